This design comes from an exercise in tuning for a short achievable clock period and few clock cycles on the open sky130 flow, not from production work. Where RTL was checked, it was by simulation tests only, not by an equivalence proof against the original. The runs stand in the order in which they began. Some may have run side by side, so a run need not build on the results above it, and the first need not be the original design. Not every run is shown, and edits may drop behaviour that the tests do not exercise. The RTL of runs 2 and 3 was laid out without a check of its function.

`design/flow/design.v`:
```
module ALU(
    input [31:0] A, B,
    input [5:0] ALUFun,
    output reg [31:0] S
);
always @(*) begin
    case (ALUFun)
        6'b000000: S <= A+B;
        6'b000001: S <= A+~B+1;
        6'b011000: S <= A&B;
        6'b011110: S <= A|B;
        6'b010110: S <= A^B;
        6'b010001: S <= ~(A|B);
        6'b011010: S <= A;
        6'b100000: S <= B<<A[4:0];
        6'b100001: S <= B>>A[4:0];
        6'b100011: S <= {{31{B[31]}}, B}>>A[4:0];
        6'b110011: S <= A==B;
        6'b110001: S <= A!=B;
        6'b110101: S <= A<B;
        6'b111101: S <= A<=B;
        6'b111011: S <= A<B;
        6'b111111: S <= A>B;
      default: S <= 0;
    endcase
end
endmodule
module Control(
    input [5:0] opcode, funct,
    input IRQ,
    output [2:0] PCSrc,
    output [1:0] RegDst,
    output RegWr,
    output ALUSrc1, ALUSrc2,
    output [5:0] ALUFun,
    output MemWr, MemRd,
    output [1:0] MemToReg,
    output EXTOp,
    output LUOp
);
wire Undefined;
assign Undefined = !((opcode==0&&(funct==6'h20||funct==6'h21||funct==6'h22||funct==6'h23||funct==6'h24||funct==6'h25||funct==6'h26||funct==6'h27||funct==6'h00||funct==6'h02||funct==6'h03||funct==6'h2A||funct==6'h2B||funct==6'h08||funct==6'h09))
                    ||opcode==6'h23||opcode==6'h2B||opcode==6'h0F||opcode==6'h08||opcode==6'h09||opcode==6'h0C||opcode==6'h0D||opcode==6'h0A||opcode==6'h0B||opcode==6'h04||opcode==6'h05||opcode==6'h06||opcode==6'h07||opcode==6'h01
                    ||opcode==6'h02||opcode==6'h03);
assign PCSrc = IRQ ? 4 :
               Undefined ? 5 :
               (opcode==0&&(funct==6'h08||funct==6'h09)) ? 3 :
               (opcode==6'h04||opcode==6'h05||opcode==6'h06||opcode==6'h07||opcode==6'h01) ? 1 :
               (opcode==6'h02||opcode==6'h03) ? 2 : 0;
assign RegDst = IRQ||Undefined ? 3 :
                opcode==0 ? 0 :
                opcode==6'h03 ? 2 : 1;
assign RegWr = IRQ||Undefined ? 1 :
               (opcode==0&&funct==6'h08)||opcode==6'h2B||opcode==6'h04||opcode==6'h05||opcode==6'h06||opcode==6'h07||opcode==6'h01||opcode==6'h02 ? 0 : 1;
assign ALUSrc1 = opcode==0&&(funct==6'h00||funct==6'h02||funct==6'h03);
assign ALUSrc2 = opcode==6'h23||opcode==6'h2B||opcode==6'h0F||opcode==6'h08||opcode==6'h09||opcode==6'h0C||opcode==6'h0D||opcode==6'h0A||opcode==6'h0B;
assign ALUFun = (opcode==0&&(funct==6'h20||funct==6'h21))||opcode==6'h23||opcode==6'h2B||opcode==6'h0F||opcode==6'h08||opcode==6'h09 ? 6'b000_000 :
                opcode==0&&(funct==6'h22||funct==6'h23) ? 6'b000_001 :
                (opcode==0&&funct==6'h24)||opcode==6'h0C ? 6'b011_000 :
                (opcode==0&&funct==6'h25)||opcode==6'h0D ? 6'b011_110 :
                opcode==0&&funct==6'h26 ? 6'b010_110 :
                opcode==0&&funct==6'h27 ? 6'b010_001 :
                opcode==0&&funct==6'h00 ? 6'b100_000 :
                opcode==0&&funct==6'h02 ? 6'b100_001 :
                opcode==0&&funct==6'h03 ? 6'b100_011 :
                (opcode==0&&(funct==6'h2A||funct==6'h2B))||opcode==6'h0A||opcode==6'h0B ? 6'b110_101 :
                opcode==6'h04 ? 6'b110_011 :
                opcode==6'h05 ? 6'b110_001 :
                opcode==6'h06 ? 6'b111_101 :
                opcode==6'h07 ? 6'b111_111 :
                opcode==6'h01 ? 6'b111_011 : 6'b000_000;
assign MemWr = !IRQ && opcode==6'h2B;
assign MemRd = opcode==6'h23;
assign MemToReg = IRQ||Undefined||(opcode==0&&funct==6'h09)||opcode==6'h03 ? 2 :
                  opcode==6'h23 ? 1 : 0;
assign EXTOp = opcode!=6'h0C;
assign LUOp = opcode==6'h0F;
endmodule
module RegFile(
    input reset, clk, wr,
    input [4:0] addr1, addr2, addr3,
    input [31:0] data3,
    output [31:0] data1, data2
);
reg [31:0] RF_DATA[31:1];
integer i;
assign data1 = (addr1==5'b0) ? 32'b0 :
               (wr&&addr1==addr3) ? data3 : RF_DATA[addr1];
assign data2 = (addr2==5'b0) ? 32'b0 :
               (wr&&addr2==addr3) ? data3 : RF_DATA[addr2];
always @(negedge reset or posedge clk) begin
    if (~reset) begin
        for(i=1; i<32; i=i+1) RF_DATA[i] <= 32'b0;
    end
    else begin
        if(wr && addr3) RF_DATA[addr3] <= data3;
    end
end
endmodule
module AheadBranch(
    input [31:0] ID_DataBusA, ID_DataBusB,
    input [5:0] ID_ALUFun,
    output reg Branch
);
always @(*) begin
    case (ID_ALUFun)
        6'b110011: Branch <= ID_DataBusA==ID_DataBusB;
        6'b110001: Branch <= ID_DataBusA!=ID_DataBusB;
        6'b110101: Branch <= ID_DataBusA<ID_DataBusB;
        6'b111101: Branch <= ID_DataBusA<=ID_DataBusB;
        6'b111011: Branch <= ID_DataBusA<ID_DataBusB;
        6'b111111: Branch <= ID_DataBusA>ID_DataBusB;
      default: Branch <= 0;
    endcase
end
endmodule
module ALUIn_Forwarding(
    input [31:0] MEM_PC_4,
    input [4:0] MEM_Rd, MEM_Rt,
    input [31:0] MEM_ALUOut,
    input [1:0] MEM_RegDst,
    input MEM_RegWr,
    input [1:0] MEM_MemToReg,
    input [31:0] WB_PC_4,
    input [4:0] WB_Rd, WB_Rt,
    input [1:0] WB_RegDst,
    input [1:0] WB_MemToReg,
    input WB_RegWr,
    input [31:0] WB_ALUOut, WB_MemOut,
    input [4:0] ALUIn_reg,  
    input [31:0] ALUIn_prev,  
    output reg [31:0] ALUIn_forw  
);
always @(*) begin
    if (MEM_RegWr && MEM_MemToReg==0 && ALUIn_reg!=0
        && ( (MEM_RegDst==0 && ALUIn_reg==MEM_Rd)
           ||(MEM_RegDst==1 && ALUIn_reg==MEM_Rt)
           ||(MEM_RegDst==2 && ALUIn_reg==5'd31)
           ||(MEM_RegDst==3 && ALUIn_reg==5'd26)))
        ALUIn_forw <= MEM_ALUOut;  
    else  
    if (MEM_RegWr && MEM_MemToReg==2 && ALUIn_reg!=0
        && ( (MEM_RegDst==0 && ALUIn_reg==MEM_Rd)
           ||(MEM_RegDst==1 && ALUIn_reg==MEM_Rt)
           ||(MEM_RegDst==2 && ALUIn_reg==5'd31)
           ||(MEM_RegDst==3 && ALUIn_reg==5'd26)))
        ALUIn_forw <= MEM_PC_4;  
    else
    if (WB_RegWr && WB_MemToReg==0 && ALUIn_reg!=0
        && ( (WB_RegDst==0 && ALUIn_reg==WB_Rd)
           ||(WB_RegDst==1 && ALUIn_reg==WB_Rt)
           ||(WB_RegDst==2 && ALUIn_reg==5'd31)
           ||(WB_RegDst==3 && ALUIn_reg==5'd26)))
        ALUIn_forw <= WB_ALUOut;  
    else
    if (WB_RegWr && WB_MemToReg==1 && ALUIn_reg!=0
        && ( (WB_RegDst==0 && ALUIn_reg==WB_Rd)
           ||(WB_RegDst==1 && ALUIn_reg==WB_Rt)
           ||(WB_RegDst==2 && ALUIn_reg==5'd31)
           ||(WB_RegDst==3 && ALUIn_reg==5'd26)))
        ALUIn_forw <= WB_MemOut;  
    else
    if (WB_RegWr && WB_MemToReg==2 && ALUIn_reg!=0
    && ( (WB_RegDst==0 && ALUIn_reg==WB_Rd)
       ||(WB_RegDst==1 && ALUIn_reg==WB_Rt)
       ||(WB_RegDst==2 && ALUIn_reg==5'd31)
       ||(WB_RegDst==3 && ALUIn_reg==5'd26)))
        ALUIn_forw <= WB_PC_4;  
    else
        ALUIn_forw <= ALUIn_prev;
end
endmodule
module MEM_DataBusB_Forwarding(
    input [31:0] WB_PC_4,
    input [4:0] WB_Rd, WB_Rt,
    input [1:0] WB_RegDst,
    input [1:0] WB_MemToReg,
    input WB_RegWr,
    input [31:0] WB_ALUOut, WB_MemOut,
    input [4:0] MEM_DataBusB_reg,  
    input [31:0] MEM_DataBusB_prev,  
    output reg [31:0] MEM_DataBusB_forw  
);
always @(*) begin
    if (WB_RegWr && WB_MemToReg==0 && MEM_DataBusB_reg!=0
        && ( (WB_RegDst==0 && MEM_DataBusB_reg==WB_Rd)
           ||(WB_RegDst==1 && MEM_DataBusB_reg==WB_Rt)
           ||(WB_RegDst==2 && MEM_DataBusB_reg==5'd31)
           ||(WB_RegDst==3 && MEM_DataBusB_reg==5'd26)))
        MEM_DataBusB_forw <= WB_ALUOut;  
    else
    if (WB_RegWr && WB_MemToReg==1 && MEM_DataBusB_reg!=0
        && ( (WB_RegDst==0 && MEM_DataBusB_reg==WB_Rd)
           ||(WB_RegDst==1 && MEM_DataBusB_reg==WB_Rt)
           ||(WB_RegDst==2 && MEM_DataBusB_reg==5'd31)
           ||(WB_RegDst==3 && MEM_DataBusB_reg==5'd26)))
        MEM_DataBusB_forw <= WB_MemOut;  
    else
    if (WB_RegWr && WB_MemToReg==2 && MEM_DataBusB_reg!=0
        && ( (WB_RegDst==0 && MEM_DataBusB_reg==WB_Rd)
           ||(WB_RegDst==1 && MEM_DataBusB_reg==WB_Rt)
           ||(WB_RegDst==2 && MEM_DataBusB_reg==5'd31)
           ||(WB_RegDst==3 && MEM_DataBusB_reg==5'd26)))
        MEM_DataBusB_forw <= WB_PC_4;  
    else
        MEM_DataBusB_forw <= MEM_DataBusB_prev;
end
endmodule
module AheadBranch_Forwarding(
    input [31:0] MEM_PC_4,
    input [4:0] MEM_Rd, MEM_Rt,
    input [31:0] MEM_ALUOut,
    input [1:0] MEM_RegDst,
    input MEM_RegWr,
    input [1:0] MEM_MemToReg,
    input [31:0] EX_PC_4,
    input [4:0] EX_Rd, EX_Rt,
    input [1:0] EX_RegDst,
    input EX_RegWr,
    input [1:0] EX_MemToReg,
    input [4:0] In_reg,  
    input [31:0] In_prev,  
    output reg [31:0] In_forw  
);
always @(*) begin
    if (MEM_RegWr && MEM_MemToReg==0 && In_reg!=0
        && ( (MEM_RegDst==0 && In_reg==MEM_Rd)
           ||(MEM_RegDst==1 && In_reg==MEM_Rt)
           ||(MEM_RegDst==2 && In_reg==5'd31)
           ||(MEM_RegDst==3 && In_reg==5'd26)))
        In_forw <= MEM_ALUOut;  
    else  
    if (MEM_RegWr && MEM_MemToReg==2 && In_reg!=0
        && ( (MEM_RegDst==0 && In_reg==MEM_Rd)
           ||(MEM_RegDst==1 && In_reg==MEM_Rt)
           ||(MEM_RegDst==2 && In_reg==5'd31)
           ||(MEM_RegDst==3 && In_reg==5'd26)))
        In_forw <= MEM_PC_4;  
    else
    if (EX_RegWr && EX_MemToReg==2 && In_reg!=0
        && ( (EX_RegDst==0 && In_reg==EX_Rd)
           ||(EX_RegDst==1 && In_reg==EX_Rt)
           ||(EX_RegDst==2 && In_reg==5'd31)
           ||(EX_RegDst==3 && In_reg==5'd26)))
        In_forw <= EX_PC_4;  
    else
        In_forw <= In_prev;
end
endmodule
module Harzard(
    input [31:0] PC,
    input [5:0] opcode, funct,
    input [2:0] PCSrc,
    input [4:0] ID_Rt, ID_Rs,
    input ID_ALUSrc1, ID_ALUSrc2,
    input Branch,
    input [4:0] EX_Rt,
    input EX_MemRd,
    input IRQ, ID_NoIRQ,
    output reg [1:0] IF_ID_Src,
    output reg IF_NoIRQ,
               ID_EX_Stall,
               PCHold,
    output IRQ_h
);
assign IRQ_h = IRQ && !PC[31] &&
               !(ID_NoIRQ
               ||(opcode==0&&(funct==6'h08||funct==6'h09))  
               ||(opcode==6'h04||opcode==6'h05||opcode==6'h06||opcode==6'h07||opcode==6'h01)  
               ||(opcode==6'h02||opcode==6'h03));  
always @(*) begin
    if (PCSrc==4 || PCSrc==5) begin
        IF_ID_Src <= 1;  
        IF_NoIRQ <= 0;
        ID_EX_Stall <= 0;  
        PCHold <= 0;
    end else
    if (EX_MemRd &&
       ((ID_ALUSrc1==0 && ID_Rs==EX_Rt)
      ||(ID_ALUSrc2==0 && ID_Rt==EX_Rt))) begin
        IF_ID_Src <= 2;  
        IF_NoIRQ <= 0;
        ID_EX_Stall <= 1;
        PCHold <= 1;
    end else
    if (PCSrc==2 || PCSrc==3) begin
        IF_ID_Src <= 1;  
        IF_NoIRQ <= 1;
        ID_EX_Stall <= 0;
        PCHold <= 0;
    end else
    if (PCSrc==1 && Branch) begin
        IF_ID_Src <= 1;  
        IF_NoIRQ <= 1;
        ID_EX_Stall <= 0;
        PCHold <= 0;
    end else begin
        IF_ID_Src <= 0;
        IF_NoIRQ <= 0;
        ID_EX_Stall <= 0;
        PCHold <= 0;
    end
end
endmodule
module IF_ID(
    input reset, clk,
    input [1:0] Src,
    input [31:0] IF_PC_4,
    input [31:0] IF_Instruct,
    input IF_NoIRQ,
    output reg [31:0] ID_PC_4,
    output reg [31:0] ID_Instruct,
    output reg ID_NoIRQ
);
always @(negedge reset or posedge clk) begin
    if (~reset) begin
        ID_PC_4 <= 32'b0;
        ID_Instruct <= 32'b0;
        ID_NoIRQ <= 0;
    end else
    case (Src)
        0:begin
            ID_PC_4 <= IF_PC_4;
            ID_Instruct <= IF_Instruct;
            ID_NoIRQ <= IF_NoIRQ;
        end
        1:begin  
            ID_PC_4 <= IF_PC_4;  
            ID_Instruct <= 32'b0;
            ID_NoIRQ <= IF_NoIRQ;
        end
        2:begin  
            ID_PC_4 <= ID_PC_4;
            ID_Instruct <= ID_Instruct;
            ID_NoIRQ <= ID_NoIRQ;
        end
        default:begin
            ID_PC_4 <= IF_PC_4;
            ID_Instruct <= IF_Instruct;
            ID_NoIRQ <= IF_NoIRQ;
        end
    endcase
end
endmodule
module ID_EX(
    input reset, clk, Stall,
    input [31:0] ID_PC_4,
    input [4:0] ID_Shamt,
    input [4:0] ID_Rd, ID_Rt, ID_Rs,
    input [31:0] ID_DataBusA, ID_DataBusB,
    input ID_ALUSrc1, ID_ALUSrc2,
    input [1:0] ID_RegDst,
    input ID_RegWr,
    input [5:0] ID_ALUFun,
    input ID_MemWr, ID_MemRd,
    input [1:0] ID_MemToReg,
    input [31:0] ID_LUOut,
    output reg [31:0] EX_PC_4,
    output reg [4:0] EX_Shamt,
    output reg [4:0] EX_Rd, EX_Rt, EX_Rs,
    output reg [31:0] EX_DataBusA, EX_DataBusB,
    output reg EX_ALUSrc1, EX_ALUSrc2,
    output reg [1:0] EX_RegDst,
    output reg EX_RegWr,
    output reg [5:0] EX_ALUFun,
    output reg EX_MemWr, EX_MemRd,
    output reg [1:0] EX_MemToReg,
    output reg [31:0] EX_LUOut
);
always @(negedge reset or posedge clk) begin
    if (~reset) begin
        EX_PC_4 <= 32'b0;
        EX_Shamt <= 5'b0;
        EX_Rd <= 5'b0;
        EX_Rt <= 5'b0;
        EX_Rs <= 5'b0;
        EX_DataBusA <= 32'b0;
        EX_DataBusB <= 32'b0;
        EX_ALUSrc1 <= 1'b0;
        EX_ALUSrc2 <= 1'b0;
        EX_RegDst <= 2'b0;
        EX_RegWr <= 1'b0;
        EX_ALUFun <= 6'b0;
        EX_MemWr <= 1'b0;
        EX_MemRd <= 1'b0;
        EX_MemToReg <= 2'b0;
        EX_LUOut <= 32'b0;
    end else
    if (Stall) begin
        EX_PC_4 <= ID_PC_4;  
        EX_Shamt <= 5'b0;
        EX_Rd <= 5'b0;
        EX_Rt <= 5'b0;
        EX_Rs <= 5'b0;
        EX_DataBusA <= 32'b0;
        EX_DataBusB <= 32'b0;
        EX_ALUSrc1 <= 1'b0;
        EX_ALUSrc2 <= 1'b0;
        EX_RegDst <= 2'b0;
        EX_RegWr <= 1'b0;
        EX_ALUFun <= 6'b0;
        EX_MemWr <= 1'b0;
        EX_MemRd <= 1'b0;
        EX_MemToReg <= 2'b0;
        EX_LUOut <= 32'b0;
    end else begin
        EX_PC_4 <= reset ? ID_PC_4 : 32'b0;
        EX_Shamt <= ID_Shamt;
        EX_Rd <= ID_Rd;
        EX_Rt <= ID_Rt;
        EX_Rs <= ID_Rs;
        EX_DataBusA <= ID_DataBusA;
        EX_DataBusB <= ID_DataBusB;
        EX_ALUSrc1 <= ID_ALUSrc1;
        EX_ALUSrc2 <= ID_ALUSrc2;
        EX_RegDst <= ID_RegDst;
        EX_RegWr <= ID_RegWr;
        EX_ALUFun <= ID_ALUFun;
        EX_MemWr <= ID_MemWr;
        EX_MemRd <= ID_MemRd;
        EX_MemToReg <= ID_MemToReg;
        EX_LUOut <= ID_LUOut;
    end
end
endmodule
module EX_MEM(
    input reset, clk,
    input [31:0] EX_PC_4,
    input [4:0] EX_Rd, EX_Rt,
    input [31:0] EX_ALUOut,
    input [31:0] EX_DataBusB,
    input [1:0] EX_RegDst,
    input EX_RegWr,
    input EX_MemWr, EX_MemRd,
    input [1:0] EX_MemToReg,
    output reg [31:0] MEM_PC_4,
    output reg [4:0] MEM_Rd, MEM_Rt,
    output reg [31:0] MEM_ALUOut,
    output reg [31:0] MEM_DataBusB,
    output reg [1:0] MEM_RegDst,
    output reg MEM_RegWr,
    output reg MEM_MemWr, MEM_MemRd,
    output reg [1:0] MEM_MemToReg
);
always @(negedge reset or posedge clk) begin
    if (~reset) begin
        MEM_PC_4 <= 32'b0;
        MEM_Rd <= 5'b0;
        MEM_Rt <= 5'b0;
        MEM_ALUOut <= 32'b0;
        MEM_DataBusB <= 32'b0;
        MEM_RegDst <= 2'b0;
        MEM_RegWr <= 1'b0;
        MEM_MemWr <= 1'b0;
        MEM_MemRd <= 1'b0;
        MEM_MemToReg <= 2'b0;
    end else begin
        MEM_PC_4 <= EX_PC_4;
        MEM_Rd <= EX_Rd;
        MEM_Rt <= EX_Rt;
        MEM_ALUOut <= EX_ALUOut;
        MEM_DataBusB <= EX_DataBusB;
        MEM_RegDst <= EX_RegDst;
        MEM_RegWr <= EX_RegWr;
        MEM_MemWr <= EX_MemWr;
        MEM_MemRd <= EX_MemRd;
        MEM_MemToReg <= EX_MemToReg;
    end
end
endmodule
module MEM_WB(
    input reset, clk,
    input [31:0] MEM_PC_4,
    input [4:0] MEM_Rd, MEM_Rt,
    input [1:0] MEM_RegDst,
    input MEM_RegWr,
    input [1:0] MEM_MemToReg,
    input [31:0] MEM_ALUOut, MEM_MemOut,
    output reg [31:0] WB_PC_4,
    output reg [4:0] WB_Rd, WB_Rt,
    output reg [1:0] WB_RegDst,
    output reg WB_RegWr,
    output reg [1:0] WB_MemToReg,
    output reg [31:0] WB_ALUOut, WB_MemOut
);
always @(negedge reset or posedge clk) begin
    if (~reset) begin
        WB_PC_4 <= 32'b0;
        WB_Rd <= 2'b0;
        WB_Rt <= 2'b0;
        WB_RegDst <= 2'b0;
        WB_RegWr <= 1'b0;
        WB_MemToReg <= 2'b0;
        WB_ALUOut <= 2'b0;
        WB_MemOut <= 2'b0;
    end else begin
        WB_PC_4 <= MEM_PC_4;
        WB_Rd <= MEM_Rd;
        WB_Rt <= MEM_Rt;
        WB_RegDst <= MEM_RegDst;
        WB_RegWr <= MEM_RegWr;
        WB_MemToReg <= MEM_MemToReg;
        WB_ALUOut <= MEM_ALUOut;
        WB_MemOut <= MEM_MemOut;
    end
end
endmodule
module CPU(
    input reset, clk,
    output [31:0] imem_addr,
    input [31:0] imem_data,
    output [31:0] dmem_addr,
    output [31:0] dmem_wdata,
    output dmem_we, dmem_re,
    input [31:0] dmem_rdata
);
reg [31:0] PC;
wire [31:0] IF_PC_4;
wire [31:0] ConBA;
wire [25:0] JT;
wire [31:0] ILLOP;
wire [31:0] XADR;
wire [2:0] PCSrc;
reg [31:0] PC_next;
wire [31:0] IF_Instruct;
wire [1:0] IF_ID_Src;
wire PCHold;
wire IF_NoIRQ;  
wire [31:0] ID_PC_4, ID_Instruct;
wire [15:0] Imm16;
wire [4:0] ID_Shamt;
wire [4:0] ID_Rd, ID_Rt, ID_Rs;
wire [5:0] opcode, funct;
wire IRQ, IRQ_h;
wire EXTOp, LUOp;
wire ID_ALUSrc1, ID_ALUSrc2;
wire [1:0] ID_RegDst;
wire ID_RegWr;
wire [5:0] ID_ALUFun;
wire ID_MemWr, ID_MemRd;
wire [1:0] ID_MemToReg;
wire [31:0] ID_DataBusA, ID_DataBusB;
wire [31:0] ID_DataBusA_forw, ID_DataBusB_forw;
wire [31:0] ID_LUOut, EXTOut;
wire Branch;
wire ID_NoIRQ;  
wire [31:0] EX_PC_4;
wire [4:0] EX_Shamt;
wire [4:0] EX_Rd, EX_Rt, EX_Rs;
wire [31:0] EX_DataBusA, EX_DataBusB;
wire [31:0] EX_DataBusA_forw, EX_DataBusB_forw;
wire EX_ALUSrc1, EX_ALUSrc2;
wire [1:0] EX_RegDst;
wire EX_RegWr;
wire [5:0] EX_ALUFun;
wire EX_MemWr, EX_MemRd;
wire [1:0] EX_MemToReg;
wire [31:0] EX_LUOut;
wire [31:0] ALUIn1, ALUIn2, EX_ALUOut;
wire [31:0] MEM_PC_4;
wire [4:0] MEM_Rd, MEM_Rt;
wire [31:0] MEM_ALUOut;
wire [31:0] MEM_DataBusB, MEM_DataBusB_forw;
wire [1:0] MEM_RegDst;
wire MEM_RegWr;
wire MEM_MemWr, MEM_MemRd;
wire [1:0] MEM_MemToReg;
wire [31:0] MemOut1, MemOut2, MEM_MemOut;  
wire [31:0] WB_PC_4;
wire [4:0] WB_Rd, WB_Rt;
wire [1:0] WB_RegDst;
wire WB_RegWr;
wire [1:0] WB_MemToReg;
wire [31:0] WB_ALUOut, WB_MemOut;
reg [31:0] WB_DataBusC;
reg [4:0] WB_AddrC;
assign IF_PC_4 = {PC[31], PC[30:0]+31'd4};  
assign ILLOP = 32'h80000004;
assign XADR = 32'h80000008;
always @(*) begin
    case (PCSrc)
        0: PC_next <= IF_PC_4;
        1: PC_next <= Branch ? ConBA : IF_PC_4;  
        2: PC_next <= {IF_PC_4[31:28] ,JT, 2'b0};
        3: PC_next <= ID_DataBusA_forw;  
        4: PC_next <= ILLOP;  
        5: PC_next <= XADR;  
        default: PC_next <= 0;
    endcase
end
always @(negedge reset or posedge clk)
    if (~reset) PC <= 32'h80000000;
    else PC <= PCHold ? PC : PC_next;
assign imem_addr = PC;
assign IF_Instruct = imem_data;
IF_ID IF_ID_reg(reset, clk, IF_ID_Src,
                IF_PC_4, IF_Instruct, IF_NoIRQ,
                ID_PC_4, ID_Instruct, ID_NoIRQ);
assign JT = ID_Instruct[25:0],
       Imm16 = ID_Instruct[15:0],
       ID_Shamt = ID_Instruct[10:6],
       ID_Rd = ID_Instruct[15:11],
       ID_Rt = ID_Instruct[20:16],
       ID_Rs = ID_Instruct[25:21],
       opcode = ID_Instruct[31:26],
       funct = ID_Instruct[5:0];
Control control(opcode, funct, IRQ_h, PCSrc, ID_RegDst, ID_RegWr, ID_ALUSrc1, ID_ALUSrc2, ID_ALUFun, ID_MemWr, ID_MemRd, ID_MemToReg, EXTOp, LUOp);
RegFile regfile(reset, clk, WB_RegWr, ID_Rs, ID_Rt, WB_AddrC, WB_DataBusC, ID_DataBusA, ID_DataBusB);
assign EXTOut = EXTOp ? {{16{Imm16[15]}}, Imm16} : {16'b0, Imm16},
       ID_LUOut = LUOp ?  {Imm16, 16'b0} : EXTOut,
       ConBA = ID_PC_4+(EXTOut<<2);  
AheadBranch ab(ID_DataBusA_forw, ID_DataBusB_forw, ID_ALUFun, Branch);
AheadBranch_Forwarding ab_F1(MEM_PC_4, MEM_Rd, MEM_Rt, MEM_ALUOut, MEM_RegDst, MEM_RegWr, MEM_MemToReg,
                             EX_PC_4,  EX_Rd,  EX_Rt,  EX_RegDst, EX_RegWr, EX_MemToReg,
                             ID_Rs, ID_DataBusA, ID_DataBusA_forw);
AheadBranch_Forwarding ab_F2(MEM_PC_4, MEM_Rd, MEM_Rt, MEM_ALUOut, MEM_RegDst, MEM_RegWr, MEM_MemToReg,
                             EX_PC_4,  EX_Rd,  EX_Rt,  EX_RegDst, EX_RegWr, EX_MemToReg,
                             ID_Rt, ID_DataBusB, ID_DataBusB_forw);
Harzard harzard(PC,
                opcode, funct,
                PCSrc, ID_Rt, ID_Rs, ID_ALUSrc1, ID_ALUSrc2, Branch,
                EX_Rt, EX_MemRd,
                IRQ, ID_NoIRQ,
                IF_ID_Src, IF_NoIRQ,
                ID_EX_Stall, PCHold,
                IRQ_h);
ID_EX ID_EX_Reg(reset, clk, ID_EX_Stall,
                ID_PC_4, ID_Shamt, ID_Rd, ID_Rt, ID_Rs, ID_DataBusA, ID_DataBusB, ID_ALUSrc1, ID_ALUSrc2, ID_RegDst, ID_RegWr, ID_ALUFun, ID_MemWr, ID_MemRd, ID_MemToReg, ID_LUOut,
                EX_PC_4, EX_Shamt, EX_Rd, EX_Rt, EX_Rs, EX_DataBusA, EX_DataBusB, EX_ALUSrc1, EX_ALUSrc2, EX_RegDst, EX_RegWr, EX_ALUFun, EX_MemWr, EX_MemRd, EX_MemToReg, EX_LUOut);
assign ALUIn1 = EX_ALUSrc1 ? EX_Shamt : EX_DataBusA_forw,
       ALUIn2 = EX_ALUSrc2 ? EX_LUOut : EX_DataBusB_forw;
ALU alu(ALUIn1, ALUIn2, EX_ALUFun, EX_ALUOut);
ALUIn_Forwarding ALUIn_F1(MEM_PC_4, MEM_Rd, MEM_Rt, MEM_ALUOut, MEM_RegDst,  MEM_RegWr, MEM_MemToReg,
                          WB_PC_4,  WB_Rd,  WB_Rt,  WB_RegDst,  WB_MemToReg, WB_RegWr,  WB_ALUOut, WB_MemOut,
                          EX_Rs, EX_DataBusA, EX_DataBusA_forw);
ALUIn_Forwarding ALUIn_F2(MEM_PC_4, MEM_Rd, MEM_Rt, MEM_ALUOut, MEM_RegDst,  MEM_RegWr, MEM_MemToReg,
                          WB_PC_4,  WB_Rd,  WB_Rt,  WB_RegDst,  WB_MemToReg, WB_RegWr,  WB_ALUOut, WB_MemOut,
                          EX_Rt, EX_DataBusB, EX_DataBusB_forw);
EX_MEM EX_MEM_reg(reset, clk, EX_PC_4,  EX_Rd,  EX_Rt,  EX_ALUOut,  EX_DataBusB_forw,  EX_RegDst,  EX_RegWr,  EX_MemWr,  EX_MemRd,  EX_MemToReg,
                              MEM_PC_4, MEM_Rd, MEM_Rt, MEM_ALUOut, MEM_DataBusB,      MEM_RegDst, MEM_RegWr, MEM_MemWr, MEM_MemRd, MEM_MemToReg);
assign dmem_addr = MEM_ALUOut,
       dmem_wdata = MEM_DataBusB_forw,
       dmem_we = MEM_MemWr,
       dmem_re = MEM_MemRd;
assign IRQ = 1'b0;
assign MEM_MemOut = dmem_rdata;
MEM_DataBusB_Forwarding MEM_DataBusB_F (WB_PC_4, WB_Rd, WB_Rt, WB_RegDst, WB_MemToReg, WB_RegWr, WB_ALUOut, WB_MemOut,
                                        MEM_Rt, MEM_DataBusB, MEM_DataBusB_forw);
MEM_WB MEM_WB_reg(reset, clk, MEM_PC_4, MEM_Rd, MEM_Rt, MEM_RegDst, MEM_RegWr, MEM_MemToReg, MEM_ALUOut, MEM_MemOut,
                              WB_PC_4,  WB_Rd,  WB_Rt,  WB_RegDst,  WB_RegWr,  WB_MemToReg,  WB_ALUOut,  WB_MemOut);
always @(*) begin
    case (WB_MemToReg)
        0: WB_DataBusC <= WB_ALUOut;
        1: WB_DataBusC <= WB_MemOut;
        2: WB_DataBusC <= WB_PC_4;
        default: WB_DataBusC <= 32'b0;
    endcase
end
always @(*) begin
    case (WB_RegDst)
        0: WB_AddrC <= WB_Rd;
        1: WB_AddrC <= WB_Rt;
        2: WB_AddrC <= 5'd31;  
        3: WB_AddrC <= 5'd26;  
    endcase
end
endmodule
```
`design/flow/run.sh`:
```
#!/bin/bash
# synth_recipe.tcl (not shown) runs the flow's synth.tcl, then flattens the netlist and writes it again
# the make line also repeats each setting of config.mk as NAME=value (left out here)
make -C /OpenROAD-flow-scripts/flow DESIGN_CONFIG=/design/flow/config.mk WORK_HOME=/design/flow/orfs CLKGATE_MAP_FILE= SYNTH_SCRIPT=/design/flow/synth_recipe.tcl finish
```
`design/flow/config.mk`:
```
export PLATFORM = sky130hd
export DESIGN_NAME = CPU
export DESIGN_NICKNAME = CPU
export VERILOG_FILES = /design/flow/design.v
export SDC_FILE = /design/flow/constraint.sdc
export NUM_CORES = 4
export LEC_CHECK = 0
export CAP_MARGIN = 40
export CORE_MARGIN = 2
export CORE_UTILIZATION = 25
export GPL_ROUTABILITY_DRIVEN = 1
export PLACE_DENSITY = 0.45
export SLEW_MARGIN = 40
```
`design/flow/constraint.sdc`:
```
create_clock -name core_clock -period 11.0 [get_ports {clk}]
set_input_delay 2.2000 -clock core_clock [delete_from_list [all_inputs] [get_ports {clk}]]
set_output_delay 2.2000 -clock core_clock [all_outputs]
set_load 0.01 [all_outputs]
```
==> out/metrics.yaml, run 1 <==
status:
  outcome: "timing/DRC/antenna clean"
grt:
  grt_max_degree: 137
  grt_pass1_vias: 82000
  grt_pass1_wl_um: 714000
  gr-total-overflow: 0
  grt_use_total_pct: 29.9
  antenna_found_initial: 37
sta:
  final_hold_viol_count: 0
  setup_tns_ns: 0
  drv_slew: 0
  period_needed_ns: 8.97
  fin_crit_sh_pct: 81.5
  tightest_slew_ns: 1.03
  max_slew_margin_pct: 31.3
  finClkSkew_ns: 0.124
  finalSetupViolCount: 0
  grt_setup_unrepaired: "false"
  fmax_mhz: 112
detailed_routing:
  avgRoutedWirePerCell_um: 37.0
  drtIter0Drc: 15100
  drc_errors: 0
  vias: 87700
  avgViaCountPerCell: 6.16
  ant_nets: 0
  routed_wl_um: 527000
  drt_pre_antenna_iters: 9
clocking:
  h-tree-depth: 4
  cts_max_path_buffers: 4
  cts_setup_buffers: 0
  postCtsResizedCells: 0
  clock_latency_ns: 0.95
  cts_buffers: 183
  cts_root_buf: "clkbuf_16"
  cts.sinks: 1475
  clk_pin_slew_ns: 0.07
  postCtsHoldBufs: 0
  cts_tree: "done"
yosys:
  yosysWarningCount: 14
  synth_top_area_share_pct: 43.9
  syn_avg_cell_area_um2: 8.54
  netlist_instances: 9843
  synth.area.top_cells: "dfrtp_1, a21oi_1, a22oi_1"
  async_flop_share_pct: 100
  ys_seq_area_share_pct: 43.9
  netlist-cell-type-count: 101
  synth_top_area_cell: "dfrtp_1"
  ys_seq_elements: 1475
  synth-edff-count: 0
  synth_ff_type: "dfrtp_1"
  syn-cell-area_um2: 84100
place:
  gp_congestion: 0.994
  hpwl_um: 362000
  port_buffers: 163
layout:
  drive_above_1_share_pct: 10.4
  fin_nets: 9913
  fillers: 35100
  regMostFlops: "regfile.RF_DATA"
  largest_reg_flops: 992
  mostFrequentLayoutCells: "dfrtp_1, nor2_1, a21oi_1"
  area_growth_pct: 17.6
  mostFrequentLayoutCell: "dfrtp_1"
worst_setup_path:
  crit_required_ns: 11.76
  end_kind: "register"
  worst_r2r_path_depth: 26
  path_common_cell: "buf_4"
  critPathBufInv: 3
  critical-path-top-delay-family: "simple AND/OR/NAND/NOR gates"
  endpoint: "PC[22]$_DFFE_PN0N_"
  start_kind: "register"
  crit_cells: 26
  critical_path_class: "register to register"
  cp_slowest_stage_delay_ns: 0.80
  cp.arrival_ns: 9.73
  r2r-end: "PC[22]$_DFFE_PN0N_"
  crit_path_start: "IF_ID_reg.ID_Instruct[22]$_DFFE_PN0P_"
  r2r_slack_ns: 2.03
  crit_path_top_delay_cell: "and2_2"
  r2r_start: "IF_ID_reg.ID_Instruct[22]$_DFFE_PN0P_"
  crit_fanout: 29
floorplan:
  start_util_pct: 25.2
  coreArea_um2: 334000
  die_h_um: 584
  dieArea_um2: 341000
  die_x_um: 584
  ios: 164
  row_count: 212
worst_hold_path:
  min_path_cells: 0
  hold_class: "register to register"
run:
  maxCapViolations: 0
[routing by layer]
layer	global-route usage [%]	vias up	wire length [um]
li1	-	35700	-
met1	39.8	43800	214000
met2	42.9	6624	216000
met3	9.58	1604	62800
met4	15.6	18	33800
met5	0.0283	-	112
[worst min path at each step]
stage                                    startpoint  slack [ns]                                end
CTS                 ID_EX_Reg.EX_PC_4[14]$_DFF_PN0_        0.32  EX_MEM_reg.MEM_PC_4[14]$_DFF_PN0_
floorplan              ID_EX_Reg.EX_MemWr$_DFF_PN0_        0.33     EX_MEM_reg.MEM_MemWr$_DFF_PN0_
global route        ID_EX_Reg.EX_PC_4[14]$_DFF_PN0_        0.33  EX_MEM_reg.MEM_PC_4[14]$_DFF_PN0_
global placement       ID_EX_Reg.EX_MemWr$_DFF_PN0_        0.34     EX_MEM_reg.MEM_MemWr$_DFF_PN0_
finish              ID_EX_Reg.EX_PC_4[14]$_DFF_PN0_        0.31  EX_MEM_reg.MEM_PC_4[14]$_DFF_PN0_
detailed placement     ID_EX_Reg.EX_MemWr$_DFF_PN0_        0.35     EX_MEM_reg.MEM_MemWr$_DFF_PN0_
[cell families (layout without fill, tap and decap cells)]
family	after synthesis	after routing	synth area share, %
flip-flops	1475	1475	43.9
AO/OA/AOI/OAI	3424	3424	26.1
AND/OR/NAND/NOR	3323	3323	18.0
buffers and inverters	1051	1042	4.85
adder cells (fa/ha/maj)	161	161	2.42
multiplexers	252	252	3.05
XOR/XNOR	157	157	1.64
other	0	24	0
[layout make-up]
class | count | area (um^2) | share of cell area (%)
multi-input cells | 7317 | 44400 | 44.9
flip-flops and latches | 1475 | 36900 | 37.3
well taps | 4387 | 5490 | 5.55
clock buffers | 252 | 5190 | 5.25
repair buffers | 548 | 5190 | 5.25
clock inverters | 81 | 985 | 0.996
inverters | 161 | 606 | 0.613
diodes | 24 | 60.1 | 0.0608
[per-stage QoR]
stage	hold WS (ns)	setup WS (ns)	cell area (um^2)	std cells	utilization, %
final	0.314	2.03	98900	14200	29.6
after global routing	0.335	2.06	98800	14200	29.6
after CTS	0.317	2.29	98600	14200	29.5
after detailed placement	0.351	2.42	92400	13900	27.7
after global placement	0.340	2.31	91600	13900	27.4
after floorplan	0.331	5.04	84100	9843	-
[Yosys cell counts (42+ instances only)]
cell type,number
o211ai_1,55
nand4_1,174
dfrtp_1,1474
a222oi_1,61
nor2b_1,89
xnor2_1,87
xor2_1,70
inv_1,156
buf_2,62
a31oi_1,52
a221oi_1,81
o21ai_0,631
a22oi_1,737
buf_1,76
nor2_1,1266
a211oi_1,112
nand2_1,826
nand3_1,349
nand2b_1,74
o21a_1,43
a21oi_1,1121
nor4_1,42
and3_1,96
clkbuf_1,741
or3_1,49
ha_1,158
nor3_1,166
o22ai_1,98
mux2i_1,222
Testbench counts, summed over its fixed seeds: cycles 25,002.
Power of run 1 is not shown: the default activity estimate is doubtful for this run.
==> run 2: changes to the inputs <==
==> design/flow/design.v (replaced) <==
module CPU(
    input reset, clk,
    output [31:0] imem_addr,
    input [31:0] imem_data,
    output [31:0] dmem_addr,
    output [31:0] dmem_wdata,
    output dmem_we, dmem_re,
    input [31:0] dmem_rdata
);
reg [31:0] PC;
reg [31:0] ras;                  
reg [31:0] D_inst, D_pc4, D_ras;
reg        D_pred;
reg [31:0] E_a, E_b, E_sd;
reg [4:0]  E_sh, E_rd;
reg        E_load, E_store;
reg        E_fAM, E_fAW, E_fBM, E_fBW, E_fSM, E_fSW, E_sdL;
reg        E_sub, E_add, E_and, E_or, E_xor, E_nor, E_slt, E_sll, E_srl, E_sra;
reg [31:0] M_res, M_sd;
reg [4:0]  M_rd, M_frd;
reg        M_load, M_store, M_sdW;
reg [31:0] W_val;
reg [4:0]  W_rd;
reg [31:0] rf [1:31];
wire [31:0] pc4 = {PC[31], PC[30:0] + 31'd4};
wire [31:0] inst = imem_data;
wire [5:0]  f_op = inst[31:26];
wire f_j   = (f_op == 6'h02) | (f_op == 6'h03);
wire f_br  = (f_op[5:2] == 4'b0001);
wire f_bt  = f_br & (f_op[0] | inst[15]);
wire f_jr  = (f_op == 6'h00) & (inst[5:0] == 6'h08) & (inst[25:21] == 5'd31);
wire f_pred = f_j | f_bt | f_jr;
wire [31:0] f_brtgt = pc4 + {{14{inst[15]}}, inst[15:0], 2'b00};
wire [31:0] f_ptgt = f_j  ? {pc4[31:28], inst[25:0], 2'b00} :
                     f_bt ? f_brtgt : ras;
assign imem_addr = PC;
wire [5:0] op = D_inst[31:26];
wire [5:0] fn = D_inst[5:0];
wire [4:0] rs = D_inst[25:21];
wire [4:0] rt = D_inst[20:16];
wire [4:0] rd = D_inst[15:11];
wire [15:0] imm = D_inst[15:0];
wire rtype  = (op == 6'h00);
wire i_jr   = rtype & (fn == 6'h08);
wire i_jalr = rtype & (fn == 6'h09);
wire i_sll  = rtype & (fn == 6'h00);
wire i_srl  = rtype & (fn == 6'h02);
wire i_sra  = rtype & (fn == 6'h03);
wire i_shift = i_sll | i_srl | i_sra;
wire i_j    = (op == 6'h02);
wire i_jal  = (op == 6'h03);
wire i_beq  = (op == 6'h04);
wire i_bne  = (op == 6'h05);
wire i_blez = (op == 6'h06);
wire i_bgtz = (op == 6'h07);
wire i_br   = (op[5:2] == 4'b0001);
wire i_lw   = (op == 6'h23);
wire i_sw   = (op == 6'h2B);
wire i_lui  = (op == 6'h0F);
wire i_andi = (op == 6'h0C);
wire i_imm  = (op == 6'h08) | (op == 6'h09) | (op == 6'h0A) | (op == 6'h0B) |
              i_andi | (op == 6'h0D) | i_lui | i_lw | i_sw;
wire i_link = i_jal | i_jalr;
wire d_add = (rtype & ((fn == 6'h20) | (fn == 6'h21))) | (op == 6'h08) | (op == 6'h09) |
             i_lui | i_lw | i_sw | i_link;
wire d_sub = rtype & ((fn == 6'h22) | (fn == 6'h23));
wire d_and = (rtype & (fn == 6'h24)) | i_andi;
wire d_or  = (rtype & (fn == 6'h25)) | (op == 6'h0D);
wire d_xor = rtype & (fn == 6'h26);
wire d_nor = rtype & (fn == 6'h27);
wire d_slt = (rtype & ((fn == 6'h2A) | (fn == 6'h2B))) | (op == 6'h0A) | (op == 6'h0B);
wire [4:0] d_rd = i_jal ? 5'd31 :
                  (rtype & ~i_jr) ? rd :
                  (i_imm & ~i_sw) ? rt : 5'd0;
wire [31:0] immv = i_lui  ? {imm, 16'b0} :
                   i_andi ? {16'b0, imm} : {{16{imm[15]}}, imm};
wire [31:0] rf_a = (rs == 5'd0) ? 32'b0 : rf[rs];
wire [31:0] rf_b = (rt == 5'd0) ? 32'b0 : rf[rt];
wire [31:0] rs_rf = (W_rd == rs && W_rd != 5'd0) ? W_val : rf_a;
wire [31:0] rt_rf = (W_rd == rt && W_rd != 5'd0) ? W_val : rf_b;
wire [31:0] rs_v = (M_frd == rs && M_frd != 5'd0) ? M_res : rs_rf;
wire [31:0] rt_v = (M_frd == rt && M_frd != 5'd0) ? M_res : rt_rf;
wire eq = (rs_v == rt_v);
wire le = (rs_v <= rt_v);
wire taken = (i_beq & eq) | (i_bne & ~eq) | (i_blez & le) | (i_bgtz & ~le);
wire [31:0] d_brtgt = D_pc4 + {{14{imm[15]}}, imm, 2'b00};
wire [31:0] d_jtgt = {D_pc4[31:28], D_inst[25:0], 2'b00};
wire use_rs = ~(i_j | i_jal | i_shift);
wire use_rt = rtype | i_beq | i_bne | i_blez | i_bgtz;
wire stall = E_load & (E_rd != 5'd0) &
             ((use_rs & (rs == E_rd)) | (use_rt & (rt == E_rd)));
wire mis_br = i_br & (taken ^ D_pred) & (imm != 16'd0);
wire mis_jr = (i_jr | i_jalr) & ~(D_pred & (rs_v == D_ras));
wire mis_j  = (i_j | i_jal) & ~D_pred;
wire redirect = ~stall & (mis_br | mis_jr | mis_j);
wire [31:0] rtgt = (i_jr | i_jalr) ? rs_v :
                   (i_j | i_jal) ? d_jtgt :
                   taken ? d_brtgt : D_pc4;
wire a_used = use_rs & ~i_link;
wire b_reg  = ~i_imm & ~i_link;
wire fAM = a_used & (rs != 5'd0) & (E_rd == rs);
wire fAW = a_used & (rs != 5'd0) & (M_rd == rs) & ~fAM;
wire fBM = b_reg & (rt != 5'd0) & (E_rd == rt);
wire fBW = b_reg & (rt != 5'd0) & (M_rd == rt) & ~fBM;
wire fSE = i_sw & (rt != 5'd0) & (E_rd == rt);
wire fSM = fSE & ~E_load;
wire fSL = fSE & E_load;
wire fSW = i_sw & (rt != 5'd0) & (M_rd == rt) & ~fSE;
always @(negedge reset or posedge clk) begin
    if (~reset) begin
        PC <= 32'h80000000;
        ras <= 32'b0;
        D_inst <= 32'b0;
        D_pc4 <= 32'b0;
        D_ras <= 32'b0;
        D_pred <= 1'b0;
    end else begin
        if (redirect) begin
            PC <= rtgt;
            D_inst <= 32'b0;
            D_pred <= 1'b0;
        end else if (~stall) begin
            PC <= f_pred ? f_ptgt : pc4;
            D_inst <= inst;
            D_pc4 <= pc4;
            D_ras <= ras;
            D_pred <= f_pred;
        end
        if (~stall & i_link)
            ras <= D_pc4;
    end
end
always @(negedge reset or posedge clk) begin
    if (~reset) begin
        E_a <= 32'b0; E_b <= 32'b0; E_sd <= 32'b0;
        E_sh <= 5'b0; E_rd <= 5'b0;
        E_load <= 1'b0; E_store <= 1'b0;
        E_fAM <= 1'b0; E_fAW <= 1'b0; E_fBM <= 1'b0; E_fBW <= 1'b0;
        E_fSM <= 1'b0; E_fSW <= 1'b0; E_sdL <= 1'b0;
        E_sub <= 1'b0; E_add <= 1'b0; E_and <= 1'b0; E_or <= 1'b0; E_xor <= 1'b0;
        E_nor <= 1'b0; E_slt <= 1'b0; E_sll <= 1'b0; E_srl <= 1'b0; E_sra <= 1'b0;
    end else if (stall) begin
        E_rd <= 5'b0;
        E_load <= 1'b0; E_store <= 1'b0;
        E_fSM <= 1'b0; E_fSW <= 1'b0; E_sdL <= 1'b0;
    end else begin
        E_a <= a_used ? rs_rf : 32'b0;
        E_b <= i_link ? D_pc4 : i_imm ? immv : rt_rf;
        E_sd <= rt_rf;
        E_sh <= D_inst[10:6];
        E_rd <= d_rd;
        E_load <= i_lw;
        E_store <= i_sw;
        E_fAM <= fAM; E_fAW <= fAW; E_fBM <= fBM; E_fBW <= fBW;
        E_fSM <= fSM; E_fSW <= fSW; E_sdL <= fSL;
        E_sub <= d_sub | d_slt;
        E_add <= d_add | d_sub;
        E_and <= d_and; E_or <= d_or; E_xor <= d_xor; E_nor <= d_nor;
        E_slt <= d_slt;
        E_sll <= i_sll; E_srl <= i_srl; E_sra <= i_sra;
    end
end
wire [31:0] A  = E_fAM ? M_res : E_fAW ? W_val : E_a;
wire [31:0] B  = E_fBM ? M_res : E_fBW ? W_val : E_b;
wire [31:0] SD = E_fSM ? M_res : E_fSW ? W_val : E_sd;
wire [31:0] Bx = B ^ {32{E_sub}};
wire [32:0] sum = {1'b0, A} + {1'b0, Bx} + {32'b0, E_sub};
wire lt = ~sum[32];
wire signed [31:0] Bs = B;
wire [31:0] sra_r = Bs >>> E_sh;
wire [31:0] res = ({32{E_add}} & sum[31:0]) |
                  ({32{E_and}} & (A & B)) |
                  ({32{E_or}}  & (A | B)) |
                  ({32{E_xor}} & (A ^ B)) |
                  ({32{E_nor}} & ~(A | B)) |
                  ({32{E_slt}} & {31'b0, lt}) |
                  ({32{E_sll}} & (B << E_sh)) |
                  ({32{E_srl}} & (B >> E_sh)) |
                  ({32{E_sra}} & sra_r);
always @(negedge reset or posedge clk) begin
    if (~reset) begin
        M_res <= 32'b0; M_sd <= 32'b0;
        M_rd <= 5'b0; M_frd <= 5'b0;
        M_load <= 1'b0; M_store <= 1'b0; M_sdW <= 1'b0;
    end else begin
        M_res <= res;
        M_sd <= SD;
        M_rd <= E_rd;
        M_frd <= E_load ? 5'b0 : E_rd;
        M_load <= E_load;
        M_store <= E_store;
        M_sdW <= E_sdL;
    end
end
assign dmem_addr = M_res;
assign dmem_wdata = M_sdW ? W_val : M_sd;
assign dmem_we = M_store;
assign dmem_re = M_load;
always @(negedge reset or posedge clk) begin
    if (~reset) begin
        W_val <= 32'b0;
        W_rd <= 5'b0;
    end else begin
        W_val <= M_load ? dmem_rdata : M_res;
        W_rd <= M_rd;
    end
end
integer i;
always @(negedge reset or posedge clk) begin
    if (~reset) begin
        for (i = 1; i < 32; i = i + 1) rf[i] <= 32'b0;
    end else if (W_rd != 5'd0) begin
        rf[W_rd] <= W_val;
    end
end
endmodule
==> out/metrics.yaml, run 2 <==
status:
  outcome: "timing/DRC/antenna clean"
layout:
  fillers: 34800  # -0.78%
  area_growth_pct: 17.0
  fin_nets: 8784  # -11%
  drive_above_1_share_pct: 22.3  # +12 points
  largest_reg_flops: 992  # unchanged
  finish.utilization_pct: 29.4  # -0.21 points
  regArea_um2: 34900  # -5.5%
  regMostFlops: "rf"
  mostFrequentLayoutCells: "dfrtp_1, mux2_2, nand3_1"
  mostFrequentLayoutCell: "dfrtp_1"
  multi_input_area_um2: 46300  # +4.2%
yosys:
  async_flop_share_pct: 100  # unchanged
  netlist_instances: 8636  # -12%
  synth_top_area_share_pct: 41.5  # -2.4 points
  synth_top_area_cell: "dfrtp_1"
  ys_seq_area_share_pct: 41.6  # -2.4 points
  syn_avg_cell_area_um2: 9.70  # +14%
  synth_compound_area_share_pct: 17.3  # -8.8 points
  synthSimpleGateAreaFrac_pct: 14.6  # -3.4 points
  synth-xor-area-share_pct: 1.85  # +0.21 points
  yosysWarningCount: 2  # -12
  syn-cell-area_um2: 83800  # -0.29%
  ys_seq_elements: 1392  # -5.6%
  synth.area.top_cells: "dfrtp_1, mux2_2, nand3_1"
  synth_ff_type: "dfrtp_1"
  netlist-cell-type-count: 97  # -4.0%
  synth_common_cells: "dfrtp_1, mux2_2, nand3_1"
  synth-edff-count: 0  # unchanged
  synth_most_common_cell: "dfrtp_1"
  synthMuxAreaShare_pct: 17.2  # +14 points
  synth_adder_area_share_pct: 2.85  # +0.42 points
  synth_top_family_by_area: "compound AO/OA/AOI/OAI gates"
place:
  hpwl_um: 335000  # -7.3%
  port_buffers: 163  # unchanged
  gp_congestion: 0.988  # -0.68%
worst_setup_path:
  critical_path_class: "register to register"
  end_kind: "register"
  cp.arrival_ns: 9.35  # -0.38 ns
  r2r-end: "PC[5]$_DFFE_PN0P_"
  r2r_slack_ns: 2.40  # +0.37 ns
  worst_r2r_path_depth: 26  # unchanged
  start_kind: "register"
  crit_required_ns: 11.75  # about the same
  r2r_start: "D_inst[16]$_DFFE_PN0P_"
  crit_fanout: 20  # -31%
floorplan:
  die_x_um: 583  # -0.14%
  coreArea_um2: 334000  # about the same
  dieArea_um2: 340000  # -0.28%
  row_count: 212  # unchanged
  ios: 164  # unchanged
  start_util_pct: 25.1  # -0.052 points
  die_h_um: 583  # -0.14%
clocking:
  clock_latency_ns: 0.92  # -0.03 ns
  postCtsResizedCells: 0  # unchanged
  cts_root_buf: "clkbuf_16"
  cts.sinks: 1392  # -5.6%
  clk_pin_slew_ns: 0.06  # about the same
  cts_tree: "done"
  h-tree-depth: 4  # unchanged
  cts_max_path_buffers: 4  # unchanged
  postCtsHoldBufs: 0  # unchanged
  cts_setup_buffers: 0  # unchanged
  cts_buffers: 168  # -8.2%
grt:
  met1_usage_pct: 36.3  # -3.5 points
  grt_use_total_pct: 28.2  # -1.8 points
  antenna_found_initial: 40  # +8.1%
  grt_pass1_vias: 77700  # -5.3%
  grtUsageMet2_pct: 41.5  # -1.4 points
  grt_pass1_wl_um: 673000  # -5.7%
  grt_max_degree: 136  # -0.73%
  gr-total-overflow: 0  # unchanged
  busiest_layer: "met2"
  met3_usage_pct: 8.80  # -0.78 points
run:
  maxCapViolations: 0  # unchanged
sta:
  grt_setup_unrepaired: "false"
  final_hold_viol_count: 0  # unchanged
  period_needed_ns: 8.60  # -0.368 ns
  fin_crit_sh_pct: 78.2  # -3.3 points
  finalSetupViolCount: 0  # unchanged
  setup_tns_ns: 0  # unchanged
  max_slew_margin_pct: 31.9  # +0.64 points
  drv_slew: 0  # unchanged
  finClkSkew_ns: 0.104  # -0.0202 ns
  tightest_slew_ns: 1.02  # -0.0121 ns
  fmax_mhz: 116  # +4.3%
detailed_routing:
  ant_nets: 0  # unchanged
  drt_pre_antenna_iters: 22  # +13
  routed_wl_um: 496000  # -6.0%
  drtIter0Drc: 13600  # -9.6%
  vias: 81200  # -7.4%
  avgViaCountPerCell: 6.23  # +1.1%
  drc_errors: 0  # unchanged
  avgRoutedWirePerCell_um: 38.0  # +2.6%
worst_hold_path:
  hp-start: "E_sdL$_DFF_PN0_"
  min_path_cells: 0  # unchanged
  hold_end: "M_sdW$_DFF_PN0_"
  hold_class: "register to register"
run 2: changes by cell type after synthesis, sizes merged, moves of 81 or more:
| cell | previous run | this run |
|---|---|---|
| mux2 | 30 | 1051 |
| nor2 | 1269 | 386 |
| a21oi | 1122 | 408 |
| a22oi | 737 | 290 |
| nand3 | 351 | 798 |
| nand2 | 826 | 580 |
| o21ai | 657 | 471 |
| a22o | 21 | 166 |
| clkbuf | 741 | 598 |
| nand4 | 174 | 263 |
| a221oi | 83 | 167 |
| dfrtp | 1474 | 1391 |
| nor3 | 166 | 85 |
run 2: kinds of logic after synthesis:
| kind of cell | after synthesis |
|---|---|
| fa+ha+maj | 189 |
| mux | 1298 |
| xor+xnor | 177 |
| flops | 1392 |
| simple gates | 2487 |
| compound gates | 2117 |
| buf+inv | 976 |
run 2: per-layer routing:
layer	part of all wire, %	wire length (um)
met1	39	195000
met2	42	208000
met3	12	58800
met4	6.7	33400
met5	0.080	396
run 2: how the worst max path moves through the flow:
stage,from,end,slack (ns),depth (start not counted)
6_report,D_inst[16]$_DFFE_PN0P_,PC[5]$_DFFE_PN0P_,2.40,26
5_1_grt,D_inst[16]$_DFFE_PN0P_,D_ras[24]$_DFFE_PN0P_,2.20,25
4_1_cts,D_inst[25]$_DFFE_PN0P_,PC[5]$_DFFE_PN0P_,2.67,24
3_5_place_dp,D_inst[25]$_DFFE_PN0P_,PC[5]$_DFFE_PN0P_,2.69,24
3_3_place_gp,D_inst[23]$_DFFE_PN0P_,PC[19]$_DFFE_PN0P_,2.04,23
2_1_floorplan,D_inst[24]$_DFFE_PN0P_,PC[5]$_DFFE_PN0P_,4.98,28
run 2: stage by stage:
stage	instance area (um^2)	worst slack [ns]	hold WS, ns	instances
2_1_floorplan	83800	4.98	0.331	8636
3_3_place_gp	91300	2.04	0.333	12700
3_5_place_dp	92200	2.69	0.335	12700
4_1_cts	97800	2.67	0.344	13000
5_1_grt	98000	2.20	0.356	13000
6_report	98100	2.40	0.342	13100
run 2: layout make-up:
cell class	instances	area share, %
inverters	154	0.589
well taps	4387	5.60
diodes	15	0.0383
repair buffers	545	5.30
clock inverters	54	0.731
multi-input cells	6268	47.2
flip-flops and latches	1392	35.6
clock buffers	236	5.00
run 2: critical path, stage by stage, from the launching register on:
cell and delay, ns:
dfrtp_1 0.66, nand2b_1 0.78, nor2_4 0.22, buf_4 0.40, buf_4 0.31, a22o_1 0.25, a221oi_1 0.23, nand3_1 0.12
nor4_1 0.52, nor2_1 0.13, a21oi_1 0.59, nand2_1 0.10, o21ai_0 0.11, ha_1 0.18, nand4_1 0.13, nor2_1 0.20
nand4_1 0.19, or3_1 0.48, or3_1 0.52, and3_1 0.23, mux2_2 0.30, or2_1 0.51, buf_4 0.34, mux2_2 0.26
o22ai_1 0.06, or3b_2 0.49, a31oi_1 0.18
Power of run 2 is not shown: the default activity estimate is doubtful for this run.
==> run 3: changes to the inputs <==
==> design/flow/design.v (replaced) <==
module CPU(
    input reset, clk,
    output [31:0] imem_addr,
    input [31:0] imem_data,
    output [31:0] dmem_addr,
    output [31:0] dmem_wdata,
    output dmem_we, dmem_re,
    input [31:0] dmem_rdata
);
reg [31:0] PC;
reg [31:0] ras;                  
reg        D_valid, D_pred;
reg [31:0] D_inst, D_pc4, D_ras;
reg [31:0] D_rsoh, D_rtoh;       
reg        D_rsW, D_rtW;         
reg [4:0]  E_rd;
reg        E_load, E_store, E_br, E_brv, E_jr, E_slow;
reg [31:0] E_a, E_b, E_sd, E_pc4, E_brtgt, E_alt, E_ras;
reg [4:0]  E_sh;
reg        E_pred, E_neg, E_nz, E_x, E_jp;
reg        E_fAM, E_fAW, E_fBM, E_fBW, E_fSM, E_fSW, E_sdL;
reg        E_sub, E_add, E_and, E_or, E_xor, E_nor, E_slt, E_sll, E_srl, E_sra, E_lnk;
reg [4:0]  M_rd;
reg        M_load, M_store, M_slow;
reg [31:0] M_res, M_sd, M_pc4, M_brtgt;
reg        M_sdW, M_le, M_neg, M_pred, M_nz;
reg [4:0]  W_rd;
reg [31:0] W_val;
reg [31:0] rf [1:31];
wire stall, e_red, m_red;
wire [31:0] e_tgt, m_tgt;
wire [31:0] pc4 = {PC[31], PC[30:0] + 31'd4};
wire [31:0] inst = imem_data;
wire [5:0]  f_op = inst[31:26];
wire f_rtype = (f_op == 6'h00);
wire f_j   = (f_op == 6'h02) | (f_op == 6'h03);
wire f_br  = (f_op[5:2] == 4'b0001);
wire f_bt  = f_br & (f_op[0] | inst[15]);
wire f_jr  = f_rtype & (inst[5:0] == 6'h08) & (inst[25:21] == 5'd31);
wire f_call = (f_op == 6'h03) | (f_rtype & (inst[5:0] == 6'h09));
wire f_pred = f_j | f_bt | f_jr;
wire [16:0] f_lo   = {1'b0, PC[17:2]} + {1'b0, inst[15:0]} + 17'd1;
wire [13:0] f_hi   = PC[31:18];
wire [13:0] f_hip1 = PC[31:18] + 14'd1;
wire [13:0] f_him1 = PC[31:18] - 14'd1;
wire        f_wrap = &PC[30:2];
wire [13:0] f_hisel = (f_lo[16] == inst[15]) ? f_hi : f_lo[16] ? f_hip1 : f_him1;
wire [31:0] f_brtgt = {f_hisel[13] ^ f_wrap, f_hisel[12:0], f_lo[15:0], 2'b00};
wire [31:0] f_ptgt = f_j  ? {pc4[31:28], inst[25:0], 2'b00} :
                     f_bt ? f_brtgt : ras;
assign imem_addr = PC;
always @(negedge reset or posedge clk) begin
    if (~reset) begin
        PC <= 32'h80000000;
        ras <= 32'b0;
        D_valid <= 1'b0;
    end else begin
        if (e_red) PC <= e_tgt;
        else if (m_red) PC <= m_tgt;
        else if (~stall) PC <= f_pred ? f_ptgt : pc4;
        if (~stall & f_call) ras <= pc4;
        if (e_red | m_red) D_valid <= 1'b0;
        else if (~stall) D_valid <= 1'b1;
    end
end
wire [4:0] n_rs = stall ? D_inst[25:21] : inst[25:21];
wire [4:0] n_rt = stall ? D_inst[20:16] : inst[20:16];
wire [31:0] f_rsoh = 32'b1 << inst[25:21];
wire [31:0] f_rtoh = 32'b1 << inst[20:16];
always @(posedge clk) begin
    if (~stall) begin
        D_inst <= inst;
        D_pc4 <= pc4;
        D_ras <= ras;
        D_pred <= f_pred;
        D_rsoh <= {f_rsoh[31:1], 1'b0};
        D_rtoh <= {f_rtoh[31:1], 1'b0};
    end
    D_rsW <= (M_rd != 5'd0) & (M_rd == n_rs);
    D_rtW <= (M_rd != 5'd0) & (M_rd == n_rt);
end
wire [5:0] op = D_inst[31:26];
wire [5:0] fn = D_inst[5:0];
wire [4:0] rs = D_inst[25:21];
wire [4:0] rt = D_inst[20:16];
wire [4:0] rd = D_inst[15:11];
wire [15:0] imm = D_inst[15:0];
wire rtype  = (op == 6'h00);
wire i_jr   = rtype & (fn == 6'h08);
wire i_jalr = rtype & (fn == 6'h09);
wire i_sll  = rtype & (fn == 6'h00);
wire i_srl  = rtype & (fn == 6'h02);
wire i_sra  = rtype & (fn == 6'h03);
wire i_shift = i_sll | i_srl | i_sra;
wire i_j    = (op == 6'h02);
wire i_jal  = (op == 6'h03);
wire i_beq  = (op == 6'h04);
wire i_bne  = (op == 6'h05);
wire i_blez = (op == 6'h06);
wire i_bgtz = (op == 6'h07);
wire i_br   = (op[5:2] == 4'b0001);
wire i_lw   = (op == 6'h23);
wire i_sw   = (op == 6'h2B);
wire i_lui  = (op == 6'h0F);
wire i_andi = (op == 6'h0C);
wire i_imm  = (op == 6'h08) | (op == 6'h09) | (op == 6'h0A) | (op == 6'h0B) |
              i_andi | (op == 6'h0D) | i_lui | i_lw | i_sw;
wire i_link = i_jal | i_jalr;
wire d_add = (rtype & ((fn == 6'h20) | (fn == 6'h21))) | (op == 6'h08) | (op == 6'h09) |
             i_lui | i_lw | i_sw;
wire d_sub = rtype & ((fn == 6'h22) | (fn == 6'h23));
wire d_and = (rtype & (fn == 6'h24)) | i_andi;
wire d_or  = (rtype & (fn == 6'h25)) | (op == 6'h0D);
wire d_xor = rtype & (fn == 6'h26);
wire d_nor = rtype & (fn == 6'h27);
wire d_slt = (rtype & ((fn == 6'h2A) | (fn == 6'h2B))) | (op == 6'h0A) | (op == 6'h0B);
wire [4:0] d_rd = i_jal ? 5'd31 :
                  (rtype & ~i_jr) ? rd :
                  (i_imm & ~i_sw) ? rt : 5'd0;
wire [31:0] immv = i_lui  ? {imm, 16'b0} :
                   i_andi ? {16'b0, imm} : {{16{imm[15]}}, imm};
reg [31:0] rf_a, rf_b;
integer k;
always @(*) begin
    rf_a = 32'b0;
    rf_b = 32'b0;
    for (k = 1; k < 32; k = k + 1) begin
        rf_a = rf_a | ({32{D_rsoh[k]}} & rf[k]);
        rf_b = rf_b | ({32{D_rtoh[k]}} & rf[k]);
    end
end
wire [31:0] rs_rf = D_rsW ? W_val : rf_a;
wire [31:0] rt_rf = D_rtW ? W_val : rf_b;
wire [31:0] d_brtgt = D_pc4 + {{14{imm[15]}}, imm, 2'b00};
wire use_rs = ~(i_j | i_jal | i_shift);
wire use_rt = rtype | i_br;
assign stall = D_valid & ((E_load & (E_rd != 5'd0) &
                           ((use_rs & (rs == E_rd)) | (use_rt & (rt == E_rd)))) | E_slow);
wire b_reg = ~i_imm & ~i_link;
wire fAM = use_rs & (rs != 5'd0) & (E_rd == rs);
wire fAW = use_rs & (rs != 5'd0) & (M_rd == rs) & ~fAM;
wire fBM = b_reg & (rt != 5'd0) & (E_rd == rt);
wire fBW = b_reg & (rt != 5'd0) & (M_rd == rt) & ~fBM;
wire fSE = i_sw & (rt != 5'd0) & (E_rd == rt);
wire fSM = fSE & ~E_load;
wire fSL = fSE & E_load;
wire fSW = i_sw & (rt != 5'd0) & (M_rd == rt) & ~fSE;
wire e_bubble = stall | e_red | m_red;
always @(negedge reset or posedge clk) begin
    if (~reset) begin
        E_rd <= 5'b0;
        E_load <= 1'b0; E_store <= 1'b0;
        E_br <= 1'b0; E_brv <= 1'b0; E_jr <= 1'b0; E_slow <= 1'b0;
    end else if (e_bubble | ~D_valid) begin
        E_rd <= 5'b0;
        E_load <= 1'b0; E_store <= 1'b0;
        E_br <= 1'b0; E_brv <= 1'b0; E_jr <= 1'b0; E_slow <= 1'b0;
    end else begin
        E_rd <= d_rd;
        E_load <= i_lw; E_store <= i_sw;
        E_br <= i_br & ~((i_blez | i_bgtz) & (rt != 5'd0));
        E_brv <= i_br & ~((i_blez | i_bgtz) & (rt != 5'd0)) & (imm != 16'd0);
        E_jr <= i_jr | i_jalr;
        E_slow <= (i_blez | i_bgtz) & (rt != 5'd0);
    end
end
always @(posedge clk) begin
    E_a <= use_rs ? rs_rf : 32'b0;
    E_b <= i_link ? D_pc4 : i_imm ? immv : rt_rf;
    E_sd <= rt_rf;
    E_sh <= D_inst[10:6];
    E_pc4 <= D_pc4;
    E_brtgt <= d_brtgt;
    E_alt <= D_pred ? D_pc4 : d_brtgt;
    E_x <= D_pred ^ (i_bne | i_bgtz);
    E_jp <= D_pred;
    E_ras <= D_ras;
    E_pred <= D_pred;
    E_neg <= i_bne | i_bgtz;
    E_nz <= (imm != 16'd0);
    E_fAM <= fAM; E_fAW <= fAW; E_fBM <= fBM; E_fBW <= fBW;
    E_fSM <= fSM; E_fSW <= fSW; E_sdL <= fSL;
    E_sub <= d_sub | d_slt | i_br;
    E_add <= d_add | d_sub;
    E_and <= d_and; E_or <= d_or; E_xor <= d_xor; E_nor <= d_nor;
    E_slt <= d_slt;
    E_sll <= i_sll; E_srl <= i_srl; E_sra <= i_sra;
    E_lnk <= i_link;
end
wire [31:0] A  = E_fAM ? M_res : E_fAW ? W_val : E_a;
wire [31:0] B  = E_fBM ? M_res : E_fBW ? W_val : E_b;
wire [31:0] SD = E_fSM ? M_res : E_fSW ? W_val : E_sd;
wire [31:0] Bx = B ^ {32{E_sub}};
wire [32:0] sum = {1'b0, A} + {1'b0, Bx} + {32'b0, E_sub};
wire lt = ~sum[32];
wire signed [31:0] Bs = B;
wire [31:0] sra_r = Bs >>> E_sh;
wire [31:0] res = ({32{E_add}} & sum[31:0]) |
                  ({32{E_and}} & (A & B)) |
                  ({32{E_or}}  & (A | B)) |
                  ({32{E_xor}} & (A ^ B)) |
                  ({32{E_nor}} & ~(A | B)) |
                  ({32{E_slt}} & {31'b0, lt}) |
                  ({32{E_sll}} & (B << E_sh)) |
                  ({32{E_srl}} & (B >> E_sh)) |
                  ({32{E_sra}} & sra_r) |
                  ({32{E_lnk}} & E_b);
wire E_fAE = ~E_fAM & ~E_fAW;
wire E_fBE = ~E_fBM & ~E_fBW;
wire eq_mw = (M_res == W_val);
wire eq_me = (M_res == E_b);
wire eq_em = (E_a == M_res);
wire eq_we = (W_val == E_b);
wire eq_ew = (E_a == W_val);
wire eq_ee = (E_a == E_b);
wire eq = (E_fAM & E_fBM) | (E_fAW & E_fBW) |
          (E_fAM & E_fBW & eq_mw) | (E_fAW & E_fBM & eq_mw) |
          (E_fAM & E_fBE & eq_me) | (E_fAE & E_fBM & eq_em) |
          (E_fAW & E_fBE & eq_we) | (E_fAE & E_fBW & eq_ew) |
          (E_fAE & E_fBE & eq_ee);
wire eqr = (E_fAM & (M_res == E_ras)) | (E_fAW & (W_val == E_ras)) | (E_fAE & (E_a == E_ras));
wire taken = eq ^ E_neg;
assign e_red = (E_brv & (eq ^ E_x)) | (E_jr & ~(E_jp & eqr));
assign e_tgt = E_jr ? A : E_alt;
always @(negedge reset or posedge clk) begin
    if (~reset) begin
        M_rd <= 5'b0;
        M_load <= 1'b0; M_store <= 1'b0; M_slow <= 1'b0;
    end else begin
        M_rd <= E_rd;
        M_load <= E_load;
        M_store <= E_store;
        M_slow <= E_slow;
    end
end
always @(posedge clk) begin
    M_res <= res;
    M_sd <= SD;
    M_sdW <= E_sdL;
    M_le <= eq | lt;
    M_neg <= E_neg;
    M_pred <= E_pred;
    M_nz <= E_nz;
    M_pc4 <= E_pc4;
    M_brtgt <= E_brtgt;
end
assign dmem_addr = M_res;
assign dmem_wdata = M_sdW ? W_val : M_sd;
assign dmem_we = M_store;
assign dmem_re = M_load;
wire m_taken = M_le ^ M_neg;
assign m_red = M_slow & (m_taken ^ M_pred) & M_nz;
assign m_tgt = m_taken ? M_brtgt : M_pc4;
always @(negedge reset or posedge clk) begin
    if (~reset) W_rd <= 5'b0;
    else W_rd <= M_rd;
end
always @(posedge clk) begin
    W_val <= M_load ? dmem_rdata : M_res;
end
integer i;
always @(negedge reset or posedge clk) begin
    if (~reset) begin
        for (i = 1; i < 32; i = i + 1) rf[i] <= 32'b0;
    end else if (W_rd != 5'd0) begin
        rf[W_rd] <= W_val;
    end
end
endmodule
==> design/flow/flow/run.sh (new file) <==
#!/bin/bash
set -euo pipefail
cd "$(dirname "$0")/.."
bash standard.sh SETUP_SLACK_MARGIN=${FLOW_MARGIN:-7} finish > flow_standard.log 2>&1
==> design/flow/standard.sh (new file) <==
#!/bin/bash
# synth_recipe.tcl (not shown) runs the flow's synth.tcl, then flattens the netlist and writes it again
# the make line also repeats each setting of config.mk as NAME=value (left out here)
make -C /OpenROAD-flow-scripts/flow DESIGN_CONFIG=/design/flow/config.mk WORK_HOME=/design/flow/orfs CLKGATE_MAP_FILE= SYNTH_SCRIPT=/design/flow/synth_recipe.tcl "${@:-finish}"
==> design/flow/config.mk (replaced) <==
export PLATFORM = sky130hd
export DESIGN_NAME = CPU
export DESIGN_NICKNAME = CPU
export VERILOG_FILES = /design/flow/design.v
export SDC_FILE = /design/flow/constraint.sdc
export NUM_CORES = 4
export LEC_CHECK = 0
export CAP_MARGIN = 20
export CORE_MARGIN = 2
export CORE_UTILIZATION = 40
export GPL_ROUTABILITY_DRIVEN = 1
export GPL_TIMING_DRIVEN = 1
export PLACE_DENSITY = 0.6
export SLEW_MARGIN = 20
removed: design/flow/run.sh
==> out/metrics.yaml, run 3 <==
clocking:
  cts_root_buf: "clkbuf_16"
  cts_tree: "done"
  clk_pin_slew_ns: 0.07  # about the same
  cts.sinks: 1651  # +19%
  clock_latency_ns: 0.87  # -0.05 ns
  cts_max_path_buffers: 3  # -1
  cts_buffers: 172  # +2.4%
  h-tree-depth: 4  # unchanged
yosys:
  yosysWarningCount: 2  # unchanged
  synth_top_area_share_pct: 31.8  # -9.7 points
  syn_avg_cell_area_um2: 10.1  # +4.2%
  synth_common_cells: "dfrtp_1, nand2_1, o21ai_0"
  ys_seq_elements: 1651  # +19%
  synth_most_common_cell: "dfrtp_1"
  ys_seq_area_share_pct: 47.2  # +5.6 points
  syn-cell-area_um2: 84900  # +1.3%
  synth_top_area_cell: "dfrtp_1"
  synth.area.top_cells: "dfrtp_1, dfxtp_1, mux2_2"
  synth-edff-count: 159  # +159
  netlist-cell-type-count: 91  # -6.2%
  netlist_instances: 8401  # -2.7%
  async_flop_share_pct: 65.4  # -35 points
  synth_ff_type: "dfrtp_1"
status:
  so.violations: "capacitance limit, slew limit"
  outcome: "finished with violations"
worst_setup_path:
  crit_path_top_delay_cell: "fa_2"
  start_kind: "primary input"
  crit_fanout: 5  # -75%
  cp.arrival_ns: 6.08  # -3.27 ns
  cp_slowest_stage_delay_ns: 0.36  # -0.42 ns
  critical_path_class: "primary input to register"
  critPathBufInv: 4  # +1
  end_kind: "register"
  critical-path-top-delay-family: "compound AO/OA/AOI/OAI gates"
  crit_chain: "clkdlybuf4s15_2, ha_4, o21a_1, o21a_1, nand4_1, a31oi_4, o41ai_4, buf_6, buf_12, buf_16, fa_2, a211oi_2, o21bai_2, a31o_2, a41o_1, o41a_1, xor2_1, a21oi_1, mux2i_1, mux2_4"
  crit_required_ns: 11.75  # about the same
  path_common_cell: "o21a_1"
sta:
  setup_tns_ns: 0  # unchanged
  tightest_slew_ns: 1.56  # +0.545 ns
  max_slew_margin_pct: -4.84  # -37 points
  period_needed_ns: 5.33  # -3.26 ns
  final_hold_viol_count: 0  # unchanged
  finalSetupViolCount: 0  # unchanged
  fmax_mhz: 187  # +61%
  grt_setup_unrepaired: "true"
  finClkSkew_ns: 0.0514  # -0.0528 ns
  drv_slew: 4  # +4
  fin_crit_sh_pct: 48.5  # -30 points
run:
  maxCapViolations: 1  # +1
floorplan:
  dieArea_um2: 216000  # -36%
  ios: 164  # unchanged
  row_count: 169  # -20%
  coreArea_um2: 212000  # -37%
  start_util_pct: 40.1  # +15 points
  die_x_um: 465  # -20%
  die_h_um: 465  # -20%
detailed_routing:
  ant_nets: 0  # unchanged
  avgViaCountPerCell: 6.97  # +12%
  vias: 79700  # -1.9%
  routed_wl_um: 432000  # -13%
  drc_errors: 0  # unchanged
  avgRoutedWirePerCell_um: 37.8  # -0.55%
  drtIter0Drc: 14900  # +9.7%
  drt_pre_antenna_iters: 15  # -32%
layout:
  fin_nets: 8670  # -1.3%
  largest_reg_flops: 992  # unchanged
  area_growth_pct: 16.5
  fillers: 19700  # -44%
  mostFrequentLayoutCell: "dfrtp_1"
  mostFrequentLayoutCells: "dfrtp_1, nand2_1, o21ai_0"
  drive_above_1_share_pct: 19.1  # -3.2 points
  regMostFlops: "rf"
grt:
  antenna_found_initial: 40  # unchanged
  grt_use_total_pct: 38.6  # +10 points
  grt_pass1_vias: 75200  # -3.2%
  grt_max_degree: 162  # +19%
  grt_pass1_wl_um: 593000  # -12%
  gr-total-overflow: 0  # unchanged
place:
  gp_congestion: 1.00  # +1.2%
  hpwl_um: 251000  # -25%
  port_buffers: 163  # unchanged
worst_hold_path:
  hold_class: "register to register"
run 3: changes by cell type in the layout (fill, tap and decap cells not counted), moves of 101 or more:
cell | before | now
edfxtp_1 | 0 | 159
xor2_1 | 55 | 235
a22oi_1 | 290 | 529
nand3_1 | 792 | 201
dfrtp_1 | 1369 | 1049
dfxtp_1 | 0 | 372
nand2_1 | 571 | 919
a21oi_1 | 402 | 212
clkdlybuf4s50_1 | 162 | 61
o21ai_0 | 439 | 777
mux2_2 | 1036 | 499
run 3: per-stage QoR:
stage / instances / instance area [um^2] / util, % / setup slack [ns] / hold WS, ns
after floorplan: 8401 / 85100 / - / 4.92 / 0.310
after global placement: 10900 / 89700 / 42.4 / 3.71 / 0.310
after detailed placement: 10900 / 89700 / 42.4 / 3.73 / 0.312
after CTS: 11400 / 97800 / 46.2 / 5.58 / 0.320
after global routing: 11400 / 98900 / 46.7 / 5.49 / 0.322
final: 11400 / 98900 / 46.7 / 5.67 / 0.321
run 3: kinds of logic (layout without fill, tap and decap cells):
logic type | after synthesis | after routing | share of synthesized area (%)
AO/OA/AOI/OAI | 2435 | 2435 | 19.5
XOR/XNOR | 444 | 444 | 4.58
adder cells (fa/ha/maj) | 157 | 157 | 2.35
buffers and inverters | 927 | 1114 | 4.36
flip-flops | 1651 | 1651 | 47.2
multiplexers | 854 | 854 | 11.7
other | 0 | 23 | 0
AND/OR/NAND/NOR | 1933 | 1933 | 10.4
run 3: routing by layer:
layer  GRT usage [%]  up-vias  share of wire (%)
li1                -    31200                  -
met1            46.7    38800                 35
met2            53.1     7299                 40
met3            18.5     2374                 16
met4            27.3       50                9.1
met5            2.61        -               0.18
run 3: path summary, 6_finish.rpt:
path / slack, ns / to / startpoint / cells after the start
max in group asynchronous: 7.28 / rf[19][15]$_DFFE_PN0P_ / reset / 3
min: 0.32 / M_brtgt[14]$_DFF_P_ / E_brtgt[14]$_DFF_P_ / 0
max: 5.67 / PC[30]$_DFFE_PN0P_ / imem_data[5] / 20
min reg2reg: 0.32 / M_brtgt[14]$_DFF_P_ / E_brtgt[14]$_DFF_P_ / 0
max reg2reg: 6.56 / PC[30]$_DFFE_PN0P_ / PC[2]$_DFFE_PN0P_ / 21
min in group asynchronous: 1.39 / rf[5][18]$_DFFE_PN0P_ / reset / 1
run 3: cell type report:
type                            count  area, um^2  share of cell area, %
Clock buffer                      246        5010                   5.06
Multi-Input combinational cell   5823       42400                   42.8
Tap cell                         2821        3530                   3.57
Sequential cell                  1651       40200                   40.6
Antenna cell                       23        57.6                 0.0582
Inverter                          157         619                  0.626
Clock inverter                     69         846                  0.855
Timing Repair Buffer              642        6270                   6.34
run 3: timing repair:
item                       in CTS  in global routing
hold buffers                    0                  0
gates cloned                   10                  3
resized for setup             510                111
setup endpoints to repair     238                247
setup buffers                 130                 48
pin swaps                      53                 41
Power of run 3 is not shown: the default activity estimate is doubtful for this run.
==> run 4: changes to the inputs <==
--- a/design/flow/design.v
+++ b/design/flow/design.v
@@ -18,7 +18,7 @@
 reg [31:0] E_a, E_b, E_sd, E_pc4, E_brtgt, E_alt, E_ras;
 reg [4:0]  E_sh;
 reg        E_pred, E_neg, E_nz, E_x, E_jp;
-reg        E_fAM, E_fAW, E_fBM, E_fBW, E_fSM, E_fSW, E_sdL;
+reg        E_fAM, E_fAW, E_fAE, E_fBM, E_fBW, E_fBE, E_fSM, E_fSW, E_fSE, E_sdL;
 reg        E_sub, E_add, E_and, E_or, E_xor, E_nor, E_slt, E_sll, E_srl, E_sra, E_lnk;
 reg [4:0]  M_rd;
 reg        M_load, M_store, M_slow;
@@ -35,19 +35,30 @@
 wire f_rtype = (f_op == 6'h00);
 wire f_j   = (f_op == 6'h02) | (f_op == 6'h03);
 wire f_br  = (f_op[5:2] == 4'b0001);
-wire f_bt  = f_br & (f_op[0] | inst[15]);
+wire f_small = (inst[15:6] == 10'h000) | (inst[15:6] == 10'h3FF);
+wire f_bt  = f_br & (f_op[0] | inst[15]) & f_small;
 wire f_jr  = f_rtype & (inst[5:0] == 6'h08) & (inst[25:21] == 5'd31);
 wire f_call = (f_op == 6'h03) | (f_rtype & (inst[5:0] == 6'h09));
 wire f_pred = f_j | f_bt | f_jr;
-wire [16:0] f_lo   = {1'b0, PC[17:2]} + {1'b0, inst[15:0]} + 17'd1;
-wire [13:0] f_hi   = PC[31:18];
-wire [13:0] f_hip1 = PC[31:18] + 14'd1;
-wire [13:0] f_him1 = PC[31:18] - 14'd1;
+wire [6:0] f_lo;
+wire       f_c;
+KSAdd #(.N(7), .L(3)) if_add(.a(PC[8:2]), .b(inst[6:0]), .ci(1'b1), .s(f_lo), .co(f_c));
+wire [22:0] f_hi   = PC[31:9];
+wire [22:0] f_hip1 = PC[31:9] + 23'd1;
+wire [22:0] f_him1 = PC[31:9] - 23'd1;
 wire        f_wrap = &PC[30:2];
-wire [13:0] f_hisel = (f_lo[16] == inst[15]) ? f_hi : f_lo[16] ? f_hip1 : f_him1;
-wire [31:0] f_brtgt = {f_hisel[13] ^ f_wrap, f_hisel[12:0], f_lo[15:0], 2'b00};
-wire [31:0] f_ptgt = f_j  ? {pc4[31:28], inst[25:0], 2'b00} :
-                     f_bt ? f_brtgt : ras;
+wire [22:0] f_hisel;
+HiSel if_hisel(.c(f_c), .sg(inst[15]),
+               .h0({f_hi[22] ^ f_wrap, f_hi[21:0]}),
+               .hp({f_hip1[22] ^ f_wrap, f_hip1[21:0]}),
+               .hm({f_him1[22] ^ f_wrap, f_him1[21:0]}),
+               .h(f_hisel));
+wire [31:0] f_brtgt = {f_hisel, f_lo, 2'b00};
+wire [31:0] pc_next;
+PcNext pc_mux(.e_red(e_red), .e_tgt(e_tgt), .m_red(m_red), .m_tgt(m_tgt),
+              .stall(stall), .pc(PC), .f_j(f_j), .f_bt(f_bt), .f_jr(f_jr),
+              .jtgt({pc4[31:28], inst[25:0], 2'b00}), .brtgt(f_brtgt), .ras(ras),
+              .pc4(pc4), .next(pc_next));
 assign imem_addr = PC;
 always @(negedge reset or posedge clk) begin
     if (~reset) begin
@@ -55,9 +66,7 @@
         ras <= 32'b0;
         D_valid <= 1'b0;
     end else begin
-        if (e_red) PC <= e_tgt;
-        else if (m_red) PC <= m_tgt;
-        else if (~stall) PC <= f_pred ? f_ptgt : pc4;
+        PC <= pc_next;
         if (~stall & f_call) ras <= pc4;
         if (e_red | m_red) D_valid <= 1'b0;
         else if (~stall) D_valid <= 1'b1;
@@ -180,6 +189,7 @@
     E_nz <= (imm != 16'd0);
     E_fAM <= fAM; E_fAW <= fAW; E_fBM <= fBM; E_fBW <= fBW;
     E_fSM <= fSM; E_fSW <= fSW; E_sdL <= fSL;
+    E_fAE <= ~fAM & ~fAW; E_fBE <= ~fBM & ~fBW; E_fSE <= ~fSM & ~fSW;
     E_sub <= d_sub | d_slt | i_br;
     E_add <= d_add | d_sub;
     E_and <= d_and; E_or <= d_or; E_xor <= d_xor; E_nor <= d_nor;
@@ -187,26 +197,14 @@
     E_sll <= i_sll; E_srl <= i_srl; E_sra <= i_sra;
     E_lnk <= i_link;
 end
-wire [31:0] A  = E_fAM ? M_res : E_fAW ? W_val : E_a;
-wire [31:0] B  = E_fBM ? M_res : E_fBW ? W_val : E_b;
-wire [31:0] SD = E_fSM ? M_res : E_fSW ? W_val : E_sd;
-wire [31:0] Bx = B ^ {32{E_sub}};
-wire [32:0] sum = {1'b0, A} + {1'b0, Bx} + {32'b0, E_sub};
-wire lt = ~sum[32];
-wire signed [31:0] Bs = B;
-wire [31:0] sra_r = Bs >>> E_sh;
-wire [31:0] res = ({32{E_add}} & sum[31:0]) |
-                  ({32{E_and}} & (A & B)) |
-                  ({32{E_or}}  & (A | B)) |
-                  ({32{E_xor}} & (A ^ B)) |
-                  ({32{E_nor}} & ~(A | B)) |
-                  ({32{E_slt}} & {31'b0, lt}) |
-                  ({32{E_sll}} & (B << E_sh)) |
-                  ({32{E_srl}} & (B >> E_sh)) |
-                  ({32{E_sra}} & sra_r) |
-                  ({32{E_lnk}} & E_b);
-wire E_fAE = ~E_fAM & ~E_fAW;
-wire E_fBE = ~E_fBM & ~E_fBW;
+wire [31:0] A  = ({32{E_fAM}} & M_res) | ({32{E_fAW}} & W_val) | ({32{E_fAE}} & E_a);
+wire [31:0] B  = ({32{E_fBM}} & M_res) | ({32{E_fBW}} & W_val) | ({32{E_fBE}} & E_b);
+wire [31:0] SD = ({32{E_fSM}} & M_res) | ({32{E_fSW}} & W_val) | ({32{E_fSE}} & E_sd);
+wire [31:0] res;
+wire lt;
+ExAlu alu(.a(A), .b(B), .sh(E_sh), .sub(E_sub), .add(E_add), .land(E_and), .lor(E_or),
+          .lxor(E_xor), .lnor(E_nor), .slt(E_slt), .sll(E_sll), .srl(E_srl), .sra(E_sra),
+          .lnk(E_lnk), .link(E_b), .res(res), .lt(lt));
 wire eq_mw = (M_res == W_val);
 wire eq_me = (M_res == E_b);
 wire eq_em = (E_a == M_res);
@@ -267,3 +265,96 @@
     end
 end
 endmodule
+module KSAdd #(parameter N = 32, parameter L = 5) (
+    input [N-1:0] a, b,
+    input ci,
+    output [N-1:0] s,
+    output co
+);
+wire [N-1:0] p = a ^ b;
+wire [N-1:0] t = a | b;
+wire [N-1:0] g1 = (a & b) | (t & {a[N-2:0] & b[N-2:0], 1'b0});
+wire [N-1:0] t1 = t & {t[N-2:0], 1'b1};
+genvar l, i;
+generate
+    for (l = 1; l <= L; l = l + 1) begin : lvl
+        wire [N-1:0] g, tt;
+        if (l == 1) begin : first
+            assign g = g1;
+            assign tt = t1;
+        end else begin : next
+            for (i = 0; i < N; i = i + 1) begin : pos
+                if (i >= (1 << (l - 1))) begin : comb
+                    assign g[i] = lvl[l-1].g[i] | (lvl[l-1].tt[i] & lvl[l-1].g[i - (1 << (l - 1))]);
+                    assign tt[i] = lvl[l-1].tt[i] & lvl[l-1].tt[i - (1 << (l - 1))];
+                end else begin : pass
+                    assign g[i] = lvl[l-1].g[i];
+                    assign tt[i] = lvl[l-1].tt[i];
+                end
+            end
+        end
+    end
+endgenerate
+wire [N-1:0] G = lvl[L].g;
+wire [N-1:0] T = lvl[L].tt;
+wire [N-1:0] c = G | (T & {N{ci}});
+assign s = p ^ {c[N-2:0], ci};
+assign co = c[N-1];
+endmodule
+module ExAlu(
+    input [31:0] a, b,
+    input [4:0] sh,
+    input sub, add, land, lor, lxor, lnor, slt, sll, srl, sra, lnk,
+    input [31:0] link,
+    output [31:0] res,
+    output lt
+);
+wire [31:0] sum;
+wire co;
+KSAdd #(.N(32), .L(5)) add32(.a(a), .b(b ^ {32{sub}}), .ci(sub), .s(sum), .co(co));
+assign lt = ~co;
+wire signed [31:0] bs = b;
+wire [31:0] sra_r = bs >>> sh;
+wire [31:0] other = ({32{land}} & (a & b)) |
+                    ({32{lor}}  & (a | b)) |
+                    ({32{lxor}} & (a ^ b)) |
+                    ({32{lnor}} & ~(a | b)) |
+                    ({32{sll}}  & (b << sh)) |
+                    ({32{srl}}  & (b >> sh)) |
+                    ({32{sra}}  & sra_r) |
+                    ({32{lnk}}  & link);
+Mux2 #(.N(31)) res_mux(.s(add), .a(other[31:1]), .b(sum[31:1]), .y(res[31:1]));
+Sel3 res0_sel(.sa(add), .a(sum[0]), .sb(slt), .b(lt), .sc(~add & ~slt), .c(other[0]), .y(res[0]));
+endmodule
+module HiSel(
+    input c, sg,
+    input [22:0] h0, hp, hm,
+    output [22:0] h
+);
+assign h = (c == sg) ? h0 : c ? hp : hm;
+endmodule
+module PcNext(
+    input e_red, m_red, stall, f_j, f_bt, f_jr,
+    input [31:0] e_tgt, m_tgt, pc, jtgt, brtgt, ras, pc4,
+    output [31:0] next
+);
+assign next = e_red ? e_tgt :
+              m_red ? m_tgt :
+              stall ? pc :
+              f_j ? jtgt :
+              f_bt ? brtgt :
+              f_jr ? ras : pc4;
+endmodule
+module Mux2 #(parameter N = 32) (
+    input s,
+    input [N-1:0] a, b,
+    output [N-1:0] y
+);
+assign y = s ? b : a;
+endmodule
+module Sel3(
+    input sa, a, sb, b, sc, c,
+    output y
+);
+assign y = (sa & a) | (sb & b) | (sc & c);
+endmodule
==> design/flow/run.sh (new file) <==
#!/bin/bash
# synth_recipe.tcl (not shown) runs the flow's synth.tcl, then flattens the netlist and writes it again
# the make line also repeats each setting of config.mk as NAME=value (left out here)
make -C /OpenROAD-flow-scripts/flow DESIGN_CONFIG=/design/flow/config.mk WORK_HOME=/design/flow/orfs CLKGATE_MAP_FILE= SYNTH_SCRIPT=/design/flow/synth_recipe.tcl finish
==> design/flow/config.mk (replaced) <==
export PLATFORM = sky130hd
export DESIGN_NAME = CPU
export DESIGN_NICKNAME = CPU
export VERILOG_FILES = /design/flow/design.v
export SDC_FILE = /design/flow/constraint.sdc
export NUM_CORES = 4
export LEC_CHECK = 0
export CAP_MARGIN = 40
export CORE_MARGIN = 2
export CORE_UTILIZATION = 25
export GPL_ROUTABILITY_DRIVEN = 1
export GPL_TIMING_DRIVEN = 1
export PLACE_DENSITY = 0.45
export SETUP_SLACK_MARGIN = 5
export SLEW_MARGIN = 40
export SYNTH_HIERARCHICAL = 1
removed: design/flow/flow/run.sh
removed: design/flow/standard.sh
==> out/metrics.yaml, run 4 <==
layout:
  mostFrequentLayoutCell: "dfrtp_1"
  fillers: 36000  # +83%
  largest_reg_flops: 992  # unchanged
  drive_above_1_share_pct: 16.5  # -2.6 points
  multi_input_area_um2: 42800  # +1.1%
  layoutNonFillerInstCount: 13300  # +16%
  fin_nets: 8775  # +1.2%
  area_growth_pct: 15.8
  regMostFlops: "rf"
  mostFrequentLayoutCells: "dfrtp_1, nand2_1, o21ai_0"
  regArea_um2: 40200  # -0.15%
worst_hold_path:
  min_path_cells: 0  # unchanged
  hold_class: "register to register"
floorplan:
  row_count: 216  # +28%
  ios: 164  # unchanged
  dieArea_um2: 353000  # +63%
  start_util_pct: 25.1  # -15 points
  die_x_um: 594  # +28%
  coreArea_um2: 346000  # +64%
  die_h_um: 594  # +28%
clocking:
  clock_latency_ns: 0.92  # +0.05 ns
  cts_tree: "done"
  cts_root_buf: "clkbuf_16"
  postCtsResizedCells: 0  # -100%
  cts_max_path_buffers: 4  # +1
  cts.sinks: 1654  # +0.18%
  postCtsHoldBufs: 0  # unchanged
  clk_pin_slew_ns: 0.06  # about the same
  cts_setup_buffers: 0  # -100%
  h-tree-depth: 4  # unchanged
  cts_buffers: 194  # +13%
worst_setup_path:
  cp.arrival_ns: 3.06  # -3.02 ns
  critical_path_class: "register to primary output"
  crit_required_ns: 8.80  # -2.95 ns
  end_kind: "primary output"
  crit_cells: 3  # -85%
  crit_fanout: 14  # +9
  start_kind: "register"
  critical-path-top-delay-family: "buffers and inverters"
  cp_slowest_stage_delay_ns: 0.87  # +0.51 ns
  crit_chain: "buf_4, mux2_2, clkdlybuf4s50_1"
  critPathBufInv: 2  # -2
  crit_path_top_delay_cell: "dfxtp_1"
  worst_r2r_path_depth: 13  # -38%
yosys:
  synth-edff-count: 159  # unchanged
  ys_seq_elements: 1654  # +0.18%
  netlist-cell-type-count: 116  # +27%
  yosysWarningCount: 8  # +6
  netlist_instances: 8678  # +3.3%
  synth_most_common_cell: "dfrtp_1"
  synth_common_cells: "dfrtp_1, nand2_1, clkbuf_1"
  synth_top_area_cell: "dfrtp_1"
  syn_avg_cell_area_um2: 10.0  # -0.81%
  synth.area.top_cells: "dfrtp_1, dfxtp_1, mux2_2"
  ys_seq_area_share_pct: 46.1  # -1.1 points
  syn-cell-area_um2: 87000  # +2.5%
  synth_top_area_share_pct: 31.0  # -0.76 points
  synth_ff_type: "dfrtp_1"
  async_flop_share_pct: 65.3  # -0.12 points
place:
  gp_congestion: 0.975  # -2.5%
  dp_cells: 12900  # +18%
  dp_slack_ns: 5.24  # +1.51 ns
  hpwl_um: 315000  # +25%
  port_buffers: 163  # unchanged
detailed_routing:
  vias: 80100  # +0.50%
  avgViaCountPerCell: 6.03  # -14%
  drc_errors: 0  # unchanged
  ant_nets: 0  # unchanged
  routed_wl_um: 495000  # +15%
  drt_pre_antenna_iters: 16  # +1
  drtIter0Drc: 14700  # -1.3%
  avgRoutedWirePerCell_um: 37.2  # -1.5%
sta:
  final_hold_viol_count: 0  # unchanged
  setup_tns_ns: 0  # unchanged
  drv_slew: 0  # -4
  worst_slack_ns: 5.74  # +0.0786 ns
  fmax_mhz: 190  # +1.5%
  finClkSkew_ns: 0.0944  # +0.0430 ns
  tightest_slew_ns: 1.04  # -0.521 ns
  period_needed_ns: 5.26  # -0.0786 ns
  finalSetupViolCount: 0  # unchanged
  fin_crit_sh_pct: 47.8  # -0.71 points
  max_slew_margin_pct: 30.5  # +35 points
  grt_setup_unrepaired: "false"
grt:
  grt_use_total_pct: 27.0  # -12 points
  grt_max_degree: 156  # -3.7%
  gr-total-overflow: 0  # unchanged
  grt_pass1_wl_um: 668000  # +13%
  antenna_found_initial: 51  # +28%
  grt_pass1_vias: 75700  # +0.70%
run:
  maxCapViolations: 0  # -1
status:
  outcome: "timing/DRC/antenna clean"
[run 4: kinds of logic after synthesis]
| kind of cell | after synthesis | share of synthesized area [%] |
|---|---|---|
| AO/OA/AOI/OAI | 2376 | 19.2 |
| AND/OR/NAND/NOR | 2021 | 10.9 |
| flip-flops | 1654 | 46.1 |
| buffers and inverters | 1167 | 5.38 |
| multiplexers | 805 | 11.0 |
| XOR/XNOR | 472 | 4.77 |
| adder cells (fa/ha/maj) | 181 | 2.63 |
| other | 2 | 0.00863 |
[run 4: Yosys stat by module, one instance, submodules excluded, a selection]
module  flops+latches  cells inside  copies in the design
CPU              1654          7046                     1
HiSel               0            77                     1
ExAlu               0           807                     1
PcNext              0           263                     1
Sel3                0             2                     1
[run 4: per-layer routing]
metal | vias up | part of all wire, % | wire length [um] | global-route usage, %
met2 | 6459 | 39 | 192000 | 36.3
li1 | 31700 | - | - | -
met3 | 1547 | 13 | 64800 | 9.50
met4 | 30 | 5.9 | 29100 | 13.5
met1 | 40400 | 42 | 209000 | 37.5
met5 | - | 0.054 | 268 | 0
[run 4: cell type report]
class                   count  share of cell area, %
clock buffers             264                   5.53
diodes                     38                 0.0943
inverters                 339                   1.26
multi-input cells        5861                   42.5
flip-flops and latches   1654                   39.8
well taps                4578                   5.68
clock inverters            82                  0.806
repair buffers            478                   4.29
[run 4: worst paths after layout]
| kind | startpoint | to | slack (ns) |
|---|---|---|---|
| max | W_val[3]$_DFF_P_ | dmem_wdata[3] | 5.74 |
| min | E_pc4[24]$_DFF_P_ | M_pc4[24]$_DFF_P_ | 0.28 |
| max reg2reg | M_res[16]$_DFF_P_ | M_res[19]$_DFF_P_ | 6.06 |
| min reg2reg | E_pc4[24]$_DFF_P_ | M_pc4[24]$_DFF_P_ | 0.28 |
| max in group asynchronous | reset | rf[10][17]$_DFFE_PN0P_ | 7.66 |
| min in group asynchronous | reset | ras[24]$_DFFE_PN0P_ | 1.18 |
[run 4: through the flow]
| step | util [%] | hold slack (ns) | cell area, um^2 |
|---|---|---|---|
| after global routing | 29.1 | 0.265 | 101000 |
| final | 29.1 | 0.275 | 101000 |
| after global placement | 27.0 | 0.310 | 93600 |
| after CTS | 29.0 | 0.266 | 100000 |
| after floorplan | - | 0.310 | 87000 |
| after detailed placement | 27.2 | 0.312 | 94100 |
Testbench counts for the RTL of run 4, summed over its fixed seeds: cycles 23,949.
Power of run 4 is not shown: the default activity estimate is doubtful for this run.
==> run 5: changes to the inputs <==
==> design/flow/flow/run.sh (new file) <==
#!/bin/bash
set -euo pipefail
cd "$(dirname "$0")/.."
bash standard.sh SETUP_SLACK_MARGIN=${FLOW_MARGIN:-7} finish > flow_standard.log 2>&1
==> design/flow/standard.sh (new file) <==
#!/bin/bash
# synth_recipe.tcl (not shown) runs the flow's synth.tcl, then flattens the netlist and writes it again
# the make line also repeats each setting of config.mk as NAME=value (left out here)
make -C /OpenROAD-flow-scripts/flow DESIGN_CONFIG=/design/flow/config.mk WORK_HOME=/design/flow/orfs CLKGATE_MAP_FILE= SYNTH_SCRIPT=/design/flow/synth_recipe.tcl "${@:-finish}"
--- a/design/flow/config.mk
+++ b/design/flow/config.mk
@@ -11,6 +11,5 @@
 export GPL_ROUTABILITY_DRIVEN = 1
 export GPL_TIMING_DRIVEN = 1
 export PLACE_DENSITY = 0.45
-export SETUP_SLACK_MARGIN = 5
 export SLEW_MARGIN = 40
 export SYNTH_HIERARCHICAL = 1
removed: design/flow/run.sh
==> out/metrics.yaml, run 5 <==
grt:
  grt_pass1_vias: 76800  # +1.4%
  grt_use_total_pct: 26.9  # -0.096 points
  gr-total-overflow: 0  # unchanged
  antenna_found_initial: 47  # -7.8%
  grt_max_degree: 152  # -2.6%
  grt_pass1_wl_um: 666000  # -0.29%
detailed_routing:
  drt_pre_antenna_iters: 14  # -2
  drc_errors: 0  # unchanged
  ant_nets: 0  # unchanged
  avgRoutedWirePerCell_um: 36.8  # -1.1%
  drtIter0Drc: 14300  # -3.0%
  routed_wl_um: 493000  # -0.30%
  vias: 80800  # +0.84%
  avgViaCountPerCell: 6.03  # about the same
yosys:
  ys_seq_elements: 1654  # unchanged
  async_flop_share_pct: 65.3  # unchanged
  yosysWarningCount: 8  # unchanged
  synth.area.top_cells: "dfrtp_1, dfxtp_1, mux2_2"
  synth_ff_type: "dfrtp_1"
  ys_seq_area_share_pct: 46.1  # unchanged
  synth_top_area_cell: "dfrtp_1"
  netlist_instances: 8678  # unchanged
  synth-edff-count: 159  # unchanged
  syn-cell-area_um2: 87000  # unchanged
  synth_most_common_cell: "dfrtp_1"
  synth_top_area_share_pct: 31.0  # unchanged
  netlist-cell-type-count: 116  # unchanged
  synth_common_cells: "dfrtp_1, nand2_1, clkbuf_1"
  syn_avg_cell_area_um2: 10.0  # unchanged
worst_setup_path:
  end_kind: "primary output"
  crit_path_top_delay_cell: "dfxtp_4"
  crit_chain: "buf_6, buf_12, buf_16, mux2_4, buf_6"
  cp_slowest_stage_delay_ns: 0.44  # -0.43 ns
  r2r_slack_ns: 6.97  # +0.91 ns
  critical_path_class: "register to primary output"
  path_common_cell: "buf_6"
  r2r_start: "W_val[3]$_DFF_P_"
  cp.arrival_ns: 2.28  # -0.78 ns
  worst_r2r_path_depth: 15  # +2
  crit_required_ns: 8.80  # about the same
  crit_fanout: 8  # -6
  start_kind: "register"
  critPathBufInv: 4  # +2
  r2r-end: "M_res[19]$_DFF_P_"
  critical-path-top-delay-family: "buffers and inverters"
floorplan:
  die_x_um: 594  # unchanged
  coreArea_um2: 346000  # unchanged
  row_count: 216  # unchanged
  die_h_um: 594  # unchanged
  start_util_pct: 25.1  # unchanged
  dieArea_um2: 353000  # unchanged
  ios: 164  # unchanged
sta:
  tightest_slew_ns: 1.03  # -0.0116 ns
  period_needed_ns: 4.48  # -0.778 ns
  finClkSkew_ns: 0.120  # +0.0254 ns
  drv_slew: 0  # unchanged
  fin_crit_sh_pct: 40.7  # -7.1 points
  final_hold_viol_count: 0  # unchanged
  grt_setup_unrepaired: "true"
  setup_tns_ns: 0  # unchanged
  fmax_mhz: 223  # +17%
  max_slew_margin_pct: 31.3  # +0.77 points
  finalSetupViolCount: 0  # unchanged
clocking:
  cts_root_buf: "clkbuf_16"
  cts_max_path_buffers: 4  # unchanged
  cts_tree: "done"
  cts_buffers: 190  # -2.1%
  cts.sinks: 1654  # unchanged
  postCtsHoldBufs: 0  # unchanged
  h-tree-depth: 4  # unchanged
  clock_latency_ns: 0.94  # +0.02 ns
  clk_pin_slew_ns: 0.07  # about the same
layout:
  largest_reg_flops: 992  # unchanged
  fin_nets: 8899  # +1.4%
  regMostFlops: "rf"
  area_growth_pct: 18.0
  mostFrequentLayoutCell: "dfrtp_1"
  drive_above_1_share_pct: 19.1  # +2.5 points
  fillers: 35700  # -0.67%
  mostFrequentLayoutCells: "dfrtp_1, nand2_1, o21ai_0"
place:
  hpwl_um: 308000  # -2.2%
  port_buffers: 163  # unchanged
  gp_congestion: 0.968  # -0.75%
worst_hold_path:
  hp-start: "E_brtgt[7]$_DFF_P_"
  hold_class: "register to register"
  hold_end: "M_brtgt[7]$_DFF_P_"
  min_path_cells: 0  # unchanged
status:
  outcome: "timing/DRC/antenna clean"
run:
  maxCapViolations: 0  # unchanged
-- run 5: cells by family after synthesis --
kind of cell | after synthesis | share of synthesized area [%]
AO/OA/AOI/OAI | 2376 | 19.2
XOR/XNOR | 472 | 4.77
adder cells (fa/ha/maj) | 181 | 2.63
buffers and inverters | 1167 | 5.38
flip-flops | 1654 | 46.1
multiplexers | 805 | 11.0
other | 2 | 0.00863
AND/OR/NAND/NOR | 2021 | 10.9
-- run 5: per-stage QoR --
stage	area, um^2	setup slack (ns)	utilization (%)	hold slack (ns)	cells
after floorplan	87100	5.70	-	0.310	8682
after detailed placement	94200	5.15	27.2	0.312	12900
after CTS	102000	6.54	29.5	0.316	13300
after global routing	103000	6.53	29.6	0.329	13400
after global placement	93700	5.21	27.1	0.310	12900
final	103000	6.52	29.7	0.320	13400
-- run 5: layout make-up --
class	instances	area (um^2)	area share, %
diodes	23	57.6	0.0560
clock inverters	54	529	0.515
well taps	4578	5730	5.58
inverters	339	1280	1.25
repair buffers	605	5910	5.75
multi-input cells	5862	43300	42.2
flip-flops and latches	1654	40300	39.2
clock buffers	288	5630	5.48
-- run 5: worst reg2reg max path: stages, from the launching register on --
cell,delay (ns)
dfxtp_1,0.30
buf_6,0.20
a222oi_1,0.53
buf_4,0.28
inv_1,0.13
inv_1,0.09
ha_2,0.24
nor3b_2,0.08
nor3_4,0.32
a2111oi_4,0.16
buf_4,0.19
o31ai_2,0.52
a31oi_1,0.27
a21oi_1,0.23
xnor2_1,0.10
mux2_2,0.26
-- run 5: worst max path at each step --
stage | start | endpoint | slack (ns) | cells after the start
2_1_floorplan | D_inst[2]$_DFFE_PN_ | ras[10]$_DFFE_PN0P_ | 5.70 | 8
3_3_place_gp | imem_data[23] | PC[30]$_DFF_PN0_ | 5.21 | 7
3_5_place_dp | imem_data[23] | PC[30]$_DFF_PN0_ | 5.15 | 7
4_1_cts | M_sdW$_DFF_P_ | dmem_wdata[25] | 6.54 | 5
5_1_grt | M_sdW$_DFF_P_ | dmem_wdata[25] | 6.53 | 5
6_report | M_sdW$_DFF_P_ | dmem_wdata[25] | 6.52 | 5
-- run 5: timing repair --
| item | in CTS | in global routing |
|---|---|---|
| cloned | 12 | 1 |
| endpoints found under the setup margin | 182 | 106 |
| pin swaps | 11 | 26 |
| gates resized for setup | 474 | 90 |
| buffers inserted | 68 | 26 |
-- run 5: metal layers --
metal	GRT usage [%]	vias to the layer above	share of wire, %
met5	0	-	0.043
li1	-	31900	-
met1	36.0	41000	40
met2	37.7	6254	40
met4	13.7	24	5.9
met3	9.59	1577	13
-- run 5: modules after synthesis (local to each module, per instance), excerpt --
| module | cells inside | flip-flops and latches | cell area (um^2) |
|---|---|---|---|
| CPU | 7046 | 1654 | 74400 |
| HiSel | 77 | 0 | 800 |
| PcNext | 263 | 0 | 1860 |
| ExAlu | 807 | 0 | 6390 |
| Sel3 | 2 | 0 | 13.8 |
Power of run 5 is not shown: the default activity estimate is doubtful for this run.
==> run 6: changes to the inputs <==
--- a/design/flow/design.v
+++ b/design/flow/design.v
@@ -23,7 +23,7 @@
 reg [4:0]  M_rd;
 reg        M_load, M_store, M_slow;
 reg [31:0] M_res, M_sd, M_pc4, M_brtgt;
-reg        M_sdW, M_le, M_neg, M_pred, M_nz;
+reg        M_le, M_neg, M_pred, M_nz;
 reg [4:0]  W_rd;
 reg [31:0] W_val;
 reg [31:0] rf [1:31];
@@ -199,10 +199,12 @@
 end
 wire [31:0] A  = ({32{E_fAM}} & M_res) | ({32{E_fAW}} & W_val) | ({32{E_fAE}} & E_a);
 wire [31:0] B  = ({32{E_fBM}} & M_res) | ({32{E_fBW}} & W_val) | ({32{E_fBE}} & E_b);
+wire [31:0] Bx = ({32{E_fBM}} & (M_res ^ {32{E_sub}})) | ({32{E_fBW}} & (W_val ^ {32{E_sub}})) |
+                 ({32{E_fBE}} & (E_b ^ {32{E_sub}}));
 wire [31:0] SD = ({32{E_fSM}} & M_res) | ({32{E_fSW}} & W_val) | ({32{E_fSE}} & E_sd);
 wire [31:0] res;
 wire lt;
-ExAlu alu(.a(A), .b(B), .sh(E_sh), .sub(E_sub), .add(E_add), .land(E_and), .lor(E_or),
+ExAlu alu(.a(A), .b(B), .bx(Bx), .sh(E_sh), .sub(E_sub), .add(E_add), .land(E_and), .lor(E_or),
           .lxor(E_xor), .lnor(E_nor), .slt(E_slt), .sll(E_sll), .srl(E_srl), .sra(E_sra),
           .lnk(E_lnk), .link(E_b), .res(res), .lt(lt));
 wire eq_mw = (M_res == W_val);
@@ -233,8 +235,7 @@
 end
 always @(posedge clk) begin
     M_res <= res;
-    M_sd <= SD;
-    M_sdW <= E_sdL;
+    M_sd <= E_sdL ? dmem_rdata : SD;
     M_le <= eq | lt;
     M_neg <= E_neg;
     M_pred <= E_pred;
@@ -243,7 +244,7 @@
     M_brtgt <= E_brtgt;
 end
 assign dmem_addr = M_res;
-assign dmem_wdata = M_sdW ? W_val : M_sd;
+assign dmem_wdata = M_sd;
 assign dmem_we = M_store;
 assign dmem_re = M_load;
 wire m_taken = M_le ^ M_neg;
@@ -302,7 +303,7 @@
 assign co = c[N-1];
 endmodule
 module ExAlu(
-    input [31:0] a, b,
+    input [31:0] a, b, bx,
     input [4:0] sh,
     input sub, add, land, lor, lxor, lnor, slt, sll, srl, sra, lnk,
     input [31:0] link,
@@ -311,7 +312,7 @@
 );
 wire [31:0] sum;
 wire co;
-KSAdd #(.N(32), .L(5)) add32(.a(a), .b(b ^ {32{sub}}), .ci(sub), .s(sum), .co(co));
+KSAdd #(.N(32), .L(5)) add32(.a(a), .b(bx), .ci(sub), .s(sum), .co(co));
 assign lt = ~co;
 wire signed [31:0] bs = b;
 wire [31:0] sra_r = bs >>> sh;
==> out/metrics.yaml, run 6 <==
place:
  port_buffers: 163  # unchanged
  gp_congestion: 0.984  # +1.7%
  hpwl_um: 327000  # +6.3%
floorplan:
  start_util_pct: 25.1  # about the same
  ios: 164  # unchanged
  row_count: 217  # +0.46%
  coreArea_um2: 349000  # +0.93%
  die_h_um: 597  # +0.46%
  dieArea_um2: 356000  # +0.91%
  die_x_um: 597  # +0.46%
layout:
  largest_reg_flops: 992  # unchanged
  fin_nets: 9099  # +2.2%
  drive_above_1_share_pct: 18.3  # -0.78 points
  regMostFlops: "rf"
  area_growth_pct: 17.7
  mostFrequentLayoutCell: "dfrtp_1"
  mostFrequentLayoutCells: "dfrtp_1, nand2_1, o21ai_0"
sta:
  finClkSkew_ns: 0.0874  # -0.0323 ns
  fmax_mhz: 244  # +9.4%
  max_slew_margin_pct: 32.1  # +0.79 points
  final_hold_viol_count: 0  # unchanged
  tightest_slew_ns: 1.01  # -0.0197 ns
  fin_crit_sh_pct: 37.2  # -3.5 points
  setup_tns_ns: 0  # unchanged
  finalSetupViolCount: 0  # unchanged
  grt_setup_unrepaired: "true"
  period_needed_ns: 4.09  # -0.386 ns
  drv_slew: 0  # unchanged
worst_hold_path:
  hold_class: "register to register"
grt:
  antenna_found_initial: 53  # +13%
  grt_use_total_pct: 27.5  # +0.62 points
  grt_pass1_vias: 77400  # +0.80%
  gr-total-overflow: 0  # unchanged
  grt_pass1_wl_um: 683000  # +2.6%
  grt_max_degree: 154  # +1.3%
yosys:
  synth_most_common_cell: "dfrtp_1"
  async_flop_share_pct: 65.3  # about the same
  netlist_instances: 8862  # +2.1%
  synth-edff-count: 159  # unchanged
  netlist-cell-type-count: 106  # -8.6%
  syn_avg_cell_area_um2: 9.91  # -1.2%
  synth_top_area_share_pct: 30.7  # -0.28 points
  ys_seq_elements: 1653  # -0.060%
  yosysWarningCount: 8  # unchanged
  syn-cell-area_um2: 87800  # +0.92%
  synth_common_cells: "dfrtp_1, nand2_1, o21ai_0"
  synth.area.top_cells: "dfrtp_1, dfxtp_1, mux2_2"
  synth_top_area_cell: "dfrtp_1"
  synth_ff_type: "dfrtp_1"
  ys_seq_area_share_pct: 45.7  # -0.44 points
clocking:
  cts_max_path_buffers: 4  # unchanged
  cts.sinks: 1653  # -0.060%
  clk_pin_slew_ns: 0.06  # about the same
  cts_root_buf: "clkbuf_16"
  h-tree-depth: 4  # unchanged
  cts_tree: "done"
  postCtsHoldBufs: 0  # unchanged
  cts_buffers: 191  # +0.53%
  clock_latency_ns: 0.93  # about the same
worst_setup_path:
  start_kind: "register"
  crit_fanout: 31  # +23
  cp.arrival_ns: 4.85  # +2.57 ns
  end_kind: "register"
  r2r_slack_ns: 6.91  # -0.06 ns
  critical_path_class: "register to register"
  crit_required_ns: 11.76  # +2.96 ns
detailed_routing:
  avgRoutedWirePerCell_um: 37.6  # +2.2%
  ant_nets: 0  # unchanged
  drtIter0Drc: 14800  # +3.9%
  vias: 82600  # +2.3%
  avgViaCountPerCell: 6.07  # +0.64%
  drc_errors: 0  # unchanged
  routed_wl_um: 512000  # +3.8%
  drt_pre_antenna_iters: 11  # -3
run:
  maxCapViolations: 0  # unchanged
status:
  outcome: "timing/DRC/antenna clean"
-- run 6: cell types whose count changed after synthesis, sizes merged, moves of 32 or more --
cell	previous run	this run
a21oi	223	280
a22oi	520	552
buf	112	220
clkbuf	716	607
inv	338	375
mux2	576	506
mux2i	168	210
nand2	846	917
xnor2	143	204
xor2	328	239
-- run 6: logic make-up after synthesis --
family,synth area share [%]
adders and majority gates,2.60
AOI/OAI and AO/OA,19.5
xor gates and xnor gates,4.42
and+or+nand+nor,11.3
buffers and inverters,5.79
muxes,10.7
DFF,45.7
other,0.00855
-- run 6: worst max-delay path, stage by stage (launching register included) --
cell and delay (ns):
dfxtp_1 0.59, xor2_1 0.44, nor4_1 0.15, nand2_1 0.21, nor4_1 0.08, or3_1 0.49
or4_1 0.49, a32o_1 0.28, buf_4 0.21, nand2b_1 0.18, buf_6 0.23, o22ai_1 0.44
a31oi_1 0.10
-- run 6: modules after synthesis (local to each module, per instance), excerpt --
module	cells inside	flops+latches	area (um^2)
ExAlu	735	0	6070
Sel3	2	0	13.8
HiSel	77	0	800
PcNext	263	0	1860
CPU	7302	1653	75600
-- run 6: timing repair --
action | CTS | global route
cloned | 9 | 11
gates resized for setup | 289 | 138
buffers inserted | 46 | 50
setup endpoints to repair | 172 | 90
pin swaps | 4 | 28
-- run 6: layer usage --
metal | vias up | global-route usage [%] | wire length (um) | share of wire, %
li1 | 32600 | - | - | -
met1 | 41900 | 38.2 | 214000 | 42
met2 | 6548 | 37.8 | 203000 | 40
met3 | 1508 | 8.94 | 64600 | 13
met4 | 36 | 13.7 | 29900 | 5.8
met5 | - | 0.203 | 315 | 0.062
-- run 6: layout make-up --
| class | count | area (um^2) |
|---|---|---|
| diodes | 21 | 52.6 |
| clock buffers | 268 | 5480 |
| multi-input cells | 6011 | 43600 |
| well taps | 4599 | 5750 |
| flip-flops and latches | 1653 | 40300 |
| fillers | 36000 | 246000 |
| clock inverters | 71 | 777 |
| repair buffers | 611 | 5840 |
| inverters | 377 | 1480 |
| repair inverters | 7 | 35.0 |
-- run 6: worst paths after layout --
kind                                   from               endpoint  depth (start not counted)
hold reg to reg            E_pc4[5]$_DFF_P_       M_pc4[5]$_DFF_P_                          0
max in group asynchronous             reset  rf[24][5]$_DFFE_PN0P_                          5
hold / removal             E_pc4[5]$_DFF_P_       M_pc4[5]$_DFF_P_                          0
setup reg to reg            E_b[27]$_DFF_P_        PC[2]$_DFF_PN0_                         12
setup / recovery            E_b[27]$_DFF_P_        PC[2]$_DFF_PN0_                         12
min in group asynchronous             reset  rf[8][27]$_DFFE_PN0P_                          1
-- run 6: through the flow --
stage | util [%] | instance area [um^2] | cells | setup slack (ns) | hold WS (ns)
floorplan | - | 87900 | 8866 | 6.94 | 0.310
global route | 29.6 | 103000 | 13600 | 6.93 | 0.327
CTS | 29.2 | 102000 | 13500 | 6.77 | 0.325
detailed placement | 27.2 | 95000 | 13100 | 5.28 | 0.312
finish | 29.6 | 103000 | 13600 | 6.91 | 0.321
global placement | 27.0 | 94400 | 13100 | 5.31 | 0.310
Testbench counts for the RTL of run 6, summed over its fixed seeds: cycles 23,949.
Power of run 6 is not shown: the default activity estimate is doubtful for this run.
==> run 7: changes to the inputs <==
==> design/flow/flow/run.sh (replaced) <==
#!/bin/bash
set -euo pipefail
cd "$(dirname "$0")/.."
bash standard.sh SETUP_SLACK_MARGIN=${FLOW_MARGIN:-8} finish > flow_standard.log 2>&1
==> out/metrics.yaml, run 7 <==
yosys:
  netlist-cell-type-count: 106  # unchanged
  yosysWarningCount: 8  # unchanged
  synth_top_area_cell: "dfrtp_1"
  synth_most_common_cell: "dfrtp_1"
  netlist_instances: 8862  # unchanged
  ys_seq_elements: 1653  # unchanged
  async_flop_share_pct: 65.3  # unchanged
  synth_top_area_share_pct: 30.7  # unchanged
  synth-edff-count: 159  # unchanged
  synth_ff_type: "dfrtp_1"
  synth_common_cells: "dfrtp_1, nand2_1, o21ai_0"
  synth.area.top_cells: "dfrtp_1, dfxtp_1, mux2_2"
  ys_seq_area_share_pct: 45.7  # unchanged
  syn_avg_cell_area_um2: 9.91  # unchanged
  syn-cell-area_um2: 87800  # unchanged
worst_setup_path:
  r2r_start: "E_fBE$_DFF_P_"
  critical-path-top-delay-family: "flip-flops"
  r2r-end: "M_res[30]$_DFF_P_"
  cp_slowest_stage_delay_ns: 0.50  # -0.09 ns
  worst_r2r_path_depth: 17  # +5
  crit_cells: 1  # -11
  crit_path_top_delay_cell: "dfrtp_2"
  critical_path_class: "register to primary output"
  r2r_slack_ns: 7.26  # +0.35 ns
  start_kind: "register"
  crit_fanout: 2  # -94%
  crit_required_ns: 8.80  # -2.96 ns
  end_kind: "primary output"
  crit_chain: "buf_6"
  cp.arrival_ns: 1.55  # -3.30 ns
  critPathBufInv: 1  # -1
sta:
  finalSetupViolCount: 0  # unchanged
  final_hold_viol_count: 0  # unchanged
  fin_crit_sh_pct: 34.1  # -3.1 points
  setup_tns_ns: 0  # unchanged
  fmax_mhz: 267  # +9.1%
  max_slew_margin_pct: 37.0  # +4.9 points
  drv_slew: 0  # unchanged
  period_needed_ns: 3.75  # -0.341 ns
  finClkSkew_ns: 0.114  # +0.0262 ns
  grt_setup_unrepaired: "true"
  tightest_slew_ns: 0.937  # -0.0746 ns
clocking:
  cts_max_path_buffers: 4  # unchanged
  cts_buffers: 192  # +0.52%
  h-tree-depth: 4  # unchanged
  cts_root_buf: "clkbuf_16"
  clk_pin_slew_ns: 0.06  # about the same
  clock_latency_ns: 0.91  # -0.02 ns
  postCtsHoldBufs: 0  # unchanged
  cts.sinks: 1653  # unchanged
  cts_tree: "done"
detailed_routing:
  routed_wl_um: 534000  # +4.3%
  drtIter0Drc: 15900  # +7.1%
  avgViaCountPerCell: 6.10  # +0.55%
  drc_errors: 0  # unchanged
  ant_nets: 0  # unchanged
  avgRoutedWirePerCell_um: 38.2  # +1.7%
  vias: 85200  # +3.1%
  drt_pre_antenna_iters: 13  # +2
worst_hold_path:
  min_path_cells: 0  # unchanged
  hp-start: "E_pc4[17]$_DFF_P_"
  hold_class: "register to register"
  hold_end: "M_pc4[17]$_DFF_P_"
layout:
  largest_reg_flops: 992  # unchanged
  regArea_um2: 40400  # +0.29%
  drive_above_1_share_pct: 26.1  # +7.9 points
  regMostFlops: "rf"
  mostFrequentLayoutCell: "dfrtp_1"
  multi_input_area_um2: 45800  # +5.0%
  area_growth_pct: 25.1
  mostFrequentLayoutCells: "dfrtp_1, nand2_1, o21ai_0"
  fillers: 35600  # -1.2%
  fin_nets: 9432  # +3.7%
floorplan:
  dieArea_um2: 356000  # unchanged
  die_h_um: 597  # unchanged
  row_count: 217  # unchanged
  start_util_pct: 25.1  # unchanged
  coreArea_um2: 349000  # unchanged
  die_x_um: 597  # unchanged
  ios: 164  # unchanged
run:
  maxCapViolations: 0  # unchanged
grt:
  antenna_found_initial: 46  # -13%
  gr-total-overflow: 0  # unchanged
  grt_pass1_wl_um: 712000  # +4.2%
  grt_max_degree: 145  # -5.8%
  grt_pass1_vias: 80700  # +4.3%
  grt_use_total_pct: 28.8  # +1.3 points
status:
  outcome: "timing/DRC/antenna clean"
place:
  hpwl_um: 330000  # +0.95%
  gp_congestion: 1.00  # +2.1%
  port_buffers: 163  # unchanged
==> run 7: cell counts after synthesis <==
Identical to the previous run, type by type.
==> run 7: kinds of logic (layout without fill, tap and decap cells) <==
kind of cell               count (synthesis)  in the layout  share of synthesized area [%]
AOI/OAI and AO/OA                       2468           2468                           19.5
DFF                                     1653           1653                           45.7
muxes                                    786            786                           10.7
and+or+nand+nor                         2125           2135                           11.3
xor gates and xnor gates                 443            443                           4.42
adders and majority gates                181            181                           2.60
buffers and inverters                   1204           1660                           5.79
other                                      2             41                        0.00855
==> run 7: worst max path at each step <==
| stage | startpoint | end | slack, ns |
|---|---|---|---|
| 3_5_place_dp | imem_data[23] | PC[14]$_DFF_PN0_ | 5.51 |
| 3_3_place_gp | E_b[7]$_DFF_P_ | PC[30]$_DFF_PN0_ | 5.52 |
| 5_1_grt | E_fBW$_DFF_P_ | M_res[30]$_DFF_P_ | 7.22 |
| 2_1_floorplan | imem_data[3] | PC[30]$_DFF_PN0_ | 6.94 |
| 4_1_cts | M_load$_DFF_PN0_ | dmem_re | 7.23 |
| 6_report | M_load$_DFF_PN0_ | dmem_re | 7.25 |
==> run 7: timing repair <==
item / CTS / global route
endpoints found under the setup margin: 772 / 883
pin swaps: 211 / 134
resized for setup: 1402 / 213
gates cloned: 60 / 14
buffers inserted: 296 / 80
==> run 7: final cells by class <==
cell class                 count  area share [%]
timing repair inverter        15          0.0775
timing repair buffer         927            8.92
multi-input combinational   6019            41.7
inverter                     377            1.44
sequential                  1653            36.8
tap                         4599            5.24
antenna                       35          0.0797
clock inverter                66           0.672
clock buffer                 275            5.06
==> run 7: metrics by stage <==
stage	instance area (um^2)	worst slack, ns	hold WS, ns	util, %	instances
after detailed placement	95100	5.51	0.312	27.2	13100
after global routing	110000	7.22	0.331	31.4	13900
after global placement	94700	5.52	0.310	27.1	13100
after CTS	108000	7.23	0.322	30.9	13800
after floorplan	88300	6.94	0.310	-	8866
final	110000	7.25	0.321	31.4	14000
==> run 7: worst reg2reg max path: cells and delay by family (launching register included) <==
family | cells | cell delay [ns]
AOI/OAI and AO/OA | 7 | 1.64
adders and majority gates | 1 | 0.19
buffers and inverters | 7 | 0.97
DFF | 1 | 0.38
muxes | 1 | 0.25
and+or+nand+nor | 1 | 0.20
==> run 7: routing by layer <==
layer	vias to the layer above	wire (um)	global-route usage (%)
met3	1881	72400	11.1
li1	33300	-	-
met2	7190	210000	39.6
met4	21	37100	15.7
met1	42800	214000	38.2
met5	-	183	0.176
==> run 7: modules after synthesis (local to each module, per instance), a selection <==
| module | copies in the design | flops+latches | cells inside | cell area [um^2] |
|---|---|---|---|---|
| CPU | 1 | 1653 | 7302 | 75600 |
| ExAlu | 1 | 0 | 735 | 6070 |
| HiSel | 1 | 0 | 77 | 800 |
| PcNext | 1 | 0 | 263 | 1860 |
| Sel3 | 1 | 0 | 2 | 13.8 |
Power of run 7 is not shown: the default activity estimate is doubtful for this run.
==> run 8: changes to the inputs <==
--- a/design/flow/design.v
+++ b/design/flow/design.v
@@ -19,11 +19,12 @@
 reg [4:0]  E_sh;
 reg        E_pred, E_neg, E_nz, E_x, E_jp;
 reg        E_fAM, E_fAW, E_fAE, E_fBM, E_fBW, E_fBE, E_fSM, E_fSW, E_fSE, E_sdL;
+reg        E_xAM, E_xAW, E_xAE, E_xBM, E_xBW, E_xBE;    
 reg        E_sub, E_add, E_and, E_or, E_xor, E_nor, E_slt, E_sll, E_srl, E_sra, E_lnk;
 reg [4:0]  M_rd;
 reg        M_load, M_store, M_slow;
-reg [31:0] M_res, M_sd, M_pc4, M_brtgt;
-reg        M_le, M_neg, M_pred, M_nz;
+reg [31:0] M_res, M_sd, M_alt;
+reg        M_mis;             
 reg [4:0]  W_rd;
 reg [31:0] W_val;
 reg [31:0] rf [1:31];
@@ -55,10 +56,12 @@
                .h(f_hisel));
 wire [31:0] f_brtgt = {f_hisel, f_lo, 2'b00};
 wire [31:0] pc_next;
-PcNext pc_mux(.e_red(e_red), .e_tgt(e_tgt), .m_red(m_red), .m_tgt(m_tgt),
+wire [31:0] pc_rest;
+Mux2 #(.N(32)) pc_emux(.s(e_red), .a(pc_rest), .b(e_tgt), .y(pc_next));
+PcNext pc_mux(.m_red(m_red), .m_tgt(m_tgt),
               .stall(stall), .pc(PC), .f_j(f_j), .f_bt(f_bt), .f_jr(f_jr),
               .jtgt({pc4[31:28], inst[25:0], 2'b00}), .brtgt(f_brtgt), .ras(ras),
-              .pc4(pc4), .next(pc_next));
+              .pc4(pc4), .next(pc_rest));
 assign imem_addr = PC;
 always @(negedge reset or posedge clk) begin
     if (~reset) begin
@@ -143,8 +146,20 @@
 wire [31:0] d_brtgt = D_pc4 + {{14{imm[15]}}, imm, 2'b00};
 wire use_rs = ~(i_j | i_jal | i_shift);
 wire use_rt = rtype | i_br;
-assign stall = D_valid & ((E_load & (E_rd != 5'd0) &
-                           ((use_rs & (rs == E_rd)) | (use_rt & (rt == E_rd)))) | E_slow);
+wire f_shift = f_rtype & ((inst[5:0] == 6'h00) | (inst[5:0] == 6'h02) | (inst[5:0] == 6'h03));
+wire f_use_rs = ~(f_j | f_shift);
+wire f_use_rt = f_rtype | f_br;
+wire d_slow = (i_blez | i_bgtz) & (rt != 5'd0);
+wire stall_next = ~stall & ~e_red & ~m_red & D_valid &
+                  ((i_lw & (d_rd != 5'd0) &
+                    ((f_use_rs & (inst[25:21] == d_rd)) | (f_use_rt & (inst[20:16] == d_rd)))) |
+                   d_slow);
+reg stall_r;
+always @(negedge reset or posedge clk) begin
+    if (~reset) stall_r <= 1'b0;
+    else stall_r <= stall_next;
+end
+assign stall = stall_r;
 wire b_reg = ~i_imm & ~i_link;
 wire fAM = use_rs & (rs != 5'd0) & (E_rd == rs);
 wire fAW = use_rs & (rs != 5'd0) & (M_rd == rs) & ~fAM;
@@ -154,6 +169,7 @@
 wire fSM = fSE & ~E_load;
 wire fSL = fSE & E_load;
 wire fSW = i_sw & (rt != 5'd0) & (M_rd == rt) & ~fSE;
+wire d_arith = d_add | d_sub | d_slt | i_br;
 wire e_bubble = stall | e_red | m_red;
 always @(negedge reset or posedge clk) begin
     if (~reset) begin
@@ -190,6 +206,8 @@
     E_fAM <= fAM; E_fAW <= fAW; E_fBM <= fBM; E_fBW <= fBW;
     E_fSM <= fSM; E_fSW <= fSW; E_sdL <= fSL;
     E_fAE <= ~fAM & ~fAW; E_fBE <= ~fBM & ~fBW; E_fSE <= ~fSM & ~fSW;
+    E_xAM <= fAM & d_arith; E_xAW <= fAW & d_arith; E_xAE <= ~fAM & ~fAW & d_arith;
+    E_xBM <= fBM & d_arith; E_xBW <= fBW & d_arith; E_xBE <= ~fBM & ~fBW & d_arith;
     E_sub <= d_sub | d_slt | i_br;
     E_add <= d_add | d_sub;
     E_and <= d_and; E_or <= d_or; E_xor <= d_xor; E_nor <= d_nor;
@@ -199,12 +217,13 @@
 end
 wire [31:0] A  = ({32{E_fAM}} & M_res) | ({32{E_fAW}} & W_val) | ({32{E_fAE}} & E_a);
 wire [31:0] B  = ({32{E_fBM}} & M_res) | ({32{E_fBW}} & W_val) | ({32{E_fBE}} & E_b);
-wire [31:0] Bx = ({32{E_fBM}} & (M_res ^ {32{E_sub}})) | ({32{E_fBW}} & (W_val ^ {32{E_sub}})) |
-                 ({32{E_fBE}} & (E_b ^ {32{E_sub}}));
+wire [31:0] Ax = ({32{E_xAM}} & M_res) | ({32{E_xAW}} & W_val) | ({32{E_xAE}} & E_a);
+wire [31:0] Bx = ({32{E_xBM}} & (M_res ^ {32{E_sub}})) | ({32{E_xBW}} & (W_val ^ {32{E_sub}})) |
+                 ({32{E_xBE}} & (E_b ^ {32{E_sub}}));
 wire [31:0] SD = ({32{E_fSM}} & M_res) | ({32{E_fSW}} & W_val) | ({32{E_fSE}} & E_sd);
 wire [31:0] res;
 wire lt;
-ExAlu alu(.a(A), .b(B), .bx(Bx), .sh(E_sh), .sub(E_sub), .add(E_add), .land(E_and), .lor(E_or),
+ExAlu alu(.a(A), .b(B), .ax(Ax), .bx(Bx), .sh(E_sh), .sub(E_sub), .add(E_add), .land(E_and), .lor(E_or),
           .lxor(E_xor), .lnor(E_nor), .slt(E_slt), .sll(E_sll), .srl(E_srl), .sra(E_sra),
           .lnk(E_lnk), .link(E_b), .res(res), .lt(lt));
 wire eq_mw = (M_res == W_val);
@@ -236,20 +255,15 @@
 always @(posedge clk) begin
     M_res <= res;
     M_sd <= E_sdL ? dmem_rdata : SD;
-    M_le <= eq | lt;
-    M_neg <= E_neg;
-    M_pred <= E_pred;
-    M_nz <= E_nz;
-    M_pc4 <= E_pc4;
-    M_brtgt <= E_brtgt;
+    M_mis <= ((eq | lt) ^ E_x) & E_nz;
+    M_alt <= E_alt;
 end
 assign dmem_addr = M_res;
 assign dmem_wdata = M_sd;
 assign dmem_we = M_store;
 assign dmem_re = M_load;
-wire m_taken = M_le ^ M_neg;
-assign m_red = M_slow & (m_taken ^ M_pred) & M_nz;
-assign m_tgt = m_taken ? M_brtgt : M_pc4;
+assign m_red = M_slow & M_mis;
+assign m_tgt = M_alt;
 always @(negedge reset or posedge clk) begin
     if (~reset) W_rd <= 5'b0;
     else W_rd <= M_rd;
@@ -303,7 +317,7 @@
 assign co = c[N-1];
 endmodule
 module ExAlu(
-    input [31:0] a, b, bx,
+    input [31:0] a, b, ax, bx,
     input [4:0] sh,
     input sub, add, land, lor, lxor, lnor, slt, sll, srl, sra, lnk,
     input [31:0] link,
@@ -312,7 +326,7 @@
 );
 wire [31:0] sum;
 wire co;
-KSAdd #(.N(32), .L(5)) add32(.a(a), .b(bx), .ci(sub), .s(sum), .co(co));
+KSAdd #(.N(32), .L(5)) add32(.a(ax), .b(bx), .ci(sub), .s(sum), .co(co));
 assign lt = ~co;
 wire signed [31:0] bs = b;
 wire [31:0] sra_r = bs >>> sh;
@@ -335,12 +349,11 @@
 assign h = (c == sg) ? h0 : c ? hp : hm;
 endmodule
 module PcNext(
-    input e_red, m_red, stall, f_j, f_bt, f_jr,
-    input [31:0] e_tgt, m_tgt, pc, jtgt, brtgt, ras, pc4,
+    input m_red, stall, f_j, f_bt, f_jr,
+    input [31:0] m_tgt, pc, jtgt, brtgt, ras, pc4,
     output [31:0] next
 );
-assign next = e_red ? e_tgt :
-              m_red ? m_tgt :
+assign next = m_red ? m_tgt :
               stall ? pc :
               f_j ? jtgt :
               f_bt ? brtgt :
==> out/metrics.yaml, run 8 <==
detailed_routing:
  drt_pre_antenna_iters: 14  # +1
  avgRoutedWirePerCell_um: 37.7  # -1.3%
  vias: 84400  # -0.98%
  drc_errors: 0  # unchanged
  drtIter0Drc: 15400  # -2.8%
  routed_wl_um: 518000  # -3.0%
  ant_nets: 0  # unchanged
  avgViaCountPerCell: 6.14  # +0.66%
clocking:
  cts_max_path_buffers: 4  # unchanged
  postCtsHoldBufs: 0  # unchanged
  h-tree-depth: 4  # unchanged
  clock_latency_ns: 0.91  # about the same
  cts_tree: "done"
  cts_buffers: 187  # -2.6%
  clk_pin_slew_ns: 0.06  # about the same
  cts.sinks: 1566  # -5.3%
  cts_root_buf: "clkbuf_16"
floorplan:
  row_count: 216  # -0.46%
  start_util_pct: 25.1  # about the same
  dieArea_um2: 353000  # -0.72%
  coreArea_um2: 347000  # -0.77%
  die_h_um: 595  # -0.36%
  die_x_um: 595  # -0.36%
  ios: 164  # unchanged
yosys:
  netlist-cell-type-count: 107  # +0.94%
  synth_top_area_share_pct: 31.0  # +0.25 points
  syn-cell-area_um2: 87200  # -0.72%
  synth_top_area_cell: "dfrtp_1"
  synth-edff-count: 159  # unchanged
  synth_most_common_cell: "dfrtp_1"
  yosysWarningCount: 8  # unchanged
  netlist_instances: 8843  # -0.21%
  ys_seq_elements: 1566  # -5.3%
  syn_avg_cell_area_um2: 9.86  # -0.51%
  ys_seq_area_share_pct: 44.0  # -1.7 points
  synth_common_cells: "dfrtp_1, nand2_1, clkbuf_1"
  synth_ff_type: "dfrtp_1"
  synth.area.top_cells: "dfrtp_1, dfxtp_1, mux2_2"
  async_flop_share_pct: 69.0  # +3.7 points
layout:
  mostFrequentLayoutCell: "dfrtp_1"
  largest_reg_flops: 992  # unchanged
  drive_above_1_share_pct: 24.7  # -1.5 points
  mostFrequentLayoutCells: "dfrtp_1, nand2_1, o21ai_0"
  fin_nets: 9235  # -2.1%
  regMostFlops: "rf"
  area_growth_pct: 22.5
  finish.utilization_pct: 30.8  # -0.64 points
  fillers: 35600  # +0.037%
grt:
  grt_pass1_wl_um: 694000  # -2.5%
  antenna_found_initial: 61  # +33%
  gr-total-overflow: 0  # unchanged
  grt_use_total_pct: 28.0  # -0.72 points
  grt_max_degree: 152  # +4.8%
  grt_pass1_vias: 79700  # -1.2%
place:
  dp_slack_ns: 4.81  # -0.696 ns
  hpwl_um: 315000  # -4.8%
  port_buffers: 163  # unchanged
  gp_congestion: 0.985  # -2.0%
worst_setup_path:
  cp.arrival_ns: 4.64  # +3.09 ns
  end_kind: "register"
  start_kind: "primary input"
  crit_fanout: 8  # +6
  crit_required_ns: 11.73  # +2.93 ns
  critical_path_class: "primary input to register"
sta:
  hold_ws_ns: 0.339  # +0.0181 ns
  final_hold_viol_count: 0  # unchanged
  fmax_mhz: 256  # -4.1%
  finClkSkew_ns: 0.0774  # -0.0362 ns
  period_needed_ns: 3.91  # +0.160 ns
  max_slew_margin_pct: 32.5  # -4.5 points
  tightest_slew_ns: 1.01  # +0.0755 ns
  worst_slack_ns: 7.09  # -0.160 ns
  drv_slew: 0  # unchanged
  setup_tns_ns: 0  # unchanged
  fin_crit_sh_pct: 35.5  # +1.5 points
  finalSetupViolCount: 0  # unchanged
  grt_setup_unrepaired: "true"
run:
  maxCapViolations: 0  # unchanged
worst_hold_path:
  hold_class: "register to register"
status:
  outcome: "timing/DRC/antenna clean"
-- run 8: worst paths after layout --
check                               startpoint                endpoint  slack (ns)  cells past startpoint
min reg2reg                D_ras[18]$_DFFE_PN_       E_ras[18]$_DFF_P_        0.34                      0
min in group asynchronous                reset       W_rd[3]$_DFF_PN0_        1.24                      1
max in group asynchronous                reset  rf[10][26]$_DFFE_PN0P_        8.12                      5
max reg2reg                 E_a[13]$_SDFF_PP0_        PC[11]$_DFF_PN0_        7.30                      9
max                               imem_data[4]        PC[27]$_DFF_PN0_        7.09                     12
min                        D_ras[18]$_DFFE_PN_       E_ras[18]$_DFF_P_        0.34                      0
-- run 8: modules after synthesis, one instance, submodules excluded, a selection --
module / flops+latches / cells inside / copies in the design
ExAlu: 0 / 735 / 1
CPU: 1566 / 7287 / 1
Sel3: 0 / 2 / 1
PcNext: 0 / 223 / 1
HiSel: 0 / 77 / 1
-- run 8: logic make-up after synthesis --
| group | Yosys count | synth area share [%] |
|---|---|---|
| xor gates and xnor gates | 454 | 4.56 |
| DFF | 1566 | 44.0 |
| adders and majority gates | 181 | 2.62 |
| AOI/OAI and AO/OA | 2570 | 21.0 |
| buffers and inverters | 1291 | 5.94 |
| muxes | 803 | 11.3 |
| other | 2 | 0.00861 |
| and+or+nand+nor | 1976 | 10.6 |
-- run 8: layout make-up --
type	count	area (um^2)	share of cell area [%]
clock buffers	270	5520	5.16
flip-flops and latches	1566	38600	36.2
repair buffers	817	8560	8.01
clock inverters	65	812	0.760
diodes	27	67.6	0.0633
well taps	4578	5730	5.36
inverters	417	1650	1.55
multi-input cells	5990	45800	42.9
repair inverters	9	45.0	0.0422
-- run 8: repair_timing --
item	4_1_cts	5_1_grt
pin swaps	135	91
gates cloned	30	5
buffers inserted	248	39
resized for setup	1140	217
setup endpoints to repair	665	470
-- run 8: routing by layer --
layer  track usage, %  up-vias  part of all wire (%)
met5            0.270        -                  0.11
met4             17.0       56                   7.3
met3             9.80     1882                    13
met2             38.9     6823                    40
met1             37.0    42600                    40
li1                 -    33000                     -
-- run 8: metrics by stage --
step | cell area [um^2] | std cells
floorplan | 87600 | 8847
global placement | 93800 | 13000
detailed placement | 94400 | 13100
CTS | 105000 | 13700
global route | 107000 | 13700
finish | 107000 | 13700
-- run 8: critical path, stage by stage --
cell and delay, ns:
buf_8 0.10, nor3_4 0.36, and3_4 0.29, nand3_4 0.09
nor4_4 0.17, buf_6 0.19, buf_12 0.13, buf_16 0.16
mux2_4 0.32, a221oi_2 0.24, o31ai_1 0.09, mux2_4 0.29
Testbench counts for the RTL of run 8, summed over its fixed seeds: cycles 23,949.
Power of run 8 is not shown: the default activity estimate is doubtful for this run.
==> run 9: changes to the inputs <==
--- a/design/flow/design.v
+++ b/design/flow/design.v
@@ -13,6 +13,8 @@
 reg [31:0] D_inst, D_pc4, D_ras;
 reg [31:0] D_rsoh, D_rtoh;       
 reg        D_rsW, D_rtW;         
+reg        D_rsM;                
+reg        D_rsL;                
 reg [4:0]  E_rd;
 reg        E_load, E_store, E_br, E_brv, E_jr, E_slow;
 reg [31:0] E_a, E_b, E_sd, E_pc4, E_brtgt, E_alt, E_ras;
@@ -28,18 +30,20 @@
 reg [4:0]  W_rd;
 reg [31:0] W_val;
 reg [31:0] rf [1:31];
-wire stall, e_red, m_red;
+wire stall, e_red, m_red, id_red;
+wire [31:0] id_tgt;
 wire [31:0] e_tgt, m_tgt;
 wire [31:0] pc4 = {PC[31], PC[30:0] + 31'd4};
 wire [31:0] inst = imem_data;
 wire [5:0]  f_op = inst[31:26];
-wire f_rtype = (f_op == 6'h00);
-wire f_j   = (f_op == 6'h02) | (f_op == 6'h03);
-wire f_br  = (f_op[5:2] == 4'b0001);
+wire f_low   = ~f_op[5] & ~f_op[3];
+wire f_rtype = f_low & ~f_op[2] & ~f_op[1];
+wire f_j     = f_low & ~f_op[2] & f_op[1];
+wire f_br    = f_low & f_op[2];
 wire f_small = (inst[15:6] == 10'h000) | (inst[15:6] == 10'h3FF);
 wire f_bt  = f_br & (f_op[0] | inst[15]) & f_small;
-wire f_jr  = f_rtype & (inst[5:0] == 6'h08) & (inst[25:21] == 5'd31);
-wire f_call = (f_op == 6'h03) | (f_rtype & (inst[5:0] == 6'h09));
+wire f_jr  = f_rtype & ~inst[5] & inst[3] & ~inst[0];
+wire f_call = (f_j & f_op[0]) | (f_rtype & ~inst[5] & inst[3] & inst[0]);
 wire f_pred = f_j | f_bt | f_jr;
 wire [6:0] f_lo;
 wire       f_c;
@@ -58,7 +62,9 @@
 wire [31:0] pc_next;
 wire [31:0] pc_rest;
 Mux2 #(.N(32)) pc_emux(.s(e_red), .a(pc_rest), .b(e_tgt), .y(pc_next));
-PcNext pc_mux(.m_red(m_red), .m_tgt(m_tgt),
+wire x_red = m_red | id_red;
+wire [31:0] x_tgt = m_red ? m_tgt : id_tgt;
+PcNext pc_mux(.m_red(x_red), .m_tgt(x_tgt),
               .stall(stall), .pc(PC), .f_j(f_j), .f_bt(f_bt), .f_jr(f_jr),
               .jtgt({pc4[31:28], inst[25:0], 2'b00}), .brtgt(f_brtgt), .ras(ras),
               .pc4(pc4), .next(pc_rest));
@@ -71,7 +77,7 @@
     end else begin
         PC <= pc_next;
         if (~stall & f_call) ras <= pc4;
-        if (e_red | m_red) D_valid <= 1'b0;
+        if (e_red | m_red | id_red) D_valid <= 1'b0;
         else if (~stall) D_valid <= 1'b1;
     end
 end
@@ -89,6 +95,8 @@
         D_rtoh <= {f_rtoh[31:1], 1'b0};
     end
     D_rsW <= (M_rd != 5'd0) & (M_rd == n_rs);
+    D_rsM <= (E_rd != 5'd0) & ~E_load & (E_rd == n_rs);
+    D_rsL <= (E_rd != 5'd0) & E_load & (E_rd == n_rs);
     D_rtW <= (M_rd != 5'd0) & (M_rd == n_rt);
 end
 wire [5:0] op = D_inst[31:26];
@@ -146,7 +154,7 @@
 wire [31:0] d_brtgt = D_pc4 + {{14{imm[15]}}, imm, 2'b00};
 wire use_rs = ~(i_j | i_jal | i_shift);
 wire use_rt = rtype | i_br;
-wire f_shift = f_rtype & ((inst[5:0] == 6'h00) | (inst[5:0] == 6'h02) | (inst[5:0] == 6'h03));
+wire f_shift = f_rtype & ~inst[5] & ~inst[3];
 wire f_use_rs = ~(f_j | f_shift);
 wire f_use_rt = f_rtype | f_br;
 wire d_slow = (i_blez | i_bgtz) & (rt != 5'd0);
@@ -170,6 +178,16 @@
 wire fSL = fSE & E_load;
 wire fSW = i_sw & (rt != 5'd0) & (M_rd == rt) & ~fSE;
 wire d_arith = d_add | d_sub | d_slt | i_br;
+wire id_rsE = (rs != 5'd0) & (E_rd == rs);
+wire id_known = D_valid & ~stall & ~id_rsE & ~D_rsL & ((rs == 5'd0) | D_rsM | D_rsW);
+wire [31:0] id_rsv = (rs == 5'd0) ? 32'b0 : D_rsM ? M_res : W_val;
+wire id_zero = (rs == 5'd0) | (D_rsM ? (M_res == 32'b0) : (W_val == 32'b0));
+wire id_taken = id_zero ^ (i_bne | i_bgtz);
+wire id_red_b = id_known & i_br & (rt == 5'd0) & (id_taken ^ D_pred) & (imm != 16'd0);
+wire id_red_j = id_known & (i_jr | i_jalr) & ~(D_pred & (id_rsv == D_ras));
+assign id_red = id_red_b | id_red_j;
+assign id_tgt = (i_jr | i_jalr) ? id_rsv : id_taken ? d_brtgt : D_pc4;
+wire d_pred2 = D_pred ^ id_red_b;
 wire e_bubble = stall | e_red | m_red;
 always @(negedge reset or posedge clk) begin
     if (~reset) begin
@@ -196,11 +214,11 @@
     E_sh <= D_inst[10:6];
     E_pc4 <= D_pc4;
     E_brtgt <= d_brtgt;
-    E_alt <= D_pred ? D_pc4 : d_brtgt;
-    E_x <= D_pred ^ (i_bne | i_bgtz);
-    E_jp <= D_pred;
-    E_ras <= D_ras;
-    E_pred <= D_pred;
+    E_alt <= d_pred2 ? D_pc4 : d_brtgt;
+    E_x <= d_pred2 ^ (i_bne | i_bgtz);
+    E_jp <= D_pred | id_red_j;
+    E_ras <= id_red_j ? id_rsv : D_ras;
+    E_pred <= d_pred2;
     E_neg <= i_bne | i_bgtz;
     E_nz <= (imm != 16'd0);
     E_fAM <= fAM; E_fAW <= fAW; E_fBM <= fBM; E_fBW <= fBW;
==> out/metrics.yaml, run 9 <==
yosys:
  synth-edff-count: 159  # unchanged
  netlist-cell-type-count: 110  # +2.8%
  synth_top_area_share_pct: 30.1  # -0.88 points
  synth_ff_type: "dfrtp_1"
  syn_avg_cell_area_um2: 9.69  # -1.7%
  ys_seq_elements: 1568  # +0.13%
  syn-cell-area_um2: 89700  # +2.9%
  synth_most_common_cell: "dfrtp_1"
  ys_seq_area_share_pct: 42.8  # -1.2 points
  async_flop_share_pct: 68.9  # -0.088 points
  synth.area.top_cells: "dfrtp_1, dfxtp_1, mux2_2"
  synth_common_cells: "dfrtp_1, nand2_1, o21ai_0"
  yosysWarningCount: 8  # unchanged
  netlist_instances: 9257  # +4.7%
  synth_top_area_cell: "dfrtp_1"
layout:
  drive_above_1_share_pct: 27.3  # +2.6 points
  fillers: 36500  # +2.7%
  regArea_um2: 38700  # +0.12%
  regMostFlops: "rf"
  mostFrequentLayoutCells: "dfrtp_1, nand2_1, o21ai_0"
  area_growth_pct: 26.4
  fin_nets: 9803  # +6.2%
  multi_input_area_um2: 49800  # +8.8%
  mostFrequentLayoutCell: "dfrtp_1"
  largest_reg_flops: 992  # unchanged
  layoutNonFillerInstCount: 14500  # +5.7%
floorplan:
  ios: 164  # unchanged
  die_x_um: 603  # +1.4%
  die_h_um: 603  # +1.4%
  dieArea_um2: 364000  # +2.9%
  coreArea_um2: 358000  # +3.3%
  row_count: 220  # +1.9%
  start_util_pct: 25.1  # -0.086 points
worst_hold_path:
  min_path_cells: 0  # unchanged
  hp-start: "E_alt[15]$_DFF_P_"
  hold_class: "register to register"
  hold_end: "M_alt[15]$_DFF_P_"
worst_setup_path:
  cp_slowest_stage_delay_ns: 0.59  # +0.23 ns
  r2r_start: "PC[10]$_DFF_PN0_"
  r2r-end: "PC[31]$_DFF_PN1_"
  crit_required_ns: 8.80  # -2.93 ns
  critical-path-top-delay-family: "flip-flops"
  end_kind: "primary output"
  critPathBufInv: 1  # -3
  cp.arrival_ns: 1.64  # -3.00 ns
  worst_r2r_path_depth: 15  # +6
  crit_fanout: 2  # -6
  start_kind: "register"
  critical_path_class: "register to primary output"
  r2r_slack_ns: 7.23  # -0.07 ns
  crit_path_top_delay_cell: "dfstp_2"
  crit_chain: "buf_6"
sta:
  period_needed_ns: 3.84  # -0.0683 ns
  grt_setup_unrepaired: "true"
  finClkSkew_ns: 0.0933  # +0.0159 ns
  setup_tns_ns: 0  # unchanged
  finalSetupViolCount: 0  # unchanged
  tightest_slew_ns: 0.983  # -0.0291 ns
  drv_slew: 0  # unchanged
  final_hold_viol_count: 0  # unchanged
  fin_crit_sh_pct: 34.9  # -0.62 points
  max_slew_margin_pct: 33.9  # +1.3 points
  fmax_mhz: 260  # +1.8%
place:
  gp_congestion: 0.986  # +0.11%
  hpwl_um: 342000  # +8.7%
  dp_cells: 13700  # +4.7%
  port_buffers: 163  # unchanged
detailed_routing:
  avgViaCountPerCell: 6.21  # +1.1%
  drc_errors: 0  # unchanged
  vias: 90200  # +6.9%
  avgRoutedWirePerCell_um: 39.0  # +3.4%
  routed_wl_um: 566000  # +9.3%
  ant_nets: 0  # unchanged
  drtIter0Drc: 16900  # +9.3%
  drt_pre_antenna_iters: 12  # -2
grt:
  antenna_found_initial: 54  # -11%
  grt_pass1_vias: 84400  # +5.9%
  grt_max_degree: 144  # -5.3%
  grt_use_total_pct: 29.8  # +1.8 points
  grt_pass1_wl_um: 754000  # +8.6%
  gr-total-overflow: 0  # unchanged
clocking:
  cts.sinks: 1568  # +0.13%
  h-tree-depth: 4  # unchanged
  cts_root_buf: "clkbuf_16"
  cts_buffers: 182  # -2.7%
  clk_pin_slew_ns: 0.07  # about the same
  clock_latency_ns: 0.92  # about the same
  cts_tree: "done"
  cts_max_path_buffers: 4  # unchanged
status:
  outcome: "timing/DRC/antenna clean"
run:
  maxCapViolations: 0  # unchanged
[run 9: cell types whose count changed in the layout (fill, tap and decap cells not counted), moves of 20 or more]
cell,previous run,this run
a21oi_1,213,240
nand4_1,164,187
buf_12,67,114
nor4_1,106,86
xor2_1,342,276
buf_8,12,34
nor2_1,257,302
nand3_1,175,195
diode_2,27,53
nand2_1,848,900
xnor2_1,106,208
mux2_2,441,463
buf_4,428,511
nand2_2,2,25
[run 9: cell families after synthesis]
logic type	Yosys count	synth area share, %
DFF	1568	42.8
and+or+nand+nor	2173	11.2
muxes	853	11.5
other	2	0.00837
xor gates and xnor gates	496	4.85
adders and majority gates	181	2.55
AOI/OAI and AO/OA	2663	21.1
buffers and inverters	1321	5.96
[run 9: layout make-up]
class	count	share of cell area, %
clock buffer	260	4.75
tap	4773	5.26
timing repair inverter	8	0.0375
inverter	409	1.42
sequential	1568	34.1
timing repair buffer	997	9.88
antenna	53	0.117
multi-input combinational	6390	43.9
clock inverter	63	0.510
[run 9: worst max-delay path by stage]
stage,start,end,slack [ns],cells past startpoint
final,PC[31]$_DFF_PN1_,imem_addr[31],7.16,1
after global routing,PC[10]$_DFF_PN0_,PC[31]$_DFF_PN1_,7.05,15
after CTS,PC[31]$_DFF_PN1_,imem_addr[31],7.13,1
after detailed placement,imem_data[3],PC[21]$_DFF_PN0_,5.35,13
after global placement,imem_data[3],PC[21]$_DFF_PN0_,5.37,13
after floorplan,stall_r$_DFF_PN0_,PC[20]$_DFF_PN0_,6.80,12
[run 9: repair_timing]
action,in CTS,in global routing
gates resized for setup,1524,254
setup buffers,332,69
hold buffers,0,0
setup endpoints to repair,878,641
cloned,65,12
pin swaps,187,160
[run 9: through the flow]
step | utilization, % | setup slack (ns) | hold WS, ns | area (um^2)
floorplan | - | 6.80 | 0.331 | 90500
global placement | 27.1 | 5.37 | 0.335 | 96900
detailed placement | 27.2 | 5.35 | 0.338 | 97500
CTS | 31.1 | 7.13 | 0.342 | 111000
global route | 31.7 | 7.05 | 0.354 | 113000
finish | 31.7 | 7.16 | 0.339 | 113000
[run 9: layer usage]
metal / GRT usage, % / vias to the layer above / wire [um]
li1: - / 34900 / -
met1: 39.2 / 45400 / 222000
met2: 40.7 / 7835 / 222000
met3: 11.4 / 2051 / 79200
met4: 18.1 / 40 / 42300
met5: 0.462 / - / 522
[run 9: Yosys stat by module (local to each module, per instance), a selection]
module / flops+latches / times used / cell area (um^2)
Sel3: 0 / 1 / 13.8
ExAlu: 0 / 1 / 6070
PcNext: 0 / 1 / 1960
CPU: 1568 / 1 / 76800
HiSel: 0 / 1 / 800
Testbench counts for the RTL of run 9, summed over its fixed seeds: cycles 23,455.
Power of run 9 is not shown: the default activity estimate is doubtful for this run.

[port drivers added, routing unchanged]
No port has a modelled driver above. Below, the same layouts with a new extraction and two added sets of constraints. Step 1: set_driving_cell puts a clkbuf_16 on clk and a buf_2 on each other input, an assumption about the parent block. Step 2, shift: input delay + t, output delay - t, t = (earliest + latest rising clock arrival at the registers) / 2. This alone moves slack from input paths to output paths. a / b / c = ideal ports / drivers / drivers and shift; a / b = the first two.
run | t (ns) | slack for setup (ns) | worst data-port slew with drivers (ns)
run 1 | 1.002 | 2.033 / 2.033 / 2.033 | 0.10
run 2 | 0.959 | 2.401 / 2.401 / 2.401 | 0.10
run 3 | 0.930 | 5.665 / 5.700 / 4.769 | 0.12
run 4 | 0.970 | 5.744 / 5.643 / 5.301 | 0.13
run 5 | 0.998 | 6.522 / 6.404 / 6.159 | 0.12
run 6 | 0.984 | 6.908 / 6.900 / 6.150 | 0.11
run 7 | 0.970 | 7.249 / 7.134 / 6.521 | 0.12
run 8 | 0.967 | 7.090 / 7.113 / 6.184 | 0.12
run 9 | 0.972 | 7.158 / 7.063 / 6.349 | 0.11
The setup slack of run 8, which loses most, moves by +0.023 ns with the drivers and by -0.906 ns with both steps.
